Context: an optimization exercise on an open-source flow, tuned for small area and a short achievable clock period. The choices shown serve that exercise and are no tape-out recipe. RTL that was checked went through simulation tests only; none was proved equivalent to the original. Runs are listed by start time; runs that overlapped did not see each other's results, and the first one shown may already differ from the original design. Not every run is shown, and edits may drop behaviour that the tests do not exercise. The RTL of run 9 was laid out without a check of its function.

### config.mk
export PLATFORM = sky130hd
export DESIGN_NAME = sisaFIR
export DESIGN_NICKNAME = sisaFIR
export VERILOG_FILES = /design/flow/design.v
export SDC_FILE = /design/flow/constraint.sdc
export NUM_CORES = 4
export LEC_CHECK = 0
export CAP_MARGIN = 20
export CORE_MARGIN = 2
export CORE_UTILIZATION = 40
export SLEW_MARGIN = 20
### constraint.sdc
create_clock -name core_clock -period 18.0 [get_ports {clock}]
set_input_delay 3.6000 -clock core_clock [delete_from_list [all_inputs] [get_ports {clock}]]
set_output_delay 3.6000 -clock core_clock [all_outputs]
set_load 0.01 [all_outputs]
### design.v
module sisaFIR(
  input         clock,
  input         reset,
  input  [63:0] io_in,
  output [63:0] io_out
);
  reg [63:0] z1;  
  reg [63:0] z2;  
  reg [63:0] z3;  
  reg [63:0] z4;  
  reg [63:0] z5;  
  reg [63:0] z6;  
  reg [63:0] z7;  
  reg [63:0] z8;  
  reg [63:0] z9;  
  wire [66:0] _T = io_in * 64'h5;  
  wire [67:0] _T_1 = z1 * 64'hc;  
  wire [67:0] _GEN_0 = {{1'd0}, _T};  
  wire [67:0] _T_3 = _GEN_0 + _T_1;  
  wire [68:0] _T_4 = z2 * 64'h1e;  
  wire [68:0] _GEN_1 = {{1'd0}, _T_3};  
  wire [68:0] _T_6 = _GEN_1 + _T_4;  
  wire [69:0] _T_7 = z3 * 64'h32;  
  wire [69:0] _GEN_2 = {{1'd0}, _T_6};  
  wire [69:0] _T_9 = _GEN_2 + _T_7;  
  wire [69:0] _T_10 = z4 * 64'h3f;  
  wire [69:0] _T_12 = _T_9 + _T_10;  
  wire [69:0] _T_13 = z5 * 64'h3f;  
  wire [69:0] _T_15 = _T_12 + _T_13;  
  wire [69:0] _T_16 = z6 * 64'h32;  
  wire [69:0] _T_18 = _T_15 + _T_16;  
  wire [68:0] _T_19 = z7 * 64'h1e;  
  wire [69:0] _GEN_3 = {{1'd0}, _T_19};  
  wire [69:0] _T_21 = _T_18 + _GEN_3;  
  wire [67:0] _T_22 = z8 * 64'hc;  
  wire [69:0] _GEN_4 = {{2'd0}, _T_22};  
  wire [69:0] _T_24 = _T_21 + _GEN_4;  
  wire [66:0] _T_25 = z9 * 64'h5;  
  wire [69:0] _GEN_5 = {{3'd0}, _T_25};  
  wire [69:0] _T_27 = _T_24 + _GEN_5;  
  assign io_out = _T_27[63:0];  
  always @(posedge clock) begin
    z1 <= io_in;  
    z2 <= z1;  
    z3 <= z2;  
    z4 <= z3;  
    z5 <= z4;  
    z6 <= z5;  
    z7 <= z6;  
    z8 <= z7;  
    z9 <= z8;  
  end
endmodule
### run.sh
#!/bin/bash
# synth_recipe.tcl (not shown) runs the flow's synth.tcl, then flattens the netlist and writes it again
# the make line also repeats each setting of config.mk as NAME=value (left out here)
make -C /OpenROAD-flow-scripts/flow DESIGN_CONFIG=/design/flow/config.mk WORK_HOME=/design/flow/orfs CLKGATE_MAP_FILE= SYNTH_SCRIPT=/design/flow/synth_recipe.tcl finish
==> out/qor.csv, run 1 <==
metric,value,unit
status,no timing/DRC/antenna violations,
first_iter_violations,2616,
cts-root-buf,clkbuf_16,
crit_top_cell,fa_1,
crit_buf_inv,8,
synth_most_common_cell,inv_1,
multiInputGateArea,54700,sq um
tightestPinTransition,1.09,ns
cts.htree.levels,3,
detail-route-antenna-nets,0,
drv_cap,0,
synth_top_area_share,38.4,%
syn_to_final_growth,9.01,%
end_kind,primary output,
fin_crit,17.27,ns
async_flop_share,0,%
gr-total-overflow,0,
gp_congestion,0.929,
insertion_delay,0.70,ns
yosys_warnings,1,
boundaryPins,130,
crit_path_top_delay_cell,or4_1,
slowest_delay,0.57,ns
dr.pass1.iters,6,
viasPerCell,4.88,
critPathTopFamily,adder cells,
die_y,437,um
yosys-top-cells-area,"fa_1, dfxtp_1, ha_1, inv_1, xnor2_1",
wl_per_cell,19.2,um
io_buffers,128,
synth_area,74900,sq um
grt_pass1_wl,311000,um
maxSlewHeadroom,27.0,%
hold_path.class,reg -> reg,
synth_edf_count,0,
dp_hpwl,178000,um
setup_violations,0,
vias,50417,
cts_tree,yes,
netlist.top_cell.by_area,fa_1,
grt_usage,21.4,%
critPathArrivalTime,13.67,ns
ys_types,85,
die_w,437,um
tns,0,ns
hold_viol_final,0,
start_kind,flop,
clk_pin_slew_worst_paths,0.06,ns
netlist_instances,7631,
die-area,191000,sq um
period_share,95.9,%
start_util,40.3,%
path_max_fanout,8,
numCtsBuffers,72,
first_global_vias,54024,
skew,0.0329,ns
grt_max_degree,14,
rows,158,
yosys-top-cells-count,"inv_1, fa_1, ha_1",
drive_gt1_share,2.27,%
ys_seq_area_share,15.4,%
fmax,0.0579,GHz
nFillCells,18023,
remaining_drc_errors,0,
cts.path.max_buffers,3,
path_class,reg -> out,
cts.sinks,576,
seqCellArea,11500,sq um
finalWirelength,199000,um
holdBufCountCts,0,
nNetsFinal,10106,
antenna_found_initial,6,
ys.flop_type,dfxtp_1,
synth-seq-cells,576,
required,14.40,ns
synth.avg_cell_area,9.82,sq um
coreArea,186000,sq um
rsz0062_at_grt,no,
maxSlewViolCount,0,
==> through the flow <==
step	cell area [sq um]	std cells	hold slack, ns	utilization (%)	worst slack [ns]
3_3_place_gp	79200	10206	0.316	42.6	1.44
6_report	81700	10338	0.325	43.9	0.734
4_1_cts	81600	10331	0.329	43.9	0.555
5_1_grt	81700	10334	0.330	43.9	0.00641
2_1_floorplan	74900	7631	0.310	-	3.71
3_5_place_dp	79200	10206	0.314	42.6	1.38
==> flip-flops by register name (all words and copies together) (netlist names) <==
name / flops
z1: 64
z2: 64
z3: 64
z4: 64
z5: 64
z6: 64
z7: 64
z8: 64
z9: 64
==> path summary, 6_finish.rpt <==
kind	startpoint	to	slack, ns	depth (start not counted)
setup / recovery	z2[8]	io_out[63]	0.73	44
hold / removal	z8[62]	z9[62]	0.33	0
setup reg to reg	z5[42]	z6[42]	17.21	0
hold reg to reg	z8[62]	z9[62]	0.33	0
==> cells by family (layout without fill, tap and decap cells) <==
| family | count (synthesis) | after routing | share of synthesized area, % |
|---|---|---|---|
| AOI/OAI and AO/OA | 1242 | 1242 | 10.6 |
| xor gates and xnor gates | 436 | 436 | 5.13 |
| adders and majority gates | 2240 | 2240 | 51.8 |
| buffers and inverters | 2331 | 2551 | 11.7 |
| DFF | 576 | 576 | 15.4 |
| muxes | 3 | 3 | 0.0401 |
| other | 0 | 7 | 0 |
| and+or+nand+nor | 803 | 803 | 5.29 |
==> cells in the final DEF (no fill, tap or decap), drive strengths merged, types with 25 or more instances in the layout <==
cell and instances:
a211oi 25, o21bai 71, a21oi 404, clkbuf 89, inv 2290, nor2b 47
and3 36, nand3 95, nor3 42, clkdlybuf4s50 128, nand2 209, o21ai 224
ha 802, fa 1438, dfxtp 576, xor2 168, o21a 61, nor2 178
a21o 247, nand2b 72, a31oi 39, nand4 39, xnor2 266
==> per-layer routing <==
metal	global-route usage [%]	wire length, um
met4	9.39	10600
met1	25.2	77600
met5	0	0
met3	2.20	6400
met2	39.1	104000
==> what timing repair did <==
action	4_1_cts	5_1_grt
setup buffers	0	0
resized for setup	0	5
setup endpoints to repair	0	5
endpoints found under the hold margin	0	0
==> final cells by class <==
cell class	count	share of cell area (%)
Inverter	2286	10.5
Sequential cell	576	14.1
Tap cell	2480	3.80
Antenna cell	7	0.0215
Clock buffer	89	2.42
Clock inverter	36	0.519
Timing Repair Buffer	140	1.68
Multi-Input combinational cell	4724	66.9
Power of run 1 is left out: the tool's default activity adds up to more than one toggle a clock period on the data nets, which glitch-free logic cannot reach.
==> run 2: changes to the inputs <==
==> design.v (replaced) <==
module sisaFIR(
  input         clock,
  input         reset,
  input  [63:0] io_in,
  output [63:0] io_out
);
  reg [63:0] r1, r2, r3, r4, r5, r6, r7, r8, r9;
  wire [63:0] x   = io_in;
  wire [63:0] m3  = x + {x[62:0], 1'b0};           
  wire [63:0] m5  = x + {x[61:0], 2'b0};           
  wire [63:0] m15 = {x[59:0], 4'b0} - x;           
  wire [63:0] m25 = m5 + {m5[61:0], 2'b0};         
  wire [63:0] m63 = {x[57:0], 6'b0} - x;           
  wire [63:0] m12 = {m3[61:0], 2'b0};
  wire [63:0] m30 = {m15[62:0], 1'b0};
  wire [63:0] m50 = {m25[62:0], 1'b0};
  assign io_out = x + {x[61:0], 2'b0} + r1;
  always @(posedge clock) begin
    r1 <= m12 + r2;
    r2 <= m30 + r3;
    r3 <= m50 + r4;
    r4 <= m63 + r5;
    r5 <= m63 + r6;
    r6 <= m50 + r7;
    r7 <= m30 + r8;
    r8 <= m12 + r9;
    r9 <= m5;
  end
endmodule
==> out/qor.csv, run 2 <==
metric,value,unit
finalWirelength,177000,um
critPathTopFamily,compound AO/OA/AOI/OAI gates,
maxSlewViolCount,0,
ys.flop_type,dfxtp_1,
insertion_delay,0.66,ns
netlist_instances,6792,
syn_to_final_growth,10.5,%
cts.path.max_buffers,3,
holdBufCountCts,0,
skew,0.0241,ns
tns,0,ns
synth-seq-cells,576,
tightestPinTransition,0.993,ns
critPathArrivalTime,12.06,ns
synth_top_area_share,20.7,%
antenna_found_initial,6,
slowest_delay,0.70,ns
layout_common_cells,"ha_1, a21oi_1, dfxtp_1",
cts.htree.levels,3,
required,14.40,ns
busiest_layer,met1,
boundaryPins,130,
synth_edf_count,0,
io_buffers,128,
path_class,in -> out,
period_share,87.0,%
setup_violations,0,
use_met1,37.1,%
hold_path.class,reg -> reg,
grt_util_met3,2.03,%
cts_setup_buffers,0,
yosys-top-cells-area,"dfxtp_1, ha_1, xnor2_1, a21o_1, a21oi_1",
grt_max_degree,21,
coreArea,138000,sq um
numCtsBuffers,70,
nNetsFinal,7884,
rsz0062_at_grt,no,
dp_hpwl,145000,um
yosys_warnings,1,
vias,51047,
ys_seq_area_share,20.7,%
die-area,142000,sq um
drv_cap,0,
viasPerCell,5.81,
final_common_cell,ha_1,
start_kind,primary input,
use_met2,34.7,%
finalCoreUtilization,44.6,%
synth_most_common_cell,ha_1,
grt_pass1_wl,264000,um
fmax,0.0639,GHz
netlist.top_cell.by_area,dfxtp_1,
cts.sinks,576,
path_max_fanout,7,
rows,136,
async_flop_share,0,%
end_kind,primary output,
maxSlewHeadroom,33.5,%
first_iter_violations,3903,
start_util,40.4,%
gr-total-overflow,0,
grt_usage,23.9,%
gp_congestion,0.965,
hold_viol_final,0,
drive_gt1_share,3.69,%
first_global_vias,47810,
cts_tree,yes,
dr.pass1.iters,6,
crit_path_top_delay_cell,clkdlybuf4s50_1,
crit_buf_inv,2,
synth.avg_cell_area,8.19,sq um
status,no timing/DRC/antenna violations,
yosys-top-cells-count,"ha_1, a21oi_1, dfxtp_1",
detail-route-antenna-nets,0,
ys_types,117,
synth_area,55600,sq um
clk_pin_slew_worst_paths,0.06,ns
cts-root-buf,clkbuf_16,
fin_crit,15.66,ns
post_cts_resized,0,
wl_per_cell,20.1,um
die_y,377,um
remaining_drc_errors,0,
die_w,377,um
==> run 2: cell families (layout without fill, tap and decap cells) <==
logic type               after synthesis  after routing  synth area share (%)
multiplexers                           3              3                0.0540
adder cells (fa/ha/maj)              884            884                  20.0
flip-flops                           576            576                  20.7
AND/OR/NAND/NOR                     1655           1655                  14.5
XOR/XNOR                             796            796                  12.6
buffers and inverters                407            605                  2.79
other                                  0              3                     0
AO/OA/AOI/OAI                       2471           2471                  29.3
==> run 2: through the flow <==
stage | hold slack, ns | area (sq um) | worst slack (ns) | cells
after detailed placement | 0.313 | 59000 | 2.48 | 8658
final | 0.325 | 61500 | 2.34 | 8787
after floorplan | 0.310 | 55600 | 5.45 | 6792
after CTS | 0.325 | 61500 | 2.47 | 8784
after global routing | 0.333 | 61500 | 1.77 | 8787
after global placement | 0.310 | 59000 | 2.54 | 8658
==> run 2: final cells by class <==
class	instances	area (sq um)
clock buffers	100	2080
flip-flops and latches	576	11500
inverters	322	1220
multi-input cells	5809	42600
repair buffers	157	1500
clock inverters	26	373
well taps	1794	2240
diodes	3	7.51
fillers	13546	76300
==> run 2: routing by layer <==
| layer | routed length [um] | part of all wire, % |
|---|---|---|
| met5 | 0 | 0 |
| met1 | 92200 | 52 |
| met4 | 3860 | 2.2 |
| met2 | 69600 | 39 |
| met3 | 11300 | 6.4 |
==> run 2: worst paths after layout <==
kind / start / end / slack (ns) / cells past startpoint
min: r9[1] / r8[1] / 0.32 / 0
max reg2reg: r8[1] / r7[63] / 12.96 / 16
min reg2reg: r9[1] / r8[1] / 0.32 / 0
max: io_in[13] / io_out[63] / 2.34 / 26
Power of run 2 is not shown: the default activity estimate is doubtful for this run.
==> run 3: too many edits to list; what changed since run 2 <==
design.v: 29 -> 2534 lines; modules unchanged: 0
  sisaFIR: edited, 29 -> 2526 lines, shown in part
  fir_fa: new, 4 lines
  fir_ha: new, 4 lines
==> module sisaFIR, changes in run 3, first 48 of 2541 lines <==
@@ -6,23 +6,2520 @@
 );
-  reg [63:0] r1, r2, r3, r4, r5, r6, r7, r8, r9;
-  wire [63:0] x   = io_in;
-  wire [63:0] m3  = x + {x[62:0], 1'b0};           
-  wire [63:0] m5  = x + {x[61:0], 2'b0};           
-  wire [63:0] m15 = {x[59:0], 4'b0} - x;           
-  wire [63:0] m25 = m5 + {m5[61:0], 2'b0};         
-  wire [63:0] m63 = {x[57:0], 6'b0} - x;           
-  wire [63:0] m12 = {m3[61:0], 2'b0};
-  wire [63:0] m30 = {m15[62:0], 1'b0};
-  wire [63:0] m50 = {m25[62:0], 1'b0};
-  assign io_out = x + {x[61:0], 2'b0} + r1;
+  reg [63:0] r1;
+  reg [6:0] p1;
+  reg [63:0] r2;
+  reg [6:0] p2;
+  reg [63:0] r3;
+  reg [6:0] p3;
+  reg [63:0] r4;
+  reg [6:0] p4;
+  reg [63:0] r5;
+  reg [6:0] p5;
+  reg [63:0] r6;
+  reg [6:0] p6;
+  reg [63:0] r7;
+  reg [6:0] p7;
+  reg [63:0] r8;
+  reg [6:0] p8;
+  reg [63:0] r9;
+  reg [6:0] p9;
+  wire c50_1_s, c50_1_c;
+  fir_ha c50_1 (.a(io_in[0]), .b(io_in[1]), .s(c50_1_s), .co(c50_1_c));
+  wire c50_2_s, c50_2_c;
+  fir_fa c50_2 (.a(io_in[1]), .b(io_in[2]), .c(io_in[5]), .s(c50_2_s), .co(c50_2_c));
+  wire c50_3_s, c50_3_c;
+  fir_fa c50_3 (.a(io_in[2]), .b(io_in[3]), .c(io_in[6]), .s(c50_3_s), .co(c50_3_c));
+  wire c50_4_s, c50_4_c;
+  fir_fa c50_4 (.a(io_in[3]), .b(io_in[4]), .c(io_in[7]), .s(c50_4_s), .co(c50_4_c));
+  wire c50_5_s, c50_5_c;
+  fir_fa c50_5 (.a(io_in[4]), .b(io_in[5]), .c(io_in[8]), .s(c50_5_s), .co(c50_5_c));
+  wire c50_6_s, c50_6_c;
+  fir_fa c50_6 (.a(io_in[5]), .b(io_in[6]), .c(io_in[9]), .s(c50_6_s), .co(c50_6_c));
+  wire c50_7_s, c50_7_c;
+  fir_fa c50_7 (.a(io_in[6]), .b(io_in[7]), .c(io_in[10]), .s(c50_7_s), .co(c50_7_c));
+  wire c50_8_s, c50_8_c;
+  fir_fa c50_8 (.a(io_in[7]), .b(io_in[8]), .c(io_in[11]), .s(c50_8_s), .co(c50_8_c));
+  wire c50_9_s, c50_9_c;
==> module fir_fa as of run 3 <==
module fir_fa(input a, input b, input c, output s, output co);
  assign s = a ^ b ^ c;
  assign co = (a & b) | (a & c) | (b & c);
endmodule
==> module fir_ha as of run 3 <==
module fir_ha(input a, input b, output s, output co);
  assign s = a ^ b;
  assign co = a & b;
endmodule
--- a/config.mk
+++ b/config.mk
@@ -11 +11,3 @@
 export SLEW_MARGIN = 20
+export SYNTH_HIERARCHICAL = 1
+export SYNTH_MINIMUM_KEEP_SIZE = 0
==> out/qor.csv, run 3 <==
metric,value,unit
fmax,0.0786,GHz
detail-route-antenna-nets,0,
crit_path_top_delay_cell,a2111oi_0,
whs_path_depth,0,
critPathArrivalTime,9.13,ns
async_flop_share,0,%
cts-root-buf,clkbuf_16,
holdBufCountCts,0,
maxSlewHeadroom,46.6,%
status,no timing/DRC/antenna violations,
skew,0.0214,ns
insertion_delay,0.64,ns
wl_per_cell,19.0,um
maxSlewViolCount,0,
syn_to_final_growth,14.1,%
path_max_fanout,16,
reg2regPathDepth,9,
die_y,326,um
io_buffers,128,
layout_common_cells,"fa_1, dfxtp_1, ha_1",
ys.flop_type,dfxtp_1,
finalWirelength,80600,um
ys_types,69,
setup_violations,0,
synth_top_family_by_area,adder cells,
grt_usage,16.7,%
crit_buf_inv,3,
crit_chain,clkdlybuf4s50_1 > buf_4 > fa_1 > fa_1 > ha_1 > o21ai_0 > o211ai_1 > a2111oi_0 > or4b_1 > nand3_1 > o21ai_1 > o21ai_0 > xor2_1 > clkdlybuf4s50_1,
cts_tree,yes,
antenna_found_initial,1,
finalCoreUtilization,46.2,%
boundaryPins,130,
dp_hpwl,63400,um
dr.pass1.iters,7,
remaining_drc_errors,0,
clk_pin_slew_worst_paths,0.06,ns
cts.htree.levels,3,
synth_top_area_share,55.6,%
start_util,40.5,%
gp_congestion,0.872,
synth_fa_ha_area_share,60.3,%
ys_seq_area_share,30.9,%
start_kind,primary input,
period_share,70.7,%
tightestPinTransition,0.797,ns
path_class,in -> out,
hold_path_end,r8[0],
synth_mux_area_share,0,%
reg2reg_to,r8[63],
rows,117,
synth_area,41300,sq um
viasPerCell,4.86,
final_common_cell,fa_1,
yosys-top-cells-area,"fa_1, dfxtp_1, ha_1, a21oi_1, inv_1",
yosys-top-cells-count,"fa_1, dfxtp_1, ha_1",
hold_path.class,reg -> reg,
r2r_slack,13.61,ns
holdCritStartpoint,r9[0],
drv_cap,0,
first_iter_violations,1255,
synth-seq-cells,639,
tns,0,ns
netlist.top_cell.by_area,fa_1,
cts_setup_buffers,0,
critPathTopFamily,compound AO/OA/AOI/OAI gates,
netlist_instances,2567,
required,14.40,ns
first_global_vias,25383,
synth.avg_cell_area,16.1,sq um
coreArea,102000,sq um
drive_gt1_share,6.81,%
cts.sinks,639,
synth_simple_gate_area_share,2.61,%
rsz0062_at_grt,no,
die-area,106000,sq um
cts.path.max_buffers,3,
fin_crit,12.73,ns
end_kind,primary output,
nFillCells,8905,
synth_compound_area_share,3.93,%
gr-total-overflow,0,
grt_pass1_wl,139000,um
grt_max_degree,19,
slowest_delay,0.68,ns
yosys_warnings,7,
synth_most_common_cell,fa_1,
synthXorXnorAreaFrac,1.17,%
nNetsFinal,4175,
post_cts_resized,0,
vias,20564,
synth_edf_count,0,
hold_viol_final,0,
die_w,326,um
reg2reg_from,r9[56],
numCtsBuffers,77,
==> run 3: kinds of logic (layout without fill, tap and decap cells) <==
family | after synthesis | count (layout)
AND/OR/NAND/NOR | 210 | 210
AO/OA/AOI/OAI | 250 | 250
flip-flops | 639 | 639
XOR/XNOR | 55 | 55
other | 1 | 6
adder cells (fa/ha/maj) | 1303 | 1303
buffers and inverters | 109 | 404
==> run 3: per-layer routing <==
layer  track usage (%)  up-vias  routed length (um)
li1                  -     8796                   -
met1              24.6    11280               37600
met4              3.95        0                1470
met2              25.8      388               38100
met3              2.89      100                3550
met5                 0        -                   0
==> run 3: final cells by class <==
class / count / area [sq um] / share of cell area, %
Inverter: 77 / 289 / 0.613
Tap cell: 1368 / 1710 / 3.63
Timing Repair Buffer: 189 / 1740 / 3.69
Sequential cell: 639 / 12800 / 27.1
Clock buffer: 114 / 2260 / 4.78
Antenna cell: 2 / 5.00 / 0.0106
Clock inverter: 24 / 259 / 0.549
Multi-Input combinational cell: 1822 / 28100 / 59.6
==> run 3: how the worst max path moves through the flow <==
stage | slack [ns] | to | cells after the start | startpoint
floorplan | 7.66 | io_out[48] | 12 | io_in[40]
global placement | 5.32 | io_out[60] | 14 | io_in[32]
detailed placement | 5.33 | io_out[60] | 14 | io_in[32]
CTS | 5.30 | io_out[60] | 14 | io_in[32]
global route | 5.10 | io_out[60] | 14 | io_in[32]
finish | 5.27 | io_out[58] | 14 | io_in[24]
==> run 3: worst reg2reg max path: stages, from the launching register on <==
cell and delay, ns:
dfxtp_1 0.32, fa_1 0.55, fa_1 0.47, fa_1 0.43
fa_1 0.41, fa_1 0.42, fa_1 0.43, fa_1 0.41
fa_1 0.39, fa_1 0.44
==> run 3: Yosys stat by module, one instance, submodules excluded <==
module / cells / flip-flops and latches / area [sq um]
sisaFIR: 1328 / 639 / 17200
fir_ha: 1 / 0 / 12.5
fir_fa: 1 / 0 / 20.0
==> run 3: stage by stage <==
step	std cells	hold WS, ns	area, sq um	worst slack (ns)
after global placement	4095	0.310	44700	5.32
after floorplan	2570	0.310	41400	7.66
after CTS	4233	0.328	47200	5.30
final	4235	0.327	47200	5.27
after global routing	4233	0.331	47200	5.10
after detailed placement	4095	0.312	44700	5.33
Power of run 3 is not shown: the default activity estimate is doubtful for this run.
==> run 4: too many edits to list; what changed since run 3 <==
design.v: 2534 -> 2517 lines; modules unchanged: 2
  sisaFIR: edited, 2526 -> 2509 lines, shown in part
==> module sisaFIR as of run 4, first 45 of 2509 lines <==
module sisaFIR(
  input         clock,
  input         reset,
  input  [63:0] io_in,
  output [63:0] io_out
);
  reg [63:0] z1;
  reg [63:0] z2;
  reg [63:0] z3;
  reg [63:0] z4;
  reg [63:0] z5;
  reg [63:0] z6;
  reg [63:0] z7;
  reg [63:0] z8;
  reg [63:0] t;
  reg [6:0] pt;
  wire p16_1_s, p16_1_c;
  fir_ha p16_1 (.a(z1[0]), .b(z6[0]), .s(p16_1_s), .co(p16_1_c));
  wire p16_2_s, p16_2_c;
  fir_fa p16_2 (.a(z1[1]), .b(z6[1]), .c(p16_1_c), .s(p16_2_s), .co(p16_2_c));
  wire p16_3_s, p16_3_c;
  fir_fa p16_3 (.a(z1[2]), .b(z6[2]), .c(p16_2_c), .s(p16_3_s), .co(p16_3_c));
  wire p16_4_s, p16_4_c;
  fir_fa p16_4 (.a(z1[3]), .b(z6[3]), .c(p16_3_c), .s(p16_4_s), .co(p16_4_c));
  wire p16_5_s, p16_5_c;
  fir_fa p16_5 (.a(z1[4]), .b(z6[4]), .c(p16_4_c), .s(p16_5_s), .co(p16_5_c));
  wire p16_6_s, p16_6_c;
  fir_fa p16_6 (.a(z1[5]), .b(z6[5]), .c(p16_5_c), .s(p16_6_s), .co(p16_6_c));
  wire p16_7_s, p16_7_c;
  fir_fa p16_7 (.a(z1[6]), .b(z6[6]), .c(p16_6_c), .s(p16_7_s), .co(p16_7_c));
  wire p16_8_s, p16_8_c;
  fir_fa p16_8 (.a(z1[7]), .b(z6[7]), .c(p16_7_c), .s(p16_8_s), .co(p16_8_c));
  wire p16_9_s, p16_9_c;
  fir_ha p16_9 (.a(z1[8]), .b(z6[8]), .s(p16_9_s), .co(p16_9_c));
  wire p16_10_s, p16_10_c;
  fir_fa p16_10 (.a(z1[9]), .b(z6[9]), .c(p16_9_c), .s(p16_10_s), .co(p16_10_c));
  wire p16_11_s, p16_11_c;
  fir_fa p16_11 (.a(z1[10]), .b(z6[10]), .c(p16_10_c), .s(p16_11_s), .co(p16_11_c));
  wire p16_12_s, p16_12_c;
  fir_fa p16_12 (.a(z1[11]), .b(z6[11]), .c(p16_11_c), .s(p16_12_s), .co(p16_12_c));
  wire p16_13_s, p16_13_c;
  fir_fa p16_13 (.a(z1[12]), .b(z6[12]), .c(p16_12_c), .s(p16_13_s), .co(p16_13_c));
  wire p16_14_s, p16_14_c;
  fir_fa p16_14 (.a(z1[13]), .b(z6[13]), .c(p16_13_c), .s(p16_14_s), .co(p16_14_c));
  wire p16_15_s, p16_15_c;
==> out/qor.csv, run 4 <==
metric,value,unit
path_max_fanout,7,
tns,0,ns
netlist_instances,2427,
crit_path_top_delay_cell,a2111oi_0,
coreArea,95000,sq um
synth_area,38300,sq um
antenna_found_initial,1,
synth_top_area_share,54.4,%
numCtsBuffers,59,
grt_pass1_wl,132000,um
remaining_drc_errors,0,
netlist.top_cell.by_area,fa_1,
layout_common_cells,"fa_1, dfxtp_1, ha_1",
cts.sinks,583,
drive_gt1_share,4.51,%
nNetsFinal,3931,
path_class,in -> out,
status,no timing/DRC/antenna violations,
yosys-top-cells-count,"fa_1, dfxtp_1, ha_1",
crit_chain,clkdlybuf4s50_1 > ha_1 > fa_1 > ha_1 > nand2_1 > or3_1 > a2111oi_0 > a211oi_1 > a21oi_1 > nand2b_1 > a21oi_1 > o21ai_1 > xor2_1 > clkdlybuf4s50_1,
clk_pin_slew_worst_paths,0.06,ns
insertion_delay,0.64,ns
async_flop_share,0,%
tightestPinTransition,0.802,ns
drv_cap,0,
synth_edf_count,0,
cts-root-buf,clkbuf_16,
skew,0.0407,ns
ys_seq_area_share,30.4,%
die-area,98300,sq um
cts.path.max_buffers,3,
ys.flop_type,dfxtp_1,
gp_congestion,0.960,
syn_to_final_growth,13.0,%
fmax,0.0784,GHz
finalWirelength,81900,um
synth.avg_cell_area,15.8,sq um
die_w,314,um
gr-total-overflow,0,
cts_setup_buffers,0,
start_util,40.3,%
final_common_cell,fa_1,
maxSlewHeadroom,45.1,%
start_kind,primary input,
dr.pass1.iters,7,
grt_max_degree,17,
detail-route-antenna-nets,0,
rsz0062_at_grt,no,
rows,113,
nFillCells,8291,
end_kind,primary output,
grt_usage,17.6,%
synth-seq-cells,583,
setup_violations,0,
ys_types,57,
critPathArrivalTime,9.16,ns
io_buffers,128,
first_iter_violations,851,
first_global_vias,23161,
maxSlewViolCount,0,
wl_per_cell,20.7,um
holdBufCountCts,0,
hold_path.class,reg -> reg,
fin_crit,12.76,ns
required,14.40,ns
cts.htree.levels,2,
yosys-top-cells-area,"fa_1, dfxtp_1, ha_1, inv_1, a21o_1",
dp_hpwl,71400,um
synth_most_common_cell,fa_1,
seqCellArea,11700,sq um
boundaryPins,130,
slowest_delay,0.77,ns
vias,18886,
die_y,314,um
viasPerCell,4.78,
post_cts_resized,0,
multiInputGateArea,26200,sq um
yosys_warnings,7,
hold_viol_final,0,
cts_tree,yes,
period_share,70.9,%
[run 4: changes by cell type after synthesis, moves of 22 or more]
| cell | before | now |
|---|---|---|
| dfxtp_1 | 639 | 583 |
| fa_1 | 1148 | 1041 |
| o21ai_0 | 39 | 17 |
| inv_1 | 77 | 150 |
| ha_1 | 155 | 189 |
[run 4: cells by family (layout without fill, tap and decap cells)]
| group | Yosys count | after routing | share of synthesized area (%) |
|---|---|---|---|
| adders and majority gates | 1230 | 1230 | 60.5 |
| and+or+nand+nor | 150 | 150 | 1.88 |
| xor gates and xnor gates | 63 | 63 | 1.44 |
| DFF | 583 | 583 | 30.4 |
| buffers and inverters | 175 | 388 | 1.73 |
| other | 1 | 46 | 0.00978 |
| AOI/OAI and AO/OA | 225 | 225 | 3.97 |
[run 4: per-stage QoR]
step	instances	hold slack (ns)	instance area [sq um]	util [%]	setup slack [ns]
after detailed placement	3839	0.314	41300	43.4	5.38
after CTS	3949	0.327	43300	45.6	5.33
after global placement	3839	0.314	41300	43.4	5.32
after global routing	3949	0.332	43300	45.6	5.15
final	3950	0.326	43300	45.6	5.24
after floorplan	2471	0.310	38500	-	7.77
[run 4: final timing paths]
check / start / to / slack (ns) / cells past startpoint
worst max-delay path: io_in[9] / io_out[44] / 5.24 / 14
worst min-delay path: z7[62] / z8[62] / 0.33 / 0
worst max register to register: z3[48] / t[63] / 8.89 / 22
worst min register to register: z7[62] / z8[62] / 0.33 / 0
[run 4: per-layer routing]
metal  part of all wire (%)  GRT usage [%]
met1                     45           24.9
met2                     49           28.8
met4                    1.9           3.70
met5                      0              0
met3                    4.7           2.73
[run 4: final cells by class]
class / instances / area share, %
multi-input cells: 1713 / 60.4
flip-flops and latches: 583 / 27.0
clock buffers: 74 / 3.80
well taps: 1265 / 3.66
repair buffers: 128 / 2.96
inverters: 150 / 1.30
clock inverters: 36 / 0.899
diodes: 1 / 0.00578
[run 4: critical path, delay by kind of cell]
kind / cells / cell delay [ns]
AOI/OAI and AO/OA: 5 / 1.82
xor gates and xnor gates: 1 / 0.42
adders and majority gates: 3 / 1.20
buffers and inverters: 2 / 1.32
and+or+nand+nor: 3 / 0.78
[run 4: Yosys stat by module (local to each module, per instance)]
module,flip-flops and latches,cells inside,area (sq um),copies in the design
sisaFIR,583,1261,15900,1
fir_fa,0,1,20.0,1040
fir_ha,0,1,12.5,126
Power of run 4 is not shown: default switching activity piles up to over one toggle a cycle in this logic, so the estimate is an artifact.
==> run 5: changes to the inputs <==
==> flow/run.sh (new file) <==
#!/bin/bash
# Standard ORFS layout, with timing repair aimed at a setup slack of
# SETUP_SLACK_MARGIN ns (the standard flow only repairs negative slack).
set -e
bash standard.sh SETUP_SLACK_MARGIN=7.5 finish > standard.log 2>&1
==> standard.sh (new file) <==
#!/bin/bash
# synth_recipe.tcl (not shown) runs the flow's synth.tcl, then flattens the netlist and writes it again
# the make line also repeats each setting of config.mk as NAME=value (left out here)
make -C /OpenROAD-flow-scripts/flow DESIGN_CONFIG=/design/flow/config.mk WORK_HOME=/design/flow/orfs CLKGATE_MAP_FILE= SYNTH_SCRIPT=/design/flow/synth_recipe.tcl "${@:-finish}"
removed: run.sh
==> out/qor.csv, run 5 <==
metric,value,unit
status,no timing/DRC/antenna violations,
period_share,60.1,%
vias,19382,
die_y,314,um
yosys-top-cells-area,"fa_1, dfxtp_1, ha_1, inv_1, a21o_1",
start_util,40.3,%
synth_most_common_cell,fa_1,
insertion_delay,0.64,ns
fmax,0.0924,GHz
cts_tree,yes,
hold_viol_final,0,
cts-root-buf,clkbuf_16,
fin_crit,10.82,ns
cts.htree.levels,2,
first_iter_violations,862,
nNetsFinal,4005,
antenna_found_initial,2,
synth_area,38300,sq um
maxSlewViolCount,0,
first_global_vias,23719,
gr-total-overflow,0,
gp_congestion,0.960,
path_class,in -> out,
drive_gt1_share,16.8,%
hold_path.class,reg -> reg,
end_kind,primary output,
setup_violations,0,
ys_types,57,
layout_common_cells,"fa_1, dfxtp_1, inv_1",
async_flop_share,0,%
holdBufCountCts,0,
cts.sinks,583,
skew,0.0366,ns
boundaryPins,130,
cts.path.max_buffers,3,
rsz0062_at_grt,yes,
start_kind,primary input,
die_w,314,um
critPathArrivalTime,7.22,ns
clk_pin_slew_worst_paths,0.06,ns
synth.avg_cell_area,15.8,sq um
netlist_instances,2427,
synth_edf_count,0,
synth_top_area_share,54.4,%
remaining_drc_errors,0,
synth-seq-cells,583,
wl_per_cell,21.3,um
drv_cap,0,
netlist.top_cell.by_area,fa_1,
finalNonFillerCells,4025,
viasPerCell,4.82,
dp.cells,3839,
rows,113,
grt_usage,18.1,%
numCtsBuffers,59,
final_common_cell,fa_1,
grt_max_degree,17,
io_buffers,128,
yosys_warnings,7,
finalWirelength,85600,um
ys.flop_type,dfxtp_1,
finalCoreUtilization,47.7,%
required,14.40,ns
detail-route-antenna-nets,0,
yosys-top-cells-count,"fa_1, dfxtp_1, ha_1",
dr.pass1.iters,6,
maxSlewHeadroom,58.4,%
coreArea,95000,sq um
path_max_fanout,4,
tns,0,ns
dp_hpwl,71400,um
tightestPinTransition,0.620,ns
ys_seq_area_share,30.4,%
grt_pass1_wl,135000,um
die-area,98300,sq um
syn_to_final_growth,18.3,%
-- run 5: kinds of logic (layout without fill, tap and decap cells) --
logic type | count (synthesis) | count (layout) | synth area share [%]
compound gates | 225 | 225 | 3.97
xor+xnor | 63 | 63 | 1.44
fa+ha+maj | 1230 | 1230 | 60.5
buf+inv | 175 | 462 | 1.73
flops | 583 | 583 | 30.4
other cells | 1 | 47 | 0.00978
simple gates | 150 | 150 | 1.88
-- run 5: cell type report --
cell class	count	area [sq um]
inverters	150	563
repair buffers	202	1720
clock inverters	36	389
flip-flops and latches	583	11700
multi-input cells	1713	27800
diodes	2	5.00
well taps	1265	1580
fillers	8097	49700
clock buffers	74	1650
-- run 5: Yosys stat by module (local to each module, per instance) --
module	cells	flops+latches
sisaFIR	1261	583
fir_fa	1	0
fir_ha	1	0
-- run 5: worst max-delay path, cell delays in order --
cell,delay [ns]
buf_12,0.10
fa_2,0.54
fa_1,0.46
ha_4,0.20
a21o_1,0.17
a31oi_1,0.33
o21ai_0,0.23
a31oi_2,0.23
buf_4,0.19
a21oi_4,0.09
o21ba_4,0.24
a211o_1,0.29
a21oi_2,0.18
xnor2_2,0.17
buf_2,0.18
-- run 5: repair_timing --
item	4_1_cts	5_1_grt
pin swaps	68	78
cloned	0	0
buffers inserted	42	32
gates resized for setup	569	170
setup endpoints to repair	55	45
-- run 5: worst paths after layout --
kind / cells past startpoint / end / from / slack (ns)
min: 0 / z8[62] / z7[62] / 0.33
max: 15 / io_out[60] / io_in[16] / 7.18
min reg2reg: 0 / z8[62] / z7[62] / 0.33
max reg2reg: 22 / t[63] / z3[48] / 8.88
-- run 5: routing by layer --
layer	wire (um)	global-route usage [%]
met5	0	0
met4	1650	3.81
met3	3770	2.86
met2	42300	29.9
met1	37900	25.3
-- run 5: stage by stage --
stage / hold slack, ns / instance area [sq um] / setup WS (ns)
global placement: 0.314 / 41300 / 5.32
floorplan: 0.310 / 38500 / 7.77
finish: 0.326 / 45300 / 7.18
CTS: 0.327 / 44600 / 7.16
global route: 0.332 / 45300 / 7.12
detailed placement: 0.314 / 41300 / 5.38
Power of run 5 is left out for the same reason.
==> run 6: changes to the inputs <==
--- a/flow/run.sh
+++ b/flow/run.sh
@@ -4,2 +4,2 @@
 set -e
-bash standard.sh SETUP_SLACK_MARGIN=7.5 finish > standard.log 2>&1
+bash standard.sh SETUP_SLACK_MARGIN=8.5 finish > standard.log 2>&1
==> out/qor.csv, run 6 <==
metric,value,unit
syn_to_final_growth,19.6,%
cts.sinks,583,
setup_violations,0,
synth_area,38300,sq um
end_kind,primary output,
tns,0,ns
path_max_fanout,5,
netlist_instances,2427,
period_share,60.6,%
finalWirelength,85700,um
gr-total-overflow,0,
ys_types,57,
io_buffers,128,
first_iter_violations,764,
required,14.40,ns
yosys-top-cells-count,"fa_1, dfxtp_1, ha_1",
synth_top_area_share,54.4,%
maxSlewHeadroom,66.3,%
remaining_drc_errors,0,
clk_pin_slew_worst_paths,0.06,ns
use_met1,25.2,%
finalNonFillerCells,4050,
yosys_warnings,7,
synth_edf_count,0,
holdBufCountCts,0,
start_kind,primary input,
critPathArrivalTime,7.30,ns
synth_mux_area_share,0,%
grt_pass1_wl,136000,um
start_util,40.3,%
layout_common_cells,"fa_1, dfxtp_1, inv_1",
cp-startpoint,io_in[16],
dr.pass1.iters,5,
coreArea,95000,sq um
ys.flop_type,dfxtp_1,
synth_simple_gate_area_share,1.88,%
maxSlewViolCount,0,
holdWs,0.325,ns
gp_congestion,0.918,
ys_seq_area_share,30.4,%
tightestPinTransition,0.500,ns
drive_gt1_share,18.7,%
cts-root-buf,clkbuf_16,
holdCritStartpoint,z7[62],
die-area,98300,sq um
final_common_cell,fa_1,
synth-seq-cells,583,
path_class,in -> out,
reg2regPathDepth,22,
hold_path.class,reg -> reg,
grt_util_met3,3.10,%
viasPerCell,4.79,
fmax,0.0917,GHz
synthXorXnorAreaFrac,1.44,%
hold_viol_final,0,
detail-route-antenna-nets,0,
synth.avg_cell_area,15.8,sq um
synth_fa_ha_area_share,60.5,%
skew,0.0135,ns
die_y,314,um
r2r_slack,8.82,ns
synth_most_common_cell,fa_1,
dp.cells,3839,
reg2reg_from,z3[48],
rsz0062_at_grt,yes,
rows,113,
async_flop_share,0,%
die_w,314,um
cts.path.max_buffers,3,
drv_cap,0,
yosys-top-cells-area,"fa_1, dfxtp_1, ha_1, inv_1, a21o_1",
reg2reg_to,t[63],
netlist.top_cell.by_area,fa_1,
boundaryPins,130,
whs_path_depth,0,
fin_crit,10.90,ns
cts.htree.levels,2,
wl_per_cell,21.1,um
synth_top_family_by_area,adder cells,
dp_hpwl,71500,um
grt_max_degree,16,
first_global_vias,23675,
cts_tree,yes,
use_met2,29.9,%
grt_usage,18.1,%
busiest_layer,met2,
synth_compound_area_share,3.97,%
insertion_delay,0.63,ns
numCtsBuffers,61,
hold_path_end,z8[62],
status,no timing/DRC/antenna violations,
antenna_found_initial,3,
nNetsFinal,4032,
vias,19408,
run 6: cell counts after synthesis:
Identical to the previous run, type by type.
run 6: how the worst max path moves through the flow:
stage,end,slack (ns),depth (start not counted)
floorplan,io_out[58],7.94,11
global placement,io_out[44],5.65,13
detailed placement,io_out[35],5.66,14
CTS,io_out[62],7.20,13
global route,io_out[63],7.00,15
finish,io_out[63],7.10,15
run 6: timing repair:
item / in CTS / in global routing
pin swaps: 81 / 100
endpoints found under the setup margin: 62 / 57
buffers inserted: 52 / 47
resized for setup: 682 / 162
run 6: area by class of cell:
class                      count  area, sq um
tap                         1265         1580
inverter                     150          563
multi-input combinational   1713        28000
timing repair buffer         227         1900
fill                        8077        49200
clock inverter                23          370
sequential                   583        11700
clock buffer                  87         1770
antenna                        2         5.00
run 6: logic make-up after synthesis:
family / Yosys count
buf+inv: 175
flops: 583
simple gates: 150
other cells: 1
xor+xnor: 63
fa+ha+maj: 1230
compound gates: 225
run 6: Yosys stat by module, one instance, submodules excluded:
module   area (sq um)  flops+latches
sisaFIR         15900            583
fir_ha           12.5              0
fir_fa           20.0              0
run 6: metal layers:
metal | up-vias | share of wire, %
met5 | - | 0
met2 | 400 | 49
met4 | 0 | 2.2
met1 | 10572 | 44
met3 | 113 | 4.5
li1 | 8323 | -
run 6: per-stage QoR:
stage	cell area, sq um	utilization (%)	setup slack, ns
2_1_floorplan	38800	-	7.94
3_3_place_gp	41500	43.7	5.65
3_5_place_dp	41500	43.7	5.66
4_1_cts	45000	47.3	7.20
5_1_grt	45800	48.3	7.00
6_report	45900	48.3	7.10
run 6: worst max-delay path, stage by stage:
cell	delay, ns
buf_12	0.11
fa_1	0.50
fa_1	0.47
ha_4	0.33
nand4_1	0.13
nor2_2	0.21
nand3_2	0.14
a211oi_4	0.37
o211ai_4	0.19
buf_6	0.16
a2111oi_4	0.34
nor2_4	0.09
o31ai_4	0.29
xnor2_2	0.18
buf_2	0.17
Power of run 6 is left out for the same reason.
--- run 7: outline of the changes from run 6 ---
design.v: 2517 -> 2475 lines; modules unchanged: 2
  sisaFIR: edited, 2509 -> 2467 lines, shown in part
==> module sisaFIR as of run 7, first 45 of 2467 lines <==
module sisaFIR(
  input         clock,
  input         reset,
  input  [63:0] io_in,
  output [63:0] io_out
);
  reg [63:0] z1;
  reg [63:0] z2;
  reg [63:0] z3;
  reg [63:0] z4;
  reg [63:0] z5;
  reg [63:0] z6;
  reg [63:0] z7;
  reg [63:0] z8;
  reg [63:0] t;
  reg [6:0] pt;
  wire p16_1_s, p16_1_c;
  fir_ha p16_1 (.a(z1[0]), .b(z6[0]), .s(p16_1_s), .co(p16_1_c));
  wire p16_2_s, p16_2_c;
  fir_fa p16_2 (.a(z1[1]), .b(z6[1]), .c(p16_1_c), .s(p16_2_s), .co(p16_2_c));
  wire p16_3_s, p16_3_c;
  fir_fa p16_3 (.a(z1[2]), .b(z6[2]), .c(p16_2_c), .s(p16_3_s), .co(p16_3_c));
  wire p16_4_s, p16_4_c;
  fir_fa p16_4 (.a(z1[3]), .b(z6[3]), .c(p16_3_c), .s(p16_4_s), .co(p16_4_c));
  wire p16_5_s, p16_5_c;
  fir_fa p16_5 (.a(z1[4]), .b(z6[4]), .c(p16_4_c), .s(p16_5_s), .co(p16_5_c));
  wire p16_6_s, p16_6_c;
  fir_fa p16_6 (.a(z1[5]), .b(z6[5]), .c(p16_5_c), .s(p16_6_s), .co(p16_6_c));
  wire p16_7_s, p16_7_c;
  fir_fa p16_7 (.a(z1[6]), .b(z6[6]), .c(p16_6_c), .s(p16_7_s), .co(p16_7_c));
  wire p16_8_s, p16_8_c;
  fir_fa p16_8 (.a(z1[7]), .b(z6[7]), .c(p16_7_c), .s(p16_8_s), .co(p16_8_c));
  wire p16_9_s, p16_9_c;
  fir_ha p16_9 (.a(z1[8]), .b(z6[8]), .s(p16_9_s), .co(p16_9_c));
  wire p16_10_s, p16_10_c;
  fir_fa p16_10 (.a(z1[9]), .b(z6[9]), .c(p16_9_c), .s(p16_10_s), .co(p16_10_c));
  wire p16_11_s, p16_11_c;
  fir_fa p16_11 (.a(z1[10]), .b(z6[10]), .c(p16_10_c), .s(p16_11_s), .co(p16_11_c));
  wire p16_12_s, p16_12_c;
  fir_fa p16_12 (.a(z1[11]), .b(z6[11]), .c(p16_11_c), .s(p16_12_s), .co(p16_12_c));
  wire p16_13_s, p16_13_c;
  fir_fa p16_13 (.a(z1[12]), .b(z6[12]), .c(p16_12_c), .s(p16_13_s), .co(p16_13_c));
  wire p16_14_s, p16_14_c;
  fir_fa p16_14 (.a(z1[13]), .b(z6[13]), .c(p16_13_c), .s(p16_14_s), .co(p16_14_c));
  wire p16_15_s, p16_15_c;
removed: flow/run.sh
removed: standard.sh
==> run.sh (new file) <==
#!/bin/bash
# synth_recipe.tcl (not shown) runs the flow's synth.tcl, then flattens the netlist and writes it again
# the make line also repeats each setting of config.mk as NAME=value (left out here)
make -C /OpenROAD-flow-scripts/flow DESIGN_CONFIG=/design/flow/config.mk WORK_HOME=/design/flow/orfs CLKGATE_MAP_FILE= SYNTH_SCRIPT=/design/flow/synth_recipe.tcl finish
--- a/config.mk
+++ b/config.mk
@@ -9,3 +9,4 @@
 export CORE_MARGIN = 2
-export CORE_UTILIZATION = 40
+export CORE_UTILIZATION = 65
+export CTS_BUF_LIST = sky130_fd_sc_hd__clkbuf_4 sky130_fd_sc_hd__clkbuf_8
 export SLEW_MARGIN = 20
==> out/qor.csv, run 7 <==
metric,value,unit
period_share,68.9,%
start_util,65.7,%
cts-root-buf,clkbuf_8,
end_kind,primary output,
boundaryPins,130,
viasPerCell,5.47,
cts_setup_buffers,0,
finalWirelength,78100,um
antenna_found_initial,1,
ys.flop_type,dfxtp_1,
ys_types,52,
remaining_drc_errors,0,
grt_usage,28.4,%
cts.sinks,583,
gp_congestion,0.897,
grt_max_degree,14,
nNetsFinal,3882,
path_max_fanout,7,
syn_to_final_growth,11.1,%
first_iter_violations,803,
yosys-top-cells-count,"fa_1, dfxtp_1, ha_1",
io_buffers,128,
setup_violations,0,
maxSlewHeadroom,57.9,%
wl_per_cell,22.7,um
required,14.40,ns
maxSlewViolCount,0,
numCtsBuffers,94,
synth_top_area_share,54.8,%
yosys_warnings,7,
clk_pin_slew_worst_paths,0.06,ns
cts.path.max_buffers,3,
netlist.top_cell.by_area,fa_1,
async_flop_share,0,%
place_area,40200,sq um
critPathArrivalTime,8.81,ns
yosys-top-cells-area,"fa_1, dfxtp_1, ha_1, inv_1, a21oi_1",
drive_gt1_share,6.67,%
status,no timing/DRC/antenna violations,
cts_tree,yes,
crit_path_top_delay_cell,clkdlybuf4s50_1,
crit_chain,clkdlybuf4s50_1 > ha_1 > fa_1 > ha_1 > a211oi_1 > nand2_1 > a31oi_1 > a21o_1 > nand2_1 > a41oi_1 > a21oi_1 > a221oi_1 > o21ai_0 > xor2_1 > clkdlybuf4s50_1,
place_ws,5.52,ns
vias,18777,
path_class,in -> out,
coreArea,57800,sq um
final_common_cell,fa_1,
holdBufCountCts,0,
rows,88,
slowest_delay,0.74,ns
die_w,246,um
post_cts_resized,0,
grt_pass1_wl,126000,um
insertion_delay,0.70,ns
synth_area,38000,sq um
first_global_vias,22846,
fin_crit,12.41,ns
ys_seq_area_share,30.7,%
dp_hpwl,67500,um
synth_most_common_cell,fa_1,
detail-route-antenna-nets,0,
dr.pass1.iters,5,
synth_edf_count,0,
skew,0.0368,ns
die-area,60400,sq um
netlist_instances,2400,
nFillCells,3729,
fin_area,42200,sq um
tns,0,ns
cts.htree.levels,3,
hold_viol_final,0,
tightestPinTransition,0.631,ns
start_kind,primary input,
die_y,246,um
synth-seq-cells,583,
fmax,0.0806,GHz
gr-total-overflow,0,
finalWorstSetupSlack,5.59,ns
drv_cap,0,
layout_common_cells,"fa_1, dfxtp_1, ha_1",
hold_path.class,reg -> reg,
synth.avg_cell_area,15.8,sq um
rsz0062_at_grt,no,
[run 7: cells by family (layout without fill, tap and decap cells)]
logic type                 Yosys count  count (layout)  synth area share, %
DFF                                583             583                 30.7
adders and majority gates         1215            1215                 60.6
buffers and inverters              165             432                 1.64
other                                0               3                    0
AOI/OAI and AO/OA                  215             215                 3.62
and+or+nand+nor                    162             162                 2.09
xor gates and xnor gates            60              60                 1.38
[run 7: per-layer routing]
layer,wire length [um],up-vias,track usage [%]
met3,5260,131,7.13
met5,0,-,0
met4,2120,0,8.82
met2,36100,488,43.1
li1,-,8061,-
met1,34600,10097,41.2
[run 7: worst paths after layout]
path,startpoint,to,slack [ns],cells past startpoint
hold reg to reg,z1[63],z2[63],0.33,0
setup reg to reg,z3[48],t[63],8.82,22
hold / removal,z1[63],z2[63],0.33,0
setup / recovery,io_in[9],io_out[56],5.59,15
[run 7: Yosys stat by module, one instance, submodules excluded]
module   cell area, sq um  times used  cells inside  flops+latches
sisaFIR             15800           1          1249            583
fir_fa               20.0        1040             1              0
fir_ha               12.5         111             1              0
[run 7: critical path, delay by kind of cell]
family / cells / cell delay [ns]
AO/OA/AOI/OAI: 7 / 2.12
buffers and inverters: 2 / 1.33
adder cells (fa/ha/maj): 3 / 1.16
AND/OR/NAND/NOR: 2 / 0.31
XOR/XNOR: 1 / 0.28
[run 7: layout make-up]
class | instances | area (sq um) | area share, %
antenna | 3 | 7.51 | 0.0178
clock buffer | 138 | 1740 | 4.11
clock inverter | 24 | 308 | 0.729
inverter | 141 | 529 | 1.25
multi-input combinational | 1652 | 25700 | 60.9
sequential | 583 | 11700 | 27.7
tap | 765 | 957 | 2.27
timing repair buffer | 129 | 1290 | 3.05
[run 7: per-stage QoR]
step / cells / utilization [%] / hold slack, ns
finish: 3435 / 73.0 / 0.328
global route: 3433 / 73.0 / 0.335
CTS: 3432 / 73.0 / 0.326
detailed placement: 3270 / 69.5 / 0.312
global placement: 3270 / 69.5 / 0.312
floorplan: 2400 / - / 0.310
Power of run 7 is left out for the same reason.
==> run 8: changes to the inputs <==
==> flow/run.sh (new file) <==
#!/bin/bash
# Standard ORFS layout (standard.sh) with two changes to how it is made:
# timing repair aims at a setup slack of SETUP_SLACK_MARGIN ns instead of 0,
# and the port buffers are buf_2 cells, which repair may resize.
set -e
bash standard.sh SETUP_SLACK_MARGIN=7.5 BUFFER_PORTS_ARGS="-buffer_cell sky130_fd_sc_hd__buf_2" finish > standard.log 2>&1
==> standard.sh (new file) <==
#!/bin/bash
# synth_recipe.tcl (not shown) runs the flow's synth.tcl, then flattens the netlist and writes it again
# the make line also repeats each setting of config.mk as NAME=value (left out here)
make -C /OpenROAD-flow-scripts/flow DESIGN_CONFIG=/design/flow/config.mk WORK_HOME=/design/flow/orfs CLKGATE_MAP_FILE= SYNTH_SCRIPT=/design/flow/synth_recipe.tcl "${@:-finish}"
removed: run.sh
==> out/qor.csv, run 8 <==
metric,value,unit
maxSlewViolCount,0,
grt_pass1_wl,128000,um
cts.sinks,583,
drv_cap,0,
syn_to_final_growth,13.5,%
cts-root-buf,clkbuf_8,
nNetsFinal,3932,
wl_met2,37000,um
coreArea,57800,sq um
io_buffers,128,
setup_violations,0,
async_flop_share,0,%
synth-seq-cells,583,
nFillCells,3576,
crit_path_top_delay_cell,fa_2,
tightestPinTransition,0.559,ns
critPathArrivalTime,7.07,ns
dr.pass1.iters,7,
yosys-top-cells-count,"fa_1, dfxtp_1, ha_1",
hold_path.class,reg -> reg,
place_ws,6.48,ns
yosys-top-cells-area,"fa_1, dfxtp_1, ha_1, inv_1, a21oi_1",
numCtsBuffers,94,
worst-path-stages,17,
synth_top_area_share,54.8,%
start_kind,primary input,
ys_types,52,
boundaryPins,130,
die-area,60400,sq um
dp_hpwl,66700,um
finalWorstSetupSlack,7.33,ns
rsz0062_at_grt,yes,
slowest_delay,0.54,ns
rows,88,
grt_usage,28.6,%
ys_seq_area_share,30.7,%
status,no timing/DRC/antenna violations,
vias,19217,
fmax,0.0937,GHz
netlist.top_cell.by_area,fa_1,
cts_tree,yes,
insertion_delay,0.70,ns
top_layer_used,met4,
first_iter_violations,898,
holdBufCountCts,0,
maxSlewHeadroom,62.7,%
critPathTopFamily,adder cells,
crit_chain,buf_12 > fa_2 > fa_2 > ha_4 > nand2_4 > buf_4 > buf_4 > o21ai_4 > a21oi_2 > nand2_4 > a41o_4 > nand2_2 > a21oi_4 > buf_6 > a31oi_2 > xnor2_2 > buf_2,
gr-total-overflow,0,
path_class,in -> out,
whs_path_depth,0,
wl_per_cell,22.8,um
path_max_fanout,6,
start_util,65.7,%
period_share,59.3,%
antenna_found_initial,5,
viasPerCell,5.51,
drive_gt1_share,17.9,%
required,14.40,ns
synth_area,38000,sq um
detail-route-antenna-nets,0,
finalWirelength,79600,um
ys.flop_type,dfxtp_1,
fin_crit,10.67,ns
end_kind,primary output,
synth_edf_count,0,
yosys_warnings,7,
clk_pin_slew_worst_paths,0.06,ns
skew,0.0414,ns
dr_wl_met3,4540,um
layout_common_cells,"fa_1, dfxtp_1, inv_1",
die_y,246,um
m1WireLength,36100,um
netlist_instances,2400,
hold_viol_final,0,
reg2regPathDepth,22,
first_global_vias,23169,
grt_max_degree,14,
remaining_drc_errors,0,
synth_most_common_cell,fa_1,
cts.htree.levels,3,
cts.path.max_buffers,3,
synth.avg_cell_area,15.8,sq um
final_common_cell,fa_1,
die_w,246,um
tns,0,ns
gp_congestion,0.899,
crit_buf_inv,5,
[run 8: cell counts after synthesis]
No cell type changed its count.
[run 8: layer usage]
layer / vias to the layer above / track usage (%)
met5: - / 0
met1: 10421 / 43.3
met4: 0 / 7.72
li1: 8159 / -
met2: 508 / 43.4
met3: 129 / 5.59
[run 8: logic make-up (layout without fill, tap and decap cells)]
logic type	after synthesis	count (layout)	synth area share (%)
and+or+nand+nor	162	162	2.09
xor gates and xnor gates	60	60	1.38
AOI/OAI and AO/OA	215	215	3.62
other	0	3	0
buffers and inverters	165	487	1.64
adders and majority gates	1215	1215	60.6
DFF	583	583	30.7
[run 8: per-module statistics from Yosys (local to each module, per instance)]
module   times used  area (sq um)  flops+latches  cells
fir_fa         1040          20.0              0      1
fir_ha          111          12.5              0      1
sisaFIR           1         15800            583   1249
[run 8: final timing paths]
kind,to,start,slack [ns]
worst max register to register,t[55],z3[40],8.87
worst min-delay path,z3[63],z2[63],0.33
worst max-delay path,io_out[58],io_in[16],7.33
worst min register to register,z3[63],z2[63],0.33
[run 8: area by class of cell]
class / instances / area [sq um] / area share, %
inverters: 141 / 529 / 1.23
multi-input cells: 1652 / 26700 / 61.9
well taps: 765 / 957 / 2.22
clock buffers: 139 / 1760 / 4.07
clock inverters: 28 / 338 / 0.783
diodes: 3 / 7.51 / 0.0174
flip-flops and latches: 583 / 11700 / 27.1
repair buffers: 179 / 1170 / 2.72
[run 8: what timing repair did]
item / in CTS / in global routing
setup buffers: 28 / 22
endpoints found under the setup margin: 34 / 25
pin swaps: 61 / 39
resized for setup: 166 / 66
[run 8: worst reg2reg max path, stage by stage, from the launching register on]
cell and delay (ns):
dfxtp_1 0.32, ha_1 0.21, fa_1 0.38, fa_1 0.40, fa_1 0.40, fa_1 0.40
fa_1 0.42, fa_1 0.48, fa_1 0.60, inv_1 0.09, fa_1 0.52, fa_1 0.44
fa_1 0.40, fa_1 0.52, fa_1 0.42, ha_1 0.20, fa_1 0.39, fa_1 0.41
fa_1 0.40, fa_1 0.40, fa_1 0.40, fa_1 0.39, fa_1 0.42
[run 8: stage by stage]
stage	utilization [%]	area (sq um)	hold slack [ns]	std cells
final	74.6	43100	0.328	3490
after global routing	74.6	43100	0.332	3489
after CTS	73.9	42700	0.329	3465
after detailed placement	68.4	39500	0.316	3270
after global placement	68.4	39500	0.313	3270
after floorplan	-	38000	0.310	2400
Power of run 8 is left out for the same reason.
==> run 9: changes to the inputs <==
--- a/design.v
+++ b/design.v
@@ -2451,5 +2451,854 @@
   fir_fa o_1282 (.a(io_in[61]), .b(o_1219_c), .c(o_1220_s), .s(o_1282_s), .co(o_1282_c));
+  wire oa_1283_s, oa_1283_c;
+  fir_ha oa_1283 (.a(t[0]), .b(io_in[0]), .s(oa_1283_s), .co(oa_1283_c));
+  wire oa_1284_s, oa_1284_c;
+  fir_ha oa_1284 (.a(t[1]), .b(io_in[1]), .s(oa_1284_s), .co(oa_1284_c));
+  wire oa_1285_s, oa_1285_c;
+  fir_ha oa_1285 (.a(io_in[0]), .b(o_1221_s), .s(oa_1285_s), .co(oa_1285_c));
+  wire oa_1286_s, oa_1286_c;
+  fir_ha oa_1286 (.a(o_1222_s), .b(o_1221_c), .s(oa_1286_s), .co(oa_1286_c));
+  wire oa_1287_s, oa_1287_c;
+  fir_ha oa_1287 (.a(o_1223_s), .b(o_1222_c), .s(oa_1287_s), .co(oa_1287_c));
+  wire oa_1288_s, oa_1288_c;
+  fir_ha oa_1288 (.a(o_1224_s), .b(o_1223_c), .s(oa_1288_s), .co(oa_1288_c));
+  wire oa_1289_s, oa_1289_c;
+  fir_ha oa_1289 (.a(o_1225_s), .b(o_1224_c), .s(oa_1289_s), .co(oa_1289_c));
+  wire oa_1290_s, oa_1290_c;
+  fir_ha oa_1290 (.a(o_1226_s), .b(o_1225_c), .s(oa_1290_s), .co(oa_1290_c));
+  wire oa_1291_s, oa_1291_c;
+  fir_ha oa_1291 (.a(o_1227_s), .b(o_1226_c), .s(oa_1291_s), .co(oa_1291_c));
+  wire oa_1292_s, oa_1292_c;
+  fir_ha oa_1292 (.a(o_1228_s), .b(o_1227_c), .s(oa_1292_s), .co(oa_1292_c));
+  wire oa_1293_s, oa_1293_c;
+  fir_ha oa_1293 (.a(o_1229_s), .b(o_1228_c), .s(oa_1293_s), .co(oa_1293_c));
+  wire oa_1294_s, oa_1294_c;
+  fir_ha oa_1294 (.a(o_1230_s), .b(o_1229_c), .s(oa_1294_s), .co(oa_1294_c));
+  wire oa_1295_s, oa_1295_c;
+  fir_ha oa_1295 (.a(o_1231_s), .b(o_1230_c), .s(oa_1295_s), .co(oa_1295_c));
+  wire oa_1296_s, oa_1296_c;
+  fir_ha oa_1296 (.a(o_1232_s), .b(o_1231_c), .s(oa_1296_s), .co(oa_1296_c));
+  wire oa_1297_s, oa_1297_c;
+  fir_ha oa_1297 (.a(o_1233_s), .b(o_1232_c), .s(oa_1297_s), .co(oa_1297_c));
+  wire oa_1298_s, oa_1298_c;
+  fir_ha oa_1298 (.a(o_1234_s), .b(o_1233_c), .s(oa_1298_s), .co(oa_1298_c));
+  wire oa_1299_s, oa_1299_c;
+  fir_ha oa_1299 (.a(o_1235_s), .b(o_1234_c), .s(oa_1299_s), .co(oa_1299_c));
+  wire oa_1300_s, oa_1300_c;
+  fir_ha oa_1300 (.a(o_1236_s), .b(o_1235_c), .s(oa_1300_s), .co(oa_1300_c));
+  wire oa_1301_s, oa_1301_c;
+  fir_ha oa_1301 (.a(o_1237_s), .b(o_1236_c), .s(oa_1301_s), .co(oa_1301_c));
+  wire oa_1302_s, oa_1302_c;
+  fir_ha oa_1302 (.a(o_1238_s), .b(o_1237_c), .s(oa_1302_s), .co(oa_1302_c));
+  wire oa_1303_s, oa_1303_c;
+  fir_ha oa_1303 (.a(o_1239_s), .b(o_1238_c), .s(oa_1303_s), .co(oa_1303_c));
+  wire oa_1304_s, oa_1304_c;
+  fir_ha oa_1304 (.a(o_1240_s), .b(o_1239_c), .s(oa_1304_s), .co(oa_1304_c));
+  wire oa_1305_s, oa_1305_c;
+  fir_ha oa_1305 (.a(o_1241_s), .b(o_1240_c), .s(oa_1305_s), .co(oa_1305_c));
+  wire oa_1306_s, oa_1306_c;
+  fir_ha oa_1306 (.a(o_1242_s), .b(o_1241_c), .s(oa_1306_s), .co(oa_1306_c));
+  wire oa_1307_s, oa_1307_c;
+  fir_ha oa_1307 (.a(o_1243_s), .b(o_1242_c), .s(oa_1307_s), .co(oa_1307_c));
+  wire oa_1308_s, oa_1308_c;
+  fir_ha oa_1308 (.a(o_1244_s), .b(o_1243_c), .s(oa_1308_s), .co(oa_1308_c));
+  wire oa_1309_s, oa_1309_c;
+  fir_ha oa_1309 (.a(o_1245_s), .b(o_1244_c), .s(oa_1309_s), .co(oa_1309_c));
+  wire oa_1310_s, oa_1310_c;
+  fir_ha oa_1310 (.a(o_1246_s), .b(o_1245_c), .s(oa_1310_s), .co(oa_1310_c));
+  wire oa_1311_s, oa_1311_c;
+  fir_ha oa_1311 (.a(o_1247_s), .b(o_1246_c), .s(oa_1311_s), .co(oa_1311_c));
+  wire oa_1312_s, oa_1312_c;
+  fir_ha oa_1312 (.a(o_1248_s), .b(o_1247_c), .s(oa_1312_s), .co(oa_1312_c));
+  wire oa_1313_s, oa_1313_c;
+  fir_ha oa_1313 (.a(o_1249_s), .b(o_1248_c), .s(oa_1313_s), .co(oa_1313_c));
+  wire oa_1314_s, oa_1314_c;
+  fir_ha oa_1314 (.a(o_1250_s), .b(o_1249_c), .s(oa_1314_s), .co(oa_1314_c));
+  wire oa_1315_s, oa_1315_c;
+  fir_ha oa_1315 (.a(o_1251_s), .b(o_1250_c), .s(oa_1315_s), .co(oa_1315_c));
+  wire oa_1316_s, oa_1316_c;
+  fir_ha oa_1316 (.a(o_1252_s), .b(o_1251_c), .s(oa_1316_s), .co(oa_1316_c));
+  wire oa_1317_s, oa_1317_c;
+  fir_ha oa_1317 (.a(o_1253_s), .b(o_1252_c), .s(oa_1317_s), .co(oa_1317_c));
+  wire oa_1318_s, oa_1318_c;
+  fir_ha oa_1318 (.a(o_1254_s), .b(o_1253_c), .s(oa_1318_s), .co(oa_1318_c));
+  wire oa_1319_s, oa_1319_c;
+  fir_ha oa_1319 (.a(o_1255_s), .b(o_1254_c), .s(oa_1319_s), .co(oa_1319_c));
+  wire oa_1320_s, oa_1320_c;
+  fir_ha oa_1320 (.a(o_1256_s), .b(o_1255_c), .s(oa_1320_s), .co(oa_1320_c));
+  wire oa_1321_s, oa_1321_c;
+  fir_ha oa_1321 (.a(o_1257_s), .b(o_1256_c), .s(oa_1321_s), .co(oa_1321_c));
+  wire oa_1322_s, oa_1322_c;
+  fir_ha oa_1322 (.a(o_1258_s), .b(o_1257_c), .s(oa_1322_s), .co(oa_1322_c));
+  wire oa_1323_s, oa_1323_c;
+  fir_ha oa_1323 (.a(o_1259_s), .b(o_1258_c), .s(oa_1323_s), .co(oa_1323_c));
+  wire oa_1324_s, oa_1324_c;
+  fir_ha oa_1324 (.a(o_1260_s), .b(o_1259_c), .s(oa_1324_s), .co(oa_1324_c));
+  wire oa_1325_s, oa_1325_c;
+  fir_ha oa_1325 (.a(o_1261_s), .b(o_1260_c), .s(oa_1325_s), .co(oa_1325_c));
+  wire oa_1326_s, oa_1326_c;
+  fir_ha oa_1326 (.a(o_1262_s), .b(o_1261_c), .s(oa_1326_s), .co(oa_1326_c));
+  wire oa_1327_s, oa_1327_c;
+  fir_ha oa_1327 (.a(o_1263_s), .b(o_1262_c), .s(oa_1327_s), .co(oa_1327_c));
+  wire oa_1328_s, oa_1328_c;
+  fir_ha oa_1328 (.a(o_1264_s), .b(o_1263_c), .s(oa_1328_s), .co(oa_1328_c));
+  wire oa_1329_s, oa_1329_c;
+  fir_ha oa_1329 (.a(o_1265_s), .b(o_1264_c), .s(oa_1329_s), .co(oa_1329_c));
+  wire oa_1330_s, oa_1330_c;
+  fir_ha oa_1330 (.a(o_1266_s), .b(o_1265_c), .s(oa_1330_s), .co(oa_1330_c));
+  wire oa_1331_s, oa_1331_c;
+  fir_ha oa_1331 (.a(o_1267_s), .b(o_1266_c), .s(oa_1331_s), .co(oa_1331_c));
+  wire oa_1332_s, oa_1332_c;
+  fir_ha oa_1332 (.a(o_1268_s), .b(o_1267_c), .s(oa_1332_s), .co(oa_1332_c));
+  wire oa_1333_s, oa_1333_c;
+  fir_ha oa_1333 (.a(o_1269_s), .b(o_1268_c), .s(oa_1333_s), .co(oa_1333_c));
+  wire oa_1334_s, oa_1334_c;
+  fir_ha oa_1334 (.a(o_1270_s), .b(o_1269_c), .s(oa_1334_s), .co(oa_1334_c));
+  wire oa_1335_s, oa_1335_c;
+  fir_ha oa_1335 (.a(o_1271_s), .b(o_1270_c), .s(oa_1335_s), .co(oa_1335_c));
+  wire oa_1336_s, oa_1336_c;
+  fir_ha oa_1336 (.a(o_1272_s), .b(o_1271_c), .s(oa_1336_s), .co(oa_1336_c));
+  wire oa_1337_s, oa_1337_c;
+  fir_ha oa_1337 (.a(o_1273_s), .b(o_1272_c), .s(oa_1337_s), .co(oa_1337_c));
+  wire oa_1338_s, oa_1338_c;
+  fir_ha oa_1338 (.a(o_1274_s), .b(o_1273_c), .s(oa_1338_s), .co(oa_1338_c));
+  wire oa_1339_s, oa_1339_c;
+  fir_ha oa_1339 (.a(o_1275_s), .b(o_1274_c), .s(oa_1339_s), .co(oa_1339_c));
+  wire oa_1340_s, oa_1340_c;
+  fir_ha oa_1340 (.a(o_1276_s), .b(o_1275_c), .s(oa_1340_s), .co(oa_1340_c));
+  wire oa_1341_s, oa_1341_c;
+  fir_ha oa_1341 (.a(o_1277_s), .b(o_1276_c), .s(oa_1341_s), .co(oa_1341_c));
+  wire oa_1342_s, oa_1342_c;
+  fir_ha oa_1342 (.a(o_1278_s), .b(o_1277_c), .s(oa_1342_s), .co(oa_1342_c));
+  wire oa_1343_s, oa_1343_c;
+  fir_ha oa_1343 (.a(o_1279_s), .b(o_1278_c), .s(oa_1343_s), .co(oa_1343_c));
+  wire oa_1344_s, oa_1344_c;
+  fir_ha oa_1344 (.a(o_1280_s), .b(o_1279_c), .s(oa_1344_s), .co(oa_1344_c));
+  wire oa_1345_s, oa_1345_c;
+  fir_ha oa_1345 (.a(o_1281_s), .b(o_1280_c), .s(oa_1345_s), .co(oa_1345_c));
+  wire oa_1346_s, oa_1346_c;
+  fir_ha oa_1346 (.a(o_1282_s), .b(o_1281_c), .s(oa_1346_s), .co(oa_1346_c));
+  wire oa_1347;
+  fir_aoi21 oa_1347_g (.a(oa_1284_s), .b(oa_1283_c), .c(oa_1284_c), .y(oa_1347));
+  wire oa_1348;
+  fir_aoi21 oa_1348_g (.a(oa_1286_s), .b(oa_1285_c), .c(oa_1286_c), .y(oa_1348));
+  wire oa_1349;
+  fir_nand2 oa_1349_g (.a(oa_1286_s), .b(oa_1285_s), .y(oa_1349));
+  wire oa_1350;
+  fir_aoi21 oa_1350_g (.a(oa_1288_s), .b(oa_1287_c), .c(oa_1288_c), .y(oa_1350));
+  wire oa_1351;
+  fir_nand2 oa_1351_g (.a(oa_1288_s), .b(oa_1287_s), .y(oa_1351));
+  wire oa_1352;
+  fir_aoi21 oa_1352_g (.a(oa_1290_s), .b(oa_1289_c), .c(oa_1290_c), .y(oa_1352));
+  wire oa_1353;
+  fir_nand2 oa_1353_g (.a(oa_1290_s), .b(oa_1289_s), .y(oa_1353));
+  wire oa_1354;
+  fir_aoi21 oa_1354_g (.a(oa_1292_s), .b(oa_1291_c), .c(oa_1292_c), .y(oa_1354));
+  wire oa_1355;
+  fir_nand2 oa_1355_g (.a(oa_1292_s), .b(oa_1291_s), .y(oa_1355));
+  wire oa_1356;
+  fir_aoi21 oa_1356_g (.a(oa_1294_s), .b(oa_1293_c), .c(oa_1294_c), .y(oa_1356));
+  wire oa_1357;
+  fir_nand2 oa_1357_g (.a(oa_1294_s), .b(oa_1293_s), .y(oa_1357));
+  wire oa_1358;
+  fir_aoi21 oa_1358_g (.a(oa_1296_s), .b(oa_1295_c), .c(oa_1296_c), .y(oa_1358));
+  wire oa_1359;
+  fir_nand2 oa_1359_g (.a(oa_1296_s), .b(oa_1295_s), .y(oa_1359));
+  wire oa_1360;
+  fir_aoi21 oa_1360_g (.a(oa_1298_s), .b(oa_1297_c), .c(oa_1298_c), .y(oa_1360));
+  wire oa_1361;
+  fir_nand2 oa_1361_g (.a(oa_1298_s), .b(oa_1297_s), .y(oa_1361));
+  wire oa_1362;
+  fir_aoi21 oa_1362_g (.a(oa_1300_s), .b(oa_1299_c), .c(oa_1300_c), .y(oa_1362));
+  wire oa_1363;
+  fir_nand2 oa_1363_g (.a(oa_1300_s), .b(oa_1299_s), .y(oa_1363));
+  wire oa_1364;
+  fir_aoi21 oa_1364_g (.a(oa_1302_s), .b(oa_1301_c), .c(oa_1302_c), .y(oa_1364));
+  wire oa_1365;
+  fir_nand2 oa_1365_g (.a(oa_1302_s), .b(oa_1301_s), .y(oa_1365));
+  wire oa_1366;
+  fir_aoi21 oa_1366_g (.a(oa_1304_s), .b(oa_1303_c), .c(oa_1304_c), .y(oa_1366));
+  wire oa_1367;
+  fir_nand2 oa_1367_g (.a(oa_1304_s), .b(oa_1303_s), .y(oa_1367));
+  wire oa_1368;
+  fir_aoi21 oa_1368_g (.a(oa_1306_s), .b(oa_1305_c), .c(oa_1306_c), .y(oa_1368));
+  wire oa_1369;
+  fir_nand2 oa_1369_g (.a(oa_1306_s), .b(oa_1305_s), .y(oa_1369));
+  wire oa_1370;
+  fir_aoi21 oa_1370_g (.a(oa_1308_s), .b(oa_1307_c), .c(oa_1308_c), .y(oa_1370));
+  wire oa_1371;
+  fir_nand2 oa_1371_g (.a(oa_1308_s), .b(oa_1307_s), .y(oa_1371));
+  wire oa_1372;
+  fir_aoi21 oa_1372_g (.a(oa_1310_s), .b(oa_1309_c), .c(oa_1310_c), .y(oa_1372));
+  wire oa_1373;
+  fir_nand2 oa_1373_g (.a(oa_1310_s), .b(oa_1309_s), .y(oa_1373));
+  wire oa_1374;
+  fir_aoi21 oa_1374_g (.a(oa_1312_s), .b(oa_1311_c), .c(oa_1312_c), .y(oa_1374));
+  wire oa_1375;
+  fir_nand2 oa_1375_g (.a(oa_1312_s), .b(oa_1311_s), .y(oa_1375));
+  wire oa_1376;
+  fir_aoi21 oa_1376_g (.a(oa_1314_s), .b(oa_1313_c), .c(oa_1314_c), .y(oa_1376));
+  wire oa_1377;
+  fir_nand2 oa_1377_g (.a(oa_1314_s), .b(oa_1313_s), .y(oa_1377));
+  wire oa_1378;
+  fir_aoi21 oa_1378_g (.a(oa_1316_s), .b(oa_1315_c), .c(oa_1316_c), .y(oa_1378));
+  wire oa_1379;
+  fir_nand2 oa_1379_g (.a(oa_1316_s), .b(oa_1315_s), .y(oa_1379));
+  wire oa_1380;
+  fir_aoi21 oa_1380_g (.a(oa_1318_s), .b(oa_1317_c), .c(oa_1318_c), .y(oa_1380));
+  wire oa_1381;
+  fir_nand2 oa_1381_g (.a(oa_1318_s), .b(oa_1317_s), .y(oa_1381));
+  wire oa_1382;
+  fir_aoi21 oa_1382_g (.a(oa_1320_s), .b(oa_1319_c), .c(oa_1320_c), .y(oa_1382));
+  wire oa_1383;
+  fir_nand2 oa_1383_g (.a(oa_1320_s), .b(oa_1319_s), .y(oa_1383));
+  wire oa_1384;
+  fir_aoi21 oa_1384_g (.a(oa_1322_s), .b(oa_1321_c), .c(oa_1322_c), .y(oa_1384));
+  wire oa_1385;
+  fir_nand2 oa_1385_g (.a(oa_1322_s), .b(oa_1321_s), .y(oa_1385));
+  wire oa_1386;
+  fir_aoi21 oa_1386_g (.a(oa_1324_s), .b(oa_1323_c), .c(oa_1324_c), .y(oa_1386));
+  wire oa_1387;
+  fir_nand2 oa_1387_g (.a(oa_1324_s), .b(oa_1323_s), .y(oa_1387));
+  wire oa_1388;
+  fir_aoi21 oa_1388_g (.a(oa_1326_s), .b(oa_1325_c), .c(oa_1326_c), .y(oa_1388));
+  wire oa_1389;
+  fir_nand2 oa_1389_g (.a(oa_1326_s), .b(oa_1325_s), .y(oa_1389));
+  wire oa_1390;
+  fir_aoi21 oa_1390_g (.a(oa_1328_s), .b(oa_1327_c), .c(oa_1328_c), .y(oa_1390));
+  wire oa_1391;
+  fir_nand2 oa_1391_g (.a(oa_1328_s), .b(oa_1327_s), .y(oa_1391));
+  wire oa_1392;
+  fir_aoi21 oa_1392_g (.a(oa_1330_s), .b(oa_1329_c), .c(oa_1330_c), .y(oa_1392));
+  wire oa_1393;
+  fir_nand2 oa_1393_g (.a(oa_1330_s), .b(oa_1329_s), .y(oa_1393));
+  wire oa_1394;
+  fir_aoi21 oa_1394_g (.a(oa_1332_s), .b(oa_1331_c), .c(oa_1332_c), .y(oa_1394));
+  wire oa_1395;
+  fir_nand2 oa_1395_g (.a(oa_1332_s), .b(oa_1331_s), .y(oa_1395));
+  wire oa_1396;
+  fir_aoi21 oa_1396_g (.a(oa_1334_s), .b(oa_1333_c), .c(oa_1334_c), .y(oa_1396));
+  wire oa_1397;
+  fir_nand2 oa_1397_g (.a(oa_1334_s), .b(oa_1333_s), .y(oa_1397));
+  wire oa_1398;
+  fir_aoi21 oa_1398_g (.a(oa_1336_s), .b(oa_1335_c), .c(oa_1336_c), .y(oa_1398));
+  wire oa_1399;
+  fir_nand2 oa_1399_g (.a(oa_1336_s), .b(oa_1335_s), .y(oa_1399));
+  wire oa_1400;
+  fir_aoi21 oa_1400_g (.a(oa_1338_s), .b(oa_1337_c), .c(oa_1338_c), .y(oa_1400));
+  wire oa_1401;
+  fir_nand2 oa_1401_g (.a(oa_1338_s), .b(oa_1337_s), .y(oa_1401));
+  wire oa_1402;
+  fir_aoi21 oa_1402_g (.a(oa_1340_s), .b(oa_1339_c), .c(oa_1340_c), .y(oa_1402));
+  wire oa_1403;
+  fir_nand2 oa_1403_g (.a(oa_1340_s), .b(oa_1339_s), .y(oa_1403));
+  wire oa_1404;
+  fir_aoi21 oa_1404_g (.a(oa_1342_s), .b(oa_1341_c), .c(oa_1342_c), .y(oa_1404));
+  wire oa_1405;
+  fir_nand2 oa_1405_g (.a(oa_1342_s), .b(oa_1341_s), .y(oa_1405));
+  wire oa_1406;
+  fir_aoi21 oa_1406_g (.a(oa_1344_s), .b(oa_1343_c), .c(oa_1344_c), .y(oa_1406));
+  wire oa_1407;
+  fir_nand2 oa_1407_g (.a(oa_1344_s), .b(oa_1343_s), .y(oa_1407));
+  wire oa_1408;
+  fir_aoi21 oa_1408_g (.a(oa_1346_s), .b(oa_1345_c), .c(oa_1346_c), .y(oa_1408));
+  wire oa_1409;
+  fir_nand2 oa_1409_g (.a(oa_1346_s), .b(oa_1345_s), .y(oa_1409));
+  wire oa_1410;
+  fir_oai21 oa_1410_g (.a(oa_1349), .b(oa_1347), .c(oa_1348), .y(oa_1410));
+  wire oa_1411;
+  fir_oai21 oa_1411_g (.a(oa_1351), .b(oa_1348), .c(oa_1350), .y(oa_1411));
+  wire oa_1412;
+  fir_nor2 oa_1412_g (.a(oa_1351), .b(oa_1349), .y(oa_1412));
+  wire oa_1413;
+  fir_oai21 oa_1413_g (.a(oa_1353), .b(oa_1350), .c(oa_1352), .y(oa_1413));
+  wire oa_1414;
+  fir_nor2 oa_1414_g (.a(oa_1353), .b(oa_1351), .y(oa_1414));
+  wire oa_1415;
+  fir_oai21 oa_1415_g (.a(oa_1355), .b(oa_1352), .c(oa_1354), .y(oa_1415));
+  wire oa_1416;
+  fir_nor2 oa_1416_g (.a(oa_1355), .b(oa_1353), .y(oa_1416));
+  wire oa_1417;
+  fir_oai21 oa_1417_g (.a(oa_1357), .b(oa_1354), .c(oa_1356), .y(oa_1417));
+  wire oa_1418;
+  fir_nor2 oa_1418_g (.a(oa_1357), .b(oa_1355), .y(oa_1418));
+  wire oa_1419;
+  fir_oai21 oa_1419_g (.a(oa_1359), .b(oa_1356), .c(oa_1358), .y(oa_1419));
+  wire oa_1420;
+  fir_nor2 oa_1420_g (.a(oa_1359), .b(oa_1357), .y(oa_1420));
+  wire oa_1421;
+  fir_oai21 oa_1421_g (.a(oa_1361), .b(oa_1358), .c(oa_1360), .y(oa_1421));
+  wire oa_1422;
+  fir_nor2 oa_1422_g (.a(oa_1361), .b(oa_1359), .y(oa_1422));
+  wire oa_1423;
+  fir_oai21 oa_1423_g (.a(oa_1363), .b(oa_1360), .c(oa_1362), .y(oa_1423));
+  wire oa_1424;
+  fir_nor2 oa_1424_g (.a(oa_1363), .b(oa_1361), .y(oa_1424));
+  wire oa_1425;
+  fir_oai21 oa_1425_g (.a(oa_1365), .b(oa_1362), .c(oa_1364), .y(oa_1425));
+  wire oa_1426;
+  fir_nor2 oa_1426_g (.a(oa_1365), .b(oa_1363), .y(oa_1426));
+  wire oa_1427;
+  fir_oai21 oa_1427_g (.a(oa_1367), .b(oa_1364), .c(oa_1366), .y(oa_1427));
+  wire oa_1428;
+  fir_nor2 oa_1428_g (.a(oa_1367), .b(oa_1365), .y(oa_1428));
+  wire oa_1429;
+  fir_oai21 oa_1429_g (.a(oa_1369), .b(oa_1366), .c(oa_1368), .y(oa_1429));
+  wire oa_1430;
+  fir_nor2 oa_1430_g (.a(oa_1369), .b(oa_1367), .y(oa_1430));
+  wire oa_1431;
+  fir_oai21 oa_1431_g (.a(oa_1371), .b(oa_1368), .c(oa_1370), .y(oa_1431));
+  wire oa_1432;
+  fir_nor2 oa_1432_g (.a(oa_1371), .b(oa_1369), .y(oa_1432));
+  wire oa_1433;
+  fir_oai21 oa_1433_g (.a(oa_1373), .b(oa_1370), .c(oa_1372), .y(oa_1433));
+  wire oa_1434;
+  fir_nor2 oa_1434_g (.a(oa_1373), .b(oa_1371), .y(oa_1434));
+  wire oa_1435;
+  fir_oai21 oa_1435_g (.a(oa_1375), .b(oa_1372), .c(oa_1374), .y(oa_1435));
+  wire oa_1436;
+  fir_nor2 oa_1436_g (.a(oa_1375), .b(oa_1373), .y(oa_1436));
+  wire oa_1437;
+  fir_oai21 oa_1437_g (.a(oa_1377), .b(oa_1374), .c(oa_1376), .y(oa_1437));
+  wire oa_1438;
+  fir_nor2 oa_1438_g (.a(oa_1377), .b(oa_1375), .y(oa_1438));
+  wire oa_1439;
+  fir_oai21 oa_1439_g (.a(oa_1379), .b(oa_1376), .c(oa_1378), .y(oa_1439));
+  wire oa_1440;
+  fir_nor2 oa_1440_g (.a(oa_1379), .b(oa_1377), .y(oa_1440));
+  wire oa_1441;
+  fir_oai21 oa_1441_g (.a(oa_1381), .b(oa_1378), .c(oa_1380), .y(oa_1441));
+  wire oa_1442;
+  fir_nor2 oa_1442_g (.a(oa_1381), .b(oa_1379), .y(oa_1442));
+  wire oa_1443;
+  fir_oai21 oa_1443_g (.a(oa_1383), .b(oa_1380), .c(oa_1382), .y(oa_1443));
+  wire oa_1444;
+  fir_nor2 oa_1444_g (.a(oa_1383), .b(oa_1381), .y(oa_1444));
+  wire oa_1445;
+  fir_oai21 oa_1445_g (.a(oa_1385), .b(oa_1382), .c(oa_1384), .y(oa_1445));
+  wire oa_1446;
+  fir_nor2 oa_1446_g (.a(oa_1385), .b(oa_1383), .y(oa_1446));
+  wire oa_1447;
+  fir_oai21 oa_1447_g (.a(oa_1387), .b(oa_1384), .c(oa_1386), .y(oa_1447));
+  wire oa_1448;
+  fir_nor2 oa_1448_g (.a(oa_1387), .b(oa_1385), .y(oa_1448));
+  wire oa_1449;
+  fir_oai21 oa_1449_g (.a(oa_1389), .b(oa_1386), .c(oa_1388), .y(oa_1449));
+  wire oa_1450;
+  fir_nor2 oa_1450_g (.a(oa_1389), .b(oa_1387), .y(oa_1450));
+  wire oa_1451;
+  fir_oai21 oa_1451_g (.a(oa_1391), .b(oa_1388), .c(oa_1390), .y(oa_1451));
+  wire oa_1452;
+  fir_nor2 oa_1452_g (.a(oa_1391), .b(oa_1389), .y(oa_1452));
+  wire oa_1453;
+  fir_oai21 oa_1453_g (.a(oa_1393), .b(oa_1390), .c(oa_1392), .y(oa_1453));
+  wire oa_1454;
+  fir_nor2 oa_1454_g (.a(oa_1393), .b(oa_1391), .y(oa_1454));
+  wire oa_1455;
+  fir_oai21 oa_1455_g (.a(oa_1395), .b(oa_1392), .c(oa_1394), .y(oa_1455));
+  wire oa_1456;
+  fir_nor2 oa_1456_g (.a(oa_1395), .b(oa_1393), .y(oa_1456));
+  wire oa_1457;
+  fir_oai21 oa_1457_g (.a(oa_1397), .b(oa_1394), .c(oa_1396), .y(oa_1457));
+  wire oa_1458;
+  fir_nor2 oa_1458_g (.a(oa_1397), .b(oa_1395), .y(oa_1458));
+  wire oa_1459;
+  fir_oai21 oa_1459_g (.a(oa_1399), .b(oa_1396), .c(oa_1398), .y(oa_1459));
+  wire oa_1460;
+  fir_nor2 oa_1460_g (.a(oa_1399), .b(oa_1397), .y(oa_1460));
+  wire oa_1461;
+  fir_oai21 oa_1461_g (.a(oa_1401), .b(oa_1398), .c(oa_1400), .y(oa_1461));
+  wire oa_1462;
+  fir_nor2 oa_1462_g (.a(oa_1401), .b(oa_1399), .y(oa_1462));
+  wire oa_1463;
+  fir_oai21 oa_1463_g (.a(oa_1403), .b(oa_1400), .c(oa_1402), .y(oa_1463));
+  wire oa_1464;
+  fir_nor2 oa_1464_g (.a(oa_1403), .b(oa_1401), .y(oa_1464));
+  wire oa_1465;
+  fir_oai21 oa_1465_g (.a(oa_1405), .b(oa_1402), .c(oa_1404), .y(oa_1465));
+  wire oa_1466;
+  fir_nor2 oa_1466_g (.a(oa_1405), .b(oa_1403), .y(oa_1466));
+  wire oa_1467;
+  fir_oai21 oa_1467_g (.a(oa_1407), .b(oa_1404), .c(oa_1406), .y(oa_1467));
+  wire oa_1468;
+  fir_nor2 oa_1468_g (.a(oa_1407), .b(oa_1405), .y(oa_1468));
+  wire oa_1469;
+  fir_oai21 oa_1469_g (.a(oa_1409), .b(oa_1406), .c(oa_1408), .y(oa_1469));
+  wire oa_1470;
+  fir_nor2 oa_1470_g (.a(oa_1409), .b(oa_1407), .y(oa_1470));
+  wire pi1471 = ~oa_1347;
+  wire oa_1472;
+  fir_aoi21 oa_1472_g (.a(oa_1412), .b(pi1471), .c(oa_1411), .y(oa_1472));
+  wire oa_1473;
+  fir_aoi21 oa_1473_g (.a(oa_1414), .b(oa_1410), .c(oa_1413), .y(oa_1473));
+  wire oa_1474;
+  fir_aoi21 oa_1474_g (.a(oa_1416), .b(oa_1411), .c(oa_1415), .y(oa_1474));
+  wire oa_1475;
+  fir_nand2 oa_1475_g (.a(oa_1416), .b(oa_1412), .y(oa_1475));
+  wire oa_1476;
+  fir_aoi21 oa_1476_g (.a(oa_1418), .b(oa_1413), .c(oa_1417), .y(oa_1476));
+  wire oa_1477;
+  fir_nand2 oa_1477_g (.a(oa_1418), .b(oa_1414), .y(oa_1477));
+  wire oa_1478;
+  fir_aoi21 oa_1478_g (.a(oa_1420), .b(oa_1415), .c(oa_1419), .y(oa_1478));
+  wire oa_1479;
+  fir_nand2 oa_1479_g (.a(oa_1420), .b(oa_1416), .y(oa_1479));
+  wire oa_1480;
+  fir_aoi21 oa_1480_g (.a(oa_1422), .b(oa_1417), .c(oa_1421), .y(oa_1480));
+  wire oa_1481;
+  fir_nand2 oa_1481_g (.a(oa_1422), .b(oa_1418), .y(oa_1481));
+  wire oa_1482;
+  fir_aoi21 oa_1482_g (.a(oa_1424), .b(oa_1419), .c(oa_1423), .y(oa_1482));
+  wire oa_1483;
+  fir_nand2 oa_1483_g (.a(oa_1424), .b(oa_1420), .y(oa_1483));
+  wire oa_1484;
+  fir_aoi21 oa_1484_g (.a(oa_1426), .b(oa_1421), .c(oa_1425), .y(oa_1484));
+  wire oa_1485;
+  fir_nand2 oa_1485_g (.a(oa_1426), .b(oa_1422), .y(oa_1485));
+  wire oa_1486;
+  fir_aoi21 oa_1486_g (.a(oa_1428), .b(oa_1423), .c(oa_1427), .y(oa_1486));
+  wire oa_1487;
+  fir_nand2 oa_1487_g (.a(oa_1428), .b(oa_1424), .y(oa_1487));
+  wire oa_1488;
+  fir_aoi21 oa_1488_g (.a(oa_1430), .b(oa_1425), .c(oa_1429), .y(oa_1488));
+  wire oa_1489;
+  fir_nand2 oa_1489_g (.a(oa_1430), .b(oa_1426), .y(oa_1489));
+  wire oa_1490;
+  fir_aoi21 oa_1490_g (.a(oa_1432), .b(oa_1427), .c(oa_1431), .y(oa_1490));
+  wire oa_1491;
+  fir_nand2 oa_1491_g (.a(oa_1432), .b(oa_1428), .y(oa_1491));
+  wire oa_1492;
+  fir_aoi21 oa_1492_g (.a(oa_1434), .b(oa_1429), .c(oa_1433), .y(oa_1492));
+  wire oa_1493;
+  fir_nand2 oa_1493_g (.a(oa_1434), .b(oa_1430), .y(oa_1493));
+  wire oa_1494;
+  fir_aoi21 oa_1494_g (.a(oa_1436), .b(oa_1431), .c(oa_1435), .y(oa_1494));
+  wire oa_1495;
+  fir_nand2 oa_1495_g (.a(oa_1436), .b(oa_1432), .y(oa_1495));
+  wire oa_1496;
+  fir_aoi21 oa_1496_g (.a(oa_1438), .b(oa_1433), .c(oa_1437), .y(oa_1496));
+  wire oa_1497;
+  fir_nand2 oa_1497_g (.a(oa_1438), .b(oa_1434), .y(oa_1497));
+  wire oa_1498;
+  fir_aoi21 oa_1498_g (.a(oa_1440), .b(oa_1435), .c(oa_1439), .y(oa_1498));
+  wire oa_1499;
+  fir_nand2 oa_1499_g (.a(oa_1440), .b(oa_1436), .y(oa_1499));
+  wire oa_1500;
+  fir_aoi21 oa_1500_g (.a(oa_1442), .b(oa_1437), .c(oa_1441), .y(oa_1500));
+  wire oa_1501;
+  fir_nand2 oa_1501_g (.a(oa_1442), .b(oa_1438), .y(oa_1501));
+  wire oa_1502;
+  fir_aoi21 oa_1502_g (.a(oa_1444), .b(oa_1439), .c(oa_1443), .y(oa_1502));
+  wire oa_1503;
+  fir_nand2 oa_1503_g (.a(oa_1444), .b(oa_1440), .y(oa_1503));
+  wire oa_1504;
+  fir_aoi21 oa_1504_g (.a(oa_1446), .b(oa_1441), .c(oa_1445), .y(oa_1504));
+  wire oa_1505;
+  fir_nand2 oa_1505_g (.a(oa_1446), .b(oa_1442), .y(oa_1505));
+  wire oa_1506;
+  fir_aoi21 oa_1506_g (.a(oa_1448), .b(oa_1443), .c(oa_1447), .y(oa_1506));
+  wire oa_1507;
+  fir_nand2 oa_1507_g (.a(oa_1448), .b(oa_1444), .y(oa_1507));
+  wire oa_1508;
+  fir_aoi21 oa_1508_g (.a(oa_1450), .b(oa_1445), .c(oa_1449), .y(oa_1508));
+  wire oa_1509;
+  fir_nand2 oa_1509_g (.a(oa_1450), .b(oa_1446), .y(oa_1509));
+  wire oa_1510;
+  fir_aoi21 oa_1510_g (.a(oa_1452), .b(oa_1447), .c(oa_1451), .y(oa_1510));
+  wire oa_1511;
+  fir_nand2 oa_1511_g (.a(oa_1452), .b(oa_1448), .y(oa_1511));
+  wire oa_1512;
+  fir_aoi21 oa_1512_g (.a(oa_1454), .b(oa_1449), .c(oa_1453), .y(oa_1512));
+  wire oa_1513;
+  fir_nand2 oa_1513_g (.a(oa_1454), .b(oa_1450), .y(oa_1513));
+  wire oa_1514;
+  fir_aoi21 oa_1514_g (.a(oa_1456), .b(oa_1451), .c(oa_1455), .y(oa_1514));
+  wire oa_1515;
+  fir_nand2 oa_1515_g (.a(oa_1456), .b(oa_1452), .y(oa_1515));
+  wire oa_1516;
+  fir_aoi21 oa_1516_g (.a(oa_1458), .b(oa_1453), .c(oa_1457), .y(oa_1516));
+  wire oa_1517;
+  fir_nand2 oa_1517_g (.a(oa_1458), .b(oa_1454), .y(oa_1517));
+  wire oa_1518;
+  fir_aoi21 oa_1518_g (.a(oa_1460), .b(oa_1455), .c(oa_1459), .y(oa_1518));
+  wire oa_1519;
+  fir_nand2 oa_1519_g (.a(oa_1460), .b(oa_1456), .y(oa_1519));
+  wire oa_1520;
+  fir_aoi21 oa_1520_g (.a(oa_1462), .b(oa_1457), .c(oa_1461), .y(oa_1520));
+  wire oa_1521;
+  fir_nand2 oa_1521_g (.a(oa_1462), .b(oa_1458), .y(oa_1521));
+  wire oa_1522;
+  fir_aoi21 oa_1522_g (.a(oa_1464), .b(oa_1459), .c(oa_1463), .y(oa_1522));
+  wire oa_1523;
+  fir_nand2 oa_1523_g (.a(oa_1464), .b(oa_1460), .y(oa_1523));
+  wire oa_1524;
+  fir_aoi21 oa_1524_g (.a(oa_1466), .b(oa_1461), .c(oa_1465), .y(oa_1524));
+  wire oa_1525;
+  fir_nand2 oa_1525_g (.a(oa_1466), .b(oa_1462), .y(oa_1525));
+  wire oa_1526;
+  fir_aoi21 oa_1526_g (.a(oa_1468), .b(oa_1463), .c(oa_1467), .y(oa_1526));
+  wire oa_1527;
+  fir_nand2 oa_1527_g (.a(oa_1468), .b(oa_1464), .y(oa_1527));
+  wire oa_1528;
+  fir_aoi21 oa_1528_g (.a(oa_1470), .b(oa_1465), .c(oa_1469), .y(oa_1528));
+  wire oa_1529;
+  fir_nand2 oa_1529_g (.a(oa_1470), .b(oa_1466), .y(oa_1529));
+  wire oa_1530;
+  fir_oai21 oa_1530_g (.a(oa_1475), .b(oa_1347), .c(oa_1474), .y(oa_1530));
+  wire pi1531 = ~oa_1410;
+  wire oa_1532;
+  fir_oai21 oa_1532_g (.a(oa_1477), .b(pi1531), .c(oa_1476), .y(oa_1532));
+  wire oa_1533;
+  fir_oai21 oa_1533_g (.a(oa_1479), .b(oa_1472), .c(oa_1478), .y(oa_1533));
+  wire oa_1534;
+  fir_oai21 oa_1534_g (.a(oa_1481), .b(oa_1473), .c(oa_1480), .y(oa_1534));
+  wire oa_1535;
+  fir_oai21 oa_1535_g (.a(oa_1483), .b(oa_1474), .c(oa_1482), .y(oa_1535));
+  wire oa_1536;
+  fir_nor2 oa_1536_g (.a(oa_1483), .b(oa_1475), .y(oa_1536));
+  wire oa_1537;
+  fir_oai21 oa_1537_g (.a(oa_1485), .b(oa_1476), .c(oa_1484), .y(oa_1537));
+  wire oa_1538;
+  fir_nor2 oa_1538_g (.a(oa_1485), .b(oa_1477), .y(oa_1538));
+  wire oa_1539;
+  fir_oai21 oa_1539_g (.a(oa_1487), .b(oa_1478), .c(oa_1486), .y(oa_1539));
+  wire oa_1540;
+  fir_nor2 oa_1540_g (.a(oa_1487), .b(oa_1479), .y(oa_1540));
+  wire oa_1541;
+  fir_oai21 oa_1541_g (.a(oa_1489), .b(oa_1480), .c(oa_1488), .y(oa_1541));
+  wire oa_1542;
+  fir_nor2 oa_1542_g (.a(oa_1489), .b(oa_1481), .y(oa_1542));
+  wire oa_1543;
+  fir_oai21 oa_1543_g (.a(oa_1491), .b(oa_1482), .c(oa_1490), .y(oa_1543));
+  wire oa_1544;
+  fir_nor2 oa_1544_g (.a(oa_1491), .b(oa_1483), .y(oa_1544));
+  wire oa_1545;
+  fir_oai21 oa_1545_g (.a(oa_1493), .b(oa_1484), .c(oa_1492), .y(oa_1545));
+  wire oa_1546;
+  fir_nor2 oa_1546_g (.a(oa_1493), .b(oa_1485), .y(oa_1546));
+  wire oa_1547;
+  fir_oai21 oa_1547_g (.a(oa_1495), .b(oa_1486), .c(oa_1494), .y(oa_1547));
+  wire oa_1548;
+  fir_nor2 oa_1548_g (.a(oa_1495), .b(oa_1487), .y(oa_1548));
+  wire oa_1549;
+  fir_oai21 oa_1549_g (.a(oa_1497), .b(oa_1488), .c(oa_1496), .y(oa_1549));
+  wire oa_1550;
+  fir_nor2 oa_1550_g (.a(oa_1497), .b(oa_1489), .y(oa_1550));
+  wire oa_1551;
+  fir_oai21 oa_1551_g (.a(oa_1499), .b(oa_1490), .c(oa_1498), .y(oa_1551));
+  wire oa_1552;
+  fir_nor2 oa_1552_g (.a(oa_1499), .b(oa_1491), .y(oa_1552));
+  wire oa_1553;
+  fir_oai21 oa_1553_g (.a(oa_1501), .b(oa_1492), .c(oa_1500), .y(oa_1553));
+  wire oa_1554;
+  fir_nor2 oa_1554_g (.a(oa_1501), .b(oa_1493), .y(oa_1554));
+  wire oa_1555;
+  fir_oai21 oa_1555_g (.a(oa_1503), .b(oa_1494), .c(oa_1502), .y(oa_1555));
+  wire oa_1556;
+  fir_nor2 oa_1556_g (.a(oa_1503), .b(oa_1495), .y(oa_1556));
+  wire oa_1557;
+  fir_oai21 oa_1557_g (.a(oa_1505), .b(oa_1496), .c(oa_1504), .y(oa_1557));
+  wire oa_1558;
+  fir_nor2 oa_1558_g (.a(oa_1505), .b(oa_1497), .y(oa_1558));
+  wire oa_1559;
+  fir_oai21 oa_1559_g (.a(oa_1507), .b(oa_1498), .c(oa_1506), .y(oa_1559));
+  wire oa_1560;
+  fir_nor2 oa_1560_g (.a(oa_1507), .b(oa_1499), .y(oa_1560));
+  wire oa_1561;
+  fir_oai21 oa_1561_g (.a(oa_1509), .b(oa_1500), .c(oa_1508), .y(oa_1561));
+  wire oa_1562;
+  fir_nor2 oa_1562_g (.a(oa_1509), .b(oa_1501), .y(oa_1562));
+  wire oa_1563;
+  fir_oai21 oa_1563_g (.a(oa_1511), .b(oa_1502), .c(oa_1510), .y(oa_1563));
+  wire oa_1564;
+  fir_nor2 oa_1564_g (.a(oa_1511), .b(oa_1503), .y(oa_1564));
+  wire oa_1565;
+  fir_oai21 oa_1565_g (.a(oa_1513), .b(oa_1504), .c(oa_1512), .y(oa_1565));
+  wire oa_1566;
+  fir_nor2 oa_1566_g (.a(oa_1513), .b(oa_1505), .y(oa_1566));
+  wire oa_1567;
+  fir_oai21 oa_1567_g (.a(oa_1515), .b(oa_1506), .c(oa_1514), .y(oa_1567));
+  wire oa_1568;
+  fir_nor2 oa_1568_g (.a(oa_1515), .b(oa_1507), .y(oa_1568));
+  wire oa_1569;
+  fir_oai21 oa_1569_g (.a(oa_1517), .b(oa_1508), .c(oa_1516), .y(oa_1569));
+  wire oa_1570;
+  fir_nor2 oa_1570_g (.a(oa_1517), .b(oa_1509), .y(oa_1570));
+  wire oa_1571;
+  fir_oai21 oa_1571_g (.a(oa_1519), .b(oa_1510), .c(oa_1518), .y(oa_1571));
+  wire oa_1572;
+  fir_nor2 oa_1572_g (.a(oa_1519), .b(oa_1511), .y(oa_1572));
+  wire oa_1573;
+  fir_oai21 oa_1573_g (.a(oa_1521), .b(oa_1512), .c(oa_1520), .y(oa_1573));
+  wire oa_1574;
+  fir_nor2 oa_1574_g (.a(oa_1521), .b(oa_1513), .y(oa_1574));
+  wire oa_1575;
+  fir_oai21 oa_1575_g (.a(oa_1523), .b(oa_1514), .c(oa_1522), .y(oa_1575));
+  wire oa_1576;
+  fir_nor2 oa_1576_g (.a(oa_1523), .b(oa_1515), .y(oa_1576));
+  wire oa_1577;
+  fir_oai21 oa_1577_g (.a(oa_1525), .b(oa_1516), .c(oa_1524), .y(oa_1577));
+  wire oa_1578;
+  fir_nor2 oa_1578_g (.a(oa_1525), .b(oa_1517), .y(oa_1578));
+  wire oa_1579;
+  fir_oai21 oa_1579_g (.a(oa_1527), .b(oa_1518), .c(oa_1526), .y(oa_1579));
+  wire oa_1580;
+  fir_nor2 oa_1580_g (.a(oa_1527), .b(oa_1519), .y(oa_1580));
+  wire oa_1581;
+  fir_oai21 oa_1581_g (.a(oa_1529), .b(oa_1520), .c(oa_1528), .y(oa_1581));
+  wire oa_1582;
+  fir_nor2 oa_1582_g (.a(oa_1529), .b(oa_1521), .y(oa_1582));
+  wire oa_1583;
+  fir_aoi21 oa_1583_g (.a(oa_1536), .b(pi1471), .c(oa_1535), .y(oa_1583));
+  wire oa_1584;
+  fir_aoi21 oa_1584_g (.a(oa_1538), .b(oa_1410), .c(oa_1537), .y(oa_1584));
+  wire pi1585 = ~oa_1472;
+  wire oa_1586;
+  fir_aoi21 oa_1586_g (.a(oa_1540), .b(pi1585), .c(oa_1539), .y(oa_1586));
+  wire pi1587 = ~oa_1473;
+  wire oa_1588;
+  fir_aoi21 oa_1588_g (.a(oa_1542), .b(pi1587), .c(oa_1541), .y(oa_1588));
+  wire oa_1589;
+  fir_aoi21 oa_1589_g (.a(oa_1544), .b(oa_1530), .c(oa_1543), .y(oa_1589));
+  wire oa_1590;
+  fir_aoi21 oa_1590_g (.a(oa_1546), .b(oa_1532), .c(oa_1545), .y(oa_1590));
+  wire oa_1591;
+  fir_aoi21 oa_1591_g (.a(oa_1548), .b(oa_1533), .c(oa_1547), .y(oa_1591));
+  wire oa_1592;
+  fir_aoi21 oa_1592_g (.a(oa_1550), .b(oa_1534), .c(oa_1549), .y(oa_1592));
+  wire oa_1593;
+  fir_aoi21 oa_1593_g (.a(oa_1552), .b(oa_1535), .c(oa_1551), .y(oa_1593));
+  wire oa_1594;
+  fir_nand2 oa_1594_g (.a(oa_1552), .b(oa_1536), .y(oa_1594));
+  wire oa_1595;
+  fir_aoi21 oa_1595_g (.a(oa_1554), .b(oa_1537), .c(oa_1553), .y(oa_1595));
+  wire oa_1596;
+  fir_nand2 oa_1596_g (.a(oa_1554), .b(oa_1538), .y(oa_1596));
+  wire oa_1597;
+  fir_aoi21 oa_1597_g (.a(oa_1556), .b(oa_1539), .c(oa_1555), .y(oa_1597));
+  wire oa_1598;
+  fir_nand2 oa_1598_g (.a(oa_1556), .b(oa_1540), .y(oa_1598));
+  wire oa_1599;
+  fir_aoi21 oa_1599_g (.a(oa_1558), .b(oa_1541), .c(oa_1557), .y(oa_1599));
+  wire oa_1600;
+  fir_nand2 oa_1600_g (.a(oa_1558), .b(oa_1542), .y(oa_1600));
+  wire oa_1601;
+  fir_aoi21 oa_1601_g (.a(oa_1560), .b(oa_1543), .c(oa_1559), .y(oa_1601));
+  wire oa_1602;
+  fir_nand2 oa_1602_g (.a(oa_1560), .b(oa_1544), .y(oa_1602));
+  wire oa_1603;
+  fir_aoi21 oa_1603_g (.a(oa_1562), .b(oa_1545), .c(oa_1561), .y(oa_1603));
+  wire oa_1604;
+  fir_nand2 oa_1604_g (.a(oa_1562), .b(oa_1546), .y(oa_1604));
+  wire oa_1605;
+  fir_aoi21 oa_1605_g (.a(oa_1564), .b(oa_1547), .c(oa_1563), .y(oa_1605));
+  wire oa_1606;
+  fir_nand2 oa_1606_g (.a(oa_1564), .b(oa_1548), .y(oa_1606));
+  wire oa_1607;
+  fir_aoi21 oa_1607_g (.a(oa_1566), .b(oa_1549), .c(oa_1565), .y(oa_1607));
+  wire oa_1608;
+  fir_nand2 oa_1608_g (.a(oa_1566), .b(oa_1550), .y(oa_1608));
+  wire oa_1609;
+  fir_aoi21 oa_1609_g (.a(oa_1568), .b(oa_1551), .c(oa_1567), .y(oa_1609));
+  wire oa_1610;
+  fir_nand2 oa_1610_g (.a(oa_1568), .b(oa_1552), .y(oa_1610));
+  wire oa_1611;
+  fir_aoi21 oa_1611_g (.a(oa_1570), .b(oa_1553), .c(oa_1569), .y(oa_1611));
+  wire oa_1612;
+  fir_nand2 oa_1612_g (.a(oa_1570), .b(oa_1554), .y(oa_1612));
+  wire oa_1613;
+  fir_aoi21 oa_1613_g (.a(oa_1572), .b(oa_1555), .c(oa_1571), .y(oa_1613));
+  wire oa_1614;
+  fir_nand2 oa_1614_g (.a(oa_1572), .b(oa_1556), .y(oa_1614));
+  wire oa_1615;
+  fir_aoi21 oa_1615_g (.a(oa_1574), .b(oa_1557), .c(oa_1573), .y(oa_1615));
+  wire oa_1616;
+  fir_nand2 oa_1616_g (.a(oa_1574), .b(oa_1558), .y(oa_1616));
+  wire oa_1617;
+  fir_aoi21 oa_1617_g (.a(oa_1576), .b(oa_1559), .c(oa_1575), .y(oa_1617));
+  wire oa_1618;
+  fir_nand2 oa_1618_g (.a(oa_1576), .b(oa_1560), .y(oa_1618));
+  wire oa_1619;
+  fir_aoi21 oa_1619_g (.a(oa_1578), .b(oa_1561), .c(oa_1577), .y(oa_1619));
+  wire oa_1620;
+  fir_nand2 oa_1620_g (.a(oa_1578), .b(oa_1562), .y(oa_1620));
+  wire oa_1621;
+  fir_aoi21 oa_1621_g (.a(oa_1580), .b(oa_1563), .c(oa_1579), .y(oa_1621));
+  wire oa_1622;
+  fir_nand2 oa_1622_g (.a(oa_1580), .b(oa_1564), .y(oa_1622));
+  wire oa_1623;
+  fir_aoi21 oa_1623_g (.a(oa_1582), .b(oa_1565), .c(oa_1581), .y(oa_1623));
+  wire oa_1624;
+  fir_nand2 oa_1624_g (.a(oa_1582), .b(oa_1566), .y(oa_1624));
+  wire oa_1625;
+  fir_oai21 oa_1625_g (.a(oa_1594), .b(oa_1347), .c(oa_1593), .y(oa_1625));
+  wire oa_1626;
+  fir_oai21 oa_1626_g (.a(oa_1596), .b(pi1531), .c(oa_1595), .y(oa_1626));
+  wire oa_1627;
+  fir_oai21 oa_1627_g (.a(oa_1598), .b(oa_1472), .c(oa_1597), .y(oa_1627));
+  wire oa_1628;
+  fir_oai21 oa_1628_g (.a(oa_1600), .b(oa_1473), .c(oa_1599), .y(oa_1628));
+  wire pi1629 = ~oa_1530;
+  wire oa_1630;
+  fir_oai21 oa_1630_g (.a(oa_1602), .b(pi1629), .c(oa_1601), .y(oa_1630));
+  wire pi1631 = ~oa_1532;
+  wire oa_1632;
+  fir_oai21 oa_1632_g (.a(oa_1604), .b(pi1631), .c(oa_1603), .y(oa_1632));
+  wire pi1633 = ~oa_1533;
+  wire oa_1634;
+  fir_oai21 oa_1634_g (.a(oa_1606), .b(pi1633), .c(oa_1605), .y(oa_1634));
+  wire pi1635 = ~oa_1534;
+  wire oa_1636;
+  fir_oai21 oa_1636_g (.a(oa_1608), .b(pi1635), .c(oa_1607), .y(oa_1636));
+  wire oa_1637;
+  fir_oai21 oa_1637_g (.a(oa_1610), .b(oa_1583), .c(oa_1609), .y(oa_1637));
+  wire oa_1638;
+  fir_oai21 oa_1638_g (.a(oa_1612), .b(oa_1584), .c(oa_1611), .y(oa_1638));
+  wire oa_1639;
+  fir_oai21 oa_1639_g (.a(oa_1614), .b(oa_1586), .c(oa_1613), .y(oa_1639));
+  wire oa_1640;
+  fir_oai21 oa_1640_g (.a(oa_1616), .b(oa_1588), .c(oa_1615), .y(oa_1640));
+  wire oa_1641;
+  fir_oai21 oa_1641_g (.a(oa_1618), .b(oa_1589), .c(oa_1617), .y(oa_1641));
+  wire oa_1642;
+  fir_oai21 oa_1642_g (.a(oa_1620), .b(oa_1590), .c(oa_1619), .y(oa_1642));
+  wire oa_1643;
+  fir_oai21 oa_1643_g (.a(oa_1622), .b(oa_1591), .c(oa_1621), .y(oa_1643));
+  wire oa_1644;
+  fir_oai21 oa_1644_g (.a(oa_1624), .b(oa_1592), .c(oa_1623), .y(oa_1644));
+  wire oa_1645;
+  fir_aoi21 oa_1645_g (.a(oa_1285_s), .b(pi1471), .c(oa_1285_c), .y(oa_1645));
+  wire oa_1646;
+  fir_aoi21 oa_1646_g (.a(oa_1287_s), .b(oa_1410), .c(oa_1287_c), .y(oa_1646));
+  wire oa_1647;
+  fir_aoi21 oa_1647_g (.a(oa_1289_s), .b(pi1585), .c(oa_1289_c), .y(oa_1647));
+  wire oa_1648;
+  fir_aoi21 oa_1648_g (.a(oa_1291_s), .b(pi1587), .c(oa_1291_c), .y(oa_1648));
+  wire oa_1649;
+  fir_aoi21 oa_1649_g (.a(oa_1293_s), .b(oa_1530), .c(oa_1293_c), .y(oa_1649));
+  wire oa_1650;
+  fir_aoi21 oa_1650_g (.a(oa_1295_s), .b(oa_1532), .c(oa_1295_c), .y(oa_1650));
+  wire oa_1651;
+  fir_aoi21 oa_1651_g (.a(oa_1297_s), .b(oa_1533), .c(oa_1297_c), .y(oa_1651));
+  wire oa_1652;
+  fir_aoi21 oa_1652_g (.a(oa_1299_s), .b(oa_1534), .c(oa_1299_c), .y(oa_1652));
+  wire pi1653 = ~oa_1583;
+  wire oa_1654;
+  fir_aoi21 oa_1654_g (.a(oa_1301_s), .b(pi1653), .c(oa_1301_c), .y(oa_1654));
+  wire pi1655 = ~oa_1584;
+  wire oa_1656;
+  fir_aoi21 oa_1656_g (.a(oa_1303_s), .b(pi1655), .c(oa_1303_c), .y(oa_1656));
+  wire pi1657 = ~oa_1586;
+  wire oa_1658;
+  fir_aoi21 oa_1658_g (.a(oa_1305_s), .b(pi1657), .c(oa_1305_c), .y(oa_1658));
+  wire pi1659 = ~oa_1588;
+  wire oa_1660;
+  fir_aoi21 oa_1660_g (.a(oa_1307_s), .b(pi1659), .c(oa_1307_c), .y(oa_1660));
+  wire pi1661 = ~oa_1589;
+  wire oa_1662;
+  fir_aoi21 oa_1662_g (.a(oa_1309_s), .b(pi1661), .c(oa_1309_c), .y(oa_1662));
+  wire pi1663 = ~oa_1590;
+  wire oa_1664;
+  fir_aoi21 oa_1664_g (.a(oa_1311_s), .b(pi1663), .c(oa_1311_c), .y(oa_1664));
+  wire pi1665 = ~oa_1591;
+  wire oa_1666;
+  fir_aoi21 oa_1666_g (.a(oa_1313_s), .b(pi1665), .c(oa_1313_c), .y(oa_1666));
+  wire pi1667 = ~oa_1592;
+  wire oa_1668;
+  fir_aoi21 oa_1668_g (.a(oa_1315_s), .b(pi1667), .c(oa_1315_c), .y(oa_1668));
+  wire oa_1669;
+  fir_aoi21 oa_1669_g (.a(oa_1317_s), .b(oa_1625), .c(oa_1317_c), .y(oa_1669));
+  wire oa_1670;
+  fir_aoi21 oa_1670_g (.a(oa_1319_s), .b(oa_1626), .c(oa_1319_c), .y(oa_1670));
+  wire oa_1671;
+  fir_aoi21 oa_1671_g (.a(oa_1321_s), .b(oa_1627), .c(oa_1321_c), .y(oa_1671));
+  wire oa_1672;
+  fir_aoi21 oa_1672_g (.a(oa_1323_s), .b(oa_1628), .c(oa_1323_c), .y(oa_1672));
+  wire oa_1673;
+  fir_aoi21 oa_1673_g (.a(oa_1325_s), .b(oa_1630), .c(oa_1325_c), .y(oa_1673));
+  wire oa_1674;
+  fir_aoi21 oa_1674_g (.a(oa_1327_s), .b(oa_1632), .c(oa_1327_c), .y(oa_1674));
+  wire oa_1675;
+  fir_aoi21 oa_1675_g (.a(oa_1329_s), .b(oa_1634), .c(oa_1329_c), .y(oa_1675));
+  wire oa_1676;
+  fir_aoi21 oa_1676_g (.a(oa_1331_s), .b(oa_1636), .c(oa_1331_c), .y(oa_1676));
+  wire oa_1677;
+  fir_aoi21 oa_1677_g (.a(oa_1333_s), .b(oa_1637), .c(oa_1333_c), .y(oa_1677));
+  wire oa_1678;
+  fir_aoi21 oa_1678_g (.a(oa_1335_s), .b(oa_1638), .c(oa_1335_c), .y(oa_1678));
+  wire oa_1679;
+  fir_aoi21 oa_1679_g (.a(oa_1337_s), .b(oa_1639), .c(oa_1337_c), .y(oa_1679));
+  wire oa_1680;
+  fir_aoi21 oa_1680_g (.a(oa_1339_s), .b(oa_1640), .c(oa_1339_c), .y(oa_1680));
+  wire oa_1681;
+  fir_aoi21 oa_1681_g (.a(oa_1341_s), .b(oa_1641), .c(oa_1341_c), .y(oa_1681));
+  wire oa_1682;
+  fir_aoi21 oa_1682_g (.a(oa_1343_s), .b(oa_1642), .c(oa_1343_c), .y(oa_1682));
+  wire oa_1683;
+  fir_aoi21 oa_1683_g (.a(oa_1345_s), .b(oa_1643), .c(oa_1345_c), .y(oa_1683));
+  wire oa_1684 = oa_1284_s ^ oa_1283_c;
+  wire oa_1685 = ~(oa_1285_s ^ oa_1347);
+  wire oa_1686 = ~(oa_1286_s ^ oa_1645);
+  wire oa_1687 = oa_1287_s ^ oa_1410;
+  wire oa_1688 = ~(oa_1288_s ^ oa_1646);
+  wire oa_1689 = ~(oa_1289_s ^ oa_1472);
+  wire oa_1690 = ~(oa_1290_s ^ oa_1647);
+  wire oa_1691 = ~(oa_1291_s ^ oa_1473);
+  wire oa_1692 = ~(oa_1292_s ^ oa_1648);
+  wire oa_1693 = oa_1293_s ^ oa_1530;
+  wire oa_1694 = ~(oa_1294_s ^ oa_1649);
+  wire oa_1695 = oa_1295_s ^ oa_1532;
+  wire oa_1696 = ~(oa_1296_s ^ oa_1650);
+  wire oa_1697 = oa_1297_s ^ oa_1533;
+  wire oa_1698 = ~(oa_1298_s ^ oa_1651);
+  wire oa_1699 = oa_1299_s ^ oa_1534;
+  wire oa_1700 = ~(oa_1300_s ^ oa_1652);
+  wire oa_1701 = ~(oa_1301_s ^ oa_1583);
+  wire oa_1702 = ~(oa_1302_s ^ oa_1654);
+  wire oa_1703 = ~(oa_1303_s ^ oa_1584);
+  wire oa_1704 = ~(oa_1304_s ^ oa_1656);
+  wire oa_1705 = ~(oa_1305_s ^ oa_1586);
+  wire oa_1706 = ~(oa_1306_s ^ oa_1658);
+  wire oa_1707 = ~(oa_1307_s ^ oa_1588);
+  wire oa_1708 = ~(oa_1308_s ^ oa_1660);
+  wire oa_1709 = ~(oa_1309_s ^ oa_1589);
+  wire oa_1710 = ~(oa_1310_s ^ oa_1662);
+  wire oa_1711 = ~(oa_1311_s ^ oa_1590);
+  wire oa_1712 = ~(oa_1312_s ^ oa_1664);
+  wire oa_1713 = ~(oa_1313_s ^ oa_1591);
+  wire oa_1714 = ~(oa_1314_s ^ oa_1666);
+  wire oa_1715 = ~(oa_1315_s ^ oa_1592);
+  wire oa_1716 = ~(oa_1316_s ^ oa_1668);
+  wire oa_1717 = oa_1317_s ^ oa_1625;
+  wire oa_1718 = ~(oa_1318_s ^ oa_1669);
+  wire oa_1719 = oa_1319_s ^ oa_1626;
+  wire oa_1720 = ~(oa_1320_s ^ oa_1670);
+  wire oa_1721 = oa_1321_s ^ oa_1627;
+  wire oa_1722 = ~(oa_1322_s ^ oa_1671);
+  wire oa_1723 = oa_1323_s ^ oa_1628;
+  wire oa_1724 = ~(oa_1324_s ^ oa_1672);
+  wire oa_1725 = oa_1325_s ^ oa_1630;
+  wire oa_1726 = ~(oa_1326_s ^ oa_1673);
+  wire oa_1727 = oa_1327_s ^ oa_1632;
+  wire oa_1728 = ~(oa_1328_s ^ oa_1674);
+  wire oa_1729 = oa_1329_s ^ oa_1634;
+  wire oa_1730 = ~(oa_1330_s ^ oa_1675);
+  wire oa_1731 = oa_1331_s ^ oa_1636;
+  wire oa_1732 = ~(oa_1332_s ^ oa_1676);
+  wire oa_1733 = oa_1333_s ^ oa_1637;
+  wire oa_1734 = ~(oa_1334_s ^ oa_1677);
+  wire oa_1735 = oa_1335_s ^ oa_1638;
+  wire oa_1736 = ~(oa_1336_s ^ oa_1678);
+  wire oa_1737 = oa_1337_s ^ oa_1639;
+  wire oa_1738 = ~(oa_1338_s ^ oa_1679);
+  wire oa_1739 = oa_1339_s ^ oa_1640;
+  wire oa_1740 = ~(oa_1340_s ^ oa_1680);
+  wire oa_1741 = oa_1341_s ^ oa_1641;
+  wire oa_1742 = ~(oa_1342_s ^ oa_1681);
+  wire oa_1743 = oa_1343_s ^ oa_1642;
+  wire oa_1744 = ~(oa_1344_s ^ oa_1682);
+  wire oa_1745 = oa_1345_s ^ oa_1643;
+  wire oa_1746 = ~(oa_1346_s ^ oa_1683);
   wire [63:0] oa = {o_1282_s, o_1281_s, o_1280_s, o_1279_s, o_1278_s, o_1277_s, o_1276_s, o_1275_s, o_1274_s, o_1273_s, o_1272_s, o_1271_s, o_1270_s, o_1269_s, o_1268_s, o_1267_s, o_1266_s, o_1265_s, o_1264_s, o_1263_s, o_1262_s, o_1261_s, o_1260_s, o_1259_s, o_1258_s, o_1257_s, o_1256_s, o_1255_s, o_1254_s, o_1253_s, o_1252_s, o_1251_s, o_1250_s, o_1249_s, o_1248_s, o_1247_s, o_1246_s, o_1245_s, o_1244_s, o_1243_s, o_1242_s, o_1241_s, o_1240_s, o_1239_s, o_1238_s, o_1237_s, o_1236_s, o_1235_s, o_1234_s, o_1233_s, o_1232_s, o_1231_s, o_1230_s, o_1229_s, o_1228_s, o_1227_s, o_1226_s, o_1225_s, o_1224_s, o_1223_s, o_1222_s, io_in[0], t[1], t[0]};
   wire [63:0] ob = {o_1281_c, o_1280_c, o_1279_c, o_1278_c, o_1277_c, o_1276_c, o_1275_c, o_1274_c, o_1273_c, o_1272_c, o_1271_c, o_1270_c, o_1269_c, o_1268_c, o_1267_c, o_1266_c, o_1265_c, o_1264_c, o_1263_c, o_1262_c, o_1261_c, o_1260_c, o_1259_c, o_1258_c, o_1257_c, o_1256_c, o_1255_c, o_1254_c, o_1253_c, o_1252_c, o_1251_c, o_1250_c, o_1249_c, o_1248_c, o_1247_c, o_1246_c, o_1245_c, o_1244_c, o_1243_c, o_1242_c, o_1241_c, o_1240_c, o_1239_c, o_1238_c, o_1237_c, o_1236_c, o_1235_c, o_1234_c, o_1233_c, o_1232_c, o_1231_c, o_1230_c, o_1229_c, o_1228_c, o_1227_c, o_1226_c, o_1225_c, o_1224_c, o_1223_c, o_1222_c, o_1221_c, o_1221_s, io_in[1], io_in[0]};
-  assign io_out = oa + ob;
+  assign io_out = {oa_1746, oa_1745, oa_1744, oa_1743, oa_1742, oa_1741, oa_1740, oa_1739, oa_1738, oa_1737, oa_1736, oa_1735, oa_1734, oa_1733, oa_1732, oa_1731, oa_1730, oa_1729, oa_1728, oa_1727, oa_1726, oa_1725, oa_1724, oa_1723, oa_1722, oa_1721, oa_1720, oa_1719, oa_1718, oa_1717, oa_1716, oa_1715, oa_1714, oa_1713, oa_1712, oa_1711, oa_1710, oa_1709, oa_1708, oa_1707, oa_1706, oa_1705, oa_1704, oa_1703, oa_1702, oa_1701, oa_1700, oa_1699, oa_1698, oa_1697, oa_1696, oa_1695, oa_1694, oa_1693, oa_1692, oa_1691, oa_1690, oa_1689, oa_1688, oa_1687, oa_1686, oa_1685, oa_1684, oa_1283_s};
   always @(posedge clock) begin
@@ -2471,2 +3320,14 @@
 endmodule
+module fir_aoi21(input a, input b, input c, output y);
+  assign y = ~((a & b) | c);
+endmodule
+module fir_oai21(input a, input b, input c, output y);
+  assign y = ~((a | b) & c);
+endmodule
+module fir_nand2(input a, input b, output y);
+  assign y = ~(a & b);
+endmodule
+module fir_nor2(input a, input b, output y);
+  assign y = ~(a | b);
+endmodule
 module fir_ha(input a, input b, output s, output co);
==> out/qor.csv, run 9 <==
metric,value,unit
status,no timing/DRC/antenna violations,
grt_usage,27.8,%
insertion_delay,0.69,ns
vias,17921,
syn_to_final_growth,9.23,%
multiInputGateArea,25700,sq um
synth_most_common_cell,fa_1,
layout_common_cells,"fa_1, dfxtp_1, ha_1",
tns,0,ns
nNetsFinal,3819,
reg2reg_from,z3[48],
synth_top_area_share,54.7,%
skew,0.0248,ns
use_met1,38.9,%
required,14.40,ns
nFillCells,3787,
synth.avg_cell_area,16.0,sq um
ys.flop_type,dfxtp_1,
cts.htree.levels,3,
die_w,246,um
first_global_vias,22421,
drv_cap,0,
rsz0062_at_grt,yes,
async_flop_share,0,%
endpoint,io_out[53],
final_common_cell,fa_1,
cts_tree,yes,
detail-route-antenna-nets,0,
fmax,0.0965,GHz
first_iter_violations,659,
die-area,60500,sq um
fin_crit,10.36,ns
gp_congestion,0.916,
dr.pass1.iters,4,
grt_util_met3,5.99,%
seqCellArea,11700,sq um
cts.sinks,583,
yosys-top-cells-area,"fa_1, dfxtp_1, ha_1, a21oi_2, inv_1",
yosys_warnings,7,
numCtsBuffers,92,
antenna_found_initial,3,
rows,88,
cts-root-buf,clkbuf_8,
remaining_drc_errors,0,
grt_pass1_wl,124000,um
hold_path.class,reg -> reg,
io_buffers,128,
holdCritStartpoint,z2[63],
maxSlewViolCount,0,
start_kind,primary input,
crit_chain,buf_2 > fa_1 > fa_1 > ha_1 > nand2_1 > nor2_2 > nand2_1 > o21ai_1 > a21oi_2 > o21ai_4 > a21oi_2 > xnor2_2 > buf_2,
boundaryPins,130,
clk_pin_slew_worst_paths,0.06,ns
setup_violations,0,
holdBufCountCts,0,
synth_edf_count,0,
busiest_layer,met2,
wl_per_cell,22.3,um
period_share,57.6,%
critPathArrivalTime,6.76,ns
reg2regPathDepth,22,
cp-startpoint,io_in[16],
coreArea,57800,sq um
synth-seq-cells,583,
netlist.top_cell.by_area,fa_1,
start_util,65.9,%
viasPerCell,5.30,
worst-path-stages,13,
use_met2,44.7,%
path_max_fanout,5,
end_kind,primary output,
cts.path.max_buffers,3,
crit_buf_inv,2,
yosys-top-cells-count,"fa_1, dfxtp_1, ha_1",
grt_max_degree,14,
reg2reg_to,t[63],
ys_seq_area_share,30.6,%
netlist_instances,2380,
slowest_delay,0.46,ns
finalWirelength,75300,um
synth_area,38100,sq um
die_y,246,um
crit_path_top_delay_cell,fa_1,
hold_viol_final,0,
r2r_slack,8.86,ns
dp_hpwl,65600,um
ys_types,11,
gr-total-overflow,0,
critPathTopFamily,adder cells,
path_class,in -> out,
maxSlewHeadroom,65.5,%
tightestPinTransition,0.514,ns
drive_gt1_share,17.7,%
run 9: cell count changes after synthesis, moves of 17 or more:
cell	change
nand3_1	-18
o21ai_1	+70
nor2_1	+19
a21oi_2	+113
nand2_1	+17
o21ai_0	-33
buf_4	+64
a21o_1	-36
clkbuf_1	-21
a21oi_1	-74
run 9: per-layer routing:
metal | part of all wire [%] | routed length [um]
met4 | 3.1 | 2300
met1 | 42 | 31500
met3 | 5.3 | 4010
met5 | 0.017 | 13
met2 | 50 | 37400
run 9: worst min-delay path by stage:
stage | end | slack, ns | cells past startpoint
after floorplan | z2[63] | 0.31 | 0
after global placement | z2[63] | 0.31 | 0
after detailed placement | z8[63] | 0.31 | 0
after CTS | z3[63] | 0.32 | 0
after global routing | z6[63] | 0.33 | 0
final | z3[63] | 0.32 | 0
run 9: repair_timing:
action	4_1_cts	5_1_grt
setup buffers	0	0
pin swaps	0	3
setup endpoints to repair	21	31
gates resized for setup	23	36
run 9: per-module statistics from Yosys (local to each module, per instance):
| module | cell area (sq um) | flops+latches | cells inside | times used |
|---|---|---|---|---|
| fir_aoi21 | 8.76 | 0 | 1 | 114 |
| fir_nand2 | 3.75 | 0 | 1 | 72 |
| sisaFIR | 13200 | 583 | 855 | 1 |
| fir_fa | 20.0 | 0 | 1 | 1040 |
| fir_oai21 | 5.00 | 0 | 1 | 72 |
| fir_ha | 12.5 | 0 | 1 | 175 |
| fir_nor2 | 3.75 | 0 | 1 | 52 |
run 9: cell families (layout without fill, tap and decap cells):
group / Yosys count / in the layout / synth area share [%]
AOI/OAI and AO/OA: 186 / 186 / 3.57
DFF: 583 / 583 / 30.6
adders and majority gates: 1215 / 1215 / 60.4
xor gates and xnor gates: 63 / 63 / 1.45
buffers and inverters: 209 / 440 / 2.69
and+or+nand+nor: 124 / 124 / 1.22
other: 0 / 3 / 0
run 9: worst reg2reg max path: stages (launching register included):
cell     delay, ns
dfxtp_1       0.32
ha_1          0.21
fa_1          0.40
fa_1          0.42
fa_1          0.40
fa_1          0.39
fa_1          0.40
fa_1          0.48
fa_1          0.60
inv_1         0.08
fa_1          0.54
fa_1          0.44
fa_1          0.39
fa_1          0.50
fa_1          0.41
ha_1          0.21
fa_1          0.38
fa_1          0.39
fa_1          0.41
fa_1          0.42
fa_1          0.41
fa_1          0.39
fa_1          0.44
run 9: cell type report:
type / count / area share (%)
Clock buffer: 146 / 4.35
Multi-Input combinational cell: 1588 / 61.7
Sequential cell: 583 / 28.1
Clock inverter: 21 / 0.701
Inverter: 145 / 1.31
Tap cell: 765 / 2.30
Timing Repair Buffer: 128 / 1.55
Antenna cell: 3 / 0.0180
run 9: metrics by stage:
step | cells | util [%] | setup slack (ns) | cell area, sq um | hold WS [ns]
6_report | 3379 | 72.0 | 7.64 | 41600 | 0.322
5_1_grt | 3378 | 72.0 | 7.45 | 41600 | 0.334
4_1_cts | 3376 | 71.7 | 7.49 | 41400 | 0.323
3_5_place_dp | 3209 | 67.8 | 7.32 | 39200 | 0.314
3_3_place_gp | 3209 | 67.8 | 7.37 | 39200 | 0.310
2_1_floorplan | 2380 | - | 8.32 | 38100 | 0.310
Power of run 9 is left out for the same reason.
==> run 10: too many edits to list; what changed since run 9 <==
design.v: 3336 -> 3657 lines; modules unchanged: 6
  sisaFIR: edited, 3316 -> 3637 lines, shown in part
==> module sisaFIR as of run 10, first 44 of 3637 lines <==
module sisaFIR(
  input         clock,
  input         reset,
  input  [63:0] io_in,
  output [63:0] io_out
);
  reg [63:0] z1;
  reg [63:0] z2;
  reg [63:0] z3;
  reg [63:0] z4;
  reg [63:0] z5;
  reg [63:0] z6;
  reg [63:0] z7;
  reg [63:0] z8;
  reg [63:0] t;
  wire p16_1_s, p16_1_c;
  fir_ha p16_1 (.a(z1[0]), .b(z6[0]), .s(p16_1_s), .co(p16_1_c));
  wire p16_2_s, p16_2_c;
  fir_fa p16_2 (.a(z1[1]), .b(z6[1]), .c(p16_1_c), .s(p16_2_s), .co(p16_2_c));
  wire p16_3_s, p16_3_c;
  fir_fa p16_3 (.a(z1[2]), .b(z6[2]), .c(p16_2_c), .s(p16_3_s), .co(p16_3_c));
  wire p16_4_s, p16_4_c;
  fir_fa p16_4 (.a(z1[3]), .b(z6[3]), .c(p16_3_c), .s(p16_4_s), .co(p16_4_c));
  wire p16_5_s, p16_5_c;
  fir_fa p16_5 (.a(z1[4]), .b(z6[4]), .c(p16_4_c), .s(p16_5_s), .co(p16_5_c));
  wire p16_6_s, p16_6_c;
  fir_fa p16_6 (.a(z1[5]), .b(z6[5]), .c(p16_5_c), .s(p16_6_s), .co(p16_6_c));
  wire p16_7_s, p16_7_c;
  fir_fa p16_7 (.a(z1[6]), .b(z6[6]), .c(p16_6_c), .s(p16_7_s), .co(p16_7_c));
  wire p16_8_s, p16_8_c;
  fir_fa p16_8 (.a(z1[7]), .b(z6[7]), .c(p16_7_c), .s(p16_8_s), .co(p16_8_c));
  wire p16_9_s, p16_9_c;
  fir_ha p16_9 (.a(z1[8]), .b(z6[8]), .s(p16_9_s), .co(p16_9_c));
  wire p16_10_s, p16_10_c;
  fir_fa p16_10 (.a(z1[9]), .b(z6[9]), .c(p16_9_c), .s(p16_10_s), .co(p16_10_c));
  wire p16_11_s, p16_11_c;
  fir_fa p16_11 (.a(z1[10]), .b(z6[10]), .c(p16_10_c), .s(p16_11_s), .co(p16_11_c));
  wire p16_12_s, p16_12_c;
  fir_fa p16_12 (.a(z1[11]), .b(z6[11]), .c(p16_11_c), .s(p16_12_s), .co(p16_12_c));
  wire p16_13_s, p16_13_c;
  fir_fa p16_13 (.a(z1[12]), .b(z6[12]), .c(p16_12_c), .s(p16_13_s), .co(p16_13_c));
  wire p16_14_s, p16_14_c;
  fir_fa p16_14 (.a(z1[13]), .b(z6[13]), .c(p16_13_c), .s(p16_14_s), .co(p16_14_c));
  wire p16_15_s, p16_15_c;
==> out/qor.csv, run 10 <==
metric,value,unit
nNetsFinal,3944,
critPathTopFamily,compound AO/OA/AOI/OAI gates,
cts.path.max_buffers,3,
period_share,57.4,%
cts_tree,yes,
antenna_found_initial,1,
end_kind,primary output,
cts-root-buf,clkbuf_8,
gr-total-overflow,0,
synth_mux_area_share,0,%
start_kind,primary input,
hold_path.class,reg -> reg,
first_global_vias,23338,
grt_max_degree,14,
rows,89,
required,14.40,ns
synth_simple_gate_area_share,1.72,%
boundaryPins,130,
netlist.top_cell.by_area,fa_1,
synth_edf_count,0,
syn_to_final_growth,7.94,%
final_common_cell,fa_1,
slowest_delay,0.45,ns
maxSlewViolCount,0,
numCtsBuffers,91,
place_area,39600,sq um
async_flop_share,0,%
setup_violations,0,
clk_pin_slew_worst_paths,0.06,ns
hold_viol_final,0,
fin_area,41500,sq um
tightestPinTransition,0.715,ns
cts.sinks,576,
yosys_warnings,7,
dp_hpwl,68500,um
wl_per_cell,22.0,um
netlist_instances,2562,
crit_buf_inv,3,
drive_gt1_share,17.2,%
ys_types,11,
die-area,61100,sq um
die_w,247,um
synth_top_area_share,50.9,%
yosys-top-cells-count,"fa_1, dfxtp_1, a21oi_2",
dr.pass1.iters,4,
die_y,247,um
drv_cap,0,
viasPerCell,5.35,
maxSlewHeadroom,52.0,%
first_iter_violations,680,
path_class,in -> out,
synth_fa_ha_area_share,56.8,%
tns,0,ns
start_util,65.4,%
status,no timing/DRC/antenna violations,
synth_compound_area_share,5.78,%
synthXorXnorAreaFrac,2.87,%
insertion_delay,0.69,ns
rsz0062_at_grt,no,
critPathArrivalTime,6.74,ns
vias,18991,
coreArea,58800,sq um
synth_top_family_by_area,adder cells,
ys_seq_area_share,30.0,%
yosys-top-cells-area,"fa_1, dfxtp_1, ha_1, a21oi_2, xnor2_1",
synth-seq-cells,576,
crit_chain,buf_2 > fa_1 > ha_1 > nand2_1 > o21ai_2 > a21oi_2 > o21ai_2 > inv_1 > o21ai_1 > a21oi_2 > xnor2_1 > buf_2,
nFillCells,4022,
crit_path_top_delay_cell,fa_1,
finalWorstSetupSlack,7.66,ns
detail-route-antenna-nets,0,
place_ws,7.41,ns
path_max_fanout,5,
io_buffers,128,
finalCoreUtilization,70.6,%
layout_common_cells,"fa_1, dfxtp_1, a21oi_2",
synth_area,38400,sq um
fmax,0.0967,GHz
finalWirelength,78300,um
grt_usage,28.2,%
gp_congestion,0.924,
holdBufCountCts,0,
fin_crit,10.34,ns
synth.avg_cell_area,15.0,sq um
synth_most_common_cell,fa_1,
skew,0.0381,ns
remaining_drc_errors,0,
cts.htree.levels,3,
ys.flop_type,dfxtp_1,
grt_pass1_wl,127000,um
==> run 10: cell families after synthesis <==
logic type	count (synthesis)
adder cells (fa/ha/maj)	1159
flip-flops	576
AO/OA/AOI/OAI	300
buffers and inverters	225
AND/OR/NAND/NOR	176
XOR/XNOR	126
==> run 10: cell type report <==
cell class	instances	area (sq um)	area share, %
Multi-Input combinational cell	1761	25800	62.3
Timing Repair Buffer	128	641	1.54
Clock inverter	26	304	0.733
Sequential cell	576	11500	27.8
Inverter	161	604	1.46
Tap cell	773	967	2.33
Clock buffer	126	1600	3.85
Antenna cell	2	5.00	0.0121
==> run 10: worst paths after layout <==
check | start | to | slack, ns | cells past startpoint
worst max-delay path | io_in[3] | io_out[49] | 7.66 | 12
worst min-delay path | z6[63] | z7[63] | 0.33 | 0
worst max register to register | z2[0] | t[63] | 8.81 | 26
worst min register to register | z6[63] | z7[63] | 0.33 | 0
==> run 10: metrics by stage <==
| step | std cells | hold slack [ns] |
|---|---|---|
| after floorplan | 2562 | 0.310 |
| after global placement | 3399 | 0.315 |
| after detailed placement | 3399 | 0.312 |
| after CTS | 3551 | 0.328 |
| after global routing | 3553 | 0.339 |
| final | 3553 | 0.331 |
==> run 10: modules after synthesis (local to each module, per instance) <==
module | area [sq um] | cells | flops+latches | times used
fir_fa | 20.0 | 1 | 0 | 978
fir_ha | 12.5 | 1 | 0 | 181
fir_aoi21 | 8.76 | 1 | 0 | 192
fir_nand2 | 3.75 | 1 | 0 | 108
sisaFIR | 13700 | 927 | 576 | 1
fir_oai21 | 5.00 | 1 | 0 | 108
fir_nor2 | 3.75 | 1 | 0 | 68
==> run 10: timing repair <==
action	in CTS	in global routing
resized for setup	2	3
buffers inserted	0	0
setup endpoints to repair	4	5
==> run 10: routing by layer <==
layer	GRT usage, %	part of all wire, %
met2	46.2	50
met3	5.70	5.1
met4	9.62	3.0
met1	38.1	42
met5	0	0
==> run 10: worst reg2reg max path, stage by stage, from the launching register on <==
cell and delay [ns]:
dfxtp_1 0.33, ha_1 0.21, fa_1 0.38, fa_1 0.42, fa_1 0.42, fa_1 0.44, fa_1 0.43, fa_1 0.43
fa_1 0.57, fa_1 0.62, fa_1 0.45, fa_1 0.40, fa_1 0.51, fa_1 0.42, ha_1 0.36, a21oi_2 0.17
o21ai_1 0.13, a21oi_2 0.12, o21ai_1 0.26, a21oi_2 0.44, inv_1 0.23, a21oi_2 0.35, o21ai_1 0.26, a21oi_2 0.32
o21ai_1 0.17, a21oi_2 0.15, xnor2_1 0.13
Power of run 10 is left out for the same reason.
==> run 11: changes to the inputs <==
--- a/flow/run.sh
+++ b/flow/run.sh
@@ -5,2 +5,2 @@
 set -e
-bash standard.sh SETUP_SLACK_MARGIN=7.5 BUFFER_PORTS_ARGS="-buffer_cell sky130_fd_sc_hd__buf_2" finish > standard.log 2>&1
+bash standard.sh SETUP_SLACK_MARGIN=8.5 BUFFER_PORTS_ARGS="-buffer_cell sky130_fd_sc_hd__buf_2" finish > standard.log 2>&1
==> out/qor.csv, run 11 <==
metric,value,unit
clk_pin_slew_worst_paths,0.06,ns
io_buffers,128,
synth_area,38400,sq um
remaining_drc_errors,0,
layout_common_cells,"fa_1, dfxtp_1, inv_1",
reg2reg_to,t[63],
skew,0.0328,ns
hold_path.class,reg -> reg,
critPathArrivalTime,6.24,ns
hold_viol_final,0,
period_share,54.6,%
coreArea,58800,sq um
holdBufCountCts,0,
seqCellArea,11500,sq um
multiInputGateArea,28700,sq um
yosys-top-cells-count,"fa_1, dfxtp_1, a21oi_2",
setup_violations,0,
slowest_delay,0.53,ns
first_global_vias,24155,
die_y,247,um
viasPerCell,5.46,
dp_hpwl,67600,um
antenna_found_initial,2,
crit_chain,buf_12 > fa_1 > ha_4 > nand2_8 > nor2_4 > a21oi_4 > buf_4 > o21ai_4 > buf_6 > inv_2 > o21ai_4 > a21oi_2 > xnor2_2 > buf_2,
netlist_instances,2562,
finalCoreUtilization,78.0,%
cts_tree,yes,
async_flop_share,0,%
tns,0,ns
yosys-top-cells-area,"fa_1, dfxtp_1, ha_1, a21oi_2, xnor2_1",
first_iter_violations,788,
reg2reg_from,z3[0],
gp_congestion,0.923,
tightestPinTransition,0.505,ns
ys_seq_area_share,30.0,%
path_class,in -> out,
dp.cells,3399,
synth-seq-cells,576,
die-area,61100,sq um
vias,20053,
crit_buf_inv,5,
cts.htree.levels,3,
reg2regPathDepth,26,
netlist.top_cell.by_area,fa_1,
status,no timing/DRC/antenna violations,
rows,89,
start_util,65.4,%
dr.pass1.iters,6,
holdCritStartpoint,z5[63],
synth_top_area_share,50.9,%
cts.path.max_buffers,3,
die_w,247,um
cp-startpoint,io_in[9],
grt_max_degree,14,
numCtsBuffers,92,
final_common_cell,fa_1,
fin_crit,9.84,ns
gr-total-overflow,0,
nNetsFinal,4049,
end_kind,primary output,
synth_edf_count,0,
crit_path_top_delay_cell,fa_1,
nFillCells,3395,
rsz0062_at_grt,yes,
worst-path-stages,14,
cts-root-buf,clkbuf_8,
grt_pass1_wl,134000,um
grt_usage,29.5,%
endpoint,io_out[45],
maxSlewViolCount,0,
insertion_delay,0.71,ns
fmax,0.102,GHz
yosys_warnings,7,
path_max_fanout,3,
place_area,39600,sq um
synth_most_common_cell,fa_1,
maxSlewHeadroom,66.3,%
ys_types,11,
synth.avg_cell_area,15.0,sq um
critPathTopFamily,adder cells,
syn_to_final_growth,19.3,%
boundaryPins,130,
r2r_slack,8.90,ns
crit_top_cell,o21ai_4,
ys.flop_type,dfxtp_1,
start_kind,primary input,
required,14.40,ns
fin_area,45900,sq um
finalNonFillerCells,3673,
wl_per_cell,23.4,um
finalWirelength,86100,um
detail-route-antenna-nets,0,
drv_cap,0,
cts.sinks,576,
drive_gt1_share,30.4,%
==> run 11: cell types whose count changed in the layout (fill, tap and decap cells not counted), sizes merged <==
cell      previous run  this run
buf                128       231
clkinvlp             3         6
clkbuf             126       135
clkinv              17        21
diode                2         3
==> run 11: timing repair <==
item | CTS | global route
gates resized for setup | 495 | 131
setup endpoints to repair | 54 | 56
pin swaps | 159 | 120
buffers inserted | 58 | 46
==> run 11: kinds of logic after synthesis <==
family	after synthesis	share of synthesized area, %
AOI/OAI and AO/OA	300	5.78
buffers and inverters	225	2.82
and+or+nand+nor	176	1.72
adders and majority gates	1159	56.8
DFF	576	30.0
xor gates and xnor gates	126	2.87
==> run 11: worst min path at each step <==
| stage | to | cells after the start |
|---|---|---|
| after floorplan | z2[63] | 0 |
| after global placement | z8[63] | 0 |
| after detailed placement | z8[63] | 0 |
| after CTS | z7[63] | 0 |
| after global routing | z7[63] | 0 |
| final | z6[63] | 0 |
==> run 11: per-layer routing <==
metal	GRT usage (%)	part of all wire (%)	vias to the layer above	wire length (um)
met5	0	0	-	0
met4	10.1	3.8	0	3270
met3	6.46	4.7	173	4060
met2	48.1	50	486	43300
met1	39.7	41	10820	35500
li1	-	-	8574	-
==> run 11: Yosys stat by module, one instance, submodules excluded <==
module	cells inside	cell area (sq um)
sisaFIR	927	13700
fir_aoi21	1	8.76
fir_nand2	1	3.75
fir_fa	1	20.0
fir_ha	1	12.5
fir_oai21	1	5.00
fir_nor2	1	3.75
==> run 11: per-stage QoR <==
| step | hold WS (ns) | setup WS, ns |
|---|---|---|
| final | 0.327 | 8.16 |
| after global routing | 0.330 | 8.16 |
| after CTS | 0.329 | 8.34 |
| after detailed placement | 0.313 | 7.53 |
| after global placement | 0.316 | 7.53 |
| after floorplan | 0.310 | 8.60 |
==> run 11: area by class of cell <==
type / instances / share of cell area, %
Tap cell: 773 / 2.11
Timing Repair Buffer: 232 / 4.23
Clock buffer: 134 / 3.78
Clock inverter: 33 / 0.728
Multi-Input combinational cell: 1761 / 62.7
Inverter: 161 / 1.32
Sequential cell: 576 / 25.1
Antenna cell: 3 / 0.0164
Power of run 11 is left out for the same reason.
==> run 12: changes to the inputs <==
--- a/flow/run.sh
+++ b/flow/run.sh
@@ -5,2 +5,2 @@
 set -e
-bash standard.sh SETUP_SLACK_MARGIN=8.5 BUFFER_PORTS_ARGS="-buffer_cell sky130_fd_sc_hd__buf_2" finish > standard.log 2>&1
+bash standard.sh SETUP_SLACK_MARGIN=7.5 BUFFER_PORTS_ARGS="-buffer_cell sky130_fd_sc_hd__buf_2" finish > standard.log 2>&1
--- a/config.mk
+++ b/config.mk
@@ -9,4 +9,6 @@
 export CORE_MARGIN = 2
-export CORE_UTILIZATION = 65
+export CORE_UTILIZATION = 75
 export CTS_BUF_LIST = sky130_fd_sc_hd__clkbuf_4 sky130_fd_sc_hd__clkbuf_8
+export CTS_CLUSTER_DIAMETER = 60
+export CTS_CLUSTER_SIZE = 16
 export SLEW_MARGIN = 20
==> out/qor.csv, run 12 <==
metric,value,unit
status,no timing/DRC/antenna violations,
required,14.40,ns
critPathTopFamily,compound AO/OA/AOI/OAI gates,
maxSlewViolCount,0,
synth-seq-cells,576,
boundaryPins,130,
reg2regPathDepth,26,
grt_usage,34.5,%
critPathArrivalTime,6.70,ns
endpoint,io_out[47],
hold_path.class,reg -> reg,
cts.sinks,576,
dr.pass1.iters,5,
netlist_instances,2562,
synth_edf_count,0,
rsz0062_at_grt,no,
yosys-top-cells-area,"fa_1, dfxtp_1, ha_1, a21oi_2, xnor2_1",
maxSlewHeadroom,52.6,%
syn_to_final_growth,4.88,%
synth_most_common_cell,fa_1,
layout_common_cells,"fa_1, dfxtp_1, a21oi_2",
worst-path-stages,12,
cp-startpoint,io_in[9],
first_global_vias,24164,
ys.flop_type,dfxtp_1,
async_flop_share,0,%
start_util,76.3,%
vias,19734,
fin_area,40300,sq um
die_w,230,um
setup_violations,0,
fin_crit,10.30,ns
detail-route-antenna-nets,0,
crit_chain,buf_2 > fa_1 > ha_1 > nand2_1 > nor2_1 > nand2_1 > o21ai_1 > inv_1 > o21ai_1 > a21oi_2 > xnor2_1 > buf_2,
path_max_fanout,5,
first_iter_violations,1112,
synth_top_area_share,50.9,%
tightestPinTransition,0.706,ns
gp_congestion,0.935,
ys_seq_area_share,30.0,%
rows,82,
cts.htree.levels,2,
clk_pin_slew_worst_paths,0.10,ns
end_kind,primary output,
io_buffers,128,
synth_area,38400,sq um
finalCoreUtilization,80.0,%
reg2reg_from,z2[0],
die_y,230,um
fmax,0.0970,GHz
drive_gt1_share,14.5,%
finalWirelength,84500,um
reg2reg_to,t[63],
synth.avg_cell_area,15.0,sq um
drv_cap,0,
slowest_delay,0.47,ns
ys_types,11,
viasPerCell,5.86,
wl_per_cell,25.1,um
cts.path.max_buffers,3,
cts_tree,yes,
grt_max_degree,17,
gr-total-overflow,0,
holdBufCountCts,0,
yosys-top-cells-count,"fa_1, dfxtp_1, a21oi_2",
tns,0,ns
numCtsBuffers,48,
period_share,57.2,%
cts-root-buf,clkbuf_8,
remaining_drc_errors,0,
crit_path_top_delay_cell,fa_1,
hold_viol_final,0,
path_class,in -> out,
coreArea,50400,sq um
r2r_slack,8.60,ns
yosys_warnings,7,
grt_pass1_wl,135000,um
skew,0.0454,ns
netlist.top_cell.by_area,fa_1,
start_kind,primary input,
place_area,39400,sq um
die-area,53100,sq um
antenna_found_initial,3,
final_common_cell,fa_1,
dp_hpwl,73800,um
nNetsFinal,3901,
crit_buf_inv,3,
insertion_delay,0.70,ns
[run 12: routing by layer]
layer | vias to the layer above | global-route usage (%) | share of wire (%)
met3 | 209 | 6.37 | 6.0
met5 | - | 0 | 0
met2 | 738 | 58.6 | 52
met4 | 0 | 13.3 | 4.1
li1 | 8237 | - | -
met1 | 10550 | 45.0 | 38
[run 12: cell type report]
type / count / area, sq um
Multi-Input combinational cell: 1761 / 25800
Tap cell: 672 / 841
Sequential cell: 576 / 11500
Clock buffer: 50 / 688
Antenna cell: 3 / 7.51
Clock inverter: 16 / 164
Inverter: 161 / 604
Timing Repair Buffer: 128 / 641
Fill cell: 2633 / 10100
[run 12: modules after synthesis, one instance, submodules excluded]
| module | flip-flops and latches | cells inside | times used | cell area (sq um) |
|---|---|---|---|---|
| fir_aoi21 | 0 | 1 | 192 | 8.76 |
| fir_fa | 0 | 1 | 978 | 20.0 |
| fir_ha | 0 | 1 | 181 | 12.5 |
| fir_nand2 | 0 | 1 | 108 | 3.75 |
| fir_nor2 | 0 | 1 | 68 | 3.75 |
| fir_oai21 | 0 | 1 | 108 | 5.00 |
| sisaFIR | 576 | 927 | 1 | 13700 |
[run 12: what timing repair did]
| item | CTS | global route |
|---|---|---|
| gates resized for setup | 2 | 2 |
| hold endpoints to repair | 0 | 0 |
| setup buffers | 0 | 0 |
| setup endpoints to repair | 4 | 4 |
[run 12: metrics by stage]
| stage | hold slack (ns) | cells | worst slack (ns) |
|---|---|---|---|
| final | 0.340 | 3367 | 7.70 |
| after global routing | 0.345 | 3367 | 7.56 |
| after CTS | 0.338 | 3364 | 7.65 |
| after detailed placement | 0.315 | 3298 | 7.40 |
| after global placement | 0.314 | 3298 | 7.41 |
| after floorplan | 0.310 | 2562 | 8.48 |
[run 12: logic make-up after synthesis]
logic type	synth area share [%]
buf+inv	2.82
simple gates	1.72
flops	30.0
fa+ha+maj	56.8
compound gates	5.78
xor+xnor	2.87
[run 12: worst min path at each step]
stage               cells after the start      to    from
floorplan                               0  z2[63]  z1[63]
global placement                        0  z6[63]  z5[63]
detailed placement                      0  z8[62]  z7[62]
CTS                                     0  z7[63]  z6[63]
global route                            0  z3[63]  z2[63]
finish                                  0  z3[63]  z2[63]
Power of run 12 is left out for the same reason.

## re-timing with driven ports
Ports are ideal in the flow. The routed layouts listed here were re-timed in OpenROAD.
Step 1, drivers: a clkbuf_16 drives clock and a buf_2 each remaining input, both assumed.
Step 2 also shifts input and output timing later by t, the mid clock arrival at the registers, as if the neighbouring blocks saw the same clock.
Slacks: ideal ports / drivers / drivers and shift; pairs: ideal ports / drivers.
run	shift t [ns]	slack for setup (ns)	latest minus earliest clock arrival (ns)	slew at the worst register clock pin (ns)	worst data-port slew with drivers (ns)
run 1	0.770	0.734 / 0.649 / 1.420	0.039 / 0.039	0.07 / 0.07	0.12
run 2	0.724	2.341 / 2.280 / 2.280	0.025 / 0.024	0.06 / 0.06	0.10
run 3	0.693	5.272 / 5.250 / 5.250	0.027 / 0.027	0.06 / 0.06	0.05
run 4	0.685	5.239 / 5.208 / 5.208	0.042 / 0.042	0.07 / 0.07	0.04
run 5	0.685	7.178 / 7.123 / 7.123	0.038 / 0.038	0.07 / 0.07	0.07
run 6	0.686	7.100 / 7.052 / 7.052	0.014 / 0.015	0.06 / 0.06	0.07
run 7	0.742	5.591 / 5.565 / 5.565	0.038 / 0.037	0.07 / 0.07	0.04
run 8	0.740	7.328 / 7.279 / 7.279	0.041 / 0.041	0.07 / 0.07	0.08
run 9	0.744	7.637 / 7.605 / 7.605	0.025 / 0.025	0.07 / 0.07	0.06
run 10	0.725	7.663 / 7.640 / 7.640	0.042 / 0.042	0.07 / 0.07	0.06
run 11	0.756	8.165 / 8.117 / 8.117	0.033 / 0.033	0.08 / 0.08	0.07
run 12	0.732	7.696 / 7.662 / 7.662	0.045 / 0.046	0.10 / 0.10	0.07
After both steps every run listed still meets setup and hold. The setup slack of run 2, which loses most, moves by -0.061 ns with the drivers and by -0.061 ns with both steps.
